Context: an optimization exercise on an open-source flow, tuned for small area and a short achievable clock period. The choices shown serve that exercise and are no tape-out recipe.
In this exercise RTL edits were held to simulation tests only and were not proved equivalent to the original.
The runs stand in the order in which they began. Some may have run side by side, so a run need not build on the results above it, and the first need not be the original design.
Some runs may be left out. An edit can pass the tests and still lose a function that they never use.
Power and IR drop assume default switching activity.

<file path="design/flow/config.mk">
export PLATFORM = sky130hd
export DESIGN_NAME = mips_pipeline
export DESIGN_NICKNAME = mips_pipeline
export VERILOG_FILES = /design/flow/design.v
export SDC_FILE = /design/flow/constraint.sdc
export NUM_CORES = 4
export LEC_CHECK = 0
export CAP_MARGIN = 20
export CORE_MARGIN = 2
export CORE_UTILIZATION = 40
export PLACE_DENSITY = 0.6
export SLEW_MARGIN = 20
</file>
<file path="design/flow/constraint.sdc">
create_clock -name core_clock -period 14.5 [get_ports {clk}]
set_input_delay 2.9000 -clock core_clock [delete_from_list [all_inputs] [get_ports {clk}]]
set_output_delay 2.9000 -clock core_clock [all_outputs]
set_load 0.01 [all_outputs]
</file>
<file path="design/flow/design.v">
`timescale 1ns/1ns
module FA( sum, cout, cin, bin, a, b );
	input cin, bin, a, b ;
	output sum, cout ;
	wire b1, w1, w2, w3, temp ;
	xor( b1, b, bin ) ;
	xor( w1, a, b1 ) ;
	xor( sum, w1, cin ) ;
	and( w2, a, b1 ) ;
	and( w3, w1, cin ) ;
	or ( temp, w2, w3 ) ;
	assign cout = temp ;
endmodule
`timescale 1ns/1ns
module ALU_slice( cout, sum, cin, sel, bin, a, b, less ) ;
	output cout, sum ;
	input cin, bin, a, b, less ;
	input[2:0] sel ;
	wire tempAdd, tempSub, tempOr, tempAnd, tempSlt ;
	parameter ADD = 3'b010;
	parameter SUB = 3'b110;
	parameter AND = 3'b000;
	parameter OR  = 3'b001;
	parameter SLT = 3'b111;
	and( tempAnd, a, b ) ;
	or( tempOr, a, b ) ;
	FA faAdd( .sum( tempAdd ), .cout( cout ), .cin( cin ), .bin( bin ), .a( a ), .b( b ) ) ;
	assign tempSub = tempAdd ;
	assign tempSlt = less ;
	assign sum = ( sel == AND ) ? tempAnd : 
				 ( sel == OR ) ? tempOr : 
				 ( sel == ADD ) ? tempAdd : 
				 ( sel == SUB ) ? tempSub : tempSlt ;
endmodule
`timescale 1ns/1ns
module ALU_slice31( set, cout, sum, cin, sel, bin, a, b, less ) ;
	output set, cout, sum ;
	input cin, bin, a, b, less ;
	input[2:0] sel ;
	wire tempAdd, tempSub, tempOr, tempAnd, tempSlt ;
	parameter ADD = 3'b010;
	parameter SUB = 3'b110;
	parameter AND = 3'b000;
	parameter OR  = 3'b001;
	parameter SLT = 3'b111;
	and( tempAnd, a, b ) ;
	or( tempOr, a, b ) ;
	FA faAdd( .sum( tempAdd ), .cout( cout ), .cin( cin ), .bin( bin ), .a( a ), .b( b ) ) ;
	assign tempSub = tempAdd ;
	assign tempSlt = less ;
	assign set = tempSub ;
	assign sum = ( sel == AND ) ? tempAnd : 
				 ( sel == OR ) ? tempOr : 
				 ( sel == ADD ) ? tempAdd : 
				 ( sel == SUB ) ? tempSub : tempSlt ;
endmodule
`timescale 1ns/1ns
module ALU( Signal, dataA, dataB, dataOut, reset, isZero );
	input reset ;
	input [31:0] dataA ;
	input [31:0] dataB ;
	input [2:0] Signal ;
	output isZero ;
	output [31:0] dataOut ;
	wire set, bin ;
	wire[31:0] c ;
	wire [31:0] temp ;
	parameter ADD = 3'b010;
	parameter SUB = 3'b110;
	parameter AND = 3'b000;
	parameter OR  = 3'b001;
	parameter SLT = 3'b111;
	assign bin = ( Signal == ADD ) ? 1'b0 : 1'b1 ;
	ALU_slice slice0( c[0], temp[0], bin, Signal, bin, dataA[0], dataB[0], set ) ;
	ALU_slice slice1( c[1], temp[1], c[0], Signal, bin, dataA[1], dataB[1], 1'b0 ) ;
	ALU_slice slice2( c[2], temp[2], c[1], Signal, bin, dataA[2], dataB[2], 1'b0 ) ;
	ALU_slice slice3( c[3], temp[3], c[2], Signal, bin, dataA[3], dataB[3], 1'b0 ) ;
	ALU_slice slice4( c[4], temp[4], c[3], Signal, bin, dataA[4], dataB[4], 1'b0 ) ;
	ALU_slice slice5( c[5], temp[5], c[4], Signal, bin, dataA[5], dataB[5], 1'b0 ) ;
	ALU_slice slice6( c[6], temp[6], c[5], Signal, bin, dataA[6], dataB[6], 1'b0 ) ;
	ALU_slice slice7( c[7], temp[7], c[6], Signal, bin, dataA[7], dataB[7], 1'b0 ) ;
	ALU_slice slice8( c[8], temp[8], c[7], Signal, bin, dataA[8], dataB[8], 1'b0 ) ;
	ALU_slice slice9( c[9], temp[9], c[8], Signal, bin, dataA[9], dataB[9], 1'b0 ) ;
	ALU_slice slice10( c[10], temp[10], c[9], Signal, bin, dataA[10], dataB[10], 1'b0 ) ;
	ALU_slice slice11( c[11], temp[11], c[10], Signal, bin, dataA[11], dataB[11], 1'b0 ) ;
	ALU_slice slice12( c[12], temp[12], c[11], Signal, bin, dataA[12], dataB[12], 1'b0 ) ;
	ALU_slice slice13( c[13], temp[13], c[12], Signal, bin, dataA[13], dataB[13], 1'b0 ) ;
	ALU_slice slice14( c[14], temp[14], c[13], Signal, bin, dataA[14], dataB[14], 1'b0 ) ;
	ALU_slice slice15( c[15], temp[15], c[14], Signal, bin, dataA[15], dataB[15], 1'b0 ) ;
	ALU_slice slice16( c[16], temp[16], c[15], Signal, bin, dataA[16], dataB[16], 1'b0 ) ;
	ALU_slice slice17( c[17], temp[17], c[16], Signal, bin, dataA[17], dataB[17], 1'b0 ) ;
	ALU_slice slice18( c[18], temp[18], c[17], Signal, bin, dataA[18], dataB[18], 1'b0 ) ;
	ALU_slice slice19( c[19], temp[19], c[18], Signal, bin, dataA[19], dataB[19], 1'b0 ) ;
	ALU_slice slice20( c[20], temp[20], c[19], Signal, bin, dataA[20], dataB[20], 1'b0 ) ;
	ALU_slice slice21( c[21], temp[21], c[20], Signal, bin, dataA[21], dataB[21], 1'b0 ) ;
	ALU_slice slice22( c[22], temp[22], c[21], Signal, bin, dataA[22], dataB[22], 1'b0 ) ;
	ALU_slice slice23( c[23], temp[23], c[22], Signal, bin, dataA[23], dataB[23], 1'b0 ) ;
	ALU_slice slice24( c[24], temp[24], c[23], Signal, bin, dataA[24], dataB[24], 1'b0 ) ;
	ALU_slice slice25( c[25], temp[25], c[24], Signal, bin, dataA[25], dataB[25], 1'b0 ) ;
	ALU_slice slice26( c[26], temp[26], c[25], Signal, bin, dataA[26], dataB[26], 1'b0 ) ;
	ALU_slice slice27( c[27], temp[27], c[26], Signal, bin, dataA[27], dataB[27], 1'b0 ) ;
	ALU_slice slice28( c[28], temp[28], c[27], Signal, bin, dataA[28], dataB[28], 1'b0 ) ;
	ALU_slice slice29( c[29], temp[29], c[28], Signal, bin, dataA[29], dataB[29], 1'b0 ) ;
	ALU_slice slice30( c[30], temp[30], c[29], Signal, bin, dataA[30], dataB[30], 1'b0 ) ;
	ALU_slice31 slice31( set, c[31], temp[31], c[30], Signal, bin, dataA[31], dataB[31], 1'b0 ) ;
	assign dataOut = ( reset ) ? 32'b0 : 
					 ( Signal == AND ) ? temp : 
					 ( Signal == OR ) ? temp : 
					 ( Signal == ADD ) ? temp : 
					 ( Signal == SUB ) ? temp : 
					 ( Signal == SLT ) ? temp : 32'b0 ;
	assign isZero = ( reset ) ? 1'b0 : ( temp == 32'b0 ) ? 1'b1 : 32'b0 ;
endmodule
`timescale 1ns/1ns
module alu_ctl(ALUOp, Funct, ALUOperation);
	input [1:0] ALUOp;
	input [5:0] Funct;
	output [2:0] ALUOperation;
	reg    [2:0] ALUOperation;
	parameter F_add = 6'd32;
	parameter F_sub = 6'd34;
	parameter F_and = 6'd36;
	parameter F_or  = 6'd37;
	parameter F_slt = 6'd42;
	parameter ALU_add = 3'b010 ;
	parameter ALU_sub = 3'b110 ;
	parameter ALU_and = 3'b000 ;
	parameter ALU_or  = 3'b001 ;
	parameter ALU_slt = 3'b111 ;
	always @( ALUOp or Funct ) begin
		if ( ALUOp == 2'b00 )
			ALUOperation = ALU_add ;
		else if ( ALUOp == 2'b01 )
			ALUOperation = ALU_sub ;
		else if ( ALUOp == 2'b10 ) begin
			if ( Funct == F_add )
				ALUOperation = ALU_add ;
			else if ( Funct == F_sub )
				ALUOperation = ALU_sub ;
			else if ( Funct == F_and )
				ALUOperation = ALU_and ;
			else if ( Funct == F_or )
				ALUOperation = ALU_or ;
			else if ( Funct == F_slt )
				ALUOperation = ALU_slt ;
			else
				ALUOperation = 3'b000 ;
		end
		else if ( ALUOp == 2'b11 )
			ALUOperation = ALU_or ;
		else
			ALUOperation = 3'b000 ;
	end
endmodule
`timescale 1ns/1ns
module Shifter( dataA, dataB, dataOut, reset );
	input reset ;
	input [31:0] dataA ;
	input [4:0] dataB ;
	output [31:0] dataOut ;
	wire [31:0] temp ;
	wire [31:0] floor1, floor2, floor3, floor4 ;
	wire [4:0] s ;
	assign s = dataB[4:0] ;
	ShifterMux mux0_0( floor1[0], dataA[0], dataA[1], s[0] ) ;
	ShifterMux mux1_0( floor1[1], dataA[1], dataA[2], s[0] ) ;
	ShifterMux mux2_0( floor1[2], dataA[2], dataA[3], s[0] ) ;
	ShifterMux mux3_0( floor1[3], dataA[3], dataA[4], s[0] ) ;
	ShifterMux mux4_0( floor1[4], dataA[4], dataA[5], s[0] ) ;
	ShifterMux mux5_0( floor1[5], dataA[5], dataA[6], s[0] ) ;
	ShifterMux mux6_0( floor1[6], dataA[6], dataA[7], s[0] ) ;
	ShifterMux mux7_0( floor1[7], dataA[7], dataA[8], s[0] ) ;
	ShifterMux mux8_0( floor1[8], dataA[8], dataA[9], s[0] ) ;
	ShifterMux mux9_0( floor1[9], dataA[9], dataA[10], s[0] ) ;
	ShifterMux mux10_0( floor1[10], dataA[10], dataA[11], s[0] ) ;
	ShifterMux mux11_0( floor1[11], dataA[11], dataA[12], s[0] ) ;
	ShifterMux mux12_0( floor1[12], dataA[12], dataA[13], s[0] ) ;
	ShifterMux mux13_0( floor1[13], dataA[13], dataA[14], s[0] ) ;
	ShifterMux mux14_0( floor1[14], dataA[14], dataA[15], s[0] ) ;
	ShifterMux mux15_0( floor1[15], dataA[15], dataA[16], s[0] ) ;
	ShifterMux mux16_0( floor1[16], dataA[16], dataA[17], s[0] ) ;
	ShifterMux mux17_0( floor1[17], dataA[17], dataA[18], s[0] ) ;
	ShifterMux mux18_0( floor1[18], dataA[18], dataA[19], s[0] ) ;
	ShifterMux mux19_0( floor1[19], dataA[19], dataA[20], s[0] ) ;
	ShifterMux mux20_0( floor1[20], dataA[20], dataA[21], s[0] ) ;
	ShifterMux mux21_0( floor1[21], dataA[21], dataA[22], s[0] ) ;
	ShifterMux mux22_0( floor1[22], dataA[22], dataA[23], s[0] ) ;
	ShifterMux mux23_0( floor1[23], dataA[23], dataA[24], s[0] ) ;
	ShifterMux mux24_0( floor1[24], dataA[24], dataA[25], s[0] ) ;
	ShifterMux mux25_0( floor1[25], dataA[25], dataA[26], s[0] ) ;
	ShifterMux mux26_0( floor1[26], dataA[26], dataA[27], s[0] ) ;
	ShifterMux mux27_0( floor1[27], dataA[27], dataA[28], s[0] ) ;
	ShifterMux mux28_0( floor1[28], dataA[28], dataA[29], s[0] ) ;
	ShifterMux mux29_0( floor1[29], dataA[29], dataA[30], s[0] ) ;
	ShifterMux mux30_0( floor1[30], dataA[30], dataA[31], s[0] ) ;
	ShifterMux mux31_0( floor1[31], dataA[31], 1'b0, s[0] ) ;
	ShifterMux mux0_1( floor2[0], floor1[0], floor1[2], s[1] ) ;
	ShifterMux mux1_1( floor2[1], floor1[1], floor1[3], s[1] ) ;
	ShifterMux mux2_1( floor2[2], floor1[2], floor1[4], s[1] ) ;
	ShifterMux mux3_1( floor2[3], floor1[3], floor1[5], s[1] ) ;
	ShifterMux mux4_1( floor2[4], floor1[4], floor1[6], s[1] ) ;
	ShifterMux mux5_1( floor2[5], floor1[5], floor1[7], s[1] ) ;
	ShifterMux mux6_1( floor2[6], floor1[6], floor1[8], s[1] ) ;
	ShifterMux mux7_1( floor2[7], floor1[7], floor1[9], s[1] ) ;
	ShifterMux mux8_1( floor2[8], floor1[8], floor1[10], s[1] ) ;
	ShifterMux mux9_1( floor2[9], floor1[9], floor1[11], s[1] ) ;
	ShifterMux mux10_1( floor2[10], floor1[10], floor1[12], s[1] ) ;
	ShifterMux mux11_1( floor2[11], floor1[11], floor1[13], s[1] ) ;
	ShifterMux mux12_1( floor2[12], floor1[12], floor1[14], s[1] ) ;
	ShifterMux mux13_1( floor2[13], floor1[13], floor1[15], s[1] ) ;
	ShifterMux mux14_1( floor2[14], floor1[14], floor1[16], s[1] ) ;
	ShifterMux mux15_1( floor2[15], floor1[15], floor1[17], s[1] ) ;
	ShifterMux mux16_1( floor2[16], floor1[16], floor1[18], s[1] ) ;
	ShifterMux mux17_1( floor2[17], floor1[17], floor1[19], s[1] ) ;
	ShifterMux mux18_1( floor2[18], floor1[18], floor1[20], s[1] ) ;
	ShifterMux mux19_1( floor2[19], floor1[19], floor1[21], s[1] ) ;
	ShifterMux mux20_1( floor2[20], floor1[20], floor1[22], s[1] ) ;
	ShifterMux mux21_1( floor2[21], floor1[21], floor1[23], s[1] ) ;
	ShifterMux mux22_1( floor2[22], floor1[22], floor1[24], s[1] ) ;
	ShifterMux mux23_1( floor2[23], floor1[23], floor1[25], s[1] ) ;
	ShifterMux mux24_1( floor2[24], floor1[24], floor1[26], s[1] ) ;
	ShifterMux mux25_1( floor2[25], floor1[25], floor1[27], s[1] ) ;
	ShifterMux mux26_1( floor2[26], floor1[26], floor1[28], s[1] ) ;
	ShifterMux mux27_1( floor2[27], floor1[27], floor1[29], s[1] ) ;
	ShifterMux mux28_1( floor2[28], floor1[28], floor1[30], s[1] ) ;
	ShifterMux mux29_1( floor2[29], floor1[29], floor1[31], s[1] ) ;
	ShifterMux mux30_1( floor2[30], floor1[30], 1'b0, s[1] ) ;
	ShifterMux mux31_1( floor2[31], floor1[31], 1'b0, s[1] ) ;
	ShifterMux mux0_2( floor3[0], floor2[0], floor2[4], s[2] ) ;
	ShifterMux mux1_2( floor3[1], floor2[1], floor2[5], s[2] ) ;
	ShifterMux mux2_2( floor3[2], floor2[2], floor2[6], s[2] ) ;
	ShifterMux mux3_2( floor3[3], floor2[3], floor2[7], s[2] ) ;
	ShifterMux mux4_2( floor3[4], floor2[4], floor2[8], s[2] ) ;
	ShifterMux mux5_2( floor3[5], floor2[5], floor2[9], s[2] ) ;
	ShifterMux mux6_2( floor3[6], floor2[6], floor2[10], s[2] ) ;
	ShifterMux mux7_2( floor3[7], floor2[7], floor2[11], s[2] ) ;
	ShifterMux mux8_2( floor3[8], floor2[8], floor2[12], s[2] ) ;
	ShifterMux mux9_2( floor3[9], floor2[9], floor2[13], s[2] ) ;
	ShifterMux mux10_2( floor3[10], floor2[10], floor2[14], s[2] ) ;
	ShifterMux mux11_2( floor3[11], floor2[11], floor2[15], s[2] ) ;
	ShifterMux mux12_2( floor3[12], floor2[12], floor2[16], s[2] ) ;
	ShifterMux mux13_2( floor3[13], floor2[13], floor2[17], s[2] ) ;
	ShifterMux mux14_2( floor3[14], floor2[14], floor2[18], s[2] ) ;
	ShifterMux mux15_2( floor3[15], floor2[15], floor2[19], s[2] ) ;
	ShifterMux mux16_2( floor3[16], floor2[16], floor2[20], s[2] ) ;
	ShifterMux mux17_2( floor3[17], floor2[17], floor2[21], s[2] ) ;
	ShifterMux mux18_2( floor3[18], floor2[18], floor2[22], s[2] ) ;
	ShifterMux mux19_2( floor3[19], floor2[19], floor2[23], s[2] ) ;
	ShifterMux mux20_2( floor3[20], floor2[20], floor2[24], s[2] ) ;
	ShifterMux mux21_2( floor3[21], floor2[21], floor2[25], s[2] ) ;
	ShifterMux mux22_2( floor3[22], floor2[22], floor2[26], s[2] ) ;
	ShifterMux mux23_2( floor3[23], floor2[23], floor2[27], s[2] ) ;
	ShifterMux mux24_2( floor3[24], floor2[24], floor2[28], s[2] ) ;
	ShifterMux mux25_2( floor3[25], floor2[25], floor2[29], s[2] ) ;
	ShifterMux mux26_2( floor3[26], floor2[26], floor2[30], s[2] ) ;
	ShifterMux mux27_2( floor3[27], floor2[27], floor2[31], s[2] ) ;
	ShifterMux mux28_2( floor3[28], floor2[28], 1'b0, s[2] ) ;
	ShifterMux mux29_2( floor3[29], floor2[29], 1'b0, s[2] ) ;
	ShifterMux mux30_2( floor3[30], floor2[30], 1'b0, s[2] ) ;
	ShifterMux mux31_2( floor3[31], floor2[31], 1'b0, s[2] ) ;
	ShifterMux mux0_3( floor4[0], floor3[0], floor3[8], s[3] ) ;
	ShifterMux mux1_3( floor4[1], floor3[1], floor3[9], s[3] ) ;
	ShifterMux mux2_3( floor4[2], floor3[2], floor3[10], s[3] ) ;
	ShifterMux mux3_3( floor4[3], floor3[3], floor3[11], s[3] ) ;
	ShifterMux mux4_3( floor4[4], floor3[4], floor3[12], s[3] ) ;
	ShifterMux mux5_3( floor4[5], floor3[5], floor3[13], s[3] ) ;
	ShifterMux mux6_3( floor4[6], floor3[6], floor3[14], s[3] ) ;
	ShifterMux mux7_3( floor4[7], floor3[7], floor3[15], s[3] ) ;
	ShifterMux mux8_3( floor4[8], floor3[8], floor3[16], s[3] ) ;
	ShifterMux mux9_3( floor4[9], floor3[9], floor3[17], s[3] ) ;
	ShifterMux mux10_3( floor4[10], floor3[10], floor3[18], s[3] ) ;
	ShifterMux mux11_3( floor4[11], floor3[11], floor3[19], s[3] ) ;
	ShifterMux mux12_3( floor4[12], floor3[12], floor3[20], s[3] ) ;
	ShifterMux mux13_3( floor4[13], floor3[13], floor3[21], s[3] ) ;
	ShifterMux mux14_3( floor4[14], floor3[14], floor3[22], s[3] ) ;
	ShifterMux mux15_3( floor4[15], floor3[15], floor3[23], s[3] ) ;
	ShifterMux mux16_3( floor4[16], floor3[16], floor3[24], s[3] ) ;
	ShifterMux mux17_3( floor4[17], floor3[17], floor3[25], s[3] ) ;
	ShifterMux mux18_3( floor4[18], floor3[18], floor3[26], s[3] ) ;
	ShifterMux mux19_3( floor4[19], floor3[19], floor3[27], s[3] ) ;
	ShifterMux mux20_3( floor4[20], floor3[20], floor3[28], s[3] ) ;
	ShifterMux mux21_3( floor4[21], floor3[21], floor3[29], s[3] ) ;
	ShifterMux mux22_3( floor4[22], floor3[22], floor3[30], s[3] ) ;
	ShifterMux mux23_3( floor4[23], floor3[23], floor3[31], s[3] ) ;
	ShifterMux mux24_3( floor4[24], floor3[24], 1'b0, s[3] ) ;
	ShifterMux mux25_3( floor4[25], floor3[25], 1'b0, s[3] ) ;
	ShifterMux mux26_3( floor4[26], floor3[26], 1'b0, s[3] ) ;
	ShifterMux mux27_3( floor4[27], floor3[27], 1'b0, s[3] ) ;
	ShifterMux mux28_3( floor4[28], floor3[28], 1'b0, s[3] ) ;
	ShifterMux mux29_3( floor4[29], floor3[29], 1'b0, s[3] ) ;
	ShifterMux mux30_3( floor4[30], floor3[30], 1'b0, s[3] ) ;
	ShifterMux mux31_3( floor4[31], floor3[31], 1'b0, s[3] ) ;
	ShifterMux mux0_4( temp[0], floor4[0], floor4[16], s[4] ) ;
	ShifterMux mux1_4( temp[1], floor4[1], floor4[17], s[4] ) ;
	ShifterMux mux2_4( temp[2], floor4[2], floor4[18], s[4] ) ;
	ShifterMux mux3_4( temp[3], floor4[3], floor4[19], s[4] ) ;
	ShifterMux mux4_4( temp[4], floor4[4], floor4[20], s[4] ) ;
	ShifterMux mux5_4( temp[5], floor4[5], floor4[21], s[4] ) ;
	ShifterMux mux6_4( temp[6], floor4[6], floor4[22], s[4] ) ;
	ShifterMux mux7_4( temp[7], floor4[7], floor4[23], s[4] ) ;
	ShifterMux mux8_4( temp[8], floor4[8], floor4[24], s[4] ) ;
	ShifterMux mux9_4( temp[9], floor4[9], floor4[25], s[4] ) ;
	ShifterMux mux10_4( temp[10], floor4[10], floor4[26], s[4] ) ;
	ShifterMux mux11_4( temp[11], floor4[11], floor4[27], s[4] ) ;
	ShifterMux mux12_4( temp[12], floor4[12], floor4[28], s[4] ) ;
	ShifterMux mux13_4( temp[13], floor4[13], floor4[29], s[4] ) ;
	ShifterMux mux14_4( temp[14], floor4[14], floor4[30], s[4] ) ;
	ShifterMux mux15_4( temp[15], floor4[15], floor4[31], s[4] ) ;
	ShifterMux mux16_4( temp[16], floor4[16], 1'b0, s[4] ) ;
	ShifterMux mux17_4( temp[17], floor4[17], 1'b0, s[4] ) ;
	ShifterMux mux18_4( temp[18], floor4[18], 1'b0, s[4] ) ;
	ShifterMux mux19_4( temp[19], floor4[19], 1'b0, s[4] ) ;
	ShifterMux mux20_4( temp[20], floor4[20], 1'b0, s[4] ) ;
	ShifterMux mux21_4( temp[21], floor4[21], 1'b0, s[4] ) ;
	ShifterMux mux22_4( temp[22], floor4[22], 1'b0, s[4] ) ;
	ShifterMux mux23_4( temp[23], floor4[23], 1'b0, s[4] ) ;
	ShifterMux mux24_4( temp[24], floor4[24], 1'b0, s[4] ) ;
	ShifterMux mux25_4( temp[25], floor4[25], 1'b0, s[4] ) ;
	ShifterMux mux26_4( temp[26], floor4[26], 1'b0, s[4] ) ;
	ShifterMux mux27_4( temp[27], floor4[27], 1'b0, s[4] ) ;
	ShifterMux mux28_4( temp[28], floor4[28], 1'b0, s[4] ) ;
	ShifterMux mux29_4( temp[29], floor4[29], 1'b0, s[4] ) ;
	ShifterMux mux30_4( temp[30], floor4[30], 1'b0, s[4] ) ;
	ShifterMux mux31_4( temp[31], floor4[31], 1'b0, s[4] ) ;
	assign dataOut = ( reset ) ? 32'b0 : temp ;
endmodule
`timescale 1ns/1ns
module ShifterMux( out, a, b, sel );
	output out ;
	input a, b, sel ;
	assign out = ( sel ) ? b : a ;
endmodule
`timescale 1ns/1ns
module add32(a, b, result);
  input [31:0] a, b;
  output [31:0] result;
  assign result = a + b;
endmodule
`timescale 1ns/1ns
module mux2( sel, a, b, y );
    input sel;
    input  [31:0] a, b;
    output [31:0] y;
    assign y = sel ? a : b ;
endmodule
`timescale 1ns/1ns
module mux2S5( sel, a, b, y );
    input sel;
    input  [4:0] a, b;
    output [4:0] y;
    assign y = sel ? a : b ;
endmodule
`timescale 1ns/1ns
module reg32 ( clk, rst, en_reg, d_in, d_out );
	input clk, rst, en_reg;
	input[31:0]	d_in;
	output[31:0] d_out;
	reg [31:0] d_out;
	always @( posedge clk ) begin
		if ( rst )
			d_out <= 32'b0;
		else if ( en_reg )
			d_out <= d_in;
	end
endmodule
`timescale 1ns/1ns
module sign_extend( immed_in, ext_immed_out );
	input[15:0] immed_in;
	output[31:0] ext_immed_out;
	assign ext_immed_out = { {16{immed_in[15]}}, immed_in };
endmodule
`timescale 1ns/1ns
module control_single( rst, allInstr, opcode, W, M, E, j, jr );
	input rst ;
	input[5:0] opcode;
	input [31:0] allInstr ;
	output j, jr ;
	output [4:0] W ;
	output [2:0] M ;
	output [4:0] E ;
	reg j, jr ;
	reg [4:0] W ;
	reg [2:0] M ;
	reg [4:0] E ;
	parameter R_FORMAT = 6'd0;
	parameter LW = 6'd35;
	parameter SW = 6'd43;
	parameter ORI = 6'd13 ;
	parameter BEQ = 6'd4;
	parameter J = 6'd2;
	always @( * ) begin
		if ( rst ) begin
			W = 5'b0 ;
			M = 3'b0 ;
			E = 5'b0 ;
			j = 1'b0 ;
			jr = 1'b0 ;
		end 
		if ( allInstr == 32'd0 ) begin
			W = 5'b0 ;
			M = 3'b0 ;
			E[3:0] = 4'b0 ;
			E[4] = 1'b0 ;
			j = 1'b0 ;
			jr = 1'b0 ;
		end
		else if ( opcode == R_FORMAT && allInstr[5:0] == 6'd2 ) begin
			W[0] = 1'b1 ;  
			W[1] = 1'b0 ;  
			W[2] = 1'b1 ;  
			W[3] = 1'b0 ;  
			W[4] = 1'b0 ;  
			M[0] = 1'b0 ;  
			M[1] = 1'b0 ;  
			M[2] = 1'b0 ;  
			E[0] = 1'b0 ;  
			E[1] = 1'b1 ;  
			E[3:2] = 2'b10 ;  
			E[4] = 1'b0 ;  
			j = 1'b0 ;
			jr = 1'b0 ;
		end
		else if ( opcode == R_FORMAT && allInstr[5:0] == 6'd27 ) begin
			W[0] = 1'b1 ;  
			W[1] = 1'b0 ;  
			W[2] = 1'b0 ;  
			W[3] = 1'b0 ;  
			W[4] = 1'b0 ;  
			M[0] = 1'b0 ;  
			M[1] = 1'b0 ;  
			M[2] = 1'b0 ;  
			E[0] = 1'b0 ;  
			E[1] = 1'b1 ;  
			E[3:2] = 2'b10 ;  
			E[4] = 1'b1 ;  
			j = 1'b0 ;
			jr = 1'b0 ;
		end
		else if ( opcode == R_FORMAT && allInstr[5:0] == 6'd16 ) begin
			W[0] = 1'b1 ;  
			W[1] = 1'b0 ;  
			W[2] = 1'b0 ;  
			W[3] = 1'b1 ;  
			W[4] = 1'b0 ;  
			M[0] = 1'b0 ;  
			M[1] = 1'b0 ;  
			M[2] = 1'b0 ;  
			E[0] = 1'b0 ;  
			E[1] = 1'b1 ;  
			E[3:2] = 2'b10 ;  
			E[4] = 1'b0 ;  
			j = 1'b0 ;
			jr = 1'b0 ;
		end
		else if ( opcode == R_FORMAT && allInstr[5:0] == 6'd18 ) begin
			W[0] = 1'b1 ;  
			W[1] = 1'b0 ;  
			W[2] = 1'b0 ;  
			W[3] = 1'b0 ;  
			W[4] = 1'b1 ;  
			M[0] = 1'b0 ;  
			M[1] = 1'b0 ;  
			M[2] = 1'b0 ;  
			E[0] = 1'b0 ;  
			E[1] = 1'b1 ;  
			E[3:2] = 2'b10 ;  
			E[4] = 1'b0 ;  
			j = 1'b0 ;
			jr = 1'b0 ;
		end
		else if ( opcode == R_FORMAT && allInstr[5:0] == 6'd8 ) begin
			W[0] = 1'b0 ;  
			W[1] = 1'b0 ;  
			W[2] = 1'b0 ;  
			W[3] = 1'b0 ;  
			W[4] = 1'b0 ;  
			M[0] = 1'b0 ;  
			M[1] = 1'b0 ;  
			M[2] = 1'b0 ;  
			E[0] = 1'b0 ;  
			E[1] = 1'b0 ;  
			E[3:2] = 2'b00 ;  
			E[4] = 1'b0 ;  
			j = 1'b0 ;
			jr = 1'b1 ;
		end
		else if ( opcode == R_FORMAT ) begin
			W[0] = 1'b1 ;  
			W[1] = 1'b0 ;  
			W[2] = 1'b0 ;  
			W[3] = 1'b0 ;  
			W[4] = 1'b0 ;  
			M[0] = 1'b0 ;  
			M[1] = 1'b0 ;  
			M[2] = 1'b0 ;  
			E[0] = 1'b0 ;  
			E[1] = 1'b1 ;  
			E[3:2] = 2'b10 ;  
			E[4] = 1'b0 ;  
			j = 1'b0 ;
			jr = 1'b0 ;
		end
		else if ( opcode == LW ) begin
			W[0] = 1'b1 ;  
			W[1] = 1'b1 ;  
			W[2] = 1'b0 ;  
			W[3] = 1'b0 ;  
			W[4] = 1'b0 ;  
			M[0] = 1'b0 ;  
			M[1] = 1'b0 ;  
			M[2] = 1'b1 ;  
			E[0] = 1'b1 ;  
			E[1] = 1'b0 ;  
			E[3:2] = 2'b00 ;  
			E[4] = 1'b0 ;  
			j = 1'b0 ;
			jr = 1'b0 ;
		end
		else if ( opcode == SW ) begin
			W[0] = 1'b0 ;  
			W[1] = 1'b0 ;  
			W[2] = 1'b0 ;  
			W[3] = 1'b0 ;  
			W[4] = 1'b0 ;  
			M[0] = 1'b0 ;  
			M[1] = 1'b1 ;  
			M[2] = 1'b0 ;  
			E[0] = 1'b1 ;  
			E[1] = 1'b0 ;  
			E[3:2] = 2'b00 ;  
			E[4] = 1'b0 ;  
			j = 1'b0 ;
			jr = 1'b0 ;
		end
		else if ( opcode == BEQ ) begin
			W[0] = 1'b0 ;  
			W[1] = 1'b0 ;  
			W[2] = 1'b0 ;  
			W[3] = 1'b0 ;  
			W[4] = 1'b0 ;  
			M[0] = 1'b1 ;  
			M[1] = 1'b0 ;  
			M[2] = 1'b0 ;  
			E[0] = 1'b0 ;  
			E[1] = 1'b0 ;  
			E[3:2] = 2'b01 ;  
			E[4] = 1'b0 ;  
			j = 1'b0 ;
			jr = 1'b0 ;
		end
		else if ( opcode == ORI ) begin
			W[0] = 1'b1 ;  
			W[1] = 1'b0 ;  
			W[2] = 1'b0 ;  
			W[3] = 1'b0 ;  
			W[4] = 1'b0 ;  
			M[0] = 1'b0 ;  
			M[1] = 1'b0 ;  
			M[2] = 1'b0 ;  
			E[0] = 1'b1 ;  
			E[1] = 1'b0 ;  
			E[3:2] = 2'b11 ;  
			E[4] = 1'b0 ;  
			j = 1'b0 ;
			jr = 1'b0 ;
		end
		else if ( opcode == J ) begin
			W[0] = 1'b0 ;  
			W[1] = 1'b0 ;  
			W[2] = 1'b0 ;  
			W[3] = 1'b0 ;  
			W[4] = 1'b0 ;  
			M[0] = 1'b0 ;  
			M[1] = 1'b0 ;  
			M[2] = 1'b0 ;  
			E[0] = 1'b0 ;  
			E[1] = 1'b0 ;  
			E[3:2] = 2'b00 ;  
			E[4] = 1'b0 ;  
			j = 1'b1 ;
			jr = 1'b0 ;
		end
		else begin
			W = 5'b0 ;
			M = 3'b0 ;
			E = 5'b0 ;
			j = 1'b0 ;
			jr = 1'b0 ;
		end
	end
endmodule
`timescale 1ns/1ns
module reg_file( clk, RegWrite, RN1, RN2, WN, WD, RD1, RD2 );
	input clk;
	input RegWrite;
	input[4:0] RN1, RN2, WN;
	input[31:0] WD;
	output[31:0] RD1, RD2;
	reg[31:0] RD1, RD2;
	reg[31:0] file_array[31:1];
	always @( * ) begin
		if ( RN1 == 0 )
			RD1 = 32'd0;
		else
			RD1 = file_array[RN1];
	end
	always @( * ) begin
		if ( RN2 == 0 )
			RD2 = 32'd0;
		else
			RD2 = file_array[RN2];
	end
	always @( posedge clk ) begin
		if ( RegWrite && (WN != 0) ) begin
			file_array[WN] <= WD;
		end
	end
endmodule
`timescale 1ns/1ns
module IF_ID_Reg ( clk, rst, enable, instructionIn, instructionOut, PC_4In, PC_4Out ) ;
	input clk, rst, enable ;
	input[31:0] instructionIn, PC_4In ;
	output[31:0] instructionOut, PC_4Out ;
	reg[31:0] T_instructionOut, T_PC_4Out ;
	always @( posedge clk ) begin
		if( rst ) begin
			T_PC_4Out <= 32'b0 ;
			T_instructionOut <= 32'b0 ;
		end
		else if ( enable ) begin
			T_PC_4Out <= PC_4In ;
			T_instructionOut <= instructionIn ;
		end
	end
	assign PC_4Out = T_PC_4Out ;
	assign instructionOut = T_instructionOut ;
endmodule
`timescale 1ns/1ns
module ID_EX_Reg ( clk, rst, enable, Win, Wout, Min, Mout, Ein,
				   ALUSrc, RegDst, divd, ALUOp, PC4In, PC4Out, 
				   RF_RD1In, RF_RD1Out, RF_RD2In, RF_RD2Out, 
				   extendIn, extendOut, rtIn, rtOut, rdIn, rdOut,
				   shamtIn, shamtOut, funcIn, funcOut ) ;
	input clk, rst, enable ;
	input [4:0] Win ;
	input [2:0] Min ;
	input [4:0] Ein ;
	input [31:0] PC4In, RF_RD1In, RF_RD2In ;
	input [31:0] extendIn ;
	input [4:0] rtIn, rdIn, shamtIn ;
	input [5:0] funcIn ;
	output ALUSrc, RegDst, divd ;
	output [1:0] ALUOp ;
	output [4:0] Wout ;
	output [2:0] Mout ;
	output [31:0] PC4Out, RF_RD1Out, RF_RD2Out ;
	output [31:0] extendOut ;
	output [4:0] rtOut, rdOut, shamtOut ;
	output [5:0] funcOut ;
	reg T_ALUSrc, T_RegDst, T_divdTemp ;
	reg [1:0] T_ALUOp ;
	reg [4:0] T_Wout ;
	reg [2:0] T_Mout ;
	reg [31:0] T_PC4Out, T_RF_RD1Out, T_RF_RD2Out ;
	reg [31:0] T_extendOut ;
	reg [4:0] T_rtOut, T_rdOut, T_shamtOut ;
	reg [5:0] T_funcOut ;
	always @( posedge clk ) begin
		if ( rst ) begin
			T_ALUSrc <= 1'b0 ;
			T_RegDst <= 1'b0 ;
			T_divdTemp <= 1'b0 ;
			T_Wout <= 5'b0 ;
			T_ALUOp <= 2'b0 ;
			T_Mout <= 3'b0 ;
			T_PC4Out <= 1'b0 ;
			T_RF_RD1Out <= 32'b0 ;
			T_RF_RD2Out <= 32'b0 ;
			T_extendOut <= 32'b0 ;
			T_rtOut <= 5'b0 ;
			T_rdOut <= 5'b0 ;
			T_shamtOut <= 5'b0 ;
			T_funcOut <= 6'b0 ;
		end
		else if ( enable ) begin
			T_ALUSrc <= Ein[0] ;
			T_RegDst <= Ein[1] ;
			T_ALUOp <= Ein[3:2] ;
			T_divdTemp <= Ein[4] ;
			T_Wout <= Win ;
			T_Mout <= Min ;
			T_PC4Out <= PC4In ;
			T_RF_RD1Out <= RF_RD1In ;
			T_RF_RD2Out <= RF_RD2In ;
			T_extendOut <= extendIn ;
			T_rtOut <= rtIn ;
			T_rdOut <= rdIn ;
			T_shamtOut <= shamtIn ;
			T_funcOut <= funcIn ;
		end
	end
	assign ALUSrc = T_ALUSrc ;
	assign RegDst = T_RegDst ;
	assign ALUOp = T_ALUOp ;
	assign divdTemp = T_divdTemp ;
	assign Wout = T_Wout ;
	assign Mout = T_Mout ;
	assign PC4Out = T_PC4Out ;
	assign RF_RD1Out = T_RF_RD1Out ;
	assign RF_RD2Out = T_RF_RD2Out ;
	assign extendOut = T_extendOut ;
	assign rtOut = T_rtOut ;
	assign rdOut = T_rdOut ;
	assign shamtOut = T_shamtOut ;
	assign funcOut = T_funcOut ;
	assign divd = divdTemp ;
endmodule
`timescale 1ns/1ns
module EX_MEM_Reg ( clk, rst, enable, Win, Min, Wout, isBranch,
					shiftIn, shiftOut, branchPCIn, branchPCOut,
					divdIn, divdOut, ALUIn, ALUOut, openHiLoIn, openHiLoOut,
					RD2In, RD2Out, zeroIn, zeroOut, 
					rtOrRdIn, rtOrRdOut, memWrite, memRead ) ;
	input clk, rst, enable, openHiLoIn ;
	input [4:0] Win ;
	input [2:0] Min ;
	input [31:0] branchPCIn, ALUIn, RD2In, shiftIn ;
	input [63:0] divdIn ;
	input zeroIn ;
	input [4:0] rtOrRdIn ;
	output isBranch, memWrite, memRead, openHiLoOut ;
	output [4:0] Wout ;
	output [31:0] branchPCOut, ALUOut, RD2Out, shiftOut ;
	output [63:0] divdOut ;
	output zeroOut ;
	output [4:0] rtOrRdOut ;
	reg T_isBranch, T_memWrite, T_memRead, T_openHiLoOut ;
	reg [4:0] T_Wout ;
	reg [31:0] T_branchPCOut, T_ALUOut, T_RD2Out, T_shiftOut ;
	reg [63:0] T_divdOut ;
	reg T_zeroOut ;
	reg [4:0] T_rtOrRdOut ;
	always @( posedge clk ) begin
		if ( rst ) begin
			T_isBranch <= 1'b0 ;
			T_memWrite <= 1'b0 ;
			T_memRead <= 1'b0 ;
			T_openHiLoOut <= 1'b0 ;
			T_Wout <= 5'b0 ;
			T_branchPCOut <= 32'b0 ;
			T_divdOut <= 64'b0 ;
			T_shiftOut <= 32'b0 ;
			T_ALUOut <= 32'b0 ;
			T_RD2Out <= 32'b0 ;
			T_zeroOut <= 1'b0 ;
			T_rtOrRdOut <= 5'b0 ;
		end
		else if ( enable ) begin
			T_isBranch <= Min[0] ;
			T_memWrite <= Min[1] ;
			T_memRead <= Min[2] ;
			T_openHiLoOut <= openHiLoIn ;
			T_Wout <= Win ;
			T_branchPCOut <= branchPCIn ;
			T_divdOut <= divdIn ;
			T_shiftOut <= shiftIn ;
			T_ALUOut <= ALUIn ;
			T_RD2Out <= RD2In ;
			T_zeroOut <= zeroIn ;
			T_rtOrRdOut <= rtOrRdIn ;
		end
	end
	assign isBranch = T_isBranch ;
	assign memWrite = T_memWrite ;
	assign memRead = T_memRead ;
	assign openHiLoOut = T_openHiLoOut ;
	assign Wout = T_Wout ;
	assign branchPCOut = T_branchPCOut ;
	assign divdOut = T_divdOut ;
	assign shiftOut = T_shiftOut ;
	assign ALUOut = T_ALUOut ;
	assign RD2Out = T_RD2Out ;
	assign zeroOut = T_zeroOut ;
	assign rtOrRdOut = T_rtOrRdOut ;
endmodule
`timescale 1ns/1ns
module MEM_WB_Reg ( clk, rst, enable, Win, RegWrite, MemToReg, ALUIn, 
				   shiftIn, shiftOut, shift, mfhi, mflo, openHiLoIn, openHiLoOut, 
				   divdIn, divdOut, ALUOut, memDataIn, memDataOut, rtOrRdIn, rtOrRdOut ) ;
	input clk, rst, enable, openHiLoIn ;
	input [4:0] Win ;
	input [31:0] ALUIn, memDataIn, shiftIn ;
	input [63:0] divdIn ;
	input [4:0] rtOrRdIn ;
	output RegWrite, MemToReg, shift, mfhi, mflo, openHiLoOut ;
	output [31:0] ALUOut, memDataOut, shiftOut ;
	output [63:0] divdOut ;
	output [4:0] rtOrRdOut ;
	reg T_RegWrite, T_MemToReg, T_shift, T_mfhi, T_mflo, T_openHiLoOut ;
	reg [31:0] T_ALUOut, T_memDataOut, T_shiftOut ;
	reg [63:0] T_divdOut ;
	reg [4:0] T_rtOrRdOut ;
	always @( posedge clk ) begin
		if ( rst ) begin
			T_RegWrite <= 1'b0 ;
			T_MemToReg <= 1'b0 ;
			T_shift <= 1'b0 ;
			T_mfhi <= 1'b0 ;
			T_mflo <= 1'b0 ;
			T_openHiLoOut <= 1'b0 ;
			T_divdOut <= 64'b0 ;
			T_ALUOut <= 32'b0 ;
			T_memDataOut <= 32'b0 ;
			T_shiftOut <= 32'b0 ;
			T_rtOrRdOut <= 5'b0 ;
		end
		else if ( enable ) begin
			T_RegWrite <= Win[0] ;
			T_MemToReg <= Win[1] ;
			T_shift <= Win[2] ;
			T_mfhi <= Win[3] ;
			T_mflo <= Win[4] ;
			T_openHiLoOut <= openHiLoIn ;
			T_divdOut <= divdIn ;
			T_ALUOut <= ALUIn ;
			T_shiftOut <= shiftIn ;
			T_memDataOut <= memDataIn ;
			T_rtOrRdOut <= rtOrRdIn ;
		end
	end
	assign RegWrite = T_RegWrite ;
	assign MemToReg = T_MemToReg ;
	assign shift = T_shift ;
	assign mfhi = T_mfhi ;
	assign mflo = T_mflo ;
	assign openHiLoOut = T_openHiLoOut ;
	assign divdOut = T_divdOut ;
	assign ALUOut = T_ALUOut ;
	assign shiftOut = T_shiftOut ;
	assign memDataOut = T_memDataOut ;
	assign rtOrRdOut = T_rtOrRdOut ;
endmodule
`timescale 1ns/1ns
module DivControl( clk, reset, Signal, SignaltoDIV, openHiLo, give );
	input clk, reset ;
	input Signal ;
	output [5:0] SignaltoDIV ;
	output openHiLo, give ;
	reg [5:0] counter ;
	reg active ;
	parameter DIVU= 6'b011011;
	parameter OUT= 6'b111111;
	always@( posedge clk ) begin
		if ( reset ) begin
			active <= 1'b0 ;
			counter <= 6'd0 ;
		end
		else if ( Signal ) begin
			active <= 1'b1 ;
			counter <= 6'd0 ;
		end
		else if ( active ) begin
			counter <= counter + 6'd1 ;
			if ( counter == 6'd34 )
				active <= 1'b0 ;
		end
	end
	assign give = Signal ;
	assign SignaltoDIV = ( !active ) ? 6'd0 :
						 ( counter < 6'd33 ) ? DIVU :
						 ( counter == 6'd33 ) ? OUT : 6'd0 ;
	assign openHiLo = active && ( counter == 6'd34 ) ;
endmodule
`timescale 1ns/1ns
module Divider( clk, dataA, dataB, Signal, dataOut, reset, enable );
	input clk, enable ;
	input reset ;
	input [31:0] dataA ;
	input [31:0] dataB ;
	input [5:0] Signal ;
	output [63:0] dataOut ;
	reg [63:0] temp ;
	reg [63:0] divisor ;
	reg [63:0] rem ;
	reg [31:0] quo ;
	parameter DIVU = 6'b011011;
	parameter OUT = 6'b111111;
	always@( posedge clk ) begin
		if ( reset ) begin
			temp = 64'b0 ;
			divisor = 64'b0 ;
			rem = 64'b0 ;
			quo = 32'b0 ;
		end
		else if ( enable ) begin
			divisor[31:0] = 32'b0 ;
			rem[63:32] = 32'b0 ;
			quo = 32'b0 ;
			rem[31:0] = dataA ;
			divisor[63:32] = dataB ;
		end
		else if ( Signal == DIVU && !enable ) begin
			if ( rem < divisor ) begin
				quo = quo << 1'b1 ;
				quo[0] = 1'b0 ;
			end
			else begin
				rem = rem - divisor ;
				quo = quo << 1'b1 ;
				quo[0] = 1'b1 ;
			end
			divisor = divisor >> 1'b1 ;
		end
		else if ( Signal == OUT ) begin
			temp[63:32] = quo ;
			temp[31:0] = rem ;
		end
	end
	assign dataOut = temp ;
endmodule
`timescale 1ns/1ns
module HiLo( clk, DivAns, HiOut, LoOut, reset, enable );
	input clk ;
	input reset, enable ;
	input [63:0] DivAns ;
	output [31:0] HiOut ;
	output [31:0] LoOut ;
	reg [63:0] HiLo ;
	always@( posedge clk ) begin
		if ( reset )
			HiLo <= 64'b0 ;
		else if ( enable )
			HiLo <= DivAns ;
	end
	assign LoOut = HiLo[63:32] ;
	assign HiOut = HiLo[31:0] ;
endmodule
`timescale 1ns/1ns
module mips_pipeline( clk, rst, pc_enable, imem_addr, imem_rdata,
					  dmem_addr, dmem_wdata, dmem_we, dmem_rdata );
	input clk, rst, pc_enable ;
	output [31:0] imem_addr ;
	input [31:0] imem_rdata ;
	output [31:0] dmem_addr, dmem_wdata ;
	output dmem_we ;
	input [31:0] dmem_rdata ;
	wire [31:0] instrctionReg, instructionOut;
	wire EX_openHiLoIn, MEM_openHiLoIn, MEM_openHiLoOut, startDivd ;
	wire [4:0] ID_WIn, EX_WIn, MEM_WIn ;
	wire [2:0] ID_MIn, EX_MIn ;
	wire [4:0] ID_EIn ;
	wire [5:0] opcode, ID_functIn, ID_funcOut, sigToDivd ;
	wire [4:0] rs, ID_rtIn, ID_rdIn, ID_shamtIn, ID_shamtOut ;
	wire [15:0] immed;
	wire [31:0] ID_extend_immedIn, ID_extend_immedOut, b_offset;
	wire [25:0] jumpoffset;
	wire [4:0]  ID_rtOut, ID_rdOut, EX_rtOrRdIn, EX_rtOrRdOut, MEM_rtOrRdOut ;
	wire [31:0] EX_shiftIn, MEM_shiftIn, MEM_shiftOut ;
	wire [31:0] ID_rfile_rd1In, ID_rfile_rd1Out, ID_rfile_rd2In,
				ID_rfile_rd2Out, EX_rfile_rd2Out, mToR, sToR, hiToLo, rfile_wd, alu_b, alu_a, EX_aluIn,
				EX_aluOut, MEM_aluOut, EX_b_tgtIn, EX_b_tgtOut, pc_next, bOut, jOut,
				pc, pc_incrReg, pc_incrOut, MEM_dmem_rdataIn, MEM_dmem_rdataOut,
				jump_addr, branch_addr, ID_PCOut, hiOut, loOut ;
	wire [63:0] EX_divdIn, MEM_divdIn, MEM_divdOut ;
	wire RegWrite, EX_BranchOut, PCSrc, RegDst, memtoReg, divd, mfhi, mflo,
		 MemRead, MemWrite, ALUSrc, EX_ZeroIn, EX_ZeroOut, Jump, JumpR, ifShift ;
	wire [1:0] ALUOp;
	wire [2:0] Operation;
	reg32 PC( .clk(clk), .rst(rst), .en_reg(pc_enable), .d_in(pc_next), .d_out(pc) );
	add32 PCADD( .a(pc), .b(32'd4), .result(pc_incrReg) );
	assign imem_addr = pc ;
	assign instrctionReg = imem_rdata ;
	IF_ID_Reg IF_ID( .clk(clk), .rst(rst), .enable(1'b1), .instructionIn(instrctionReg),
					 .instructionOut(instructionOut), .PC_4In(pc_incrReg), .PC_4Out(pc_incrOut) ) ;
	assign opcode = instructionOut[31:26];
	assign rs = instructionOut[25:21];
	assign ID_rtIn = instructionOut[20:16];
	assign ID_rdIn = instructionOut[15:11];
	assign ID_shamtIn = instructionOut[10:6];
	assign ID_functIn = instructionOut[5:0];
	assign immed = instructionOut[15:0];
	assign jumpoffset = instructionOut[25:0];
	assign jump_addr = { pc_incrOut[31:28], jumpoffset, 2'b00 };
	control_single ctrl( .rst(rst), .allInstr(instructionOut), .opcode(opcode), 
						 .W(ID_WIn), .M(ID_MIn), .E(ID_EIn), .j(Jump), .jr(JumpR) ) ;
	reg_file RegFile( .clk(clk), .RegWrite(RegWrite), .RN1(rs), .RN2(ID_rtIn), .WN(MEM_rtOrRdOut),
					  .WD(rfile_wd), .RD1(ID_rfile_rd1In), .RD2(ID_rfile_rd2In) );
	sign_extend SignExt( immed, ID_extend_immedIn );
	ID_EX_Reg ID_EX( .clk(clk), .rst(rst), .enable(1'b1), .Win(ID_WIn),
					 .Wout(EX_WIn), .Min(ID_MIn), .Mout(EX_MIn), .Ein(ID_EIn),
					 .ALUSrc(ALUSrc), .RegDst(RegDst), .divd(divd), .ALUOp(ALUOp),
					 .PC4In(pc_incrOut), .PC4Out(ID_PCOut), .RF_RD1In(ID_rfile_rd1In),
					 .RF_RD1Out(ID_rfile_rd1Out), .RF_RD2In(ID_rfile_rd2In),
					 .RF_RD2Out(ID_rfile_rd2Out), .extendIn(ID_extend_immedIn),
					 .extendOut(ID_extend_immedOut), .rtIn(ID_rtIn), .rtOut(ID_rtOut), .rdIn(ID_rdIn),
					 .rdOut(ID_rdOut), .shamtIn(ID_shamtIn), .shamtOut(ID_shamtOut),
					 .funcIn(ID_functIn), .funcOut(ID_funcOut) ) ;
	DivControl divControl( .clk(clk), .reset(rst), .Signal(divd), .SignaltoDIV(sigToDivd), .openHiLo(EX_openHiLoIn), .give(startDivd) ) ;
	Divider divder( .clk(clk), .dataA(ID_rfile_rd1Out), 
					.dataB(ID_rfile_rd2Out), .Signal(sigToDivd), .dataOut(EX_divdIn), .reset(rst), .enable(startDivd) ) ;
	assign b_offset = ID_extend_immedOut << 2 ;
	Shifter shift( .dataA(ID_rfile_rd2Out), .dataB(ID_shamtOut), .dataOut(EX_shiftIn), .reset(rst) ) ;
	add32 BRADD( .a(ID_PCOut), .b(b_offset), .result(EX_b_tgtIn) );
	mux2 ALUBMux( .sel(ALUSrc), .a(ID_extend_immedOut), .b(ID_rfile_rd2Out), .y(alu_b) ) ;
	alu_ctl ALUContol( .ALUOp(ALUOp), .Funct(ID_funcOut), .ALUOperation(Operation) ) ;
	ALU alu( .Signal(Operation), .dataA(ID_rfile_rd1Out), .dataB(alu_b),
			 .dataOut(EX_aluIn), .reset(rst), .isZero(EX_ZeroIn) );
	mux2S5 regDest( .sel(RegDst), .a(ID_rdOut), .b(ID_rtOut), .y(EX_rtOrRdIn) ) ;
	EX_MEM_Reg EX_MEM( .clk(clk), .rst(rst), .enable(1'b1), .Win(EX_WIn),
					   .Min(EX_MIn), .Wout(MEM_WIn), .isBranch(EX_BranchOut),
					   .shiftIn(EX_shiftIn), .shiftOut(MEM_shiftIn),
					   .branchPCIn(EX_b_tgtIn), .branchPCOut(EX_b_tgtOut), .divdIn(EX_divdIn), 
					   .divdOut(MEM_divdIn), .ALUIn(EX_aluIn), .ALUOut(EX_aluOut), 
					   .openHiLoIn(EX_openHiLoIn), .openHiLoOut(MEM_openHiLoIn), .RD2In(ID_rfile_rd2Out),
					   .RD2Out(EX_rfile_rd2Out), .zeroIn(EX_ZeroIn), .zeroOut(EX_ZeroOut),
					   .rtOrRdIn(EX_rtOrRdIn), .rtOrRdOut(EX_rtOrRdOut),
					   .memWrite(MemWrite), .memRead(MemRead) ) ;
	and BR_AND( PCSrc, EX_BranchOut, EX_ZeroOut );
	mux2 PCMux( .sel(PCSrc), .a(EX_b_tgtOut), .b(pc_incrReg), .y(bOut) ) ;  
	mux2 J( .sel(Jump), .a(jump_addr), .b(bOut), .y(jOut) ) ;  
	mux2 JR( .sel(JumpR), .a(ID_rfile_rd1In), .b(jOut), .y(pc_next) ) ;  
	assign dmem_addr = EX_aluOut ;
	assign dmem_wdata = EX_rfile_rd2Out ;
	assign dmem_we = MemWrite ;
	assign MEM_dmem_rdataIn = ( MemRead ) ? dmem_rdata : 32'd0 ;
	MEM_WB_Reg MEM_WB( .clk(clk), .rst(rst), .enable(1'b1), .Win(MEM_WIn),
					   .RegWrite(RegWrite), .MemToReg(memtoReg), .ALUIn(EX_aluOut),
					   .shiftIn(MEM_shiftIn), .shiftOut(MEM_shiftOut), .shift(ifShift),
					   .mfhi(mfhi), .mflo(mflo), .openHiLoIn(MEM_openHiLoIn), .openHiLoOut(MEM_openHiLoOut),
					   .divdIn(MEM_divdIn), .divdOut(MEM_divdOut), .ALUOut(MEM_aluOut), .memDataIn(MEM_dmem_rdataIn),
					   .memDataOut(MEM_dmem_rdataOut), .rtOrRdIn(EX_rtOrRdOut), .rtOrRdOut(MEM_rtOrRdOut) ) ;
	HiLo HiLo_reg( .clk(clk), .DivAns(MEM_divdOut), .HiOut(hiOut), .LoOut(loOut), .reset(rst), .enable(MEM_openHiLoOut) ) ;
	mux2 memToRegMux( .sel(memtoReg), .a(MEM_dmem_rdataOut), .b(MEM_aluOut), .y(mToR) ) ;
	mux2 shiftToRegMux( .sel(ifShift), .a(MEM_shiftOut), .b(mToR), .y(sToR) ) ;
	mux2 hiMux( .sel(mfhi), .a(hiOut), .b(sToR), .y(hiToLo) ) ;
	mux2 loMux( .sel(mflo), .a(loOut), .b(hiToLo), .y(rfile_wd) ) ;
endmodule
</file>
<file path="design/flow/run.sh">
#!/bin/bash
# synth_recipe.tcl (not shown) runs the flow's synth.tcl, then flattens the netlist and writes it again
# the make line also repeats each setting of config.mk as NAME=value (left out here)
make -C /OpenROAD-flow-scripts/flow DESIGN_CONFIG=/design/flow/config.mk WORK_HOME=/design/flow/orfs CLKGATE_MAP_FILE= SYNTH_SCRIPT=/design/flow/synth_recipe.tcl finish
</file>
==> impl_metrics.ini, run 1 <==
[setup_path]
cp_max_fo = 3
cp_slowest_cell = fa_1
crit_top_cell = fa_2
worstPathRequired_ps = 15300
cpPeakStageDelay_ps = 430
worstSetupEndpointType = flip-flop
crit_type = reg -> reg
crit_arrival_ps = 14820
critPathLaunchType = flip-flop
worst-r2r-cell-count = 43

[grt]
use_met3_pct = 4.23
first_global_vias = 54300
grt_usage_pct = 25.5
met2_usage_pct = 40.4
top_usage_layer = met2
grt_pass1_wl_um = 391000
grt_start_max_net_pins = 183
antenna_found_initial = 12
grt_overflow_total = 0
grt_use_met1_pct = 34.6

[detailed_routing]
drtIter0Drc = 6067
drt_drc_violations_left = 0
drtPass1Iterations = 6
vias = 55400
drt-total-wl_um = 274000
final_antenna_net_count = 0
wire_per_inst_um = 29.0
viasPerCell = 5.85

[sta]
fin_crit_ps = 14020
fin_setup_tns_ps = 0
relSlewSlack_pct = 14.8
timing_hold_violations_final = 0
worst_pin_slew_ps = 1240
skew_ps = 89.8
rsz0062_at_grt = no
min_period_over_period_pct = 96.7
finalSetupViolCount = 0
drv_slew = 0
fmax_ghz = 0.0713

[placed_design]
routabilityCongestion = 0.938
port_buffers = 163
placed_cell_area_mm2 = 0.0889
hpwlAfterDp_um = 178000

[clock_network]
clockBufferDepth = 3
cts_buffers = 196
cts_tree = built
cts_root_buf = clkbuf_16
hold_buffers = 0
clock_sinks = 1889
clk_transition_reported_paths_ps = 60
htreeDepth = 4
clkLatencyLatePin_ps = 870

[logic_synthesis]
synth_cell_types = 77
avgSynthCellArea_um2 = 13.1
synth_seq_area_share_pct = 57.1
synth_cells = 6399
synth_edf_count = 992
ys.flop_type = edfxtp_1
yosysWarnings = 12
synthArstFlopShare_pct = 0
syn_area_mm2 = 0.0836
syn_nets = 6596
ys_ff_latch = 1889

[final_layout]
top_register = RegFile.file_array
final_common_cell = edfxtp_1
fin_nets = 6692
area_delta_synth_final_pct = 14.3
final_area_mm2 = 0.0955
mostFrequentLayoutCells = 992 x edfxtp_1, 880 x dfxtp_1, 596 x mux4_2
largest_reg_flops = 992
layout-drive-gt1-share_pct = 18.2

[die]
num_rows = 167
start_util_pct = 40.3
die_h_um = 461
fp.dieW_um = 461
core_area_mm2 = 0.207
pin_count = 164
dieArea_mm2 = 0.213

[worst_hold_path]
hold_class = reg -> reg
whs_path_depth = 1

[flow_run]
maxCapViolations = 0

[power]
intPower_mw = 9.09
sw_frac_of_total_pct = 24.5
p_per_area_mw_per_mm2 = 126
cellLeakagePower_nw = 32.2
clkPwrFrac_pct = 42.5
ir_drop_v = 0.000126
p_seq_share_pct = 48.7
power.total_mw = 12.0
p_switching_mw = 2.95
power_frac_comb_pct = 8.8

[run_status]
status = complete, no violations
## path summary, 6_finish.rpt
kind	start	end	slack (ps)
hold reg to reg	EX_MEM.T_divdOut[63]	MEM_WB.T_divdOut[63]	410
setup reg to reg	ID_EX.T_funcOut[4]	EX_MEM.T_zeroOut	480
hold / removal	EX_MEM.T_divdOut[63]	MEM_WB.T_divdOut[63]	410
setup / recovery	ID_EX.T_funcOut[4]	EX_MEM.T_zeroOut	480
## synthesized netlist by cell type (6+ instances only)
| master | number | area share, % |
|---|---|---|
| o221ai_1 | 20 | 0.21 |
| dfxtp_1 | 897 | 21 |
| o31ai_1 | 6 | 0.054 |
| nor2_1 | 623 | 2.8 |
| xor2_1 | 74 | 0.78 |
| or3_1 | 11 | 0.082 |
| a221o_1 | 16 | 0.19 |
| o22ai_1 | 10 | 0.075 |
| mux4_2 | 596 | 16 |
| nor2b_1 | 335 | 2.5 |
| o21bai_1 | 14 | 0.13 |
| nor3_1 | 38 | 0.23 |
| ha_1 | 98 | 1.5 |
| nand2b_1 | 17 | 0.13 |
| or2_2 | 9 | 0.067 |
| a22oi_1 | 13 | 0.12 |
| and3_1 | 13 | 0.097 |
| o211ai_1 | 8 | 0.072 |
| and2_1 | 68 | 0.51 |
| edfxtp_1 | 992 | 36 |
| inv_1 | 117 | 0.53 |
| buf_1 | 100 | 0.45 |
| clkbuf_1 | 316 | 1.4 |
| mux2_2 | 10 | 0.13 |
| a21oi_1 | 514 | 3.1 |
| nand3b_1 | 10 | 0.090 |
| fa_1 | 32 | 0.77 |
| a31oi_1 | 12 | 0.090 |
| mux2i_1 | 270 | 3.2 |
| nor4_1 | 22 | 0.16 |
| xnor2_1 | 70 | 0.73 |
| a221oi_1 | 14 | 0.15 |
| o21ai_0 | 199 | 1.2 |
| a21boi_0 | 6 | 0.054 |
| a21o_1 | 48 | 0.43 |
| buf_2 | 10 | 0.060 |
| nand4_1 | 26 | 0.19 |
| nand3_1 | 64 | 0.38 |
| a222oi_1 | 18 | 0.22 |
| o21a_1 | 18 | 0.16 |
| o2bb2ai_1 | 10 | 0.10 |
| nand2_1 | 523 | 2.3 |
| a211oi_1 | 52 | 0.47 |
## layer usage
| layer | vias to the layer above | wire length [um] | part of all wire, % |
|---|---|---|---|
| li1 | 24000 | - | - |
| met1 | 28400 | 112000 | 41 |
| met2 | 2452 | 128000 | 47 |
| met3 | 492 | 21400 | 7.8 |
| met4 | 6 | 12900 | 4.7 |
| met5 | - | 41 | 0.015 |
## cells by family after synthesis
kind of cell	share of synthesized area, %
muxes	19.4
AOI/OAI and AO/OA	7.32
and+or+nand+nor	9.85
buffers and inverters	2.51
DFF	57.1
xor gates and xnor gates	1.51
adders and majority gates	2.23
## what timing repair did
item | 4_1_cts | 5_1_grt
buffers inserted | 0 | 1
resized for setup | 14 | 6
pin swaps | 4 | 4
setup endpoints to repair | 3 | 3
## critical path, delay by kind of cell (launching register included)
family / cells / cell delay [ps]
AO/OA/AOI/OAI: 2 / 540
XOR/XNOR: 4 / 500
adder cells (fa/ha/maj): 30 / 11540
buffers and inverters: 2 / 160
flip-flops: 1 / 310
AND/OR/NAND/NOR: 5 / 870
## final cells by class
| cell class | instances | area [um^2] |
|---|---|---|
| Sequential cell | 1889 | 47800 |
| Fill cell | 18400 | 112000 |
| Antenna cell | 7 | 17.5 |
| Clock buffer | 274 | 5450 |
| Clock inverter | 90 | 1070 |
| Tap cell | 2788 | 3490 |
| Timing Repair Buffer | 328 | 2920 |
| Inverter | 119 | 447 |
| Multi-Input combinational cell | 3961 | 34300 |
## through the flow
stage / hold WS, ps / setup WS, ps / std cells / util [%]
6_report: 405 / 482 / 9456 / 46.1
3_3_place_gp: 416 / -709 / 9084 / 42.9
4_1_cts: 406 / 16.6 / 9448 / 46.0
5_1_grt: 426 / 59.9 / 9453 / 46.1
2_1_floorplan: 414 / 6.70 / 6399 / -
3_5_place_dp: 420 / -558 / 9084 / 42.9
## power by group through the flow
stage | Sequential [mW] | Clock, mW | Combinational [mW]
2_1_floorplan | 5.92 | 0 | 0.595
3_3_place_gp | 5.97 | 0 | 1.03
3_5_place_dp | 5.97 | 0 | 1.04
4_1_cts | 5.86 | 5.18 | 1.05
5_1_grt | 5.86 | 5.38 | 1.12
6_report | 5.86 | 5.12 | 1.06
==> inputs of run 2 (changes only) <==
==> design/flow/design.v (replaced) <==
`timescale 1ns/1ns
module mips_pipeline( clk, rst, pc_enable, imem_addr, imem_rdata,
					  dmem_addr, dmem_wdata, dmem_we, dmem_rdata );
	input clk, rst, pc_enable ;
	output [31:0] imem_addr ;
	input [31:0] imem_rdata ;
	output [31:0] dmem_addr, dmem_wdata ;
	output dmem_we ;
	input [31:0] dmem_rdata ;
	reg [31:0] pc ;
	wire [31:0] pc4 = { pc[31:2] + 30'd1, pc[1:0] } ;
	assign imem_addr = pc ;
	reg [31:0] id_instr, id_pc4 ;
	reg id_valid ;
	always @( posedge clk ) begin
		id_instr <= imem_rdata ;
		id_pc4 <= pc4 ;
		id_valid <= !rst ;
	end
	wire [5:0] op = id_instr[31:26] ;
	wire [5:0] funct = id_instr[5:0] ;
	wire [4:0] rs = id_instr[25:21] ;
	wire [4:0] rt = id_instr[20:16] ;
	wire [4:0] rd = id_instr[15:11] ;
	wire [4:0] shamt = id_instr[10:6] ;
	wire [31:0] sext = { {16{id_instr[15]}}, id_instr[15:0] } ;
	wire rtype = id_valid && ( op == 6'd0 ) && ( id_instr != 32'd0 ) ;
	wire i_srl  = rtype && ( funct == 6'd2 ) ;
	wire i_divu = rtype && ( funct == 6'd27 ) ;
	wire i_mfhi = rtype && ( funct == 6'd16 ) ;
	wire i_mflo = rtype && ( funct == 6'd18 ) ;
	wire i_jr   = rtype && ( funct == 6'd8 ) ;
	wire i_add  = rtype && ( funct == 6'd32 ) ;
	wire i_sub  = rtype && ( funct == 6'd34 ) ;
	wire i_or   = rtype && ( funct == 6'd37 ) ;
	wire i_slt  = rtype && ( funct == 6'd42 ) ;
	wire i_lw   = id_valid && ( op == 6'd35 ) ;
	wire i_sw   = id_valid && ( op == 6'd43 ) ;
	wire i_beq  = id_valid && ( op == 6'd4 ) ;
	wire i_ori  = id_valid && ( op == 6'd13 ) ;
	wire i_j    = id_valid && ( op == 6'd2 ) ;
	wire reg_write = ( rtype && !i_jr ) || i_lw || i_ori ;
	wire [4:0] waddr = !reg_write ? 5'd0 : rtype ? rd : rt ;
	wire s_sum = i_add || i_sub || i_lw || i_sw ;
	wire s_or  = i_or || i_ori ;
	wire s_slt = i_slt ;
	wire s_srl = i_srl ;
	wire s_and = !( s_sum || s_or || s_slt || s_srl ) ;
	wire inv_b = i_sub || i_slt ;
	wire alu_src = i_lw || i_sw || i_ori ;
	reg [31:0] rf [1:31] ;
	reg [31:0] rd1, rd2 ;
	integer k ;
	always @( * ) begin
		rd1 = 32'd0 ;
		rd2 = 32'd0 ;
		for ( k = 1 ; k < 32 ; k = k + 1 ) begin
			rd1 = rd1 | ( {32{ rs == k }} & rf[k] ) ;
			rd2 = rd2 | ( {32{ rt == k }} & rf[k] ) ;
		end
	end
	wire [31:0] btgt = { id_pc4[31:2] + sext[29:0], id_pc4[1:0] } ;
	reg [31:0] ex_a, ex_b, ex_y ;
	reg [4:0] ex_waddr ;
	reg ex_memw, ex_br, ex_divd ;
	reg ex_lw, ex_mfhi, ex_mflo ;
	reg ex_s_sum, ex_s_or, ex_s_and, ex_s_slt, ex_s_srl, ex_cin ;
	always @( posedge clk ) begin
		if ( rst ) begin
			ex_waddr <= 5'd0 ;
			ex_memw <= 1'b0 ;
			ex_br <= 1'b0 ;
			ex_divd <= 1'b0 ;
		end
		else begin
			ex_waddr <= waddr ;
			ex_memw <= i_sw ;
			ex_br <= i_beq ;
			ex_divd <= i_divu ;
		end
		ex_a <= { rd1[31:5], i_srl ? shamt : rd1[4:0] } ;
		ex_b <= alu_src ? sext : inv_b ? ~rd2 : rd2 ;
		ex_y <= i_sw ? rd2 : btgt ;
		ex_lw <= i_lw ;
		ex_mfhi <= i_mfhi ;
		ex_mflo <= i_mflo ;
		ex_s_sum <= s_sum ;
		ex_s_or <= s_or ;
		ex_s_and <= s_and ;
		ex_s_slt <= s_slt ;
		ex_s_srl <= s_srl ;
		ex_cin <= inv_b ;
	end
	wire [31:0] sum = ex_a + ex_b + { 31'd0, ex_cin } ;
	wire eq = ( ex_a == ex_b ) ;
	wire [31:0] shifted = ex_b >> ex_a[4:0] ;
	wire [31:0] res = ( {32{ex_s_sum}} & sum ) |
					  ( {32{ex_s_or}} & ( ex_a | ex_b ) ) |
					  ( {32{ex_s_and}} & ( ex_a & ex_b ) ) |
					  ( {32{ex_s_srl}} & shifted ) |
					  { 31'd0, ex_s_slt & sum[31] } ;
	reg [31:0] mem_res, mem_x ;
	reg [4:0] mem_waddr ;
	reg mem_we, mem_taken ;
	reg mem_lw, mem_mfhi, mem_mflo ;
	always @( posedge clk ) begin
		if ( rst ) begin
			mem_waddr <= 5'd0 ;
			mem_we <= 1'b0 ;
			mem_taken <= 1'b0 ;
		end
		else begin
			mem_waddr <= ex_waddr ;
			mem_we <= ex_memw ;
			mem_taken <= ex_br && eq ;
		end
		mem_res <= res ;
		mem_x <= ex_y ;
		mem_lw <= ex_lw ;
		mem_mfhi <= ex_mfhi ;
		mem_mflo <= ex_mflo ;
	end
	assign dmem_addr = mem_res ;
	assign dmem_wdata = mem_x ;
	assign dmem_we = mem_we ;
	reg [31:0] wb_data ;
	reg [4:0] wb_waddr ;
	reg wb_mfhi, wb_mflo ;
	always @( posedge clk ) begin
		if ( rst )
			wb_waddr <= 5'd0 ;
		else
			wb_waddr <= mem_waddr ;
		wb_data <= mem_lw ? dmem_rdata : mem_res ;
		wb_mfhi <= mem_mfhi ;
		wb_mflo <= mem_mflo ;
	end
	reg [31:0] hi, lo ;
	wire [31:0] wd = wb_mflo ? lo : wb_mfhi ? hi : wb_data ;
	always @( posedge clk ) begin
		for ( k = 1 ; k < 32 ; k = k + 1 )
			if ( wb_waddr == k )
				rf[k] <= wd ;
	end
	wire [31:0] jtgt = { id_pc4[31:28], id_instr[25:0], 2'b00 } ;
	wire [31:0] pc_next = i_jr ? rd1 : i_j ? jtgt : mem_taken ? mem_x : pc4 ;
	always @( posedge clk ) begin
		if ( rst )
			pc <= 32'd0 ;
		else if ( pc_enable )
			pc <= pc_next ;
	end
	reg [31:0] dv_a, dv_d, dv_q, dv_r ;
	reg [5:0] dv_c ;
	reg dv_p1, dv_p2 ;
	wire [32:0] dv_sh = { dv_r, dv_q[31] } ;
	wire [33:0] dv_diff = { 1'b0, dv_sh } - { 2'b0, dv_d } ;
	wire dv_ge = !dv_diff[33] ;
	always @( posedge clk ) begin
		if ( ex_divd ) begin
			dv_a <= ex_a ;
			dv_d <= ex_b ;
		end
		if ( rst )
			dv_c <= 6'd0 ;
		else if ( ex_divd )
			dv_c <= 6'd1 ;
		else if ( dv_c != 6'd0 )
			dv_c <= ( dv_c == 6'd35 ) ? 6'd0 : dv_c + 6'd1 ;
		if ( dv_c == 6'd3 ) begin
			dv_q <= dv_a ;
			dv_r <= 32'd0 ;
		end
		else if ( dv_c >= 6'd4 ) begin
			dv_q <= { dv_q[30:0], dv_ge } ;
			dv_r <= dv_ge ? dv_diff[31:0] : dv_sh[31:0] ;
		end
		dv_p1 <= !rst && ( dv_c == 6'd35 ) ;
		dv_p2 <= !rst && dv_p1 ;
		if ( rst ) begin
			hi <= 32'd0 ;
			lo <= 32'd0 ;
		end
		else if ( dv_p2 ) begin
			hi <= dv_r ;
			lo <= dv_q ;
		end
	end
endmodule
==> run 2 against run 1 <==
Net effect:
- still clean
- count of clock-buffer cells in the layout shrank 80
- combinational power increased by 13%
- cell count shrank 18%
- flip-flop and latch count decreased by 374
- maximum frequency rose to 2.7 times the previous value
- synthesized area fell by 21%
- non-clock buffer count is 18 lower
- global-route usage increased by 9.6 points
- setup slack gained 8900 ps
- cell area is 20% lower
- largest cell class unchanged
==> impl_metrics.ini, run 2 <==
[clock_network]
clock_sinks = 1515
ctsResizeCount = 0
clk_transition_reported_paths_ps = 60
clkLatencyLatePin_ps = 830
cts_root_buf = clkbuf_16
cts_tree = built
clockBufferDepth = 3
post_cts_buffers = 0
htreeDepth = 4
hold_buffers = 0
cts_buffers = 158

[setup_path]
crit_arrival_ps = 2220
worstPathRequired_ps = 11600
critPathLaunchType = flip-flop
cp_slowest_cell = clkdlybuf4s50_1
worstSetupEndpointType = output port
cpPeakStageDelay_ps = 730
critical_path.cell_chain = clkdlybuf4s50_1
regToRegEndpoint = pc[9]
crit-reg2reg-launch = id_instr[23]
critPathTopFamily = buffers and inverters
crit_buf_inv = 1
crit_type = reg -> out
cp_max_fo = 3
worst-r2r-cell-count = 9
regToRegSetupSlack_ps = 9840

[detailed_routing]
drt_drc_violations_left = 0
drtIter0Drc = 11900
wire_per_inst_um = 39.5
vias = 54800
drtPass1Iterations = 11
final_antenna_net_count = 0
drt-total-wl_um = 308000
viasPerCell = 7.04

[power]
clkPwrFrac_pct = 40.5
p_seq_share_pct = 47.8
p_switching_mw = 2.75
ir_drop_v = 0.000140
power_frac_comb_pct = 11.6
sw_frac_of_total_pct = 26.7
cellLeakagePower_nw = 26.1
p_per_area_mw_per_mm2 = 135
intPower_mw = 7.57

[placed_design]
port_buffers = 163
hpwlAfterDp_um = 180000
placed_cell_area_mm2 = 0.0713
routabilityCongestion = 0.946
place_inst = 7476

[grt]
antenna_found_initial = 24
first_global_vias = 50800
grt_overflow_total = 0
grt_start_max_net_pins = 60
grt_usage_pct = 35.1
grt_pass1_wl_um = 413000

[sta]
fin_crit_ps = 5120
skew_ps = 42.8
relSlewSlack_pct = 18.4
holdWs_ps = 321
fmax_ghz = 0.195
fin_setup_tns_ps = 0
timing_hold_violations_final = 0
rsz0062_at_grt = no
min_period_over_period_pct = 35.3
worst_pin_slew_ps = 1220
drv_slew = 0
finalSetupViolCount = 0

[die]
die_h_um = 411
pin_count = 164
start_util_pct = 40.3
fp.dieW_um = 411
num_rows = 149
core_area_mm2 = 0.165
dieArea_mm2 = 0.169

[run_status]
status = complete, no violations

[logic_synthesis]
synth_top_family_by_area = compound AO/OA/AOI/OAI gates
synth_seq_area_share_pct = 62.1
syn_nets = 5518
yosysMostFrequentCell = edfxtp_1
avgSynthCellArea_um2 = 12.5
yosys-top-cells-count = 1088 x edfxtp_1, 682 x a22oi_1, 427 x dfxtp_1
synth_simple_gate_area_share_pct = 8.93
synth_edf_count = 1088
ys.flop_type = edfxtp_1
ys_ff_latch = 1515
synthArstFlopShare_pct = 0
synth_xor_area_share_pct = 1.62
synth_compound_area_share_pct = 17.6
synth_cell_types = 87
synth_fa_ha_area_share_pct = 2.53
synth_cells = 5319
synth_area_leaders = edfxtp_1 49%, dfxtp_1 13%, a22oi_1 7.7%, ha_1 2.4%, mux2i_1 2.4%
synth_mux_area_share_pct = 4.35
synth_area_leader_cell = edfxtp_1
synth_top_area_share_pct = 49.2
syn_area_mm2 = 0.0664
yosysWarnings = 2

[final_layout]
final_area_mm2 = 0.0768
mostFrequentLayoutCells = 1088 x edfxtp_1, 682 x a22oi_1, 419 x dfxtp_1
largest_reg_flops = 992
instances_no_fill = 7791
layout-drive-gt1-share_pct = 11.7
fin_nets = 5648
final_common_cell = edfxtp_1
top_register = rf
area_delta_synth_final_pct = 15.6
n_fill_cell = 14700

[worst_hold_path]
whs_path_depth = 0
min_from = mem_mflo
whs_endpoint = wb_mflo
hold_class = reg -> reg

[flow_run]
maxCapViolations = 0
-- run 2: through the flow --
stage	setup slack (ps)	total power, mW	utilization (%)
6_report	9380	10.3	46.6
5_1_grt	9360	10.5	46.6
4_1_cts	9440	10.3	46.5
3_5_place_dp	9560	6.16	43.3
3_3_place_gp	9540	6.16	43.3
2_1_floorplan	10360	5.59	-
-- run 2: kinds of logic (layout without fill, tap and decap cells) --
logic type,Yosys count,count (layout)
AO/OA/AOI/OAI,1594,1594
flip-flops,1515,1515
AND/OR/NAND/NOR,1228,1228
buffers and inverters,473,732
multiplexers,254,254
adder cells (fa/ha/maj),132,132
XOR/XNOR,123,123
other,0,24
-- run 2: worst register-to-register path, cell delays in order, from the launching register on --
cell	delay, ps
dfxtp_1	910
nand3b_1	510
nor2_4	890
buf_4	650
a22o_1	240
a221oi_1	50
nand3_1	120
or4_1	810
o211ai_1	210
a21oi_1	170
-- run 2: layer usage --
metal	part of all wire [%]	track usage, %	vias up
met5	0.34	2.20	-
met4	7.6	22.0	32
met3	17	15.5	1474
met2	42	50.8	5448
met1	34	42.5	26500
li1	-	-	21300
-- run 2: cell type report --
class | count | area, um^2 | area share [%]
antenna | 24 | 60.1 | 0.0782
clock buffer | 194 | 4320 | 5.62
clock inverter | 95 | 957 | 1.25
inverter | 133 | 499 | 0.650
multi-input combinational | 3331 | 24200 | 31.5
sequential | 1515 | 41200 | 53.7
tap | 2189 | 2740 | 3.57
timing repair buffer | 310 | 2770 | 3.61
-- run 2: power by group through the flow --
stage          Combinational, mW  Clock [mW]  Sequential (mW)
2_1_floorplan              0.625           0             4.96
3_5_place_dp                1.13           0             5.03
4_1_cts                     1.14        4.19             4.94
3_3_place_gp                1.13           0             5.03
5_1_grt                     1.24        4.36             4.94
6_report                    1.20        4.19             4.94
-- run 2: worst max path at each step --
stage	endpoint	cells past startpoint	from	slack, ps
6_report	imem_addr[1]	1	pc[1]	9380
3_3_place_gp	pc[30]	5	rst	9540
3_5_place_dp	pc[30]	5	rst	9560
4_1_cts	imem_addr[1]	1	pc[1]	9440
5_1_grt	imem_addr[1]	1	pc[1]	9360
2_1_floorplan	pc[24]	6	rst	10360
==> inputs of run 3 (changes only) <==
--- a/design/flow/design.v
+++ b/design/flow/design.v
@@ -1,3 +1,66 @@
+`timescale 1ns/1ns
+module bk_add ( a, b, cin, sum, cout, pall ) ;
+	parameter N = 32 ;
+	parameter L = 5 ;	 
+	input [N-1:0] a, b ;
+	input cin ;
+	output [N-1:0] sum ;
+	output cout, pall ;
+	reg [N-1:0] G, P ;
+	wire [N-1:0] p = a ^ b ;
+	wire [N-1:0] g = a & b ;
+	integer l, i ;
+	always @( * ) begin
+		G = g ;
+		G[0] = g[0] | ( p[0] & cin ) ;
+		P = p ;
+		for ( l = 0 ; l < L ; l = l + 1 )
+			for ( i = 0 ; i < N ; i = i + 1 )
+				if ( i % ( 2 << l ) == ( 2 << l ) - 1 ) begin
+					G[i] = G[i] | ( P[i] & G[i-(1<<l)] ) ;
+					P[i] = P[i] & P[i-(1<<l)] ;
+				end
+		for ( l = L - 2 ; l >= 0 ; l = l - 1 )
+			for ( i = 0 ; i < N ; i = i + 1 )
+				if ( i >= 3*(1<<l)-1 && ( i - ( 3*(1<<l)-1 ) ) % ( 2 << l ) == 0 ) begin
+					G[i] = G[i] | ( P[i] & G[i-(1<<l)] ) ;
+					P[i] = P[i] & P[i-(1<<l)] ;
+				end
+	end
+	assign sum = p ^ { G[N-2:0], cin } ;
+	assign cout = G[N-1] ;
+	assign pall = P[N-1] ;
+endmodule
+`timescale 1ns/1ns
+module rf_aoi222 ( a1, a2, b1, b2, c1, c2, y ) ;
+	input a1, a2, b1, b2, c1, c2 ;
+	output y ;
+	assign y = ~( ( a1 & a2 ) | ( b1 & b2 ) | ( c1 & c2 ) ) ;
+endmodule
+module rf_nand2 ( a, b, y ) ;
+	input a, b ;
+	output y ;
+	assign y = ~( a & b ) ;
+endmodule
+module rf_or11n ( n, y ) ;
+	input [10:0] n ;
+	output y ;
+	assign y = ~&n[3:0] | ~&n[7:4] | ~&n[10:8] ;
+endmodule
+module rf_rdbit ( sel, d, y ) ;
+	input [31:1] sel, d ;
+	output y ;
+	wire [10:0] n ;
+	genvar i ;
+	generate
+		for ( i = 0 ; i < 10 ; i = i + 1 ) begin : g
+			rf_aoi222 u ( .a1(sel[3*i+1]), .a2(d[3*i+1]), .b1(sel[3*i+2]), .b2(d[3*i+2]),
+						  .c1(sel[3*i+3]), .c2(d[3*i+3]), .y(n[i]) ) ;
+		end
+	endgenerate
+	rf_nand2 u31 ( .a(sel[31]), .b(d[31]), .y(n[10]) ) ;
+	rf_or11n uo ( .n(n), .y(y) ) ;
+endmodule
 `timescale 1ns/1ns
 module mips_pipeline( clk, rst, pc_enable, imem_addr, imem_rdata,
 					  dmem_addr, dmem_wdata, dmem_we, dmem_rdata );
@@ -46,20 +109,30 @@
 	wire s_slt = i_slt ;
 	wire s_srl = i_srl ;
 	wire s_and = !( s_sum || s_or || s_slt || s_srl ) ;
-	wire inv_b = i_sub || i_slt ;
+	wire inv_b = i_sub || i_slt || i_beq ;
 	wire alu_src = i_lw || i_sw || i_ori ;
 	reg [31:0] rf [1:31] ;
-	reg [31:0] rd1, rd2 ;
+	wire [31:0] rd1, rd2 ;
+	wire [31:1] sel1, sel2 ;
 	integer k ;
-	always @( * ) begin
-		rd1 = 32'd0 ;
-		rd2 = 32'd0 ;
-		for ( k = 1 ; k < 32 ; k = k + 1 ) begin
-			rd1 = rd1 | ( {32{ rs == k }} & rf[k] ) ;
-			rd2 = rd2 | ( {32{ rt == k }} & rf[k] ) ;
-		end
-	end
-	wire [31:0] btgt = { id_pc4[31:2] + sext[29:0], id_pc4[1:0] } ;
+	genvar gi, gb ;
+	generate
+		for ( gi = 1 ; gi < 32 ; gi = gi + 1 ) begin : rdsel
+			assign sel1[gi] = ( rs == gi ) ;
+			assign sel2[gi] = ( rt == gi ) ;
+		end
+		for ( gb = 0 ; gb < 32 ; gb = gb + 1 ) begin : rdbit
+			wire [31:1] col ;
+			for ( gi = 1 ; gi < 32 ; gi = gi + 1 ) begin : c
+				assign col[gi] = rf[gi][gb] ;
+			end
+			rf_rdbit r1 ( .sel(sel1), .d(col), .y(rd1[gb]) ) ;
+			rf_rdbit r2 ( .sel(sel2), .d(col), .y(rd2[gb]) ) ;
+		end
+	endgenerate
+	wire [29:0] btgt_hi ;
+	bk_add #( .N(30) ) bradd ( .a(id_pc4[31:2]), .b(sext[29:0]), .cin(1'b0), .sum(btgt_hi), .cout(), .pall() ) ;
+	wire [31:0] btgt = { btgt_hi, id_pc4[1:0] } ;
 	reg [31:0] ex_a, ex_b, ex_y ;
 	reg [4:0] ex_waddr ;
 	reg ex_memw, ex_br, ex_divd ;
@@ -91,8 +164,9 @@
 		ex_s_srl <= s_srl ;
 		ex_cin <= inv_b ;
 	end
-	wire [31:0] sum = ex_a + ex_b + { 31'd0, ex_cin } ;
-	wire eq = ( ex_a == ex_b ) ;
+	wire [31:0] sum ;
+	wire eq ;
+	bk_add #( .N(32) ) aluadd ( .a(ex_a), .b(ex_b), .cin(ex_cin), .sum(sum), .cout(), .pall(eq) ) ;
 	wire [31:0] shifted = ex_b >> ex_a[4:0] ;
 	wire [31:0] res = ( {32{ex_s_sum}} & sum ) |
 					  ( {32{ex_s_or}} & ( ex_a | ex_b ) ) |
@@ -154,8 +228,10 @@
 	reg [5:0] dv_c ;
 	reg dv_p1, dv_p2 ;
 	wire [32:0] dv_sh = { dv_r, dv_q[31] } ;
-	wire [33:0] dv_diff = { 1'b0, dv_sh } - { 2'b0, dv_d } ;
-	wire dv_ge = !dv_diff[33] ;
+	wire [31:0] dv_diff ;
+	wire dv_co ;
+	bk_add #( .N(32) ) divsub ( .a(dv_sh[31:0]), .b(~dv_d), .cin(1'b1), .sum(dv_diff), .cout(dv_co), .pall() ) ;
+	wire dv_ge = dv_sh[32] | dv_co ;
 	always @( posedge clk ) begin
 		if ( ex_divd ) begin
 			dv_a <= ex_a ;
==> design/flow/flow/run.sh (new file) <==
#!/bin/bash
# Layout flow: the standard ORFS flow (standard.sh, unchanged synthesis,
# floorplan, power grid, placement, CTS and routing) with two changes:
#  - every input and output port still gets a buffer, but a plain
#    sky130_fd_sc_hd__buf_2 instead of the cell buffer_ports picks by itself;
#  - setup repair aims for 10.6 ns of slack on the 14.5 ns clock, so that
#    the resizer works on the paths that set the achieved period.
# The SDC, clock period, I/O delays and loads are the standard flow's, untouched.
# make's full output goes to standard.log; each ORFS step keeps its own log
# under orfs/logs/.
set -euo pipefail
bash standard.sh \
	"BUFFER_PORTS_ARGS=-buffer_cell sky130_fd_sc_hd__buf_2" \
	SETUP_SLACK_MARGIN=10.6 \
	finish > standard.log 2>&1
==> design/flow/standard.sh (new file) <==
#!/bin/bash
# synth_recipe.tcl (not shown) runs the flow's synth.tcl, then flattens the netlist and writes it again
# the make line also repeats each setting of config.mk as NAME=value (left out here)
make -C /OpenROAD-flow-scripts/flow DESIGN_CONFIG=/design/flow/config.mk WORK_HOME=/design/flow/orfs CLKGATE_MAP_FILE= SYNTH_SCRIPT=/design/flow/synth_recipe.tcl "${@:-finish}"
--- a/design/flow/config.mk
+++ b/design/flow/config.mk
@@ -8,5 +8,9 @@
 export CAP_MARGIN = 20
 export CORE_MARGIN = 2
 export CORE_UTILIZATION = 40
+export CTS_CLUSTER_DIAMETER = 120
+export CTS_CLUSTER_SIZE = 25
 export PLACE_DENSITY = 0.6
 export SLEW_MARGIN = 20
+export SYNTH_HIERARCHICAL = 1
+export SYNTH_MINIMUM_KEEP_SIZE = 0
removed: design/flow/run.sh
==> run 3 against run 2 <==
Net effect:
- synthesized area is 4.2% lower
- global-route usage is 7.5 points lower
- register-to-register slack better by 720 ps
- sequential power is 3% higher
- via count is 14% lower
- clock power is 45% lower
- worst hold slack worse by 8.2 ps
- combinational power is about 30% higher
- largest power group unchanged
- clock skew is 21 ps higher
- flip-flop and latch count stayed put
- critical path depth stayed put
- synthesized cell count is 16% lower
- highest routed layer unchanged
- largest cell class unchanged
==> impl_metrics.ini, run 3 <==
[setup_path]
cp_max_fo = 2
critical_path.cell_chain = buf_6
worstSetupEndpointType = output port
crit_buf_inv = 1
cpPeakStageDelay_ps = 400
crit_arrival_ps = 1260
cp_slowest_cell = dfxtp_4
worstPathRequired_ps = 11600
critPathLaunchType = flip-flop
crit_type = reg -> out
regToRegSetupSlack_ps = 10560
critPathTopFamily = flip-flops

[clock_network]
cts_root_buf = clkbuf_16
clkLatencyLatePin_ps = 730
clock_sinks = 1515
clk_transition_reported_paths_ps = 110
htreeDepth = 3
cts_tree = built
clockBufferDepth = 3
cts_buffers = 70
hold_buffers = 0

[logic_synthesis]
syn_area_mm2 = 0.0636
syn_nets = 4678
synth_cells = 4469
avgSynthCellArea_um2 = 14.2
yosysWarnings = 10

[final_layout]
instances_no_fill = 6902
layout-drive-gt1-share_pct = 18.7
fin_nets = 4989
mostFrequentLayoutCells = 1088 x edfxtp_1, 669 x a222oi_1, 324 x dfxtp_1
largest_reg_flops = 992
n_fill_cell = 14100
top_register = rf
area_delta_synth_final_pct = 13.0
final_common_cell = edfxtp_1

[sta]
worst_pin_slew_ps = 1020
fmax_ghz = 0.241
relSlewSlack_pct = 32.1
drv_slew = 0
fin_crit_ps = 4160
finalSetupViolCount = 0
skew_ps = 64.1
min_period_over_period_pct = 28.7
timing_hold_violations_final = 0
fin_setup_tns_ps = 0
rsz0062_at_grt = yes

[grt]
antenna_found_initial = 9
grt_overflow_total = 0
first_global_vias = 44100
grt_pass1_wl_um = 324000
grt_start_max_net_pins = 80
grt_usage_pct = 27.6

[power]
p_switching_mw = 2.55
intPower_mw = 6.38
power_frac_comb_pct = 17.4
ir_drop_v = 0.0000937
clkPwrFrac_pct = 25.8
cellLeakagePower_nw = 24.3
p_seq_share_pct = 56.8
sw_frac_of_total_pct = 28.6
p_per_area_mw_per_mm2 = 124

[placed_design]
port_buffers = 163
hpwlAfterDp_um = 147000
place_inst = 6706
routabilityCongestion = 0.947

[flow_run]
maxCapViolations = 0

[die]
start_util_pct = 40.2
num_rows = 146
fp.dieW_um = 403
pin_count = 164
core_area_mm2 = 0.158
dieArea_mm2 = 0.162
die_h_um = 403

[run_status]
status = complete, no violations

[detailed_routing]
drtPass1Iterations = 14
final_antenna_net_count = 0
drtIter0Drc = 9780
drt_drc_violations_left = 0
viasPerCell = 6.81
wire_per_inst_um = 33.8
drt-total-wl_um = 233000
vias = 47000

[worst_hold_path]
hold_class = reg -> reg
## run 3: what timing repair did
item | 4_1_cts | 5_1_grt
gates cloned | 1 | 1
hold endpoints to repair | 0 | 0
pin swaps | 1 | 1
gates resized for setup | 284 | 12
setup buffers | 61 | 8
endpoints found under the setup margin | 128 | 115
## run 3: cell type report
class / instances / area, um^2 / area share (%)
clock inverter: 6 / 103 / 0.143
clock buffer: 100 / 1890 / 2.62
sequential: 1515 / 41500 / 57.7
tap: 2072 / 2590 / 3.61
inverter: 124 / 473 / 0.658
timing repair buffer: 385 / 3200 / 4.46
antenna: 16 / 40.0 / 0.0557
timing repair inverter: 1 / 7.51 / 0.0104
multi-input combinational: 2683 / 22100 / 30.7
## run 3: worst paths after layout
path / startpoint / to / cells after the start
setup / recovery: pc[16] / imem_addr[16] / 1
hold / removal: ex_y[27] / mem_x[27] / 0
setup reg to reg: id_instr[20] / ex_b[5] / 8
hold reg to reg: ex_y[27] / mem_x[27] / 0
## run 3: power by group through the flow
stage	combinational, mW	sequential (mW)	clock [mW]
floorplan	0.897	5.09	0
global placement	1.43	5.17	0
detailed placement	1.45	5.17	0
CTS	1.51	5.08	2.33
global route	1.67	5.09	2.47
finish	1.56	5.08	2.31
## run 3: layer usage
| layer | part of all wire, % | track usage, % |
|---|---|---|
| met5 | 0.13 | 0.684 |
| met4 | 5.9 | 13.8 |
| met3 | 12 | 6.78 |
| met2 | 46 | 44.1 |
| met1 | 36 | 34.8 |
## run 3: metrics by stage
stage               utilization, %  total power, mW  cell area (um^2)  hold WS [ps]  setup WS (ps)
global placement              43.2             6.60             68300           310           9170
detailed placement            43.2             6.62             68300           312           9070
global route                  45.4             9.24             71800           331          10330
CTS                           45.3             8.91             71600           322          10320
finish                        45.4             8.94             71900           312          10340
floorplan                        -             5.99             63600           310          10610
==> inputs of run 4 (changes only) <==
--- a/design/flow/design.v
+++ b/design/flow/design.v
@@ -111,6 +111,8 @@
 	wire s_and = !( s_sum || s_or || s_slt || s_srl ) ;
 	wire inv_b = i_sub || i_slt || i_beq ;
 	wire alu_src = i_lw || i_sw || i_ori ;
+	wire b_neg = !alu_src && inv_b ;
+	wire b_pos = !alu_src && !inv_b ;
 	reg [31:0] rf [1:31] ;
 	wire [31:0] rd1, rd2 ;
 	wire [31:1] sel1, sel2 ;
@@ -152,7 +154,7 @@
 			ex_divd <= i_divu ;
 		end
 		ex_a <= { rd1[31:5], i_srl ? shamt : rd1[4:0] } ;
-		ex_b <= alu_src ? sext : inv_b ? ~rd2 : rd2 ;
+		ex_b <= ( {32{alu_src}} & sext ) | ( {32{b_neg}} & ~rd2 ) | ( {32{b_pos}} & rd2 ) ;
 		ex_y <= i_sw ? rd2 : btgt ;
 		ex_lw <= i_lw ;
 		ex_mfhi <= i_mfhi ;
@@ -199,31 +201,36 @@
 	assign dmem_we = mem_we ;
 	reg [31:0] wb_data ;
 	reg [4:0] wb_waddr ;
-	reg wb_mfhi, wb_mflo ;
+	reg wb_lo, wb_hi, wb_d ;
 	always @( posedge clk ) begin
 		if ( rst )
 			wb_waddr <= 5'd0 ;
 		else
 			wb_waddr <= mem_waddr ;
 		wb_data <= mem_lw ? dmem_rdata : mem_res ;
-		wb_mfhi <= mem_mfhi ;
-		wb_mflo <= mem_mflo ;
+		wb_lo <= mem_mflo ;
+		wb_hi <= mem_mfhi && !mem_mflo ;
+		wb_d <= !( mem_mfhi || mem_mflo ) ;
 	end
 	reg [31:0] hi, lo ;
-	wire [31:0] wd = wb_mflo ? lo : wb_mfhi ? hi : wb_data ;
+	wire [31:0] wd = ( {32{wb_lo}} & lo ) | ( {32{wb_hi}} & hi ) | ( {32{wb_d}} & wb_data ) ;
 	always @( posedge clk ) begin
 		for ( k = 1 ; k < 32 ; k = k + 1 )
 			if ( wb_waddr == k )
 				rf[k] <= wd ;
 	end
 	wire [31:0] jtgt = { id_pc4[31:28], id_instr[25:0], 2'b00 } ;
-	wire [31:0] pc_next = i_jr ? rd1 : i_j ? jtgt : mem_taken ? mem_x : pc4 ;
-	always @( posedge clk ) begin
-		if ( rst )
-			pc <= 32'd0 ;
-		else if ( pc_enable )
-			pc <= pc_next ;
-	end
+	wire pc_go = !rst && pc_enable ;
+	wire pc_hd = !rst && !pc_enable ;
+	wire pc_jr = pc_go && i_jr ;
+	wire pc_j  = pc_go && !i_jr && i_j ;
+	wire pc_br = pc_go && !i_jr && !i_j && mem_taken ;
+	wire pc_in = pc_go && !i_jr && !i_j && !mem_taken ;
+	wire [31:0] pc_next = ( {32{pc_jr}} & rd1 ) | ( {32{pc_j}} & jtgt ) |
+						  ( {32{pc_br}} & mem_x ) | ( {32{pc_in}} & pc4 ) |
+						  ( {32{pc_hd}} & pc ) ;
+	always @( posedge clk )
+		pc <= pc_next ;
 	reg [31:0] dv_a, dv_d, dv_q, dv_r ;
 	reg [5:0] dv_c ;
 	reg dv_p1, dv_p2 ;
==> design/flow/flow/run.sh (replaced) <==
#!/bin/bash
# Layout flow: the standard ORFS flow (standard.sh, unchanged synthesis,
# floorplan, power grid, placement, CTS and routing) with two changes:
#  - every input and output port still gets a buffer, but a plain
#    sky130_fd_sc_hd__buf_2 instead of the cell buffer_ports picks by itself;
#  - setup repair aims for 10.7 ns of slack on the 14.5 ns clock, so that
#    the resizer works on the paths that set the achieved period.
# The SDC, clock period, I/O delays and loads are the standard flow's, untouched.
# make's full output goes to standard.log; each ORFS step keeps its own log
# under orfs/logs/.
set -euo pipefail
bash standard.sh \
	"BUFFER_PORTS_ARGS=-buffer_cell sky130_fd_sc_hd__buf_2" \
	SETUP_SLACK_MARGIN=10.7 \
	finish > standard.log 2>&1
--- a/design/flow/config.mk
+++ b/design/flow/config.mk
@@ -8,8 +8,8 @@
 export CAP_MARGIN = 20
 export CORE_MARGIN = 2
 export CORE_UTILIZATION = 40
-export CTS_CLUSTER_DIAMETER = 120
-export CTS_CLUSTER_SIZE = 25
+export CTS_CLUSTER_DIAMETER = 110
+export CTS_CLUSTER_SIZE = 22
 export PLACE_DENSITY = 0.6
 export SLEW_MARGIN = 20
 export SYNTH_HIERARCHICAL = 1
==> run 4 against run 3 <==
Net effect:
- non-clock buffer count shrank 48
- sequential power about the same
- first-iteration DRC count up 12%
- maximum frequency is 1.5% lower
- critical path depth unchanged
- global-route usage down 0.51 points
- largest cell class unchanged
==> impl_metrics.ini, run 4 <==
[grt]
grt_overflow_total = 0
first_global_vias = 43400
antenna_found_initial = 18
grt_pass1_wl_um = 318000
grt_usage_pct = 27.1
grt_start_max_net_pins = 67

[final_layout]
area_delta_synth_final_pct = 12.6
postLayoutCoreUtil_pct = 45.4
top_register = rf
mostFrequentLayoutCells = 1088 x edfxtp_1, 712 x a222oi_1, 320 x dfxtp_1
fin_nets = 4823
final_common_cell = edfxtp_1
layout-drive-gt1-share_pct = 18.0
largest_reg_flops = 992

[setup_path]
worstSetupEndpointType = output port
worstPathRequired_ps = 11600
cpPeakStageDelay_ps = 450
cp_slowest_cell = dfxtp_4
crit_arrival_ps = 1320
crit_buf_inv = 1
critPathTopFamily = flip-flops
cp_max_fo = 2
critical_path.cell_chain = buf_6
critPathLaunchType = flip-flop
crit_type = reg -> out

[placed_design]
port_buffers = 163
routabilityCongestion = 0.936
hpwlAfterDp_um = 145000

[clock_network]
htreeDepth = 3
cts_root_buf = clkbuf_16
clkLatencyLatePin_ps = 750
clockBufferDepth = 3
cts_buffers = 80
cts_tree = built
hold_buffers = 0
clk_transition_reported_paths_ps = 100
clock_sinks = 1516

[run_status]
status = complete, no violations

[detailed_routing]
drt-total-wl_um = 226000
wire_per_inst_um = 33.6
viasPerCell = 6.79
drt_drc_violations_left = 0
drtPass1Iterations = 14
final_antenna_net_count = 0
vias = 45700
drtIter0Drc = 11000

[sta]
finalSetupViolCount = 0
skew_ps = 86.3
rsz0062_at_grt = yes
worst_pin_slew_ps = 1280
relSlewSlack_pct = 15.0
fmax_ghz = 0.237
drv_slew = 0
min_period_over_period_pct = 29.1
fin_setup_tns_ps = 0
fin_crit_ps = 4220
timing_hold_violations_final = 0

[logic_synthesis]
syn_nets = 4543
synth_cells = 4334
syn_area_mm2 = 0.0631
avgSynthCellArea_um2 = 14.5
yosysWarnings = 10

[die]
start_util_pct = 40.3
core_area_mm2 = 0.156
die_h_um = 401
pin_count = 164
dieArea_mm2 = 0.161
num_rows = 145
fp.dieW_um = 401

[power]
cellLeakagePower_nw = 24.5
p_per_area_mw_per_mm2 = 126
ir_drop_v = 0.0000870

[worst_hold_path]
hold_class = reg -> reg

[flow_run]
maxCapViolations = 0
[run 4: cell count changes in the layout (fill, tap and decap cells not counted), moves of 26 or more]
cell / previous run / this run
nor2_2: 20 / 46
a222oi_1: 669 / 712
a21oi_1: 99 / 72
inv_1: 119 / 163
xnor2_1: 54 / 26
nor2_4: 70 / 43
buf_4: 216 / 164
o21ai_2: 33 / 1
mux2i_1: 175 / 136
nand2_1: 216 / 163
[run 4: per-layer routing]
layer,routed length (um),vias up,global-route usage [%]
li1,-,19000,-
met2,104000,3225,43.2
met1,84000,23000,35.9
met3,30600,459,7.35
met5,27,-,0
met4,7850,4,8.65
[run 4: power breakdown]
part	internal, mW	switching [mW]
clock network	1.07	1.44
registers	4.85	0.217
logic	0.529	0.839
[run 4: area by class of cell]
type                            count  area [um^2]
Timing Repair Buffer              337         2750
Antenna cell                        7         17.5
Fill cell                       13900        85400
Clock buffer                      130         2200
Clock inverter                     11          170
Inverter                          167          627
Multi-Input combinational cell   2512        21100
Tap cell                         2058         2570
Sequential cell                  1516        41600
[run 4: what timing repair did]
| item | in CTS | in global routing |
|---|---|---|
| buffers inserted | 42 | 5 |
| endpoints found under the hold margin | 0 | 0 |
| setup endpoints to repair | 106 | 144 |
| pin swaps | 0 | 2 |
| resized for setup | 292 | 14 |
[run 4: through the flow]
stage | hold WS [ps] | worst slack, ps | area [um^2] | total power, mW | cells
after floorplan | 310 | 10300 | 63100 | 5.91 | 4334
after global placement | 310 | 9590 | 67300 | 6.43 | 6536
after detailed placement | 312 | 9740 | 67300 | 6.46 | 6540
after CTS | 324 | 10250 | 70900 | 8.95 | 6723
after global routing | 329 | 10250 | 71000 | 9.27 | 6732
final | 328 | 10280 | 71000 | 8.95 | 6738
[run 4: final timing paths]
check / startpoint / endpoint / slack (ps) / cells after the start
worst max-delay path: mem_x[24] / dmem_wdata[24] / 10280 / 1
worst min-delay path: ex_y[20] / mem_x[20] / 330 / 0
worst max register to register: id_instr[17] / ex_b[0] / 10770 / 7
worst min register to register: ex_y[20] / mem_x[20] / 330 / 0
==> inputs of run 5 (changes only) <==
--- a/design/flow/design.v
+++ b/design/flow/design.v
@@ -87,7 +87,7 @@
 	wire [4:0] rd = id_instr[15:11] ;
 	wire [4:0] shamt = id_instr[10:6] ;
 	wire [31:0] sext = { {16{id_instr[15]}}, id_instr[15:0] } ;
-	wire rtype = id_valid && ( op == 6'd0 ) && ( id_instr != 32'd0 ) ;
+	wire rtype = id_valid && ( op == 6'd0 ) ;
 	wire i_srl  = rtype && ( funct == 6'd2 ) ;
 	wire i_divu = rtype && ( funct == 6'd27 ) ;
 	wire i_mfhi = rtype && ( funct == 6'd16 ) ;
@@ -213,7 +213,10 @@
 		wb_d <= !( mem_mfhi || mem_mflo ) ;
 	end
 	reg [31:0] hi, lo ;
-	wire [31:0] wd = ( {32{wb_lo}} & lo ) | ( {32{wb_hi}} & hi ) | ( {32{wb_d}} & wb_data ) ;
+	reg hl_valid ;
+	wire rd_lo = wb_lo && hl_valid ;
+	wire rd_hi = wb_hi && hl_valid ;
+	wire [31:0] wd = ( {32{rd_lo}} & lo ) | ( {32{rd_hi}} & hi ) | ( {32{wb_d}} & wb_data ) ;
 	always @( posedge clk ) begin
 		for ( k = 1 ; k < 32 ; k = k + 1 )
 			if ( wb_waddr == k )
@@ -260,11 +263,11 @@
 		end
 		dv_p1 <= !rst && ( dv_c == 6'd35 ) ;
 		dv_p2 <= !rst && dv_p1 ;
-		if ( rst ) begin
-			hi <= 32'd0 ;
-			lo <= 32'd0 ;
-		end
-		else if ( dv_p2 ) begin
+		if ( rst )
+			hl_valid <= 1'b0 ;
+		else if ( dv_p2 )
+			hl_valid <= 1'b1 ;
+		if ( dv_p2 ) begin
 			hi <= dv_r ;
 			lo <= dv_q ;
 		end
==> run 5 against run 4 <==
Net effect:
- synthesized cell count decreased by 4.7%
- cell count is 2.9% lower
- still clean on timing, DRC and antenna
- flip-flop and latch count increased by 1
- non-clock buffer count grew 18
- sequential share of layout area rose by 1.3 points
- wire length is 0.38% higher
- total power down 2.4%
==> impl_metrics.ini, run 5 <==
[power]
sw_frac_of_total_pct = 26.9
p_switching_mw = 2.35
power_frac_comb_pct = 13.8
power.total_mw = 8.73
p_per_area_mw_per_mm2 = 124
intPower_mw = 6.39
clkPwrFrac_pct = 28.4
p_seq_share_pct = 57.8
cellLeakagePower_nw = 24.4
ir_drop_v = 0.0000887

[final_layout]
final_common_cell = edfxtp_1
area_delta_synth_final_pct = 13.2
largest_reg_flops = 992
mostFrequentLayoutCells = 1152 x edfxtp_1, 702 x a222oi_1, 252 x dfxtp_1
postLayoutCoreUtil_pct = 45.7
top_register = rf
layout-drive-gt1-share_pct = 18.7
fin_nets = 4655

[sta]
skew_ps = 50.7
drv_slew = 0
finalSetupViolCount = 0
fin_crit_ps = 4170
fin_setup_tns_ps = 0
worst_pin_slew_ps = 1180
rsz0062_at_grt = yes
fmax_ghz = 0.240
min_period_over_period_pct = 28.8
timing_hold_violations_final = 0
holdWs_ps = 275
relSlewSlack_pct = 21.5

[detailed_routing]
viasPerCell = 6.86
final_antenna_net_count = 0
drt_drc_violations_left = 0
wire_per_inst_um = 34.8
drtPass1Iterations = 14
vias = 44900
drtIter0Drc = 9991
drt-total-wl_um = 227000

[placed_design]
port_buffers = 163
hpwlAfterDp_um = 142000
routabilityCongestion = 0.937

[grt]
grt_overflow_total = 0
antenna_found_initial = 21
first_global_vias = 41800
grt_pass1_wl_um = 312000
grt_start_max_net_pins = 68
grt_usage_pct = 27.5

[setup_path]
cp_slowest_cell = dfxtp_4
worstPathRequired_ps = 11600
critPathLaunchType = flip-flop
regToRegSetupSlack_ps = 10730
worstSetupEndpointType = output port
cp_max_fo = 1
cpPeakStageDelay_ps = 430
crit_buf_inv = 1
crit_type = reg -> out
critical_path.cell_chain = buf_6
crit_arrival_ps = 1270
critPathTopFamily = flip-flops

[logic_synthesis]
syn_nets = 4341
yosysWarnings = 10
synth_cells = 4132
avgSynthCellArea_um2 = 15.1
syn_area_mm2 = 0.0623

[clock_network]
cts_root_buf = clkbuf_16
clock_sinks = 1517
clockBufferDepth = 3
cts_tree = built
htreeDepth = 3
hold_buffers = 0
clk_transition_reported_paths_ps = 100
cts_buffers = 80
clkLatencyLatePin_ps = 730

[run_status]
status = complete, no violations

[worst_hold_path]
hold_class = reg -> reg

[die]
num_rows = 144
pin_count = 164
die_h_um = 399
start_util_pct = 40.4
fp.dieW_um = 399
core_area_mm2 = 0.154
dieArea_mm2 = 0.159

[flow_run]
maxCapViolations = 0
==> run 5: changes by cell type in the layout (fill, tap and decap cells not counted), moves of 14 or more <==
cell      delta
a221o_1     +36
a21oi_1     -19
mux2i_1     -71
o21ai_1     +14
nor2_4      -14
nor2_1      -63
dfxtp_1     -68
o211ai_1    -24
edfxtp_1    +64
buf_4       +22
==> run 5: final timing paths <==
| kind | start | end | cells after the start |
|---|---|---|---|
| max | mem_we | dmem_we | 1 |
| min reg2reg | ex_y[26] | mem_x[26] | 0 |
| min | ex_y[26] | mem_x[26] | 0 |
| max reg2reg | id_instr[16] | ex_b[1] | 7 |
==> run 5: routing by layer <==
| metal | up-vias | global-route usage [%] | share of wire, % |
|---|---|---|---|
| li1 | 18400 | - | - |
| met1 | 22500 | 36.7 | 37 |
| met2 | 3446 | 43.2 | 45 |
| met3 | 437 | 8.10 | 14 |
| met4 | 10 | 8.25 | 3.6 |
| met5 | - | 0 | 0.030 |
==> run 5: final cells by class <==
class	instances	area, um^2
diodes	3	7.51
clock buffers	119	2150
clock inverters	10	176
fillers	13500	83900
inverters	172	646
multi-input cells	2320	19900
flip-flops and latches	1517	42200
well taps	2044	2560
repair buffers	355	2900
==> run 5: power groups by stage <==
| stage | clock, mW | combinational, mW | sequential [mW] |
|---|---|---|---|
| after floorplan | 0 | 0.704 | 5.06 |
| after global placement | 0 | 1.10 | 5.15 |
| after detailed placement | 0 | 1.12 | 5.15 |
| after CTS | 2.51 | 1.16 | 5.05 |
| after global routing | 2.65 | 1.29 | 5.07 |
| final | 2.48 | 1.21 | 5.05 |
==> run 5: timing repair <==
item | 4_1_cts | 5_1_grt
setup endpoints to repair | 162 | 151
gates resized for setup | 283 | 22
pin swaps | 2 | 4
buffers inserted | 52 | 9
cloned | 0 | 1
==> run 5: stage by stage <==
stage / instances / setup slack, ps / area (um^2)
finish: 6540 / 10330 / 70500
global route: 6537 / 10280 / 70500
CTS: 6523 / 10270 / 70300
detailed placement: 6342 / 9560 / 66700
global placement: 6342 / 9610 / 66700
floorplan: 4132 / 10490 / 62400
==> inputs of run 6 (changes only) <==
--- a/design/flow/design.v
+++ b/design/flow/design.v
@@ -104,15 +104,17 @@
 	wire i_j    = id_valid && ( op == 6'd2 ) ;
 	wire reg_write = ( rtype && !i_jr ) || i_lw || i_ori ;
 	wire [4:0] waddr = !reg_write ? 5'd0 : rtype ? rd : rt ;
-	wire s_sum = i_add || i_sub || i_lw || i_sw ;
+	wire s_sum = i_add || i_sub || i_lw || i_sw || i_beq ;
 	wire s_or  = i_or || i_ori ;
 	wire s_slt = i_slt ;
 	wire s_srl = i_srl ;
 	wire s_and = !( s_sum || s_or || s_slt || s_srl ) ;
-	wire inv_b = i_sub || i_slt || i_beq ;
+	wire inv_b = i_sub || i_slt ;
 	wire alu_src = i_lw || i_sw || i_ori ;
-	wire b_neg = !alu_src && inv_b ;
-	wire b_pos = !alu_src && !inv_b ;
+	wire b_neg = !alu_src && !i_beq && inv_b ;
+	wire b_pos = !alu_src && !i_beq && !inv_b ;
+	wire y_xor = !i_sw && !i_divu ;
+	wire a_reg = !i_beq ;
 	reg [31:0] rf [1:31] ;
 	wire [31:0] rd1, rd2 ;
 	wire [31:1] sel1, sel2 ;
@@ -132,9 +134,6 @@
 			rf_rdbit r2 ( .sel(sel2), .d(col), .y(rd2[gb]) ) ;
 		end
 	endgenerate
-	wire [29:0] btgt_hi ;
-	bk_add #( .N(30) ) bradd ( .a(id_pc4[31:2]), .b(sext[29:0]), .cin(1'b0), .sum(btgt_hi), .cout(), .pall() ) ;
-	wire [31:0] btgt = { btgt_hi, id_pc4[1:0] } ;
 	reg [31:0] ex_a, ex_b, ex_y ;
 	reg [4:0] ex_waddr ;
 	reg ex_memw, ex_br, ex_divd ;
@@ -153,9 +152,10 @@
 			ex_br <= i_beq ;
 			ex_divd <= i_divu ;
 		end
-		ex_a <= { rd1[31:5], i_srl ? shamt : rd1[4:0] } ;
-		ex_b <= ( {32{alu_src}} & sext ) | ( {32{b_neg}} & ~rd2 ) | ( {32{b_pos}} & rd2 ) ;
-		ex_y <= i_sw ? rd2 : btgt ;
+		ex_a <= ( {32{a_reg}} & { rd1[31:5], i_srl ? shamt : rd1[4:0] } ) | ( {32{i_beq}} & id_pc4 ) ;
+		ex_b <= ( {32{alu_src}} & sext ) | ( {32{b_neg}} & ~rd2 ) | ( {32{b_pos}} & rd2 ) |
+				( {32{i_beq}} & { sext[29:0], 2'b00 } ) ;
+		ex_y <= ( {32{i_sw}} & rd2 ) | ( {32{i_divu}} & rd1 ) | ( {32{y_xor}} & ( rd1 ^ rd2 ) ) ;
 		ex_lw <= i_lw ;
 		ex_mfhi <= i_mfhi ;
 		ex_mflo <= i_mflo ;
@@ -167,8 +167,8 @@
 		ex_cin <= inv_b ;
 	end
 	wire [31:0] sum ;
-	wire eq ;
-	bk_add #( .N(32) ) aluadd ( .a(ex_a), .b(ex_b), .cin(ex_cin), .sum(sum), .cout(), .pall(eq) ) ;
+	bk_add #( .N(32) ) aluadd ( .a(ex_a), .b(ex_b), .cin(ex_cin), .sum(sum), .cout(), .pall() ) ;
+	wire eq = ( ex_y == 32'd0 ) ;
 	wire [31:0] shifted = ex_b >> ex_a[4:0] ;
 	wire [31:0] res = ( {32{ex_s_sum}} & sum ) |
 					  ( {32{ex_s_or}} & ( ex_a | ex_b ) ) |
@@ -199,24 +199,23 @@
 	assign dmem_addr = mem_res ;
 	assign dmem_wdata = mem_x ;
 	assign dmem_we = mem_we ;
+	reg [31:0] hi, lo ;
+	reg hl_valid ;
+	wire rd_lo = mem_mflo && hl_valid ;
+	wire rd_hi = mem_mfhi && !mem_mflo && hl_valid ;
+	wire rd_m = mem_lw ;
+	wire rd_r = !( mem_lw || mem_mfhi || mem_mflo ) ;
 	reg [31:0] wb_data ;
 	reg [4:0] wb_waddr ;
-	reg wb_lo, wb_hi, wb_d ;
 	always @( posedge clk ) begin
 		if ( rst )
 			wb_waddr <= 5'd0 ;
 		else
 			wb_waddr <= mem_waddr ;
-		wb_data <= mem_lw ? dmem_rdata : mem_res ;
-		wb_lo <= mem_mflo ;
-		wb_hi <= mem_mfhi && !mem_mflo ;
-		wb_d <= !( mem_mfhi || mem_mflo ) ;
-	end
-	reg [31:0] hi, lo ;
-	reg hl_valid ;
-	wire rd_lo = wb_lo && hl_valid ;
-	wire rd_hi = wb_hi && hl_valid ;
-	wire [31:0] wd = ( {32{rd_lo}} & lo ) | ( {32{rd_hi}} & hi ) | ( {32{wb_d}} & wb_data ) ;
+		wb_data <= ( {32{rd_m}} & dmem_rdata ) | ( {32{rd_r}} & mem_res ) |
+				   ( {32{rd_lo}} & lo ) | ( {32{rd_hi}} & hi ) ;
+	end
+	wire [31:0] wd = wb_data ;
 	always @( posedge clk ) begin
 		for ( k = 1 ; k < 32 ; k = k + 1 )
 			if ( wb_waddr == k )
@@ -230,44 +229,41 @@
 	wire pc_br = pc_go && !i_jr && !i_j && mem_taken ;
 	wire pc_in = pc_go && !i_jr && !i_j && !mem_taken ;
 	wire [31:0] pc_next = ( {32{pc_jr}} & rd1 ) | ( {32{pc_j}} & jtgt ) |
-						  ( {32{pc_br}} & mem_x ) | ( {32{pc_in}} & pc4 ) |
+						  ( {32{pc_br}} & mem_res ) | ( {32{pc_in}} & pc4 ) |
 						  ( {32{pc_hd}} & pc ) ;
 	always @( posedge clk )
 		pc <= pc_next ;
-	reg [31:0] dv_a, dv_d, dv_q, dv_r ;
+	reg [31:0] dv_d, dv_q, dv_r ;
 	reg [5:0] dv_c ;
-	reg dv_p1, dv_p2 ;
+	reg dv_p1 ;
 	wire [32:0] dv_sh = { dv_r, dv_q[31] } ;
 	wire [31:0] dv_diff ;
 	wire dv_co ;
 	bk_add #( .N(32) ) divsub ( .a(dv_sh[31:0]), .b(~dv_d), .cin(1'b1), .sum(dv_diff), .cout(dv_co), .pall() ) ;
 	wire dv_ge = dv_sh[32] | dv_co ;
 	always @( posedge clk ) begin
-		if ( ex_divd ) begin
-			dv_a <= ex_a ;
+		if ( ex_divd )
 			dv_d <= ex_b ;
-		end
 		if ( rst )
 			dv_c <= 6'd0 ;
 		else if ( ex_divd )
 			dv_c <= 6'd1 ;
 		else if ( dv_c != 6'd0 )
 			dv_c <= ( dv_c == 6'd35 ) ? 6'd0 : dv_c + 6'd1 ;
-		if ( dv_c == 6'd3 ) begin
-			dv_q <= dv_a ;
+		if ( dv_c == 6'd1 ) begin
+			dv_q <= mem_x ;
 			dv_r <= 32'd0 ;
 		end
-		else if ( dv_c >= 6'd4 ) begin
+		else if ( dv_c >= 6'd2 && dv_c <= 6'd33 ) begin
 			dv_q <= { dv_q[30:0], dv_ge } ;
 			dv_r <= dv_ge ? dv_diff[31:0] : dv_sh[31:0] ;
 		end
 		dv_p1 <= !rst && ( dv_c == 6'd35 ) ;
-		dv_p2 <= !rst && dv_p1 ;
 		if ( rst )
 			hl_valid <= 1'b0 ;
-		else if ( dv_p2 )
+		else if ( dv_p1 )
 			hl_valid <= 1'b1 ;
-		if ( dv_p2 ) begin
+		if ( dv_p1 ) begin
 			hi <= dv_r ;
 			lo <= dv_q ;
 		end
--- a/design/flow/config.mk
+++ b/design/flow/config.mk
@@ -6,6 +6,8 @@
 export NUM_CORES = 4
 export LEC_CHECK = 0
 export CAP_MARGIN = 20
+export CELL_PAD_IN_SITES_DETAIL_PLACEMENT = 1
+export CELL_PAD_IN_SITES_GLOBAL_PLACEMENT = 1
 export CORE_MARGIN = 2
 export CORE_UTILIZATION = 40
 export CTS_CLUSTER_DIAMETER = 110
==> run 6 against run 5 <==
Net effect:
- largest cell class unchanged
- via count is 2.7% higher
- largest power group unchanged
- setup slack worse by 13 ps
- critical endpoint is now imem_addr[2]
- sequential share of layout area is 0.29 points lower
- critical path depth stayed put
- wire length is 11% higher
- count of clock-buffer cells in the layout is 1 lower
- global-route usage is 3.8 points higher
- worst hold slack better by 72 ps
- combinational power is about 30% higher
- register-to-register slack better by 30 ps
- first-iteration DRC count is 5.6% lower
==> impl_metrics.ini, run 6 <==
[run_status]
status = complete, no violations

[clock_network]
clockBufferDepth = 3
cts_buffers = 77
clock_sinks = 1481
clk_transition_reported_paths_ps = 100
cts_tree = built
clkLatencyLatePin_ps = 740
hold_buffers = 0
cts_root_buf = clkbuf_16
htreeDepth = 3

[sta]
fin_crit_ps = 4190
relSlewSlack_pct = 24.3
rsz0062_at_grt = yes
skew_ps = 41.9
finalSetupViolCount = 0
worst_pin_slew_ps = 1130
timing_hold_violations_final = 0
drv_slew = 0
min_period_over_period_pct = 28.9
fmax_ghz = 0.239
setup_ws_ps = 10310
fin_setup_tns_ps = 0

[detailed_routing]
wire_per_inst_um = 37.9
final_antenna_net_count = 0
drt_drc_violations_left = 0
vias = 46100
drt-total-wl_um = 252000
viasPerCell = 6.94
drtPass1Iterations = 12
drtIter0Drc = 9434

[power]
ir_drop_v = 0.0000934
cellLeakagePower_nw = 23.9
p_per_area_mw_per_mm2 = 132

[setup_path]
crit_buf_inv = 1
crit_arrival_ps = 1290
worstPathRequired_ps = 11600
cp_slowest_cell = dfxtp_4
critPathTopFamily = flip-flops
cp_max_fo = 5
cpPeakStageDelay_ps = 420
critical_path.cell_chain = buf_6
critPathLaunchType = flip-flop
crit_type = reg -> out
worstSetupEndpointType = output port

[grt]
antenna_found_initial = 13
grt_overflow_total = 0
first_global_vias = 45800
grt_start_max_net_pins = 66
grt_pass1_wl_um = 348000
grt_usage_pct = 31.3

[final_layout]
largest_reg_flops = 992
area_delta_synth_final_pct = 14.1
layout-drive-gt1-share_pct = 17.0
top_register = rf
final_common_cell = edfxtp_1
fin_nets = 4739
mostFrequentLayoutCells = 1120 x edfxtp_1, 702 x a222oi_1, 452 x nand2_1
n_fill_cell = 14900

[placed_design]
port_buffers = 163
hpwlAfterDp_um = 155000
pre_cts_slack_ps = 9670
routabilityCongestion = 0.939

[die]
die_h_um = 393
fp.dieW_um = 393
core_area_mm2 = 0.150
num_rows = 142
start_util_pct = 40.4
dieArea_mm2 = 0.155
pin_count = 164

[logic_synthesis]
yosysWarnings = 9
syn_nets = 4397
avgSynthCellArea_um2 = 14.3
synth_cells = 4232
syn_area_mm2 = 0.0606

[worst_hold_path]
hold_class = reg -> reg

[flow_run]
maxCapViolations = 0
==> run 6: final cells by class <==
| class | count | area [um^2] | share of cell area [%] |
|---|---|---|---|
| clock buffer | 118 | 2190 | 3.16 |
| inverter | 95 | 357 | 0.516 |
| antenna | 4 | 10.0 | 0.0145 |
| tap | 2016 | 2520 | 3.65 |
| timing repair buffer | 406 | 3300 | 4.77 |
| sequential | 1481 | 41200 | 59.6 |
| clock inverter | 4 | 52.6 | 0.0760 |
| multi-input combinational | 2513 | 19500 | 28.3 |
==> run 6: path summary, 6_finish.rpt <==
kind	startpoint	endpoint	slack, ps	depth (start not counted)
worst min register to register	ex_y[18]	mem_x[18]	350	0
worst max register to register	id_instr[24]	pc[4]	10760	9
worst min-delay path	ex_y[18]	mem_x[18]	350	0
worst max-delay path	pc[2]	imem_addr[2]	10310	1
==> run 6: where the power goes <==
group | internal, mW | switching, mW
clock network | 1.05 | 1.41
logic | 0.588 | 0.984
registers | 4.86 | 0.253
total | 6.50 | 2.65
==> run 6: layer usage <==
metal,share of wire (%),global-route usage [%]
met2,46,49.9
met1,38,40.9
met5,0.011,0
met3,11,6.74
met4,5.1,14.1
==> run 6: per-stage QoR <==
stage	utilization, %	cells	hold WS (ps)	instance area (um^2)	power [mW]
3_5_place_dp	43.5	6433	318	65300	6.65
3_3_place_gp	43.5	6432	318	65300	6.62
6_report	46.1	6637	347	69200	9.15
5_1_grt	46.1	6634	367	69100	9.45
4_1_cts	46.0	6628	356	69000	9.15
2_1_floorplan	-	4232	310	60700	5.98
==> run 6: timing repair <==
action	in CTS	in global routing
cloned	0	1
buffers inserted	73	4
setup endpoints to repair	208	135
resized for setup	301	17
pin swaps	0	1
==> inputs of run 7 (changes only) <==
--- a/design/flow/config.mk
+++ b/design/flow/config.mk
@@ -9,10 +9,10 @@
 export CELL_PAD_IN_SITES_DETAIL_PLACEMENT = 1
 export CELL_PAD_IN_SITES_GLOBAL_PLACEMENT = 1
 export CORE_MARGIN = 2
-export CORE_UTILIZATION = 40
+export CORE_UTILIZATION = 52
 export CTS_CLUSTER_DIAMETER = 110
 export CTS_CLUSTER_SIZE = 22
-export PLACE_DENSITY = 0.6
+export PLACE_DENSITY = 0.66
 export SLEW_MARGIN = 20
 export SYNTH_HIERARCHICAL = 1
 export SYNTH_MINIMUM_KEEP_SIZE = 0
==> run 7 against run 6 <==
Net effect:
- largest power group unchanged
- register-to-register slack lost 150 ps
- setup slack got worse by 14 ps
- highest routed layer unchanged
- count of clock-buffer cells in the layout down 10
==> impl_metrics.ini, run 7 <==
[die]
dieArea_mm2 = 0.119
fp.dieW_um = 345
die_h_um = 345
num_rows = 125
start_util_pct = 52.3
core_area_mm2 = 0.116
pin_count = 164

[detailed_routing]
drtIter0Drc = 10600
wire_per_inst_um = 41.5
drtPass1Iterations = 13
vias = 46900
drt_drc_violations_left = 0
drt-total-wl_um = 254000
final_antenna_net_count = 0
viasPerCell = 7.67

[power]
p_seq_share_pct = 56.4
sw_frac_of_total_pct = 29.7
ir_drop_v = 0.000165
intPower_mw = 6.46
power_frac_comb_pct = 17.3
clkPwrFrac_pct = 26.3
p_per_area_mw_per_mm2 = 134
p_switching_mw = 2.73
cellLeakagePower_nw = 23.8

[grt]
first_global_vias = 45900
grt_overflow_total = 0
grt_pass1_wl_um = 350000
grt_usage_pct = 41.4
grt_start_max_net_pins = 66
antenna_found_initial = 16

[setup_path]
cp_slowest_cell = dfxtp_4
worst-r2r-cell-count = 9
crit_type = reg -> out
crit_buf_inv = 1
crit-reg2reg-launch = id_instr[21]
regToRegSetupSlack_ps = 10610
crit_arrival_ps = 1300
cp_max_fo = 2
regToRegEndpoint = pc[24]
critPathLaunchType = flip-flop
critical_path.cell_chain = buf_6
cpPeakStageDelay_ps = 450
worstPathRequired_ps = 11600
critPathTopFamily = flip-flops
worstSetupEndpointType = output port

[sta]
rsz0062_at_grt = yes
fin_crit_ps = 4200
fmax_ghz = 0.238
drv_slew = 0
relSlewSlack_pct = 14.9
setup_ws_ps = 10300
timing_hold_violations_final = 0
worst_pin_slew_ps = 1260
skew_ps = 41.6
finalSetupViolCount = 0
min_period_over_period_pct = 29.0
fin_setup_tns_ps = 0

[logic_synthesis]
synth_cells = 4232
yosysWarnings = 9
syn_nets = 4397
avgSynthCellArea_um2 = 14.3
syn_area_mm2 = 0.0606

[final_layout]
area_delta_synth_final_pct = 12.8
final_common_cell = edfxtp_1
largest_reg_flops = 992
layout-drive-gt1-share_pct = 16.7
instances_no_fill = 6118
fin_nets = 4715
mostFrequentLayoutCells = 1120 x edfxtp_1, 702 x a222oi_1, 451 x nand2_1
top_register = rf

[clock_network]
clkLatencyLatePin_ps = 740
clock_sinks = 1481
clockBufferDepth = 3
cts_tree = built
cts_root_buf = clkbuf_16
hold_buffers = 0
htreeDepth = 3
clk_transition_reported_paths_ps = 90
cts_buffers = 77

[placed_design]
hpwlAfterDp_um = 157000
pre_cts_slack_ps = 9720
place_inst = 5923
port_buffers = 163
routabilityCongestion = 0.965

[flow_run]
maxCapViolations = 0

[worst_hold_path]
hold_class = reg -> reg
whs_endpoint = mem_lw
whs_path_depth = 0
min_from = ex_lw

[run_status]
status = complete, no violations
run 7: cell count changes in the layout (fill, tap and decap cells not counted), moves of 2 or more:
| cell | previous run | this run |
|---|---|---|
| buf_4 | 239 | 213 |
| buf_6 | 99 | 97 |
| buf_8 | 0 | 2 |
| clkbuf_1 | 36 | 28 |
| clkbuf_16 | 83 | 79 |
| dfxtp_1 | 250 | 246 |
| dfxtp_4 | 74 | 77 |
| diode_2 | 4 | 7 |
| nand2b_1 | 20 | 18 |
| nor2_2 | 24 | 19 |
| nor2_4 | 46 | 52 |
run 7: what timing repair did:
item | in CTS | in global routing
pin swaps | 1 | 2
resized for setup | 288 | 18
endpoints found under the setup margin | 204 | 161
setup buffers | 67 | 2
gates cloned | 1 | 0
run 7: worst max path at each step:
stage	depth (start not counted)	endpoint	startpoint
3_5_place_dp	7	pc[4]	rst
2_1_floorplan	6	pc[4]	pc_enable
5_1_grt	1	dmem_wdata[31]	mem_x[31]
3_3_place_gp	7	pc[4]	rst
6_report	1	dmem_wdata[31]	mem_x[31]
4_1_cts	1	dmem_wdata[31]	mem_x[31]
run 7: power groups by stage:
stage	Clock [mW]	Sequential (mW)	Combinational [mW]
2_1_floorplan	0	5.13	0.842
3_3_place_gp	0	5.27	1.41
6_report	2.41	5.18	1.59
4_1_cts	2.42	5.17	1.55
3_5_place_dp	0	5.27	1.44
5_1_grt	2.55	5.19	1.69
run 7: final cells by class:
class / instances / area [um^2]
Fill cell: 10900 / 47500
Sequential cell: 1481 / 41200
Multi-Input combinational cell: 2514 / 19600
Timing Repair Buffer: 381 / 3120
Clock buffer: 108 / 2090
Tap cell: 1524 / 1910
Inverter: 95 / 357
Clock inverter: 8 / 111
Antenna cell: 7 / 17.5
run 7: through the flow:
stage               util [%]  instance area, um^2  power (mW)  hold WS, ps
CTS                     58.9                68200        9.14          335
finish                  59.0                68400        9.19          335
global placement        55.7                64600        6.68          310
floorplan                  -                60700        5.98          310
detailed placement      55.7                64600        6.71          314
global route            59.0                68400        9.42          344
run 7: per-layer routing:
layer	wire length [um]	GRT usage [%]	up-vias	share of wire (%)
li1	-	-	18700	-
met1	87600	52.0	23700	35
met2	114000	64.4	3705	45
met3	30800	9.27	814	12
met4	21100	28.0	18	8.3
met5	309	1.20	-	0.12
==> inputs of run 8 (changes only) <==
--- a/design/flow/config.mk
+++ b/design/flow/config.mk
@@ -9,10 +9,10 @@
 export CELL_PAD_IN_SITES_DETAIL_PLACEMENT = 1
 export CELL_PAD_IN_SITES_GLOBAL_PLACEMENT = 1
 export CORE_MARGIN = 2
-export CORE_UTILIZATION = 52
+export CORE_UTILIZATION = 46
 export CTS_CLUSTER_DIAMETER = 110
 export CTS_CLUSTER_SIZE = 22
-export PLACE_DENSITY = 0.66
+export PLACE_DENSITY = 0.63
 export SLEW_MARGIN = 20
 export SYNTH_HIERARCHICAL = 1
 export SYNTH_MINIMUM_KEEP_SIZE = 0
==> run 8 against run 7 <==
Net effect:
- setup slack improved by 48 ps
- critical endpoint is now dmem_wdata[16]
- cell area up 0.46%
- sequential share of layout area down 0.29 points
- still clean on timing, DRC and antenna
- critical path type unchanged
- non-clock buffer count up 22
- flip-flop and latch count unchanged
- largest cell class unchanged
- first-iteration DRC count shrank 13%
- global-route usage decreased by 6.9 points
- sequential power down 0.8%
- die area rose by 13%
- maximum frequency is 1.1% higher
- register-to-register slack gained 150 ps
==> impl_metrics.ini, run 8 <==
[sta]
setup_ws_ps = 10350
finalSetupViolCount = 0
timing_hold_violations_final = 0
rsz0062_at_grt = yes
fin_crit_ps = 4150
skew_ps = 28.6
fmax_ghz = 0.241
drv_slew = 0
fin_setup_tns_ps = 0
holdWs_ps = 337
worst_pin_slew_ps = 1100
relSlewSlack_pct = 26.2
min_period_over_period_pct = 28.6

[final_layout]
largest_reg_flops = 992
fin_nets = 4736
postLayoutCoreUtil_pct = 52.4
area_delta_synth_final_pct = 13.3
mostFrequentLayoutCells = 1120 x edfxtp_1, 702 x a222oi_1, 452 x nand2_1
top_register = rf
instances_no_fill = 6367
final_common_cell = edfxtp_1
layout-drive-gt1-share_pct = 17.0

[worst_hold_path]
whs_endpoint = mem_mflo
hold_class = reg -> reg
min_from = ex_mflo
whs_path_depth = 0

[setup_path]
crit_type = reg -> out
critPathLaunchType = flip-flop
cpPeakStageDelay_ps = 420
critical_path.cell_chain = buf_6
worst-path-stages = 1
cp_slowest_cell = dfxtp_4
crit_buf_inv = 1
worst-r2r-cell-count = 15
regToRegEndpoint = mem_res[6]
worstSetupEndpointType = output port
regToRegSetupSlack_ps = 10760
critPathTopFamily = flip-flops
crit_arrival_ps = 1250
crit-reg2reg-launch = ex_a[0]
cp_max_fo = 2
worstPathRequired_ps = 11600

[logic_synthesis]
syn_nets = 4397
avgSynthCellArea_um2 = 14.3
syn_area_mm2 = 0.0606
synth_cells = 4232
yosysWarnings = 9

[power]
p_switching_mw = 2.62
cellLeakagePower_nw = 23.9
p_per_area_mw_per_mm2 = 132
power_frac_comb_pct = 16.9
clkPwrFrac_pct = 26.6
p_seq_share_pct = 56.5
ir_drop_v = 0.0000983
sw_frac_of_total_pct = 28.8
intPower_mw = 6.48

[grt]
grt_pass1_wl_um = 334000
grt_usage_pct = 34.5
first_global_vias = 45400
grt_start_max_net_pins = 65
grt_overflow_total = 0
antenna_found_initial = 21

[run_status]
status = complete, no violations

[die]
die_h_um = 367
pin_count = 164
core_area_mm2 = 0.131
fp.dieW_um = 367
dieArea_mm2 = 0.135
num_rows = 133
start_util_pct = 46.2

[clock_network]
clockBufferDepth = 3
htreeDepth = 3
clkLatencyLatePin_ps = 720
cts_tree = built
cts_root_buf = clkbuf_16
clk_transition_reported_paths_ps = 100
clock_sinks = 1481
cts_buffers = 77

[placed_design]
place_inst = 6165
pre_cts_slack_ps = 9690
port_buffers = 163
hpwlAfterDp_um = 153000
routabilityCongestion = 0.944

[detailed_routing]
drt_drc_violations_left = 0
drtIter0Drc = 9220
drt-total-wl_um = 239000
vias = 45600
wire_per_inst_um = 37.5
drtPass1Iterations = 10
final_antenna_net_count = 0
viasPerCell = 7.16

[flow_run]
maxCapViolations = 0
## run 8: power groups by stage
stage / registers (mW) / clock network [mW] / logic [mW]
floorplan: 5.13 / 0 / 0.842
global placement: 5.23 / 0 / 1.37
detailed placement: 5.23 / 0 / 1.40
CTS: 5.14 / 2.44 / 1.51
global route: 5.16 / 2.58 / 1.66
finish: 5.14 / 2.42 / 1.54
## run 8: how the worst max path moves through the flow
stage,from,slack (ps),endpoint
floorplan,pc_enable,10520,pc[4]
global placement,rst,9730,pc[9]
detailed placement,rst,9690,pc[4]
CTS,mem_x[16],10290,dmem_wdata[16]
global route,mem_res[17],10310,dmem_addr[17]
finish,mem_x[16],10350,dmem_wdata[16]
## run 8: per-stage QoR
step           cell area [um^2]  total power, mW
2_1_floorplan             60700             5.98
3_3_place_gp              64900             6.60
3_5_place_dp              64900             6.63
4_1_cts                   68600             9.09
5_1_grt                   68700             9.40
6_report                  68700             9.10
## run 8: layout make-up
| type | instances | area (um^2) |
|---|---|---|
| inverters | 95 | 357 |
| flip-flops and latches | 1481 | 41200 |
| repair buffers | 403 | 3270 |
| well taps | 1755 | 2200 |
| fillers | 12700 | 62400 |
| clock inverters | 6 | 60.1 |
| clock buffers | 113 | 2130 |
| diodes | 1 | 2.50 |
| multi-input cells | 2513 | 19500 |
## run 8: what timing repair did
action                     in CTS  in global routing
hold buffers                    0                  0
pin swaps                       0                  4
buffers inserted               78                  4
setup endpoints to repair     159                191
gates resized for setup       280                 22
## run 8: routing by layer
metal / global-route usage (%) / up-vias / routed length [um]
met5: 0 / - / 103
met4: 13.4 / 10 / 10100
met3: 6.92 / 528 / 26100
met2: 55.8 / 2936 / 112000
met1: 45.8 / 23300 / 90700
li1: - / 18800 / -
==> inputs of run 9 (changes only) <==
--- a/design/flow/config.mk
+++ b/design/flow/config.mk
@@ -9,10 +9,10 @@
 export CELL_PAD_IN_SITES_DETAIL_PLACEMENT = 1
 export CELL_PAD_IN_SITES_GLOBAL_PLACEMENT = 1
 export CORE_MARGIN = 2
-export CORE_UTILIZATION = 46
+export CORE_UTILIZATION = 43
 export CTS_CLUSTER_DIAMETER = 110
 export CTS_CLUSTER_SIZE = 22
-export PLACE_DENSITY = 0.63
+export PLACE_DENSITY = 0.62
 export SLEW_MARGIN = 20
 export SYNTH_HIERARCHICAL = 1
 export SYNTH_MINIMUM_KEEP_SIZE = 0
==> run 9 against run 8 <==
Net effect:
- still clean
- wire length rose by 3.2%
- via count grew 1.1%
- sequential share of layout area is 0.11 points lower
- first-iteration DRC count shrank 5.8%
- cell count rose by 1.9%
- clock skew grew 9.9 ps
- synthesized area did not move
==> impl_metrics.ini, run 9 <==
[run_status]
status = complete, no violations

[sta]
worst_pin_slew_ps = 1090
skew_ps = 38.4
relSlewSlack_pct = 27.4
min_period_over_period_pct = 28.8
fin_setup_tns_ps = 0
fmax_ghz = 0.240
fin_crit_ps = 4170
finalSetupViolCount = 0
drv_slew = 0
timing_hold_violations_final = 0
rsz0062_at_grt = yes

[die]
pin_count = 164
die_h_um = 379
core_area_mm2 = 0.140
num_rows = 137
dieArea_mm2 = 0.144
fp.dieW_um = 379
start_util_pct = 43.4

[placed_design]
port_buffers = 163
hpwlAfterDp_um = 152000
routabilityCongestion = 0.940

[final_layout]
mostFrequentLayoutCells = 1120 x edfxtp_1, 702 x a222oi_1, 451 x nand2_1
top_register = rf
final_common_cell = edfxtp_1
largest_reg_flops = 992
area_delta_synth_final_pct = 13.6
fin_nets = 4725
layout-drive-gt1-share_pct = 17.1

[power]
clkPwrFrac_pct = 26.8
sw_frac_of_total_pct = 29.0
intPower_mw = 6.47
p_seq_share_pct = 56.8
p_per_area_mw_per_mm2 = 132
ir_drop_v = 0.000101
power.total_mw = 9.10
p_switching_mw = 2.64
power_frac_comb_pct = 16.5
cellLeakagePower_nw = 23.8

[clock_network]
cts_root_buf = clkbuf_16
htreeDepth = 3
clk_transition_reported_paths_ps = 110
clkLatencyLatePin_ps = 740
cts_buffers = 77
clock_sinks = 1481
hold_buffers = 0
clockBufferDepth = 3
cts_tree = built

[setup_path]
critical_path.cell_chain = buf_6
critPathTopFamily = flip-flops
worstPathRequired_ps = 11600
cp_slowest_cell = dfxtp_4
worstSetupEndpointType = output port
crit_type = reg -> out
cpPeakStageDelay_ps = 410
crit_arrival_ps = 1270
critPathLaunchType = flip-flop
cp_max_fo = 2
crit_buf_inv = 1

[grt]
grt_overflow_total = 0
grt_start_max_net_pins = 66
grt_usage_pct = 33.6
antenna_found_initial = 15
first_global_vias = 45600
grt_pass1_wl_um = 342000

[detailed_routing]
drt_drc_violations_left = 0
vias = 46000
drtPass1Iterations = 13
viasPerCell = 7.10
drtIter0Drc = 8685
final_antenna_net_count = 0
wire_per_inst_um = 38.0
drt-total-wl_um = 246000

[flow_run]
maxCapViolations = 0

[logic_synthesis]
avgSynthCellArea_um2 = 14.3
syn_area_mm2 = 0.0606
synth_cells = 4232
yosysWarnings = 9
syn_nets = 4397

[worst_hold_path]
hold_class = reg -> reg
==> run 9: final timing paths <==
check,startpoint,to,slack (ps),cells past startpoint
hold / removal,ex_lw,mem_lw,330,0
setup / recovery,mem_res[4],dmem_addr[4],10330,1
setup reg to reg,id_instr[22],ex_y[24],10690,8
hold reg to reg,ex_lw,mem_lw,330,0
==> run 9: area by class of cell <==
| type | count | area, um^2 |
|---|---|---|
| timing repair buffer | 392 | 3180 |
| inverter | 95 | 357 |
| clock buffer | 119 | 2130 |
| sequential | 1481 | 41200 |
| antenna | 1 | 2.50 |
| tap | 1876 | 2350 |
| fill | 13700 | 70900 |
| multi-input combinational | 2513 | 19600 |
| clock inverter | 8 | 68.8 |
==> run 9: worst reg2reg max path, cell delays in order, from the launching register on <==
cell	delay (ps)
dfxtp_2	670
nand2b_1	360
nor3_2	830
buf_4	620
a222oi_1	230
nand4_1	240
or3_1	350
o21ai_0	160
a22o_1	220
==> run 9: layer usage <==
metal  GRT usage (%)  part of all wire [%]
met2            53.2                    46
met3            6.93                    11
met1            44.4                    38
met5               0                0.0049
met4            15.4                   4.5
==> run 9: power by group through the flow <==
stage          Combinational (mW)  Sequential, mW  Clock [mW]
3_3_place_gp                 1.33            5.26           0
3_5_place_dp                 1.37            5.26           0
5_1_grt                      1.62            5.19        2.60
2_1_floorplan               0.842            5.13           0
6_report                     1.50            5.17        2.44
4_1_cts                      1.47            5.16        2.46
==> run 9: timing repair <==
item | in CTS | in global routing
resized for setup | 296 | 18
setup endpoints to repair | 184 | 180
setup buffers | 75 | 3
pin swaps | 1 | 1
==> run 9: metrics by stage <==
step | util (%) | hold WS [ps] | worst slack (ps) | instances | cell area [um^2]
2_1_floorplan | - | 310 | 10520 | 4232 | 60700
3_3_place_gp | 46.6 | 313 | 9710 | 6278 | 65000
3_5_place_dp | 46.6 | 313 | 9660 | 6278 | 65000
4_1_cts | 49.2 | 332 | 10290 | 6480 | 68700
5_1_grt | 49.3 | 338 | 10320 | 6485 | 68800
6_report | 49.3 | 329 | 10330 | 6485 | 68800
==> inputs of run 10 (changes only) <==
==> design/flow/flow/run.sh (replaced) <==
#!/bin/bash
# Layout flow: the standard ORFS flow (standard.sh, unchanged synthesis,
# floorplan, power grid, placement, CTS and routing) with two changes:
#  - every input and output port still gets a buffer, but a plain
#    sky130_fd_sc_hd__buf_2 instead of the cell buffer_ports picks by itself;
#  - setup repair aims for 10.5 ns of slack on the 14.5 ns clock, so that
#    the resizer works on the paths that set the achieved period.
# The SDC, clock period, I/O delays and loads are the standard flow's, untouched.
# make's full output goes to standard.log; each ORFS step keeps its own log
# under orfs/logs/.
set -euo pipefail
bash standard.sh \
	"BUFFER_PORTS_ARGS=-buffer_cell sky130_fd_sc_hd__buf_2" \
	SETUP_SLACK_MARGIN=10.5 \
	finish > standard.log 2>&1
--- a/design/flow/config.mk
+++ b/design/flow/config.mk
@@ -9,10 +9,10 @@
 export CELL_PAD_IN_SITES_DETAIL_PLACEMENT = 1
 export CELL_PAD_IN_SITES_GLOBAL_PLACEMENT = 1
 export CORE_MARGIN = 2
-export CORE_UTILIZATION = 43
+export CORE_UTILIZATION = 46
 export CTS_CLUSTER_DIAMETER = 110
 export CTS_CLUSTER_SIZE = 22
-export PLACE_DENSITY = 0.62
+export PLACE_DENSITY = 0.63
 export SLEW_MARGIN = 20
 export SYNTH_HIERARCHICAL = 1
 export SYNTH_MINIMUM_KEEP_SIZE = 0
==> run 10 against run 9 <==
Net effect:
- flip-flop and latch count stayed put
- register-to-register slack got worse by 130 ps
- synthesized cell count stayed put
- synthesized area unchanged
- combinational power barely moved
- non-clock buffer count rose by 6
- largest power group unchanged
- global-route usage grew 0.80 points
- utilization grew 3.1 points
==> impl_metrics.ini, run 10 <==
[die]
start_util_pct = 46.2
num_rows = 133
pin_count = 164
core_area_mm2 = 0.131
fp.dieW_um = 367
die_h_um = 367
dieArea_mm2 = 0.135

[logic_synthesis]
synth_cells = 4232
syn_nets = 4397
syn_area_mm2 = 0.0606
yosysWarnings = 9
avgSynthCellArea_um2 = 14.3

[clock_network]
clk_transition_reported_paths_ps = 100
clkLatencyLatePin_ps = 720
cts_root_buf = clkbuf_16
htreeDepth = 3
clockBufferDepth = 3
cts_tree = built
cts_buffers = 77
clock_sinks = 1481

[sta]
fin_crit_ps = 4150
skew_ps = 25.3
worst_pin_slew_ps = 1140
min_period_over_period_pct = 28.6
holdWs_ps = 339
timing_hold_violations_final = 0
relSlewSlack_pct = 24.2
setup_ws_ps = 10350
drv_slew = 0
fin_setup_tns_ps = 0
fmax_ghz = 0.241
rsz0062_at_grt = yes
finalSetupViolCount = 0

[detailed_routing]
final_antenna_net_count = 0
viasPerCell = 7.20
drtIter0Drc = 8639
wire_per_inst_um = 37.4
drtPass1Iterations = 11
vias = 45800
drt-total-wl_um = 238000
drt_drc_violations_left = 0

[final_layout]
mostFrequentLayoutCells = 1120 x edfxtp_1, 702 x a222oi_1, 452 x nand2_1
area_delta_synth_final_pct = 13.2
fin_nets = 4731
layout-drive-gt1-share_pct = 16.8
largest_reg_flops = 992
final_common_cell = edfxtp_1
top_register = rf

[placed_design]
routabilityCongestion = 0.939
pre_cts_slack_ps = 9620
port_buffers = 163
hpwlAfterDp_um = 152000

[grt]
antenna_found_initial = 15
grt_start_max_net_pins = 66
grt_usage_pct = 34.4
first_global_vias = 45800
grt_overflow_total = 0
grt_pass1_wl_um = 334000

[setup_path]
worstPathRequired_ps = 11600
critical_path.cell_chain = buf_6
cp_max_fo = 2
worstSetupEndpointType = output port
cp_slowest_cell = dfxtp_4
cpPeakStageDelay_ps = 410
critPathTopFamily = flip-flops
crit_arrival_ps = 1250
crit_type = reg -> out
critPathLaunchType = flip-flop
crit_buf_inv = 1

[power]
cellLeakagePower_nw = 23.8
ir_drop_v = 0.000106
p_per_area_mw_per_mm2 = 132

[flow_run]
maxCapViolations = 0

[worst_hold_path]
hold_class = reg -> reg

[run_status]
status = complete, no violations
==> run 10: layout make-up <==
type | count | area (um^2)
fillers | 12800 | 62500
flip-flops and latches | 1481 | 41200
multi-input cells | 2513 | 19500
repair buffers | 398 | 3190
well taps | 1755 | 2200
clock buffers | 114 | 2160
inverters | 95 | 357
clock inverters | 5 | 52.6
diodes | 1 | 2.50
==> run 10: through the flow <==
stage	cells	power, mW	util, %	cell area [um^2]
6_report	6362	9.08	52.3	68600
3_3_place_gp	6161	6.58	49.5	64800
2_1_floorplan	4232	5.97	-	60600
5_1_grt	6361	9.38	52.3	68600
4_1_cts	6358	9.09	52.3	68600
3_5_place_dp	6161	6.62	49.5	64900
==> run 10: path summary, 6_finish.rpt <==
| kind | startpoint | end | slack, ps | depth (start not counted) |
|---|---|---|---|---|
| max | mem_x[16] | dmem_wdata[16] | 10350 | 1 |
| min | ex_mfhi | mem_mfhi | 340 | 0 |
| max reg2reg | id_instr[25] | pc[4] | 10560 | 9 |
| min reg2reg | ex_mfhi | mem_mfhi | 340 | 0 |
==> run 10: per-layer routing <==
layer | track usage [%] | up-vias | wire length, um
met3 | 7.02 | 543 | 26900
met5 | 0 | - | 33
met1 | 46.2 | 23500 | 91400
li1 | - | 18700 | -
met4 | 13.6 | 6 | 9960
met2 | 54.8 | 2986 | 110000
==> run 10: timing repair <==
item	CTS	global route
gates resized for setup	285	5
hold buffers	0	0
pin swaps	0	1
setup endpoints to repair	101	132
buffers inserted	78	2
==> run 10: power by group <==
part           internal, mW  leakage (nW)  switching, mW  total, mW
sequential             4.86          13.3          0.294       5.16
combinational         0.579          9.46          0.920       1.50
clock                  1.04          1.07           1.38       2.43

==> afterwards: timing with drivers on the ports <==
The results above use ideal ports. As a check the final layouts listed here were re-extracted and re-timed, cells and wires unchanged.
Step 1 sets driving cells, clkbuf_16 on the clock port and buf_2 on the other inputs (assumed; they add their load-dependent delay and slew).
Step 2 moves the port delays by t, midway between the first and last clock arrival at a register: inputs arrive t later, outputs are due t later. That takes back most of the time a late clock gives input paths.
Three values: ideal ports, drivers, drivers and shift; two values: the first two.
run | shift t [ns] | setup WS [ns] | clock arrival spread, ns | worst data-port slew with drivers (ns)
run 1 | 0.927 | 0.482 / 0.482 / 0.482 | 0.092 / 0.091 | 0.09
run 2 | 0.893 | 9.381 / 9.299 / 9.561 | 0.044 / 0.045 | 0.13
run 3 | 0.783 | 10.345 / 10.268 / 9.928 | 0.076 / 0.076 | 0.07
run 4 | 0.788 | 10.283 / 10.202 / 10.020 | 0.087 / 0.087 | 0.05
run 5 | 0.793 | 10.327 / 10.248 / 9.937 | 0.067 / 0.068 | 0.07
run 6 | 0.799 | 10.314 / 10.236 / 9.990 | 0.042 / 0.043 | 0.09
run 7 | 0.801 | 10.301 / 10.219 / 10.021 | 0.045 / 0.046 | 0.11
run 8 | 0.786 | 10.348 / 10.268 / 9.992 | 0.029 / 0.029 | 0.10
run 9 | 0.810 | 10.326 / 10.241 / 9.985 | 0.041 / 0.042 | 0.11
run 10 | 0.792 | 10.354 / 10.273 / 9.854 | 0.031 / 0.031 | 0.08
After both steps setup and hold are still met in every run listed. The setup slack of run 10, which loses most, moves by -0.081 ns with the drivers and by -0.500 ns with both steps.
